What follows belongs to an exercise in optimizing a design on an open flow for small area and a short achievable clock period; a production flow would make more cautious choices.
At most, simulation tests tie the RTL to the original design; equivalence was not proved.
Runs are listed by start time; runs that overlapped did not see each other's results, and the first one shown may already differ from the original design.
The series may have gaps, and a smaller design here may also do less where the tests do not look.
Only the layout flow was run in runs 2 to 5, 17 and 22; the RTL was not checked for function there.
Power figures rest on the tool's default switching activity, not on a simulated workload.

==> design.v <==
`timescale 1ns/1ps
module fp_add#(parameter BITS = 16)			 
(
input wire [BITS-1:0] iA,
input wire [BITS-1:0] iB,
output wire [BITS-1:0] oZ
);
localparam M_BITS = 11;
localparam E_BITS = 5;
logic sign_A;
logic sign_B;
logic [E_BITS-1:0] exp_A;
logic [E_BITS-1:0] exp_B;
logic [M_BITS-1:0] man_A;
logic [M_BITS-1:0] man_B;
assign sign_A = iA[BITS-1];
assign sign_B = iB[BITS-1];
assign exp_A = iA[BITS-2:M_BITS-1];
assign exp_B = iB[BITS-2:M_BITS-1];
assign man_A = {|exp_A,iA[M_BITS-2:0]};
assign man_B = {|exp_B,iB[M_BITS-2:0]};
logic res_nan;
logic pos_inf;
logic neg_inf;
assign res_nan = ((&exp_A && &exp_B) && (sign_A ^ sign_B)) || ((&exp_A && |man_A[M_BITS-2:0])||(&exp_B && |man_B[M_BITS-2:0]));
assign pos_inf = ((&exp_A && ~sign_A)||(&exp_B && ~sign_B)) && ~res_nan;
assign neg_inf = ((&exp_A && sign_A)||(&exp_B && sign_B)) && ~res_nan;
logic exp_equals;
logic expA_higher;
logic expB_higher;
logic [E_BITS-1:0] higher_exp;
assign exp_equals = exp_A == exp_B;
assign expA_higher = exp_A > exp_B;
assign expB_higher = !expA_higher && !exp_equals;
assign higher_exp = expA_higher ? (exp_A) : (exp_B);
logic [E_BITS-1:0] exp_diff;
assign exp_diff = expA_higher ? (exp_A - exp_B) : (expB_higher ? (exp_B - exp_A) : 5'd0);
logic [M_BITS-1:0] man_to_shift;
logic [M_BITS-1:0] man_higher;
logic [2*M_BITS-1:0] double_man;
logic [2*M_BITS-1:0] shifted_man;
logic G1;
logic R1;
logic S1;
logic subnormal_to_shift;
logic [E_BITS-1:0] right_shift_val;
assign man_to_shift =  (expA_higher && !exp_equals) ? (man_B) : (man_A);  
assign man_higher = (expA_higher && !exp_equals) ? (man_A) : (man_B);  
assign double_man = {man_to_shift, 11'b0};
assign subnormal_to_shift = (~|exp_A || ~(|exp_B)) && (exp_diff!=0) ? ~man_to_shift [M_BITS-1] : 1'b0;  
assign right_shift_val = (exp_diff - subnormal_to_shift);
always_comb begin
    shifted_man = double_man >> right_shift_val;
    G1 = shifted_man [M_BITS-1];
    R1 = shifted_man [M_BITS-2];
	S1 = |shifted_man [M_BITS-3:0];
end
logic [M_BITS+2:0] X1;  
logic [M_BITS+2:0] X2;
logic X1s;
logic X2s;
logic [M_BITS+4:0] SUM1;
logic [M_BITS+4:0] SUM2;
logic carry;
logic [M_BITS+3:0] SUM;
logic sb;
logic sb1;
assign X1s = (shifted_man[2*M_BITS-1:M_BITS-3] == 0) ? (1'b0):((expA_higher && !exp_equals) ?  sign_B : sign_A);
assign X2s = (man_higher == 0) ? (1'b0):((expA_higher && !exp_equals) ? sign_A : sign_B);
assign X1 = (X1s ? (({~shifted_man[2*M_BITS-1:M_BITS],~G1,~R1,~S1}) + 14'd1) : {shifted_man[2*M_BITS-1:M_BITS],G1,R1,S1});
assign X2 = (X2s ? ((~{man_higher,3'd0}) + 14'd1) : {man_higher,3'd0}); 
assign SUM1 = {X1s,X1} + {X2s,X2};
assign sb1 = (X1s || X2s) ? ((X1s && X2s) ? (1'b1) : (SUM1[M_BITS+3])):(1'b0);
assign SUM2 = (sb1)?((~SUM1) + 16'd1):(SUM1);
assign carry = ((X1s||X2s)?(SUM2[M_BITS+3]):(SUM1[M_BITS+3]));
assign SUM =  (right_shift_val > 12) ? {1'b0,man_higher,3'b0} : {carry,SUM2[M_BITS+2:0]};
logic [E_BITS-1:0] LZ;
logic [E_BITS-1:0] left_shift_val;
always_comb begin
	casex(SUM[M_BITS+3:3])
		12'b1xxx_xxxx_xxxx: begin
            LZ = 0;
		end
		12'b01xx_xxxx_xxxx: begin
			LZ = 1;
		end
		12'b001x_xxxx_xxxx: begin
			LZ = 2;
		end
		12'b0001_xxxx_xxxx: begin
			LZ = 3;
		end
		12'b0000_1xxx_xxxx: begin
			LZ = 4;
		end
		12'b0000_01xx_xxxx: begin
			LZ = 5;
		end
		12'b0000_001x_xxxx: begin
			LZ = 6;
		end
		12'b0000_0001_xxxx: begin
			LZ = 7;
		end
		12'b0000_0000_1xxx: begin
			LZ = 8;
		end
		12'b0000_0000_01xx: begin
			LZ = 9;
		end
		12'b0000_0000_001x: begin
			LZ = 10;
		end
		12'b0000_0000_0001: begin
			LZ = 11;
		end
		default: begin
			LZ = 12;
		end
	endcase
end
logic infinite;
assign infinite = (&exp_A || &exp_B);
logic [E_BITS-1:0] exp1;
logic [E_BITS-1:0] exp;
always_comb begin
	if (higher_exp==0) begin  
		exp1 = 5'd0;
		left_shift_val = 5'd1;
	end else if (LZ > higher_exp)begin  
		exp1 = 5'd0;
		left_shift_val = higher_exp;
	end else begin  
		exp1 = higher_exp - LZ + 5'd1;
		left_shift_val = LZ;
	end
end
logic [M_BITS+3:0] norm_man;
logic G;
logic R;
logic S;
always_comb begin
	norm_man = SUM << left_shift_val;
	G = norm_man[4];
	R = norm_man[3];
	S = |norm_man[2:0];
end
assign round = R && (G||S);
logic [M_BITS-1:0]mantissa;
logic [M_BITS-1:0]mantissa1;
assign mantissa1 = (norm_man[M_BITS+3:4] + round); 
always_comb begin
	if (infinite || res_nan) begin
		exp = 5'h1f;
	end else if ((!mantissa1[M_BITS-1] && norm_man[M_BITS+3]) || (mantissa1[M_BITS-1] && (exp1==0))) begin 
		exp = exp1 + 5'd1;
	end else if(!(|mantissa1)) begin  
		exp = 5'd0;
	end else begin
		exp = exp1;
	end
end
assign mantissa = res_nan ? 11'h600 :(&exp ? 11'd0 : mantissa1);
assign sb = pos_inf ? 1'b0 : (neg_inf || res_nan ? 1'b1 : sb1);
assign oZ = {sb, exp, mantissa[M_BITS-2:0]};
endmodule
`timescale 1ns/1ps
module fp_mult#(parameter BITS = 16)			 
(
input wire [BITS-1:0] iA,
input wire [BITS-1:0] iB,
output wire [BITS-1:0] oZ
);
localparam M_BITS = 11;
localparam E_BITS = 5;
logic [E_BITS-1:0] exp;
logic [M_BITS-1:0] man;
logic sign;
logic sign_A;
logic sign_B;
logic signed [E_BITS:0] exp_A;
logic signed [E_BITS:0] exp_B;
logic signed [E_BITS+1:0] sum1;
logic signed [E_BITS+1:0] sum2;
logic signed [E_BITS+1:0] exp1;
logic signed [E_BITS+1:0] exp2;
logic signed [E_BITS+1:0] exp3;
logic infinite;
logic normal_num;
logic subnormal_num;
logic signed [E_BITS+1:0] right_shift;
logic [M_BITS-1:0] man_A;
logic [M_BITS-1:0] man_B;
logic [M_BITS-1:0] man1;
logic [2*M_BITS-1:0] mult;
logic signed [E_BITS+1:0] left_shift;
logic [2*M_BITS-1:0] mult1;
logic [4*M_BITS-1:0] shifted_mult;
logic zero;
logic G;
logic R;
logic S;
logic round;
logic res_nan;
assign sign_A = iA[BITS-1];
assign sign_B = iB[BITS-1];
assign exp_A = {1'b0,iA[BITS-2:M_BITS-1]};  
assign exp_B = {1'b0,iB[BITS-2:M_BITS-1]};  
assign man_A = {|exp_A,iA[M_BITS-2:0]};
assign man_B = {|exp_B,iB[M_BITS-2:0]};
assign zero = ~(|iA[BITS-2:0]) || ~(|iB[BITS-2:0]);
assign res_nan =((~(|iA[BITS-2:0]) && &exp_B[E_BITS-1:0]) || (~(|iB[BITS-2:0]) && &exp_A[E_BITS-1:0])) || ((&exp_A[E_BITS-1:0] && |man_A[M_BITS-2:0])||(&exp_B[E_BITS-1:0] && |man_B[M_BITS-2:0]));
assign sign = res_nan ? 1'b1 : sign_A^sign_B;
logic [1:0] extra_add;
logic exp_A_zero;
logic exp_B_zero;
logic mult_MSB;
assign exp_A_zero = ~(|exp_A);
assign exp_B_zero = ~(|exp_B);
assign mult_MSB = mult[2*M_BITS-1];
always_comb begin  
	case ({exp_A_zero, exp_B_zero})
		2'b00 : extra_add = 2'b00;
		2'b01 : extra_add = 2'b01;
		2'b10 : extra_add = 2'b01;
		2'b11 : extra_add = 2'b10;
	endcase
end
assign sum1 = {1'b0,exp_A} + {1'b0,exp_B};
assign sum2 = {5'd0,extra_add} - 7'd14;
assign exp1 = sum1 + sum2;
assign exp2 = exp1 - left_shift;
assign infinite = (exp2[E_BITS] || (&(exp2[E_BITS-1:0]))) && ~exp2[E_BITS+1] || (&exp_A[E_BITS-1:0] || &exp_B[E_BITS-1:0]);  
assign normal_num = |exp2[E_BITS:0] && ~exp2[E_BITS+1];
assign subnormal_num = ~(|exp2[E_BITS:0]) || exp2[E_BITS+1];  
assign right_shift = subnormal_num ? ~exp2 + 7'd2 : 7'd0;  
logic man_full;
logic man_semifull;
assign man_full = &man1;
assign man_semifull = &man1[M_BITS-2:0];
assign exp3 = exp2 + (round && man_full);
assign exp = (infinite || res_nan || ((exp3[E_BITS] ^ exp3[E_BITS+1]) && ~(zero || subnormal_num))) ? 5'b1_1111 : (zero || (subnormal_num && ~(round && man_semifull))) ? 5'd0 : (subnormal_num && (round && man_semifull)) ? 5'd1 :exp3[E_BITS-1:0]; 
logic l_shift;
logic [E_BITS+1:0] shift_val;
assign mult = man_A * man_B;
LZ48 LZ_48_i(.bus(mult),.LZ(left_shift));
assign l_shift = left_shift > right_shift;
assign shift_val = l_shift ? (left_shift - right_shift) : (right_shift - left_shift);
assign shifted_mult = l_shift ? {mult,22'd0} << shift_val : {mult,22'd0} >> shift_val;
assign G = shifted_mult [3*M_BITS];
assign R = shifted_mult [3*M_BITS-1];
assign S = |shifted_mult [3*M_BITS-2:0];
assign round = R && (G||S);
assign man1 = shifted_mult[4*M_BITS-1:3*M_BITS];
assign man = res_nan ? 11'h600 :((infinite || zero) ? 11'd0: man1 + round);
assign oZ = {sign,exp,man[M_BITS-2:0]};
endmodule
module LZ48 (input logic[21:0] bus, output logic [6:0] LZ);
always_comb begin
	casex(bus)
		22'b1xxx_xxxx_xxxx_xxxx_xxxx_xx: begin
            LZ = 0;
		end
		22'b01xx_xxxx_xxxx_xxxx_xxxx_xx: begin
            LZ = 1;
		end
		22'b001x_xxxx_xxxx_xxxx_xxxx_xx: begin
            LZ = 2;
		end
		22'b0001_xxxx_xxxx_xxxx_xxxx_xx: begin
            LZ = 3;
		end
		22'b0000_1xxx_xxxx_xxxx_xxxx_xx: begin
            LZ = 4;
		end
		22'b0000_01xx_xxxx_xxxx_xxxx_xx: begin
            LZ = 5;
		end
		22'b0000_001x_xxxx_xxxx_xxxx_xx: begin
            LZ = 6;
		end
		22'b0000_0001_xxxx_xxxx_xxxx_xx: begin
            LZ = 7;
		end
		22'b0000_0000_1xxx_xxxx_xxxx_xx: begin
            LZ = 8;
		end
		22'b0000_0000_01xx_xxxx_xxxx_xx: begin
            LZ = 9;
		end
		22'b0000_0000_001x_xxxx_xxxx_xx: begin
            LZ = 10;
		end
		22'b0000_0000_0001_xxxx_xxxx_xx: begin
            LZ = 11;
		end
		22'b0000_0000_0000_1xxx_xxxx_xx: begin
            LZ = 12;
		end
		22'b0000_0000_0000_01xx_xxxx_xx: begin
            LZ = 13;
		end
		22'b0000_0000_0000_001x_xxxx_xx: begin
            LZ = 14;
		end
		22'b0000_0000_0000_0001_xxxx_xx: begin
            LZ = 15;
		end
		22'b0000_0000_0000_0000_1xxx_xx: begin
            LZ = 16;
		end
		22'b0000_0000_0000_0000_01xx_xx: begin
            LZ = 17;
		end
		22'b0000_0000_0000_0000_001x_xx: begin
            LZ = 18;
		end
		22'b0000_0000_0000_0000_0001_xx: begin
            LZ = 19;
		end
		22'b0000_0000_0000_0000_0000_1x: begin
            LZ = 20;
		end
		22'b0000_0000_0000_0000_0000_01: begin
            LZ = 21;
		end
		default: begin
			LZ = 22;
		end
	endcase
end
endmodule
`timescale 1ns/1ps
module flpcomp#(parameter Bits = 16)(
	input logic [Bits-1:0] iA,
	input logic [Bits-1:0] iB,
	output logic [Bits-1:0] oZ
);
	logic a_mag_higher;
	logic b_mag_higher;
	logic dif_sign;
	always_comb begin
		if(iA[Bits-2:0] < iB[Bits-2:0]) begin
			a_mag_higher = 0;
			b_mag_higher = 1;
		end else begin
			a_mag_higher = 1;
			b_mag_higher = 0;
		end
	end
	always_comb begin
		case({iA[Bits-1],iB[Bits-1],a_mag_higher,b_mag_higher})
			4'b0001: oZ = iB;
			4'b0010: oZ = iA;
			4'b0101: oZ = iA;
			4'b0110: oZ = iA;
			4'b1001: oZ = iB;
			4'b1010: oZ = iB;
			4'b1101: oZ = iA;
			4'b1110: oZ = iB;
			default: oZ = iA;
		endcase
	end
endmodule
`timescale 1ns/1ps
module fp16_alu (
  input  wire        clk,
  input  wire [1:0]  op,
  input  wire [15:0] a,
  input  wire [15:0] b,
  output wire [15:0] z
);
  reg [1:0]  op_q;
  reg [15:0] a_q, b_q, z_q;
  wire [15:0] add_b = (op_q == 2'd3) ? {~b_q[15], b_q[14:0]} : b_q;
  wire [15:0] add_z, mul_z, max_z;
  fp_add  #(.BITS(16)) u_add (.iA(a_q), .iB(add_b), .oZ(add_z));
  fp_mult #(.BITS(16)) u_mul (.iA(a_q), .iB(b_q), .oZ(mul_z));
  flpcomp #(.Bits(16)) u_max (.iA(a_q), .iB(b_q), .oZ(max_z));
  always @(posedge clk) begin
    op_q <= op;
    a_q  <= a;
    b_q  <= b;
    case (op_q)
      2'd1:    z_q <= mul_z;
      2'd2:    z_q <= max_z;
      default: z_q <= add_z;
    endcase
  end
  assign z = z_q;
endmodule
==> run.sh <==
#!/bin/bash
# synth_recipe.tcl (not shown) runs the flow's synth.tcl, then flattens the netlist and writes it again
# the make line also repeats each setting of config.mk as NAME=value (left out here)
make -C /OpenROAD-flow-scripts/flow DESIGN_CONFIG=/design/flow/config.mk WORK_HOME=/design/flow/orfs CLKGATE_MAP_FILE= SYNTH_SCRIPT=/design/flow/synth_recipe.tcl finish
==> config.mk <==
export PLATFORM = sky130hd
export DESIGN_NAME = fp16_alu
export DESIGN_NICKNAME = fp16_alu
export VERILOG_FILES = /design/flow/design.v
export SDC_FILE = /design/flow/constraint.sdc
export NUM_CORES = 4
export LEC_CHECK = 0
export CAP_MARGIN = 20
export CORE_MARGIN = 2
export CORE_UTILIZATION = 40
export PLACE_DENSITY = 0.6
export SLEW_MARGIN = 20
==> constraint.sdc <==
create_clock -name core_clock -period 23.0 [get_ports {clk}]
set_input_delay 4.6000 -clock core_clock [delete_from_list [all_inputs] [get_ports {clk}]]
set_output_delay 4.6000 -clock core_clock [all_outputs]
set_load 0.01 [all_outputs]
==> results of run 1 <==
==> state kept, by name, summed over array words and instances, names as in the netlist <==
signal,cells
a_q,16
b_q,16
op_q,2
z_q,16
==> cell type report <==
type,count,share of cell area [%]
Timing Repair Buffer,79,4.20
Sequential cell,50,5.70
Multi-Input combinational cell,1852,81.0
Clock inverter,3,0.164
Clock buffer,5,0.712
Tap cell,532,3.79
Inverter,209,4.46
==> layer usage <==
metal  vias up  wire length (um)  share of wire [%]
li1       7942                 -                  -
met1      8196             25800                 46
met2       790             24500                 43
met3       102              4620                8.2
met4         0              1420                2.5
met5         -                 0                  0
==> synth_stat cells, types with 61 or more instances <==
cell type,n
nand2_1,219
nor3_1,72
mux2i_1,70
fa_1,91
o21ai_0,89
inv_1,204
a21oi_1,148
ha_1,154
and2_1,61
clkbuf_1,85
nor2_1,173
xnor2_1,79
nand3_1,68
==> path summary, 6_finish.rpt <==
check	slack (ns)	start	cells after the start	to
worst max-delay path	5.91	b_q[11]	64	z_q[12]
worst min-delay path	0.85	a_q[15]	2	z_q[15]
worst max register to register	5.91	b_q[11]	64	z_q[12]
worst min register to register	0.85	a_q[15]	2	z_q[15]
==> per-stage QoR <==
| step | hold WS [ns] | std cells | setup slack (ns) | cell area [um^2] |
|---|---|---|---|---|
| floorplan | 0.634 | 2235 | 8.02 | 16600 |
| finish | 0.854 | 2730 | 5.91 | 17600 |
| global placement | 0.805 | 2721 | 6.49 | 17400 |
| detailed placement | 0.801 | 2721 | 5.98 | 17400 |
| CTS | 0.818 | 2729 | 5.87 | 17500 |
| global route | 0.852 | 2730 | 4.30 | 17600 |
==> logic make-up after synthesis <==
group	share of synthesized area, %
xor+xnor	5.81
compound gates	26.4
simple gates	23.1
mux	7.74
flops	6.04
buf+inv	8.27
fa+ha+maj	22.6
==> critical path: cells and delay by family (launching register included) <==
| kind | cells | cell delay (ns) |
|---|---|---|
| AO/OA/AOI/OAI | 25 | 5.62 |
| XOR/XNOR | 2 | 0.54 |
| adder cells (fa/ha/maj) | 11 | 4.32 |
| buffers and inverters | 7 | 0.96 |
| flip-flops | 1 | 0.45 |
| multiplexers | 2 | 1.39 |
| AND/OR/NAND/NOR | 17 | 3.62 |
==> placed cells by master (no fill, tap or decap), types with 29 or more instances in the layout <==
master and n:
a21oi_1 148, a31oi_1 47, and2_1 61, clkdlybuf4s50_1 50, dfxtp_1 50, fa_1 91, ha_1 154, inv_1 204
mux2i_1 68, nand2_1 219, nand3_1 68, nor2_1 173, nor3_1 72, o21ai_0 89, xnor2_1 77, xor2_1 29
==> impl_metrics.yaml, run 1 <==
yosys:
  postSynthCellCount: 2235
  async_flop_share_pct: 0
  synthTopCellsByArea: "ha_1 (12%), fa_1 (11%), dfxtp_1 (6.0%)"
  yosysTopAreaCell: "ha_1"
  synth_area_mm2: 0.0166
  synthDistinctLibCells: 122
  synth-main-ff-cell: "dfxtp_1"
  synth-edff-count: 0
  yosysTopAreaCellShare_pct: 11.6
  syn_nets: 2515
  seq_area_frac_synth_pct: 6.04
  ys_warn_count: 6
  synth_area_per_cell_um2: 7.41
  synth_seq_cells: 50
clock_tree:
  htree_levels: 2
  clk_path_buf_depth: 2
  clock_sinks: 50
  cts_buffers: 5
  cts_setup_buffers: 0
  path_clk_slew_ns: 0.09
  cts_tree: "built"
  cts_resized: 0
  cts_hold_buf: 0
  clockRootBuffer: "clkbuf_16"
  insertion_delay_ns: 0.32
timing:
  rsz0062_at_grt: "no"
  finClkSkew_ns: 0.00962
  setup_violations: 0
  max_freq_mhz: 58.5
  slew_headroom_pct: 27.3
  final_hold_viol_count: 0
  tightest_slew_ns: 1.09
  min_period_ns: 17.09
  post-route-period-util_pct: 74.3
  maxSlewViolCount: 0
  tns_ns: 0
setup_path:
  cp_max_fo: 45
  critPathRequiredTime_ns: 23.16
  critPathLaunchType: "flip-flop"
  path_class: "flip-flop to flip-flop"
  critPathCaptureType: "flip-flop"
  slowest_delay_ns: 0.86
  critPathArrivalTime_ns: 17.25
  cpMaxStageDelayCell: "mux2_2"
global_routing:
  grt_pass1_vias: 16100
  grt_max_degree: 46
  grt_overflow_total: 0
  track_usage_pct: 25.6
  use_met3_pct: 3.16
  grtUsageMet1_pct: 37.5
  use_met2_pct: 39.3
  grt_antenna_before_repair: 1
  busiest_layer: "met2"
  grt_pass1_wl_um: 90000
finish:
  area_growth_pct: 6.11
  drive_gt1_share_pct: 6.96
  regArea_mm2: 0.00100
  multi_input_area_mm2: 0.0142
  final_nets: 2477
  post-route-util_pct: 43.0
  diodes: 0
  fill_cells: 4135
run:
  maxCapViolCount: 0
min_path:
  hp-class: "flip-flop to flip-flop"
die:
  fp.coreArea_mm2: 0.0408
  dieArea_mm2: 0.0431
  die_h_um: 207
  row_count: 74
  ios: 51
  initial_utilization_pct: 40.6
  fp.dieW_um: 207
drt:
  ant_nets: 0
  wl_um: 56400
  drc: 0
  drt_iter0_drc: 1931
  dr.pass1.iters: 6
  vias_per_cell: 6.24
  vias: 17000
  wl_per_cell_um: 20.7
placed_design:
  port_buffers: 50
  dp_hpwl_um: 42800
  globalplace.congestion: 0.951
run_status:
  status: "complete, no violations"
Power of run 1 is left out: the tool's default activity adds up to more than one toggle a clock period on the data nets, which glitch-free logic cannot reach.
==> run 2, diff against run 1 <==
==> design.v (replaced) <==
`timescale 1ns/1ps
module fp_add (
  input  logic [15:0] iA,
  input  logic [15:0] iB,
  input  logic        lt,      
  input  logic        eq,      
  output logic        oS,
  output logic [4:0]  oE,
  output logic [9:0]  oM,
  output logic        oR
);
  logic [4:0] eA, eB, eL, eS;
  logic [10:0] mL, mS;
  logic sL, sS;
  assign eA = iA[14:10];
  assign eB = iB[14:10];
  logic res_nan, pos_inf, infinite;
  logic infA, infB;
  assign infA = &eA;
  assign infB = &eB;
  assign res_nan = (infA & infB & (iA[15] ^ iB[15])) | (infA & |iA[9:0]) | (infB & |iB[9:0]);
  assign pos_inf = (infA & ~iA[15]) | (infB & ~iB[15]);
  assign infinite = infA | infB;
  assign eL = lt ? eB : eA;
  assign eS = lt ? eA : eB;
  assign sL = lt ? iB[15] : iA[15];
  assign sS = lt ? iA[15] : iB[15];
  assign mL = lt ? {|eB, iB[9:0]} : {|eA, iA[9:0]};
  assign mS = lt ? {|eA, iA[9:0]} : {|eB, iB[9:0]};
  logic [4:0] rsv;
  assign rsv = {eL[4:1], eL[0] | ~|eL} - {eS[4:1], eS[0] | ~|eS};
  logic far;
  assign far = rsv > 5'd12;
  logic [21:0] sh;
  assign sh = {mS, 11'b0} >> rsv[3:0];
  logic [13:0] x1;
  assign x1 = {sh[21:9], |sh[8:0]};
  logic X1s, X2s, eff_sub;
  assign X1s = sS & |sh[21:8];
  assign X2s = sL & |mL;
  assign eff_sub = X1s ^ X2s;
  logic [14:0] mag;
  assign mag = {1'b0, mL, 3'b0} + ({1'b0, x1} ^ {15{eff_sub}}) + {14'd0, eff_sub};
  logic sb1;
  assign sb1 = far ? sL : (X2s & ~(eff_sub & eq));
  logic [14:0] SUM;
  assign SUM = far ? {1'b0, mL, 3'b0} : mag;
  logic [3:0] LZ;
  always_comb begin
    LZ = 4'd12;
    for (int i = 3; i < 15; i++)
      if (SUM[i]) LZ = 4'(14 - i);
  end
  logic [4:0] exp1;
  logic [3:0] lsv;
  always_comb begin
    if (eL == 5'd0) begin
      exp1 = 5'd0;
      lsv = 4'd1;
    end else if ({1'b0, LZ} > eL) begin
      exp1 = 5'd0;
      lsv = eL[3:0];
    end else begin
      exp1 = eL - {1'b0, LZ} + 5'd1;
      lsv = LZ;
    end
  end
  logic [14:0] norm_man;
  assign norm_man = SUM << lsv;
  logic round;
  assign round = norm_man[3] & (norm_man[4] | |norm_man[2:0]);
  logic [4:0] E;
  assign E = norm_man[14] ? (exp1 | {4'd0, exp1 == 5'd0}) : 5'd0;
  always_comb begin
    if (res_nan) begin
      oS = 1'b1; oE = 5'h1f; oM = 10'h200; oR = 1'b0;
    end else if (infinite) begin
      oS = ~pos_inf; oE = 5'h1f; oM = 10'd0; oR = 1'b0;
    end else if (E == 5'h1f) begin
      oS = sb1; oE = (round & &norm_man[13:4]) ? 5'd0 : 5'h1f; oM = 10'd0; oR = 1'b0;
    end else begin
      oS = sb1; oE = E; oM = norm_man[13:4]; oR = round;
    end
  end
endmodule
`timescale 1ns/1ps
module fp_mult (
  input  logic [15:0] iA,
  input  logic [15:0] iB,
  output logic        oS,
  output logic [4:0]  oE,
  output logic [9:0]  oM,
  output logic        oR
);
  logic [4:0] eA, eB;
  assign eA = iA[14:10];
  assign eB = iB[14:10];
  logic [10:0] mA, mB;
  assign mA = {|eA, iA[9:0]};
  assign mB = {|eB, iB[9:0]};
  logic zero, res_nan, infA, infB;
  assign infA = &eA;
  assign infB = &eB;
  assign zero = ~|iA[14:0] | ~|iB[14:0];
  assign res_nan = (~|iA[14:0] & infB) | (~|iB[14:0] & infA) | (infA & |iA[9:0]) | (infB & |iB[9:0]);
  logic [21:0] P;
  mul11 u_m (.a(mA), .b(mB), .p(P));
  logic [9:0] fs;
  assign fs = (eA == 5'd0) ? iA[9:0] : ((eB == 5'd0) ? iB[9:0] : 10'h3ff);
  logic [3:0] lzs;
  always_comb begin
    lzs = 4'd11;
    for (int i = 0; i < 10; i++)
      if (fs[i]) lzs = 4'(10 - i);
    if (eA != 5'd0 && eB != 5'd0) lzs = 4'd0;
  end
  logic [3:0] tzA, tzB;
  always_comb begin
    tzA = 4'd11;
    for (int i = 10; i >= 0; i--)
      if (mA[i]) tzA = 4'(i);
    tzB = 4'd11;
    for (int i = 10; i >= 0; i--)
      if (mB[i]) tzB = 4'(i);
  end
  logic signed [7:0] exp1, ea, u;
  assign exp1 = $signed({3'b0, eA[4:1], eA[0] | ~|eA}) + $signed({3'b0, eB[4:1], eB[0] | ~|eB}) - 8'sd14;
  assign ea = exp1 - $signed({4'b0, lzs});
  logic lim;      
  assign lim = ea < 8'sd1;
  assign u = lim ? 8'sd11 - exp1 : 8'sd10 - $signed({4'b0, lzs});
  logic [31:0] pext, q;
  assign pext = {P, 10'd0};
  assign q = (u > 8'sd23) ? 32'd0 : (pext >> u[4:0]);
  logic n;
  assign n = ~q[21] & (ea > 8'sd1);
  logic [11:0] w;
  assign w = n ? q[20:9] : q[21:10];
  logic signed [7:0] t;
  assign t = $signed({4'b0, tzA}) + $signed({4'b0, tzB}) + 8'sd10 - u;
  logic S;
  assign S = n ? (t < 8'sd9) : (t < 8'sd10);
  logic rnd;
  assign rnd = w[0] & (w[1] | S);
  logic subn, infinite;
  logic signed [7:0] ea1;
  assign ea1 = ea - 8'sd1;
  assign subn = lim | (~q[21] & (ea == 8'sd1));
  assign infinite = (q[21] ? (ea > 8'sd30) : (ea > 8'sd31)) | infA | infB;
  logic [4:0] E;
  assign E = subn ? 5'd0 : (q[21] ? ea[4:0] : ea1[4:0]);
  always_comb begin
    if (res_nan) begin
      oS = 1'b1; oE = 5'h1f; oM = 10'h200; oR = 1'b0;
    end else if (infinite) begin
      oS = iA[15] ^ iB[15]; oE = 5'h1f; oM = 10'd0; oR = 1'b0;
    end else if (zero) begin
      oS = iA[15] ^ iB[15]; oE = 5'd0; oM = 10'd0; oR = 1'b0;
    end else begin
      oS = iA[15] ^ iB[15]; oE = E; oM = w[10:1]; oR = rnd;
    end
  end
endmodule
module mul11 (input [10:0] a, input [10:0] b, output [21:0] p);
  localparam W=22;
  wire pp0_0 = a[0] & b[0];
  wire pp0_1 = a[0] & b[1];
  wire pp0_2 = a[0] & b[2];
  wire pp0_3 = a[0] & b[3];
  wire pp0_4 = a[0] & b[4];
  wire pp0_5 = a[0] & b[5];
  wire pp0_6 = a[0] & b[6];
  wire pp0_7 = a[0] & b[7];
  wire pp0_8 = a[0] & b[8];
  wire pp0_9 = a[0] & b[9];
  wire pp0_10 = a[0] & b[10];
  wire pp1_0 = a[1] & b[0];
  wire pp1_1 = a[1] & b[1];
  wire pp1_2 = a[1] & b[2];
  wire pp1_3 = a[1] & b[3];
  wire pp1_4 = a[1] & b[4];
  wire pp1_5 = a[1] & b[5];
  wire pp1_6 = a[1] & b[6];
  wire pp1_7 = a[1] & b[7];
  wire pp1_8 = a[1] & b[8];
  wire pp1_9 = a[1] & b[9];
  wire pp1_10 = a[1] & b[10];
  wire pp2_0 = a[2] & b[0];
  wire pp2_1 = a[2] & b[1];
  wire pp2_2 = a[2] & b[2];
  wire pp2_3 = a[2] & b[3];
  wire pp2_4 = a[2] & b[4];
  wire pp2_5 = a[2] & b[5];
  wire pp2_6 = a[2] & b[6];
  wire pp2_7 = a[2] & b[7];
  wire pp2_8 = a[2] & b[8];
  wire pp2_9 = a[2] & b[9];
  wire pp2_10 = a[2] & b[10];
  wire pp3_0 = a[3] & b[0];
  wire pp3_1 = a[3] & b[1];
  wire pp3_2 = a[3] & b[2];
  wire pp3_3 = a[3] & b[3];
  wire pp3_4 = a[3] & b[4];
  wire pp3_5 = a[3] & b[5];
  wire pp3_6 = a[3] & b[6];
  wire pp3_7 = a[3] & b[7];
  wire pp3_8 = a[3] & b[8];
  wire pp3_9 = a[3] & b[9];
  wire pp3_10 = a[3] & b[10];
  wire pp4_0 = a[4] & b[0];
  wire pp4_1 = a[4] & b[1];
  wire pp4_2 = a[4] & b[2];
  wire pp4_3 = a[4] & b[3];
  wire pp4_4 = a[4] & b[4];
  wire pp4_5 = a[4] & b[5];
  wire pp4_6 = a[4] & b[6];
  wire pp4_7 = a[4] & b[7];
  wire pp4_8 = a[4] & b[8];
  wire pp4_9 = a[4] & b[9];
  wire pp4_10 = a[4] & b[10];
  wire pp5_0 = a[5] & b[0];
  wire pp5_1 = a[5] & b[1];
  wire pp5_2 = a[5] & b[2];
  wire pp5_3 = a[5] & b[3];
  wire pp5_4 = a[5] & b[4];
  wire pp5_5 = a[5] & b[5];
  wire pp5_6 = a[5] & b[6];
  wire pp5_7 = a[5] & b[7];
  wire pp5_8 = a[5] & b[8];
  wire pp5_9 = a[5] & b[9];
  wire pp5_10 = a[5] & b[10];
  wire pp6_0 = a[6] & b[0];
  wire pp6_1 = a[6] & b[1];
  wire pp6_2 = a[6] & b[2];
  wire pp6_3 = a[6] & b[3];
  wire pp6_4 = a[6] & b[4];
  wire pp6_5 = a[6] & b[5];
  wire pp6_6 = a[6] & b[6];
  wire pp6_7 = a[6] & b[7];
  wire pp6_8 = a[6] & b[8];
  wire pp6_9 = a[6] & b[9];
  wire pp6_10 = a[6] & b[10];
  wire pp7_0 = a[7] & b[0];
  wire pp7_1 = a[7] & b[1];
  wire pp7_2 = a[7] & b[2];
  wire pp7_3 = a[7] & b[3];
  wire pp7_4 = a[7] & b[4];
  wire pp7_5 = a[7] & b[5];
  wire pp7_6 = a[7] & b[6];
  wire pp7_7 = a[7] & b[7];
  wire pp7_8 = a[7] & b[8];
  wire pp7_9 = a[7] & b[9];
  wire pp7_10 = a[7] & b[10];
  wire pp8_0 = a[8] & b[0];
  wire pp8_1 = a[8] & b[1];
  wire pp8_2 = a[8] & b[2];
  wire pp8_3 = a[8] & b[3];
  wire pp8_4 = a[8] & b[4];
  wire pp8_5 = a[8] & b[5];
  wire pp8_6 = a[8] & b[6];
  wire pp8_7 = a[8] & b[7];
  wire pp8_8 = a[8] & b[8];
  wire pp8_9 = a[8] & b[9];
  wire pp8_10 = a[8] & b[10];
  wire pp9_0 = a[9] & b[0];
  wire pp9_1 = a[9] & b[1];
  wire pp9_2 = a[9] & b[2];
  wire pp9_3 = a[9] & b[3];
  wire pp9_4 = a[9] & b[4];
  wire pp9_5 = a[9] & b[5];
  wire pp9_6 = a[9] & b[6];
  wire pp9_7 = a[9] & b[7];
  wire pp9_8 = a[9] & b[8];
  wire pp9_9 = a[9] & b[9];
  wire pp9_10 = a[9] & b[10];
  wire pp10_0 = a[10] & b[0];
  wire pp10_1 = a[10] & b[1];
  wire pp10_2 = a[10] & b[2];
  wire pp10_3 = a[10] & b[3];
  wire pp10_4 = a[10] & b[4];
  wire pp10_5 = a[10] & b[5];
  wire pp10_6 = a[10] & b[6];
  wire pp10_7 = a[10] & b[7];
  wire pp10_8 = a[10] & b[8];
  wire pp10_9 = a[10] & b[9];
  wire pp10_10 = a[10] & b[10];
  wire t1 = pp0_9 ^ pp1_8;
  wire t2 = pp0_9 & pp1_8;
  wire t3 = pp0_10 ^ pp1_9 ^ pp2_8;
  wire t4 = (pp0_10 & pp1_9) | (pp0_10 & pp2_8) | (pp1_9 & pp2_8);
  wire t5 = pp3_7 ^ pp4_6;
  wire t6 = pp3_7 & pp4_6;
  wire t7 = pp1_10 ^ pp2_9 ^ pp3_8;
  wire t8 = (pp1_10 & pp2_9) | (pp1_10 & pp3_8) | (pp2_9 & pp3_8);
  wire t9 = pp4_7 ^ pp5_6;
  wire t10 = pp4_7 & pp5_6;
  wire t11 = pp2_10 ^ pp3_9 ^ pp4_8;
  wire t12 = (pp2_10 & pp3_9) | (pp2_10 & pp4_8) | (pp3_9 & pp4_8);
  wire t13 = pp0_6 ^ pp1_5;
  wire t14 = pp0_6 & pp1_5;
  wire t15 = pp0_7 ^ pp1_6 ^ pp2_5;
  wire t16 = (pp0_7 & pp1_6) | (pp0_7 & pp2_5) | (pp1_6 & pp2_5);
  wire t17 = pp3_4 ^ pp4_3;
  wire t18 = pp3_4 & pp4_3;
  wire t19 = pp0_8 ^ pp1_7 ^ pp2_6;
  wire t20 = (pp0_8 & pp1_7) | (pp0_8 & pp2_6) | (pp1_7 & pp2_6);
  wire t21 = pp3_5 ^ pp4_4 ^ pp5_3;
  wire t22 = (pp3_5 & pp4_4) | (pp3_5 & pp5_3) | (pp4_4 & pp5_3);
  wire t23 = pp6_2 ^ pp7_1;
  wire t24 = pp6_2 & pp7_1;
  wire t25 = t1 ^ pp2_7 ^ pp3_6;
  wire t26 = (t1 & pp2_7) | (t1 & pp3_6) | (pp2_7 & pp3_6);
  wire t27 = pp4_5 ^ pp5_4 ^ pp6_3;
  wire t28 = (pp4_5 & pp5_4) | (pp4_5 & pp6_3) | (pp5_4 & pp6_3);
  wire t29 = pp7_2 ^ pp8_1 ^ pp9_0;
  wire t30 = (pp7_2 & pp8_1) | (pp7_2 & pp9_0) | (pp8_1 & pp9_0);
  wire t31 = t3 ^ t5 ^ pp5_5;
  wire t32 = (t3 & t5) | (t3 & pp5_5) | (t5 & pp5_5);
  wire t33 = pp6_4 ^ pp7_3 ^ pp8_2;
  wire t34 = (pp6_4 & pp7_3) | (pp6_4 & pp8_2) | (pp7_3 & pp8_2);
  wire t35 = pp9_1 ^ pp10_0 ^ t2;
  wire t36 = (pp9_1 & pp10_0) | (pp9_1 & t2) | (pp10_0 & t2);
  wire t37 = t7 ^ t9 ^ pp6_5;
  wire t38 = (t7 & t9) | (t7 & pp6_5) | (t9 & pp6_5);
  wire t39 = pp7_4 ^ pp8_3 ^ pp9_2;
  wire t40 = (pp7_4 & pp8_3) | (pp7_4 & pp9_2) | (pp8_3 & pp9_2);
  wire t41 = pp10_1 ^ t4 ^ t6;
  wire t42 = (pp10_1 & t4) | (pp10_1 & t6) | (t4 & t6);
  wire t43 = t11 ^ pp5_7 ^ pp6_6;
  wire t44 = (t11 & pp5_7) | (t11 & pp6_6) | (pp5_7 & pp6_6);
  wire t45 = pp7_5 ^ pp8_4 ^ pp9_3;
  wire t46 = (pp7_5 & pp8_4) | (pp7_5 & pp9_3) | (pp8_4 & pp9_3);
  wire t47 = pp10_2 ^ t8 ^ t10;
  wire t48 = (pp10_2 & t8) | (pp10_2 & t10) | (t8 & t10);
  wire t49 = pp3_10 ^ pp4_9 ^ pp5_8;
  wire t50 = (pp3_10 & pp4_9) | (pp3_10 & pp5_8) | (pp4_9 & pp5_8);
  wire t51 = pp6_7 ^ pp7_6 ^ pp8_5;
  wire t52 = (pp6_7 & pp7_6) | (pp6_7 & pp8_5) | (pp7_6 & pp8_5);
  wire t53 = pp9_4 ^ pp10_3 ^ t12;
  wire t54 = (pp9_4 & pp10_3) | (pp9_4 & t12) | (pp10_3 & t12);
  wire t55 = pp4_10 ^ pp5_9 ^ pp6_8;
  wire t56 = (pp4_10 & pp5_9) | (pp4_10 & pp6_8) | (pp5_9 & pp6_8);
  wire t57 = pp7_7 ^ pp8_6 ^ pp9_5;
  wire t58 = (pp7_7 & pp8_6) | (pp7_7 & pp9_5) | (pp8_6 & pp9_5);
  wire t59 = pp5_10 ^ pp6_9 ^ pp7_8;
  wire t60 = (pp5_10 & pp6_9) | (pp5_10 & pp7_8) | (pp6_9 & pp7_8);
  wire t61 = pp0_4 ^ pp1_3;
  wire t62 = pp0_4 & pp1_3;
  wire t63 = pp0_5 ^ pp1_4 ^ pp2_3;
  wire t64 = (pp0_5 & pp1_4) | (pp0_5 & pp2_3) | (pp1_4 & pp2_3);
  wire t65 = pp3_2 ^ pp4_1;
  wire t66 = pp3_2 & pp4_1;
  wire t67 = t13 ^ pp2_4 ^ pp3_3;
  wire t68 = (t13 & pp2_4) | (t13 & pp3_3) | (pp2_4 & pp3_3);
  wire t69 = pp4_2 ^ pp5_1 ^ pp6_0;
  wire t70 = (pp4_2 & pp5_1) | (pp4_2 & pp6_0) | (pp5_1 & pp6_0);
  wire t71 = t15 ^ t17 ^ pp5_2;
  wire t72 = (t15 & t17) | (t15 & pp5_2) | (t17 & pp5_2);
  wire t73 = pp6_1 ^ pp7_0 ^ t14;
  wire t74 = (pp6_1 & pp7_0) | (pp6_1 & t14) | (pp7_0 & t14);
  wire t75 = t19 ^ t21 ^ t23;
  wire t76 = (t19 & t21) | (t19 & t23) | (t21 & t23);
  wire t77 = pp8_0 ^ t16 ^ t18;
  wire t78 = (pp8_0 & t16) | (pp8_0 & t18) | (t16 & t18);
  wire t79 = t25 ^ t27 ^ t29;
  wire t80 = (t25 & t27) | (t25 & t29) | (t27 & t29);
  wire t81 = t20 ^ t22 ^ t24;
  wire t82 = (t20 & t22) | (t20 & t24) | (t22 & t24);
  wire t83 = t31 ^ t33 ^ t35;
  wire t84 = (t31 & t33) | (t31 & t35) | (t33 & t35);
  wire t85 = t26 ^ t28 ^ t30;
  wire t86 = (t26 & t28) | (t26 & t30) | (t28 & t30);
  wire t87 = t37 ^ t39 ^ t41;
  wire t88 = (t37 & t39) | (t37 & t41) | (t39 & t41);
  wire t89 = t32 ^ t34 ^ t36;
  wire t90 = (t32 & t34) | (t32 & t36) | (t34 & t36);
  wire t91 = t43 ^ t45 ^ t47;
  wire t92 = (t43 & t45) | (t43 & t47) | (t45 & t47);
  wire t93 = t38 ^ t40 ^ t42;
  wire t94 = (t38 & t40) | (t38 & t42) | (t40 & t42);
  wire t95 = t49 ^ t51 ^ t53;
  wire t96 = (t49 & t51) | (t49 & t53) | (t51 & t53);
  wire t97 = t44 ^ t46 ^ t48;
  wire t98 = (t44 & t46) | (t44 & t48) | (t46 & t48);
  wire t99 = t55 ^ t57 ^ pp10_4;
  wire t100 = (t55 & t57) | (t55 & pp10_4) | (t57 & pp10_4);
  wire t101 = t50 ^ t52 ^ t54;
  wire t102 = (t50 & t52) | (t50 & t54) | (t52 & t54);
  wire t103 = t59 ^ pp8_7 ^ pp9_6;
  wire t104 = (t59 & pp8_7) | (t59 & pp9_6) | (pp8_7 & pp9_6);
  wire t105 = pp10_5 ^ t56 ^ t58;
  wire t106 = (pp10_5 & t56) | (pp10_5 & t58) | (t56 & t58);
  wire t107 = pp6_10 ^ pp7_9 ^ pp8_8;
  wire t108 = (pp6_10 & pp7_9) | (pp6_10 & pp8_8) | (pp7_9 & pp8_8);
  wire t109 = pp9_7 ^ pp10_6 ^ t60;
  wire t110 = (pp9_7 & pp10_6) | (pp9_7 & t60) | (pp10_6 & t60);
  wire t111 = pp7_10 ^ pp8_9 ^ pp9_8;
  wire t112 = (pp7_10 & pp8_9) | (pp7_10 & pp9_8) | (pp8_9 & pp9_8);
  wire t113 = pp0_3 ^ pp1_2;
  wire t114 = pp0_3 & pp1_2;
  wire t115 = t61 ^ pp2_2 ^ pp3_1;
  wire t116 = (t61 & pp2_2) | (t61 & pp3_1) | (pp2_2 & pp3_1);
  wire t117 = t63 ^ t65 ^ pp5_0;
  wire t118 = (t63 & t65) | (t63 & pp5_0) | (t65 & pp5_0);
  wire t119 = t67 ^ t69 ^ t64;
  wire t120 = (t67 & t69) | (t67 & t64) | (t69 & t64);
  wire t121 = t71 ^ t73 ^ t68;
  wire t122 = (t71 & t73) | (t71 & t68) | (t73 & t68);
  wire t123 = t75 ^ t77 ^ t72;
  wire t124 = (t75 & t77) | (t75 & t72) | (t77 & t72);
  wire t125 = t79 ^ t81 ^ t76;
  wire t126 = (t79 & t81) | (t79 & t76) | (t81 & t76);
  wire t127 = t83 ^ t85 ^ t80;
  wire t128 = (t83 & t85) | (t83 & t80) | (t85 & t80);
  wire t129 = t87 ^ t89 ^ t84;
  wire t130 = (t87 & t89) | (t87 & t84) | (t89 & t84);
  wire t131 = t91 ^ t93 ^ t88;
  wire t132 = (t91 & t93) | (t91 & t88) | (t93 & t88);
  wire t133 = t95 ^ t97 ^ t92;
  wire t134 = (t95 & t97) | (t95 & t92) | (t97 & t92);
  wire t135 = t99 ^ t101 ^ t96;
  wire t136 = (t99 & t101) | (t99 & t96) | (t101 & t96);
  wire t137 = t103 ^ t105 ^ t100;
  wire t138 = (t103 & t105) | (t103 & t100) | (t105 & t100);
  wire t139 = t107 ^ t109 ^ t104;
  wire t140 = (t107 & t109) | (t107 & t104) | (t109 & t104);
  wire t141 = t111 ^ pp10_7 ^ t108;
  wire t142 = (t111 & pp10_7) | (t111 & t108) | (pp10_7 & t108);
  wire t143 = pp8_10 ^ pp9_9 ^ pp10_8;
  wire t144 = (pp8_10 & pp9_9) | (pp8_10 & pp10_8) | (pp9_9 & pp10_8);
  wire t145 = pp0_2 ^ pp1_1;
  wire t146 = pp0_2 & pp1_1;
  wire t147 = t113 ^ pp2_1 ^ pp3_0;
  wire t148 = (t113 & pp2_1) | (t113 & pp3_0) | (pp2_1 & pp3_0);
  wire t149 = t115 ^ pp4_0 ^ t114;
  wire t150 = (t115 & pp4_0) | (t115 & t114) | (pp4_0 & t114);
  wire t151 = t117 ^ t62 ^ t116;
  wire t152 = (t117 & t62) | (t117 & t116) | (t62 & t116);
  wire t153 = t119 ^ t66 ^ t118;
  wire t154 = (t119 & t66) | (t119 & t118) | (t66 & t118);
  wire t155 = t121 ^ t70 ^ t120;
  wire t156 = (t121 & t70) | (t121 & t120) | (t70 & t120);
  wire t157 = t123 ^ t74 ^ t122;
  wire t158 = (t123 & t74) | (t123 & t122) | (t74 & t122);
  wire t159 = t125 ^ t78 ^ t124;
  wire t160 = (t125 & t78) | (t125 & t124) | (t78 & t124);
  wire t161 = t127 ^ t82 ^ t126;
  wire t162 = (t127 & t82) | (t127 & t126) | (t82 & t126);
  wire t163 = t129 ^ t86 ^ t128;
  wire t164 = (t129 & t86) | (t129 & t128) | (t86 & t128);
  wire t165 = t131 ^ t90 ^ t130;
  wire t166 = (t131 & t90) | (t131 & t130) | (t90 & t130);
  wire t167 = t133 ^ t94 ^ t132;
  wire t168 = (t133 & t94) | (t133 & t132) | (t94 & t132);
  wire t169 = t135 ^ t98 ^ t134;
  wire t170 = (t135 & t98) | (t135 & t134) | (t98 & t134);
  wire t171 = t137 ^ t102 ^ t136;
  wire t172 = (t137 & t102) | (t137 & t136) | (t102 & t136);
  wire t173 = t139 ^ t106 ^ t138;
  wire t174 = (t139 & t106) | (t139 & t138) | (t106 & t138);
  wire t175 = t141 ^ t110 ^ t140;
  wire t176 = (t141 & t110) | (t141 & t140) | (t110 & t140);
  wire t177 = t143 ^ t112 ^ t142;
  wire t178 = (t143 & t112) | (t143 & t142) | (t112 & t142);
  wire t179 = pp9_10 ^ pp10_9 ^ t144;
  wire t180 = (pp9_10 & pp10_9) | (pp9_10 & t144) | (pp10_9 & t144);
  wire [21:0] ra = {1'b0, pp10_10, t179, t177, t175, t173, t171, t169, t167, t165, t163, t161, t159, t157, t155, t153, t151, t149, t147, t145, pp0_1, pp0_0};
  wire [21:0] rb = {1'b0, t180, t178, t176, t174, t172, t170, t168, t166, t164, t162, t160, t158, t156, t154, t152, t150, t148, t146, pp2_0, pp1_0, 1'b0};
  assign p = ra + rb;
endmodule
`timescale 1ns/1ps
module flpcomp (
  input  logic [15:0] iA,
  input  logic [15:0] iB,
  input  logic        lt,      
  output logic [15:0] oZ
);
  logic pick_b;
  always_comb begin
    case ({iA[15], iB[15]})
      2'b00:   pick_b = lt;
      2'b01:   pick_b = 1'b0;
      2'b10:   pick_b = 1'b1;
      default: pick_b = ~lt;
    endcase
  end
  assign oZ = pick_b ? iB : iA;
endmodule
`timescale 1ns/1ps
module fp16_alu (
  input  wire        clk,
  input  wire [1:0]  op,
  input  wire [15:0] a,
  input  wire [15:0] b,
  output wire [15:0] z
);
  reg [1:0]  op_q;
  reg [15:0] a_q, b_q;
  reg        s_q, r_q;
  reg [14:0] em_q;
  wire [15:0] add_b = (op_q == 2'd3) ? {~b_q[15], b_q[14:0]} : b_q;
  wire lt = a_q[14:0] < b_q[14:0];
  wire eq = a_q[14:0] == b_q[14:0];
  wire [15:0] max_z;
  wire as, ar, ms, mr;
  wire [4:0] ae, me;
  wire [9:0] am, mm;
  fp_add  u_add (.iA(a_q), .iB(add_b), .lt(lt), .eq(eq), .oS(as), .oE(ae), .oM(am), .oR(ar));
  fp_mult u_mul (.iA(a_q), .iB(b_q), .oS(ms), .oE(me), .oM(mm), .oR(mr));
  flpcomp u_max (.iA(a_q), .iB(b_q), .lt(lt), .oZ(max_z));
  always @(posedge clk) begin
    op_q <= op;
    a_q  <= a;
    b_q  <= b;
    case (op_q)
      2'd1: begin
        s_q <= ms; em_q <= {me, mm}; r_q <= mr;
      end
      2'd2: begin
        s_q <= max_z[15]; em_q <= max_z[14:0]; r_q <= 1'b0;
      end
      default: begin
        s_q <= as; em_q <= {ae, am}; r_q <= ar;
      end
    endcase
  end
  assign z = {s_q, em_q + {14'd0, r_q}};
endmodule
==> run 2 against run 1 <==
Net effect: first-iteration DRC count decreased by 9.9%; utilization increased by 0.52 points; via count fell by 22%; register-to-register slack better by 2.1 ns; maximum frequency increased by 14%; die area is 17% lower; critical path type unchanged; critical endpoint is now em_q[13].
==> impl_metrics.yaml, run 2 <==
timing:
  finClkSkew_ns: 0.0135
  min_period_ns: 15.00
  tightest_slew_ns: 1.10
  tns_ns: 0
  final_hold_viol_count: 0
  slew_headroom_pct: 26.8
  maxSlewViolCount: 0
  max_freq_mhz: 66.7
  setup_violations: 0
  rsz0062_at_grt: "no"
  post-route-period-util_pct: 65.2
yosys:
  seq_area_frac_synth_pct: 7.49
  syn_nets: 2028
  synth_area_mm2: 0.0136
  synthTopCellsByArea: "fa_1 (13%), ha_1 (11%), dfxtp_1 (7.5%)"
  synthDistinctLibCells: 118
  synth-edff-count: 0
  ys_warn_count: 4
  yosys-top-cells-count: "nor2_1 (183), inv_1 (172), nand2_1 (147), a21oi_1 (115), ha_1 (115)"
  synth_seq_cells: 51
  synth-main-ff-cell: "dfxtp_1"
  synth_area_per_cell_um2: 7.61
  synth.most_common_cell: "nor2_1"
  async_flop_share_pct: 0
  yosysTopAreaCell: "fa_1"
  postSynthCellCount: 1791
  yosysTopAreaCellShare_pct: 12.8
drt:
  vias: 13300
  vias_per_cell: 5.98
  drt_iter0_drc: 1739
  wl_per_cell_um: 19.9
  dr.pass1.iters: 5
  ant_nets: 0
  wl_um: 44300
  drc: 0
placed_design:
  dp.cells: 2221
  placed_area_mm2: 0.0144
  port_buffers: 50
  globalplace.congestion: 0.967
  dp_hpwl_um: 34900
finish:
  area_growth_pct: 7.17
  fill_cells: 3469
  final_nets: 2017
  reg_top3: "a_q: 16 flops, b_q: 16 flops, em_q: 15 flops"
  multi_input_area_mm2: 0.0116
  final_cell_mix: "nor2_1 (183), inv_1 (172), nand2_1 (147)"
  final_area_mm2: 0.0146
  regArea_mm2: 0.00102
  drive_gt1_share_pct: 7.08
  diodes: 0
  fin_cells: 2228
  layout_commonest_cell: "nor2_1"
global_routing:
  grt_max_degree: 33
  grt_pass1_vias: 12600
  grt_overflow_total: 0
  track_usage_pct: 24.5
  grt_pass1_wl_um: 70000
  grt_antenna_before_repair: 0
die:
  ios: 51
  dieArea_mm2: 0.0356
  fp.coreArea_mm2: 0.0335
  row_count: 67
  die_h_um: 189
  initial_utilization_pct: 40.6
  fp.dieW_um: 189
clock_tree:
  cts_buffers: 5
  cts_hold_buf: 0
  clk_path_buf_depth: 2
  clockRootBuffer: "clkbuf_16"
  htree_levels: 2
  insertion_delay_ns: 0.32
  cts_resized: 0
  cts_tree: "built"
  path_clk_slew_ns: 0.07
  cts_setup_buffers: 0
  clock_sinks: 51
setup_path:
  critPathLaunchType: "flip-flop"
  cp_common_cell: "inv_1"
  cpMaxStageDelayCell: "dfxtp_1"
  cp_max_fo: 24
  critPathRequiredTime_ns: 23.16
  critPathCaptureType: "flip-flop"
  path_class: "flip-flop to flip-flop"
  slowest_delay_ns: 0.81
  critPathArrivalTime_ns: 15.17
run_status:
  status: "complete, no violations"
min_path:
  hp-class: "flip-flop to flip-flop"
run:
  maxCapViolCount: 0
==> run 2: critical path, delay by kind of cell, from the launching register on <==
family	cells	cell delay [ns]
compound gates	20	5.27
xor+xnor	2	0.78
fa+ha+maj	5	1.87
buf+inv	7	1.49
flops	1	0.81
mux	3	0.84
simple gates	16	3.75
==> run 2: final cells by class <==
cell class / count / area share [%]
Clock buffer: 5 / 0.857
Sequential cell: 51 / 6.99
Clock inverter: 2 / 0.257
Tap cell: 448 / 3.84
Inverter: 179 / 4.60
Timing Repair Buffer: 68 / 4.35
Multi-Input combinational cell: 1475 / 79.1
==> run 2: worst paths after layout <==
path         slack, ns  endpoint    start  depth (start not counted)
max               8.00  em_q[13]   b_q[7]                         53
min               0.86  em_q[14]  b_q[14]                          4
max reg2reg       8.00  em_q[13]   b_q[7]                         53
min reg2reg       0.86  em_q[14]  b_q[14]                          4
==> run 2: kinds of logic (layout without fill, tap and decap cells) <==
kind of cell | Yosys count | in the layout | share of synthesized area [%]
fa+ha+maj | 204 | 204 | 23.5
flops | 51 | 51 | 7.49
buf+inv | 265 | 254 | 7.81
compound gates | 475 | 475 | 25.2
xor+xnor | 73 | 73 | 4.83
simple gates | 609 | 609 | 22.1
mux | 114 | 114 | 9.11
==> run 2: layer usage <==
metal  up-vias  wire [um]  GRT usage, %
li1       6305          -             -
met1      6360      20800          36.2
met2       584      18800          37.4
met3        79       3340          3.46
met4         0       1320          6.22
met5         -          0             0
==> run 2: stage by stage <==
step / hold WS (ns) / util, % / setup slack (ns)
3_3_place_gp: 0.846 / 43.1 / 8.67
4_1_cts: 0.857 / 43.6 / 8.27
2_1_floorplan: 0.584 / - / 10.86
6_report: 0.862 / 43.6 / 8.00
3_5_place_dp: 0.851 / 43.1 / 8.36
5_1_grt: 0.894 / 43.6 / 6.81
Power of run 2 is not shown: the default activity estimate is doubtful for this run.
==> run 3, diff against run 2 <==
--- a/config.mk
+++ b/config.mk
@@ -7,2 +7,3 @@
 export LEC_CHECK = 0
+export ABC_AREA = 1
 export CAP_MARGIN = 20
==> run 3 against run 2 <==
Net effect: sequential share of layout area is 0.60 points higher; first-iteration DRC count is 35% lower; highest routed layer unchanged; still clean; synthesized cell count is 13% higher; clock skew is 0.0080 ns lower; register-to-register slack better by 3.5 ns; non-clock buffer count is 6 higher; utilization is 0.40 points higher; final cell count is 9.6% higher; worst setup slack better by 3.5 ns; final area is 7.9% lower; area after synthesis is 8.7% lower.
==> impl_metrics.yaml, run 3 <==
drt:
  wl_met3_um: 2460
  wl_per_cell_um: 15.9
  vias: 12700
  wl_um: 38800
  vias_per_cell: 5.21
  routed-wl-met2_um: 16800
  drc: 0
  met1_length_um: 19100
  ant_nets: 0
  drt_iter0_drc: 1135
  top_layer_used: "met4"
  dr.pass1.iters: 6
die:
  fp.dieW_um: 180
  initial_utilization_pct: 40.7
  ios: 51
  row_count: 64
  fp.coreArea_mm2: 0.0306
  dieArea_mm2: 0.0325
  die_h_um: 180
power_and_ir_drop:
  combPwrFrac_pct: 88.4
  pwr-share-seq_pct: 6.8
  intPower_uw: 690
  total_power_mw: 1.77
  vdd_drop_max_v: 0.0000640
  power_frac_clock_pct: 4.8
  p_sw_mw: 1.08
  switching_share_pct: 61.0
  leakage_nw: 7.51
  power_density_mw_per_mm2: 131
yosys:
  synth_seq_cells: 51
  yosys-top-cells-count: "nand2_1 (583), inv_1 (381), nand3_1 (191), ha_1 (115), o21ai_0 (107)"
  async_flop_share_pct: 0
  synth.most_common_cell: "nand2_1"
  synth-main-ff-cell: "dfxtp_1"
  ys_warn_count: 4
  seq_area_frac_synth_pct: 8.20
  yosysTopAreaCellShare_pct: 17.6
  synth_area_mm2: 0.0124
  synthTopCellsByArea: "nand2_1 (18%), fa_1 (14%), ha_1 (12%)"
  synth_area_per_cell_um2: 6.14
  yosysTopAreaCell: "nand2_1"
  synth-edff-count: 0
  postSynthCellCount: 2028
  syn_nets: 2265
  synthDistinctLibCells: 56
timing:
  min_period_ns: 11.51
  slew_headroom_pct: 36.7
  finalWorstSetupSlack_ns: 11.49
  holdWs_ns: 0.760
  finClkSkew_ns: 0.00554
  rsz0062_at_grt: "no"
  setup_violations: 0
  tightest_slew_ns: 0.946
  max_freq_mhz: 86.9
  tns_ns: 0
  maxSlewViolCount: 0
  final_hold_viol_count: 0
  post-route-period-util_pct: 50.0
clock_tree:
  cts_tree: "built"
  cts_buffers: 5
  clk_path_buf_depth: 2
  cts_hold_buf: 0
  htree_levels: 2
  clock_sinks: 51
  path_clk_slew_ns: 0.08
  clockRootBuffer: "clkbuf_16"
  cts_resized: 0
  cts_setup_buffers: 0
  insertion_delay_ns: 0.32
global_routing:
  track_usage_pct: 23.5
  grt_overflow_total: 0
  grt_antenna_before_repair: 0
  grt_pass1_vias: 11900
  grt_pass1_wl_um: 62600
  grt_max_degree: 51
setup_path:
  slowest_delay_ns: 0.81
  path_class: "flip-flop to flip-flop"
  cp_common_cell: "nand2_1"
  r2r-start: "b_q[8]"
  critPathLaunchType: "flip-flop"
  critPathCaptureType: "flip-flop"
  critPathArrivalTime_ns: 11.72
  reg2reg_depth: 61
  cp_max_fo: 50
  critPathRequiredTime_ns: 23.22
  worst-r2r-setup-slack_ns: 11.49
  cpMaxStageDelayCell: "dfxtp_1"
  reg2reg_to: "em_q[14]"
  crit_start: "b_q[8]"
finish:
  fill_cells: 3273
  fin_cells: 2441
  reg_top3: "a_q: 16 flops, b_q: 16 flops, em_q: 15 flops"
  layout_commonest_cell: "nand2_1"
  final_nets: 2281
  drive_gt1_share_pct: 5.04
  area_growth_pct: 8.04
  diodes: 0
  final_cell_mix: "nand2_1 (583), inv_1 (381), nand3_1 (191)"
placed_design:
  globalplace.congestion: 0.912
  port_buffers: 50
  dp_hpwl_um: 30600
  dp.cells: 2433
  dp_slack_ns: 11.66
min_path:
  hold_end: "s_q"
  worstHoldPathCells: 3
  hp-class: "flip-flop to flip-flop"
  hp-start: "b_q[15]"
run_status:
  status: "complete, no violations"
run:
  maxCapViolCount: 0
[run 3: cell count changes after synthesis, sizes merged, moves of 28 or more]
cell and delta:
nor2 -86, mux2i -81, a21oi -51, inv +215
clkbuf -29, o21ai +28, nand2 +461, and2 -57
nand3 +159
[run 3: cell families after synthesis]
kind of cell | share of synthesized area, %
flops | 8.20
compound gates | 11.8
simple gates | 34.8
xor+xnor | 4.85
fa+ha+maj | 25.6
buf+inv | 14.5
mux | 0.322
[run 3: per-layer routing]
metal	vias to the layer above	track usage, %
met3	34	2.87
met2	446	37.0
met4	0	2.97
li1	6418	-
met1	5831	35.0
met5	-	0
[run 3: final cells by class]
class	count	area [um^2]	area share, %
well taps	396	495	3.68
inverters	392	1470	11.0
repair buffers	74	681	5.06
flip-flops and latches	51	1020	7.59
clock inverters	3	28.8	0.214
multi-input cells	1520	9620	71.6
clock buffers	5	125	0.930
[run 3: stage by stage]
stage	area, um^2	utilization [%]
global route	13400	44.0
global placement	13300	43.5
detailed placement	13300	43.5
floorplan	12400	-
finish	13400	44.0
CTS	13400	44.0
[run 3: worst max-delay path by stage]
| stage | endpoint | slack, ns | depth (start not counted) |
|---|---|---|---|
| floorplan | em_q[10] | 13.79 | 69 |
| global route | em_q[13] | 10.36 | 66 |
| CTS | em_q[13] | 11.62 | 59 |
| global placement | em_q[10] | 11.95 | 65 |
| finish | em_q[14] | 11.49 | 61 |
| detailed placement | em_q[10] | 11.66 | 59 |
[run 3: power by group through the flow]
stage	sequential (mW)	combinational, mW	clock, mW
floorplan	0.118	1.18	0
global placement	0.122	1.53	0
detailed placement	0.122	1.54	0
CTS	0.120	1.54	0.0889
global route	0.122	1.78	0.0905
finish	0.120	1.56	0.0850
[run 3: worst max-delay path: cells and delay by family, from the launching register on]
family | cells | cell delay (ns)
adder cells (fa/ha/maj) | 5 | 1.73
AND/OR/NAND/NOR | 37 | 4.57
flip-flops | 1 | 0.81
XOR/XNOR | 2 | 0.38
AO/OA/AOI/OAI | 9 | 2.62
buffers and inverters | 8 | 1.26
==> run 4, diff against run 3 <==
==> flow/run.sh (new file) <==
#!/bin/bash
# Standard layout, with timing repair aiming for setup slack 13 ns
# so that the achieved clock period is short.
set -euo pipefail
export SETUP_SLACK_MARGIN=13
bash standard.sh > standard_flow.log 2>&1
==> standard.sh (new file) <==
#!/bin/bash
# synth_recipe.tcl (not shown) runs the flow's synth.tcl, then flattens the netlist and writes it again
# the make line also repeats each setting of config.mk as NAME=value (left out here)
make -C /OpenROAD-flow-scripts/flow DESIGN_CONFIG=/design/flow/config.mk WORK_HOME=/design/flow/orfs CLKGATE_MAP_FILE= SYNTH_SCRIPT=/design/flow/synth_recipe.tcl "${@:-finish}"
removed: run.sh
==> run 4 against run 3 <==
Net effect: final cell count increased by 0.61%; combinational power increased by 3%; global-route usage about the same; sequential share of layout area decreased by 0.068 points; critical path depth decreased by 1; clock skew increased by 0.0011 ns; sequential power about the same; wire length increased by 1.5%; register-to-register slack improved by 2.3 ns; critical endpoint is now em_q[13]; largest power group unchanged; highest routed layer unchanged.
==> impl_metrics.yaml, run 4 <==
timing:
  tightest_slew_ns: 0.944
  final_hold_viol_count: 0
  post-route-period-util_pct: 40.1
  min_period_ns: 9.22
  maxSlewViolCount: 0
  holdWs_ns: 0.768
  setup_violations: 0
  slew_headroom_pct: 36.8
  finClkSkew_ns: 0.00667
  rsz0062_at_grt: "no"
  max_freq_mhz: 109
  tns_ns: 0
setup_path:
  reg2reg_depth: 60
  r2r-start: "b_q[12]"
  cp_max_fo: 17
  critPathLaunchType: "flip-flop"
  reg2reg_to: "em_q[13]"
  slowest_delay_ns: 0.51
  cp_common_cell: "nand2_1"
  critPathCaptureType: "flip-flop"
  path_class: "flip-flop to flip-flop"
  critPathArrivalTime_ns: 9.43
  cpMaxStageDelayCell: "ha_2"
  critPathRequiredTime_ns: 23.21
  worst-r2r-setup-slack_ns: 13.78
min_path:
  hp-start: "a_q[15]"
  worstHoldPathCells: 3
  hp-class: "flip-flop to flip-flop"
  hold_end: "s_q"
power_and_ir_drop:
  power_density_mw_per_mm2: 131
  vdd_drop_max_v: 0.0000641
  total_power_mw: 1.80
  leakage_nw: 7.61
finish:
  fill_cells: 3253
  drive_gt1_share_pct: 7.04
  reg_top3: "a_q: 16 flops, b_q: 16 flops, em_q: 15 flops"
  layout_commonest_cell: "nand2_1"
  final_cell_mix: "nand2_1 (582), inv_1 (377), nand3_1 (191)"
  final_nets: 2296
  area_growth_pct: 10.5
  diodes: 0
global_routing:
  grt_pass1_wl_um: 62700
  grt_antenna_before_repair: 0
  grt_max_degree: 51
  grt_pass1_vias: 11900
  track_usage_pct: 23.5
  grt_overflow_total: 0
yosys:
  synthTopCellsByArea: "nand2_1 (18%), fa_1 (14%), ha_1 (12%)"
  yosysTopAreaCell: "nand2_1"
  yosys.area_share.xor_xnor_pct: 4.85
  synth_seq_cells: 51
  postSynthCellCount: 2028
  yosysTopAreaCellShare_pct: 17.6
  syn_nets: 2265
  synth.most_common_cell: "nand2_1"
  synth_area_per_cell_um2: 6.14
  synthDistinctLibCells: 56
  synth-edff-count: 0
  synth-main-ff-cell: "dfxtp_1"
  synth-simple-area-share_pct: 34.8
  synth-compound-area-share_pct: 11.8
  async_flop_share_pct: 0
  synth-adder-area-share_pct: 25.6
  synth_top_family_by_area: "simple AND/OR/NAND/NOR gates"
  seq_area_frac_synth_pct: 8.20
  synth_area_mm2: 0.0124
  yosys-top-cells-count: "nand2_1 (583), inv_1 (381), nand3_1 (191), ha_1 (115), o21ai_0 (107)"
  ys_warn_count: 4
  synthMuxAreaShare_pct: 0.322
drt:
  ant_nets: 0
  wl_um: 39400
  vias: 12800
  wl_per_cell_um: 16.0
  vias_per_cell: 5.22
  drt_iter0_drc: 1265
  drc: 0
  dr.pass1.iters: 5
die:
  initial_utilization_pct: 40.7
  fp.coreArea_mm2: 0.0306
  dieArea_mm2: 0.0325
  die_h_um: 180
  fp.dieW_um: 180
  ios: 51
  row_count: 64
clock_tree:
  cts_buffers: 5
  clock_sinks: 51
  insertion_delay_ns: 0.32
  cts_hold_buf: 0
  htree_levels: 2
  clockRootBuffer: "clkbuf_16"
  cts_tree: "built"
  clk_path_buf_depth: 2
  path_clk_slew_ns: 0.08
run:
  maxCapViolCount: 0
placed_design:
  globalplace.congestion: 0.912
  dp_hpwl_um: 30600
  port_buffers: 50
run_status:
  status: "complete, no violations"
[run 4: cell counts after synthesis]
Identical to the previous run, type by type.
[run 4: layer usage]
metal	routed length (um)	global-route usage, %	vias up
met4	502	2.97	0
met2	17100	37.0	453
li1	-	-	6453
met5	0	0	-
met1	19500	35.1	5876
met3	2320	2.87	46
[run 4: how the worst max path moves through the flow]
stage,start,to,slack (ns)
6_report,b_q[12],em_q[13],13.78
2_1_floorplan,b_q[12],em_q[10],13.79
3_3_place_gp,b_q[8],em_q[10],11.95
3_5_place_dp,b_q[8],em_q[10],11.66
4_1_cts,b_q[6],em_q[13],13.07
5_1_grt,b_q[12],em_q[13],13.00
[run 4: kinds of logic (layout without fill, tap and decap cells)]
kind of cell	Yosys count	count (layout)
simple gates	989	991
buf+inv	457	487
compound gates	256	256
fa+ha+maj	202	202
xor+xnor	69	69
flops	51	51
mux	4	4
[run 4: worst max-delay path, delay by kind of cell (launching register included)]
kind	cells	cell delay (ns)
xor gates and xnor gates	2	0.35
adders and majority gates	6	1.94
and+or+nand+nor	36	3.89
AOI/OAI and AO/OA	8	1.40
buffers and inverters	8	1.06
DFF	1	0.44
[run 4: power breakdown]
part           switching, mW  leakage, nW  internal [mW]
Sequential            0.0149        0.430          0.105
Combinational           1.04         7.10          0.561
Clock                 0.0441       0.0759         0.0418
[run 4: timing repair]
item                       in CTS  in global routing
cloned                          0                  3
setup endpoints to repair      16                 16
hold endpoints to repair        0                  0
gates resized for setup        13                 34
pin swaps                       2                  5
buffers inserted                3                  9
[run 4: through the flow]
stage / cell area (um^2) / worst slack [ns] / util, % / cells
floorplan: 12400 / 13.79 / - / 2028
global placement: 13300 / 11.95 / 43.5 / 2433
detailed placement: 13300 / 11.66 / 43.5 / 2433
CTS: 13500 / 13.07 / 44.2 / 2444
global route: 13800 / 13.00 / 45.0 / 2456
finish: 13800 / 13.78 / 45.0 / 2456
[run 4: area by class of cell]
class	instances	area, um^2	share of cell area, %
Multi-Input combinational cell	1522	9780	71.1
Inverter	392	1480	10.8
Sequential cell	51	1030	7.52
Timing Repair Buffer	86	798	5.80
Tap cell	396	495	3.60
Clock buffer	5	125	0.910
Clock inverter	3	28.8	0.209
Timing Repair inverter	1	7.51	0.0546
==> run 5, diff against run 4 <==
==> flow/run.sh (replaced) <==
#!/bin/bash
# Standard layout, with timing repair aiming for setup slack 16 ns
# so that the achieved clock period is short.
set -euo pipefail
export SETUP_SLACK_MARGIN=16
bash standard.sh > standard_flow.log 2>&1
==> run 5 against run 4 <==
Net effect: die area unchanged; non-clock buffer count up 119; maximum frequency grew 9.8%; worst hold slack worse by 0.075 ns; worst setup slack better by 0.82 ns; critical path depth up 3; utilization grew 7.4 points; critical path type unchanged; largest cell class unchanged.
==> impl_metrics.yaml, run 5 <==
yosys:
  syn_nets: 2265
  synth-edff-count: 0
  async_flop_share_pct: 0
  yosysTopAreaCellShare_pct: 17.6
  yosys-top-cells-count: "nand2_1 (583), inv_1 (381), nand3_1 (191), ha_1 (115), o21ai_0 (107)"
  synthTopCellsByArea: "nand2_1 (18%), fa_1 (14%), ha_1 (12%)"
  ys_warn_count: 4
  postSynthCellCount: 2028
  yosysTopAreaCell: "nand2_1"
  synth_area_per_cell_um2: 6.14
  synth_area_mm2: 0.0124
  synth.most_common_cell: "nand2_1"
  synth_seq_cells: 51
  synth-main-ff-cell: "dfxtp_1"
  seq_area_frac_synth_pct: 8.20
  synthDistinctLibCells: 56
timing:
  min_period_ns: 8.40
  post-route-period-util_pct: 36.5
  final_hold_viol_count: 0
  slew_headroom_pct: 21.1
  tns_ns: 0
  tightest_slew_ns: 1.17
  maxSlewViolCount: 0
  finClkSkew_ns: 0.0152
  setup_violations: 0
  max_freq_mhz: 119
  rsz0062_at_grt: "yes"
die:
  fp.coreArea_mm2: 0.0306
  row_count: 64
  dieArea_mm2: 0.0325
  ios: 51
  initial_utilization_pct: 40.7
  fp.dieW_um: 180
  die_h_um: 180
run:
  maxCapViolCount: 0
clock_tree:
  path_clk_slew_ns: 0.08
  clock_sinks: 51
  insertion_delay_ns: 0.32
  clk_path_buf_depth: 2
  cts_buffers: 5
  cts_hold_buf: 0
  cts_tree: "built"
  htree_levels: 2
  clockRootBuffer: "clkbuf_16"
finish:
  reg_top3: "a_q: 16 flops, b_q: 16 flops, em_q: 15 flops"
  layout_commonest_cell: "nand2_1"
  area_growth_pct: 28.8
  final_cell_mix: "nand2_1 (522), inv_1 (352), nand3_1 (130)"
  diodes: 0
  post-route-util_pct: 52.4
  final_nets: 2420
  drive_gt1_share_pct: 22.5
run_status:
  status: "complete, no violations"
placed_design:
  dp_hpwl_um: 31300
  globalplace.congestion: 0.908
  port_buffers: 50
setup_path:
  slowest_delay_ns: 0.40
  critPathArrivalTime_ns: 8.60
  critPathRequiredTime_ns: 23.21
  cpMaxStageDelayCell: "dfxtp_4"
  critPathLaunchType: "flip-flop"
  critPathCaptureType: "flip-flop"
  reg2reg_depth: 63
  path_class: "flip-flop to flip-flop"
  cp_max_fo: 8
  cp_common_cell: "nand2_2"
global_routing:
  grt_pass1_wl_um: 69200
  grt_pass1_vias: 13100
  grt_overflow_total: 0
  grt_antenna_before_repair: 1
  track_usage_pct: 26.4
  grt_max_degree: 29
min_path:
  hp-class: "flip-flop to flip-flop"
  worstHoldPathCells: 4
drt:
  drc: 0
  vias: 13700
  wl_um: 44400
  wl_per_cell_um: 17.2
  dr.pass1.iters: 6
  vias_per_cell: 5.32
  ant_nets: 0
  drt_iter0_drc: 1164
==> run 5: cell counts after synthesis <==
Identical to the previous run, type by type.
==> run 5: timing repair <==
| action | CTS | global route |
|---|---|---|
| gates resized for setup | 219 | 87 |
| buffers inserted | 109 | 32 |
| hold endpoints to repair | 0 | 0 |
| pin swaps | 99 | 102 |
| cloned | 7 | 1 |
| setup endpoints to repair | 20 | 19 |
==> run 5: layer usage <==
metal	GRT usage, %	up-vias	part of all wire, %
met5	0	-	0.018
met2	41.3	543	44
li1	-	6705	-
met4	5.52	2	2.3
met1	36.9	6389	44
met3	6.41	94	8.9
==> run 5: worst max-delay path, delay by kind of cell, from the launching register on <==
family,cells,cell delay [ns]
xor+xnor,1,0.15
buf+inv,10,1.23
flops,1,0.40
compound gates,7,1.44
simple gates,40,3.62
fa+ha+maj,5,1.41
==> run 5: through the flow <==
stage	worst slack [ns]	instance area (um^2)	std cells	hold slack, ns
after global routing	14.10	16000	2580	0.705
after global placement	12.73	13500	2423	0.721
after floorplan	14.90	12800	2028	0.597
final	14.60	16000	2580	0.693
after CTS	15.00	15400	2547	0.667
after detailed placement	12.52	13500	2423	0.705
==> run 5: logic make-up after synthesis <==
kind of cell    count (synthesis)  share of synthesized area (%)
simple gates                  989                           34.8
buf+inv                       457                           14.5
compound gates                256                           11.8
fa+ha+maj                     202                           25.6
xor+xnor                       69                           4.85
flops                          51                           8.20
mux                             4                          0.322
==> run 5: layout make-up <==
cell class / count / area, um^2
clock buffers: 5 / 125
clock inverters: 3 / 27.5
fillers: 3026 / 14600
inverters: 392 / 1540
multi-input cells: 1526 / 10900
flip-flops and latches: 51 / 1110
well taps: 396 / 495
repair buffers: 205 / 1860
repair inverters: 2 / 18.8
==> run 5: path summary, 6_finish.rpt <==
kind	startpoint	end	slack, ns
worst max-delay path	b_q[8]	em_q[6]	14.60
worst min-delay path	b_q[13]	em_q[13]	0.69
worst max register to register	b_q[8]	em_q[6]	14.60
worst min register to register	b_q[13]	em_q[13]	0.69
Power of run 5 is not shown: the default activity estimate is doubtful for this run.
==> run 6, diff against run 5 <==
--- a/design.v
+++ b/design.v
@@ -125,19 +125,21 @@
   end
-  logic signed [7:0] exp1, ea, u;
-  assign exp1 = $signed({3'b0, eA[4:1], eA[0] | ~|eA}) + $signed({3'b0, eB[4:1], eB[0] | ~|eB}) - 8'sd14;
-  assign ea = exp1 - $signed({4'b0, lzs});
+  logic [5:0] X;
+  assign X = {1'b0, eA[4:1], eA[0] | ~|eA} + {1'b0, eB[4:1], eB[0] | ~|eB};
+  logic [6:0] D;
+  assign D = {1'b0, X} - {3'b0, lzs};
   logic lim;      
-  assign lim = ea < 8'sd1;
-  assign u = lim ? 8'sd11 - exp1 : 8'sd10 - $signed({4'b0, lzs});
+  assign lim = D[6] | (D < 7'd15);
+  logic [4:0] u;
+  assign u = lim ? 5'(6'd25 - X) : 5'(4'd10 - lzs);
   logic [31:0] pext, q;
   assign pext = {P, 10'd0};
-  assign q = (u > 8'sd23) ? 32'd0 : (pext >> u[4:0]);
+  assign q = pext >> u;
   logic n;
-  assign n = ~q[21] & (ea > 8'sd1);
+  assign n = ~q[21] & ~D[6] & (D > 7'd15);
   logic [11:0] w;
   assign w = n ? q[20:9] : q[21:10];
-  logic signed [7:0] t;
-  assign t = $signed({4'b0, tzA}) + $signed({4'b0, tzB}) + 8'sd10 - u;
+  logic [4:0] tz;
+  assign tz = tzA + tzB;
   logic S;
-  assign S = n ? (t < 8'sd9) : (t < 8'sd10);
+  assign S = n ? (tz + 5'd1 < u) : (tz < u);
   logic rnd;
@@ -145,8 +147,6 @@
   logic subn, infinite;
-  logic signed [7:0] ea1;
-  assign ea1 = ea - 8'sd1;
-  assign subn = lim | (~q[21] & (ea == 8'sd1));
-  assign infinite = (q[21] ? (ea > 8'sd30) : (ea > 8'sd31)) | infA | infB;
+  assign subn = lim | (~q[21] & (D == 7'd15));
+  assign infinite = (~D[6] & (q[21] ? (D > 7'd44) : (D > 7'd45))) | infA | infB;
   logic [4:0] E;
-  assign E = subn ? 5'd0 : (q[21] ? ea[4:0] : ea1[4:0]);
+  assign E = subn ? 5'd0 : (q[21] ? 5'(D - 7'd14) : 5'(D - 7'd15));
   always_comb begin
@@ -468,3 +468,97 @@
   wire [21:0] rb = {1'b0, t180, t178, t176, t174, t172, t170, t168, t166, t164, t162, t160, t158, t156, t154, t152, t150, t148, t146, pp2_0, pp1_0, 1'b0};
-  assign p = ra + rb;
+  wire [21:0] g0 = ra & rb, p0 = ra ^ rb;
+  wire bg1 = g0[1] | (p0[1] & g0[0]);
+  wire bp1 = p0[1] & p0[0];
+  wire bg2 = g0[3] | (p0[3] & g0[2]);
+  wire bp2 = p0[3] & p0[2];
+  wire bg3 = g0[5] | (p0[5] & g0[4]);
+  wire bp3 = p0[5] & p0[4];
+  wire bg4 = g0[7] | (p0[7] & g0[6]);
+  wire bp4 = p0[7] & p0[6];
+  wire bg5 = g0[9] | (p0[9] & g0[8]);
+  wire bp5 = p0[9] & p0[8];
+  wire bg6 = g0[11] | (p0[11] & g0[10]);
+  wire bp6 = p0[11] & p0[10];
+  wire bg7 = g0[13] | (p0[13] & g0[12]);
+  wire bp7 = p0[13] & p0[12];
+  wire bg8 = g0[15] | (p0[15] & g0[14]);
+  wire bp8 = p0[15] & p0[14];
+  wire bg9 = g0[17] | (p0[17] & g0[16]);
+  wire bp9 = p0[17] & p0[16];
+  wire bg10 = g0[19] | (p0[19] & g0[18]);
+  wire bp10 = p0[19] & p0[18];
+  wire bg11 = g0[21] | (p0[21] & g0[20]);
+  wire bp11 = p0[21] & p0[20];
+  wire bg12 = bg2 | (bp2 & bg1);
+  wire bp12 = bp2 & bp1;
+  wire bg13 = bg4 | (bp4 & bg3);
+  wire bp13 = bp4 & bp3;
+  wire bg14 = bg6 | (bp6 & bg5);
+  wire bp14 = bp6 & bp5;
+  wire bg15 = bg8 | (bp8 & bg7);
+  wire bp15 = bp8 & bp7;
+  wire bg16 = bg10 | (bp10 & bg9);
+  wire bp16 = bp10 & bp9;
+  wire bg17 = bg13 | (bp13 & bg12);
+  wire bp17 = bp13 & bp12;
+  wire bg18 = bg15 | (bp15 & bg14);
+  wire bp18 = bp15 & bp14;
+  wire bg19 = bg18 | (bp18 & bg17);
+  wire bp19 = bp18 & bp17;
+  wire bg20 = bg14 | (bp14 & bg17);
+  wire bp20 = bp14 & bp17;
+  wire bg21 = bg16 | (bp16 & bg19);
+  wire bp21 = bp16 & bp19;
+  wire bg22 = bg3 | (bp3 & bg12);
+  wire bp22 = bp3 & bp12;
+  wire bg23 = bg5 | (bp5 & bg17);
+  wire bp23 = bp5 & bp17;
+  wire bg24 = bg7 | (bp7 & bg20);
+  wire bp24 = bp7 & bp20;
+  wire bg25 = bg9 | (bp9 & bg19);
+  wire bp25 = bp9 & bp19;
+  wire bg26 = bg11 | (bp11 & bg21);
+  wire bp26 = bp11 & bp21;
+  wire bg27 = g0[2] | (p0[2] & bg1);
+  wire bp27 = p0[2] & bp1;
+  wire bg28 = g0[4] | (p0[4] & bg12);
+  wire bp28 = p0[4] & bp12;
+  wire bg29 = g0[6] | (p0[6] & bg22);
+  wire bp29 = p0[6] & bp22;
+  wire bg30 = g0[8] | (p0[8] & bg17);
+  wire bp30 = p0[8] & bp17;
+  wire bg31 = g0[10] | (p0[10] & bg23);
+  wire bp31 = p0[10] & bp23;
+  wire bg32 = g0[12] | (p0[12] & bg20);
+  wire bp32 = p0[12] & bp20;
+  wire bg33 = g0[14] | (p0[14] & bg24);
+  wire bp33 = p0[14] & bp24;
+  wire bg34 = g0[16] | (p0[16] & bg19);
+  wire bp34 = p0[16] & bp19;
+  wire bg35 = g0[18] | (p0[18] & bg25);
+  wire bp35 = p0[18] & bp25;
+  wire bg36 = g0[20] | (p0[20] & bg21);
+  wire bp36 = p0[20] & bp21;
+  assign p[0] = p0[0];
+  assign p[1] = p0[1] ^ g0[0];
+  assign p[2] = p0[2] ^ bg1;
+  assign p[3] = p0[3] ^ bg27;
+  assign p[4] = p0[4] ^ bg12;
+  assign p[5] = p0[5] ^ bg28;
+  assign p[6] = p0[6] ^ bg22;
+  assign p[7] = p0[7] ^ bg29;
+  assign p[8] = p0[8] ^ bg17;
+  assign p[9] = p0[9] ^ bg30;
+  assign p[10] = p0[10] ^ bg23;
+  assign p[11] = p0[11] ^ bg31;
+  assign p[12] = p0[12] ^ bg20;
+  assign p[13] = p0[13] ^ bg32;
+  assign p[14] = p0[14] ^ bg24;
+  assign p[15] = p0[15] ^ bg33;
+  assign p[16] = p0[16] ^ bg19;
+  assign p[17] = p0[17] ^ bg34;
+  assign p[18] = p0[18] ^ bg25;
+  assign p[19] = p0[19] ^ bg35;
+  assign p[20] = p0[20] ^ bg21;
+  assign p[21] = p0[21] ^ bg36;
 endmodule
==> flow/run.sh (replaced) <==
#!/bin/bash
# Standard layout, with timing repair aiming for setup slack 13 ns
# so that the achieved clock period is short.
set -euo pipefail
export SETUP_SLACK_MARGIN=13
bash standard.sh > standard_flow.log 2>&1
==> run 6 against run 5 <==
Net effect: via count is 9.1% lower; still clean; die area decreased by 1.7%; critical endpoint is now r_q; largest cell class unchanged; count of clock-buffer cells in the layout unchanged; final area down 15%; highest routed layer is now met4.
==> impl_metrics.yaml, run 6 <==
timing:
  min_period_ns: 9.24
  tightest_slew_ns: 0.960
  post-route-period-util_pct: 40.2
  max_freq_mhz: 108
  rsz0062_at_grt: "no"
  slew_headroom_pct: 35.6
  setup_violations: 0
  finalWorstSetupSlack_ns: 13.76
  maxSlewViolCount: 0
  finClkSkew_ns: 0.0245
  tns_ns: 0
  final_hold_viol_count: 0
yosys:
  synth-main-ff-cell: "dfxtp_1"
  synth_area_mm2: 0.0122
  synth_seq_cells: 51
  postSynthCellCount: 1959
  seq_area_frac_synth_pct: 8.35
  async_flop_share_pct: 0
  yosys-top-cells-count: "nand2_1 (527), inv_1 (368), nand3_1 (188), o21ai_0 (119), ha_1 (114)"
  synth_area_per_cell_um2: 6.24
  synthDistinctLibCells: 59
  yosysTopAreaCell: "nand2_1"
  syn_nets: 2203
  ys_warn_count: 4
  synth.most_common_cell: "nand2_1"
  synthTopCellsByArea: "nand2_1 (16%), fa_1 (16%), ha_1 (12%)"
  synth-edff-count: 0
  yosysTopAreaCellShare_pct: 16.2
setup_path:
  critPathArrivalTime_ns: 9.49
  crit_start: "b_q[12]"
  slowest_delay_ns: 0.55
  path_class: "flip-flop to flip-flop"
  critPathRequiredTime_ns: 23.25
  r2r-start: "b_q[12]"
  critPathLaunchType: "flip-flop"
  critPathCaptureType: "flip-flop"
  cp_top_family: "adder cells"
  cp_common_cell: "nand2_1"
  cpMaxStageDelayCell: "fa_1"
  cp_max_fo: 15
  worst-path-buf-inv: 6
global_routing:
  grt_antenna_before_repair: 0
  grt_overflow_total: 0
  track_usage_pct: 23.6
  grt_pass1_wl_um: 59900
  grt_pass1_vias: 11500
  grt_max_degree: 52
finish:
  final_cell_mix: "nand2_1 (526), inv_1 (364), nand3_1 (187)"
  area_growth_pct: 11.3
  diodes: 0
  reg_top3: "a_q: 16 flops, b_q: 16 flops, em_q: 15 flops"
  final_nets: 2242
  post-route-util_pct: 44.9
  layout_commonest_cell: "nand2_1"
  fin_cells: 2395
  drive_gt1_share_pct: 7.50
die:
  ios: 51
  row_count: 64
  dieArea_mm2: 0.0320
  initial_utilization_pct: 40.3
  fp.coreArea_mm2: 0.0303
  fp.dieW_um: 179
  die_h_um: 179
clock_tree:
  insertion_delay_ns: 0.33
  cts_buffers: 5
  clockRootBuffer: "clkbuf_16"
  clk_path_buf_depth: 2
  htree_levels: 2
  clock_sinks: 51
  cts_tree: "built"
  path_clk_slew_ns: 0.10
  cts_hold_buf: 0
drt:
  vias_per_cell: 5.21
  drc: 0
  wl_um: 37500
  dr.pass1.iters: 6
  wl_per_cell_um: 15.7
  vias: 12500
  drt_iter0_drc: 1071
  ant_nets: 0
power_and_ir_drop:
  vdd_drop_max_v: 0.0000790
  leakage_nw: 7.42
  power_density_mw_per_mm2: 127
placed_design:
  dp_slack_ns: 11.54
  globalplace.congestion: 0.894
  dp.cells: 2362
  dp_hpwl_um: 29200
  port_buffers: 50
run:
  maxCapViolCount: 0
min_path:
  hp-start: "b_q[14]"
  hp-class: "flip-flop to flip-flop"
run_status:
  status: "complete, no violations"
-- run 6: cell types whose count changed after synthesis, moves of 7 or more --
cell / delta
nand2_1: -56
nor2_1: +14
nand4_1: -12
o21ai_0: +12
fa_1: +8
inv_1: -13
xnor2_1: -7
nand3_2: -8
a31oi_1: -8
-- run 6: layout make-up --
class | instances | area [um^2]
sequential | 51 | 1030
clock buffer | 5 | 125
timing repair buffer | 93 | 858
timing repair inverter | 1 | 7.51
clock inverter | 3 | 27.5
inverter | 382 | 1450
tap | 396 | 495
multi-input combinational | 1464 | 9620
fill | 3202 | 16700
-- run 6: final timing paths --
path | cells after the start | to | slack (ns)
worst min-delay path | 3 | em_q[14] | 0.72
worst max register to register | 39 | r_q | 13.76
worst max-delay path | 39 | r_q | 13.76
worst min register to register | 3 | em_q[14] | 0.72
-- run 6: kinds of logic (layout without fill, tap and decap cells) --
family	Yosys count	after routing	synth area share (%)
adder cells (fa/ha/maj)	209	209	27.2
buffers and inverters	448	484	14.5
multiplexers	4	4	0.327
XOR/XNOR	57	57	4.08
AND/OR/NAND/NOR	919	922	32.4
flip-flops	51	51	8.35
AO/OA/AOI/OAI	271	272	13.1
-- run 6: per-stage QoR --
| stage | total power, mW | hold WS [ns] | instance area [um^2] |
|---|---|---|---|
| after global routing | 1.94 | 0.730 | 13600 |
| after floorplan | 1.23 | 0.611 | 12200 |
| after detailed placement | 1.58 | 0.699 | 13100 |
| after CTS | 1.70 | 0.711 | 13300 |
| final | 1.73 | 0.723 | 13600 |
| after global placement | 1.57 | 0.704 | 13100 |
-- run 6: per-layer routing --
layer | global-route usage (%) | vias up | wire length, um
met2 | 37.0 | 449 | 16300
met5 | 0.641 | - | 0
met4 | 3.35 | 0 | 579
li1 | - | 6246 | -
met3 | 3.88 | 49 | 2820
met1 | 34.4 | 5736 | 17900
-- run 6: tightest hold or removal path, stage by stage, from the launching register on --
cell     delay, ns
dfxtp_1       0.37
nor2_1        0.12
o21a_1        0.15
nand2_1       0.05
-- run 6: repair_timing --
| item | 4_1_cts | 5_1_grt |
|---|---|---|
| endpoints found under the hold margin | 0 | 0 |
| cloned | 1 | 4 |
| setup endpoints to repair | 16 | 16 |
| setup buffers | 5 | 15 |
| pin swaps | 3 | 7 |
| resized for setup | 15 | 35 |
-- run 6: report_power, final --
| part | switching [mW] | internal (mW) |
|---|---|---|
| registers | 0.0120 | 0.106 |
| clock network | 0.0410 | 0.0415 |
| logic | 0.985 | 0.546 |
==> run 7, diff against run 6 <==
--- a/design.v
+++ b/design.v
@@ -2,6 +2,6 @@
 module fp_add (
-  input  logic [15:0] iA,
-  input  logic [15:0] iB,
-  input  logic        lt,      
+  input  logic [15:0] iL,
+  input  logic [15:0] iS,
   input  logic        eq,      
+  input  logic [4:0]  rsv,     
   output logic        oS,
@@ -11,22 +11,18 @@
 );
-  logic [4:0] eA, eB, eL, eS;
+  logic [4:0] eL, eS;
   logic [10:0] mL, mS;
   logic sL, sS;
-  assign eA = iA[14:10];
-  assign eB = iB[14:10];
+  assign eL = iL[14:10];
+  assign eS = iS[14:10];
+  assign sL = iL[15];
+  assign sS = iS[15];
+  assign mL = {|eL, iL[9:0]};
+  assign mS = {|eS, iS[9:0]};
   logic res_nan, pos_inf, infinite;
-  logic infA, infB;
-  assign infA = &eA;
-  assign infB = &eB;
-  assign res_nan = (infA & infB & (iA[15] ^ iB[15])) | (infA & |iA[9:0]) | (infB & |iB[9:0]);
-  assign pos_inf = (infA & ~iA[15]) | (infB & ~iB[15]);
-  assign infinite = infA | infB;
-  assign eL = lt ? eB : eA;
-  assign eS = lt ? eA : eB;
-  assign sL = lt ? iB[15] : iA[15];
-  assign sS = lt ? iA[15] : iB[15];
-  assign mL = lt ? {|eB, iB[9:0]} : {|eA, iA[9:0]};
-  assign mS = lt ? {|eA, iA[9:0]} : {|eB, iB[9:0]};
-  logic [4:0] rsv;
-  assign rsv = {eL[4:1], eL[0] | ~|eL} - {eS[4:1], eS[0] | ~|eS};
+  logic infL, infS;
+  assign infL = &eL;
+  assign infS = &eS;
+  assign res_nan = (infL & infS & (sL ^ sS)) | (infL & |iL[9:0]) | (infS & |iS[9:0]);
+  assign pos_inf = (infL & ~sL) | (infS & ~sS);
+  assign infinite = infL | infS;
   logic far;
@@ -107,4 +103,2 @@
   mul11 u_m (.a(mA), .b(mB), .p(P));
-  logic [9:0] fs;
-  assign fs = (eA == 5'd0) ? iA[9:0] : ((eB == 5'd0) ? iB[9:0] : 10'h3ff);
   logic [3:0] lzs;
@@ -113,4 +107,4 @@
     for (int i = 0; i < 10; i++)
-      if (fs[i]) lzs = 4'(10 - i);
-    if (eA != 5'd0 && eB != 5'd0) lzs = 4'd0;
+      if (iB[i]) lzs = 4'(10 - i);
+    if (eB != 5'd0) lzs = 4'd0;
   end
@@ -568,5 +562,19 @@
   input  logic [15:0] iB,
-  input  logic        lt,      
-  output logic [15:0] oZ
+  output logic [15:0] oL,      
+  output logic [15:0] oS,      
+  output logic        oEq,     
+  output logic [4:0]  oRsv,    
+  output logic        oMaxL    
 );
+  logic lt;
+  assign lt = iA[14:0] < iB[14:0];
+  assign oEq = iA[14:0] == iB[14:0];
+  assign oL = lt ? iB : iA;
+  assign oS = lt ? iA : iB;
+  logic [4:0] ea, eb, dab, dba;
+  assign ea = {iA[14:11], iA[10] | ~|iA[14:10]};
+  assign eb = {iB[14:11], iB[10] | ~|iB[14:10]};
+  assign dab = ea - eb;
+  assign dba = eb - ea;
+  assign oRsv = lt ? dba : dab;
   logic pick_b;
@@ -580,3 +588,3 @@
   end
-  assign oZ = pick_b ? iB : iA;
+  assign oMaxL = pick_b == lt;
 endmodule
@@ -590,10 +598,13 @@
 );
+  wire [15:0] b_in = (op == 2'd3) ? {~b[15], b[14:0]} : b;
+  wire [15:0] l_in, s_in;
+  wire eq_in, maxl_in;
+  wire [4:0] rsv_in;
+  flpcomp u_ord (.iA(a), .iB(b_in), .oL(l_in), .oS(s_in), .oEq(eq_in), .oRsv(rsv_in), .oMaxL(maxl_in));
   reg [1:0]  op_q;
-  reg [15:0] a_q, b_q;
-  reg        s_q, r_q;
+  reg [15:0] l_q, s_q;
+  reg        eq_q, maxl_q;
+  reg [4:0]  rsv_q;
+  reg        zs_q, r_q;
   reg [14:0] em_q;
-  wire [15:0] add_b = (op_q == 2'd3) ? {~b_q[15], b_q[14:0]} : b_q;
-  wire lt = a_q[14:0] < b_q[14:0];
-  wire eq = a_q[14:0] == b_q[14:0];
-  wire [15:0] max_z;
   wire as, ar, ms, mr;
@@ -601,18 +612,21 @@
   wire [9:0] am, mm;
-  fp_add  u_add (.iA(a_q), .iB(add_b), .lt(lt), .eq(eq), .oS(as), .oE(ae), .oM(am), .oR(ar));
-  fp_mult u_mul (.iA(a_q), .iB(b_q), .oS(ms), .oE(me), .oM(mm), .oR(mr));
-  flpcomp u_max (.iA(a_q), .iB(b_q), .lt(lt), .oZ(max_z));
+  wire [15:0] max_z = maxl_q ? l_q : s_q;
+  fp_add  u_add (.iL(l_q), .iS(s_q), .eq(eq_q), .rsv(rsv_q), .oS(as), .oE(ae), .oM(am), .oR(ar));
+  fp_mult u_mul (.iA(l_q), .iB(s_q), .oS(ms), .oE(me), .oM(mm), .oR(mr));
   always @(posedge clk) begin
-    op_q <= op;
-    a_q  <= a;
-    b_q  <= b;
+    op_q   <= op;
+    l_q    <= l_in;
+    s_q    <= s_in;
+    eq_q   <= eq_in;
+    maxl_q <= maxl_in;
+    rsv_q  <= rsv_in;
     case (op_q)
       2'd1: begin
-        s_q <= ms; em_q <= {me, mm}; r_q <= mr;
+        zs_q <= ms; em_q <= {me, mm}; r_q <= mr;
       end
       2'd2: begin
-        s_q <= max_z[15]; em_q <= max_z[14:0]; r_q <= 1'b0;
+        zs_q <= max_z[15]; em_q <= max_z[14:0]; r_q <= 1'b0;
       end
       default: begin
-        s_q <= as; em_q <= {ae, am}; r_q <= ar;
+        zs_q <= as; em_q <= {ae, am}; r_q <= ar;
       end
@@ -620,3 +634,3 @@
   end
-  assign z = {s_q, em_q + {14'd0, r_q}};
+  assign z = {zs_q, em_q + {14'd0, r_q}};
 endmodule
==> flow/run.sh (replaced) <==
#!/bin/bash
# Standard layout, with timing repair aiming for setup slack 15 ns
# so that the achieved clock period is short.
set -euo pipefail
export SETUP_SLACK_MARGIN=15
bash standard.sh > standard_flow.log 2>&1
==> run 7 against run 6 <==
Net effect: area after synthesis increased by 0.78%; register-to-register slack improved by 1.7 ns; utilization about the same; clock skew decreased by 0.017 ns; count of clock-buffer cells in the layout increased by 5; worst hold slack got worse by 0.049 ns; worst setup slack improved by 1.7 ns; die area increased by 0.76%; synthesized cell count increased by 0.87%; final area increased by 0.30%; critical path type is now flip-flop to output port; critical endpoint is now z[14].
==> impl_metrics.yaml, run 7 <==
timing:
  post-route-period-util_pct: 32.9
  slew_headroom_pct: 37.3
  min_period_ns: 7.56
  rsz0062_at_grt: "yes"
  tns_ns: 0
  final_hold_viol_count: 0
  maxSlewViolCount: 0
  finClkSkew_ns: 0.00783
  max_freq_mhz: 132
  tightest_slew_ns: 0.935
  setup_violations: 0
drt:
  drt_iter0_drc: 1131
  vias: 12600
  ant_nets: 0
  vias_per_cell: 5.27
  wl_per_cell_um: 15.8
  drc: 0
  dr.pass1.iters: 6
  wl_um: 37800
global_routing:
  grt_pass1_vias: 12300
  grt_max_degree: 71
  grt_overflow_total: 0
  grt_pass1_wl_um: 61900
  grt_antenna_before_repair: 0
  track_usage_pct: 23.5
clock_tree:
  clock_sinks: 58
  insertion_delay_ns: 0.34
  cts_hold_buf: 0
  clk_path_buf_depth: 2
  cts_buffers: 9
  clockRootBuffer: "clkbuf_16"
  path_clk_slew_ns: 0.05
  htree_levels: 3
  cts_tree: "built"
placed_design:
  dp_hpwl_um: 29800
  globalplace.congestion: 0.940
  port_buffers: 50
  dp.cells: 2368
finish:
  regArea_mm2: 0.00118
  drive_gt1_share_pct: 6.20
  final_cell_mix: "nand2_1 (527), inv_1 (381), nand3_1 (151)"
  fin_cells: 2395
  fill_cells: 3251
  area_growth_pct: 10.8
  final_nets: 2230
  layout_commonest_cell: "nand2_1"
  multi_input_area_mm2: 0.00945
  reg_top3: "l_q: 16 flops, s_q: 16 flops, em_q: 15 flops"
  diodes: 0
setup_path:
  critPathRequiredTime_ns: 18.40
  cp_max_fo: 2
  worst-path-buf-inv: 1
  critPathLaunchType: "flip-flop"
  path_class: "flip-flop to output port"
  critPathCaptureType: "output port"
  critPathArrivalTime_ns: 2.96
  cpMaxStageDelayCell: "clkdlybuf4s50_1"
  slowest_delay_ns: 0.57
  cp_top_family: "simple AND/OR/NAND/NOR gates"
  cp_common_cell: "nand3_1"
  path_cells: "ha_1 -> ha_1 -> nand3_1 -> nor3b_2 -> nand3_1 -> nor3b_1 -> nand3_1 -> nor2_1 -> nand2_1 -> xnor2_1 -> clkdlybuf4s50_1"
yosys:
  synth_area_mm2: 0.0123
  synth.most_common_cell: "nand2_1"
  yosysTopAreaCellShare_pct: 16.2
  synthTopCellsByArea: "nand2_1 (16%), fa_1 (16%), inv_1 (12%)"
  ys_warn_count: 4
  synth_area_per_cell_um2: 6.24
  synthDistinctLibCells: 59
  synth-main-ff-cell: "dfxtp_1"
  async_flop_share_pct: 0
  synth-edff-count: 0
  synth_seq_cells: 58
  postSynthCellCount: 1976
  yosysTopAreaCell: "nand2_1"
  yosys-top-cells-count: "nand2_1 (532), inv_1 (384), nand3_1 (153), o21ai_0 (124), nor2_1 (111)"
  syn_nets: 2212
  seq_area_frac_synth_pct: 9.42
die:
  row_count: 64
  dieArea_mm2: 0.0322
  die_h_um: 180
  ios: 51
  fp.dieW_um: 180
  initial_utilization_pct: 40.5
  fp.coreArea_mm2: 0.0304
run_status:
  status: "complete, no violations"
run:
  maxCapViolCount: 0
min_path:
  hp-class: "flip-flop to flip-flop"
==> run 7: cell count changes in the layout (fill, tap and decap cells not counted), moves of 6 or more <==
cell,delta
a21oi_1,+25
nand3_1,-36
nand4_1,+26
o21ai_1,-13
buf_4,-7
xnor2_1,+6
inv_1,+17
nor3_1,-6
nand2_2,-9
==> run 7: metrics by stage <==
step	util, %	setup WS, ns	hold slack, ns	instance area [um^2]
2_1_floorplan	-	15.55	0.573	12300
3_5_place_dp	43.2	14.91	0.663	13200
4_1_cts	44.2	14.99	0.676	13400
5_1_grt	44.9	14.97	0.713	13700
3_3_place_gp	43.2	15.13	0.676	13200
6_report	44.9	15.44	0.674	13700
==> run 7: worst register-to-register path, delay by kind of cell, from the launching register on <==
| family | cells | cell delay [ns] |
|---|---|---|
| multiplexers | 1 | 0.11 |
| AND/OR/NAND/NOR | 11 | 1.16 |
| flip-flops | 1 | 0.34 |
| adder cells (fa/ha/maj) | 7 | 3.37 |
| AO/OA/AOI/OAI | 9 | 1.45 |
| buffers and inverters | 8 | 0.91 |
==> run 7: layout make-up <==
cell class / instances / share of cell area (%)
Clock buffer: 10 / 1.75
Timing Repair Buffer: 83 / 5.52
Sequential cell: 58 / 8.63
Inverter: 396 / 11.0
Clock inverter: 6 / 0.302
Multi-Input combinational cell: 1446 / 69.2
Tap cell: 396 / 3.63
==> run 7: final timing paths <==
kind / startpoint / endpoint / slack, ns / cells after the start
setup / recovery: em_q[0] / z[14] / 15.44 / 11
hold / removal: op_q[1] / em_q[14] / 0.67 / 3
setup reg to reg: s_q[14] / em_q[2] / 15.51 / 36
hold reg to reg: op_q[1] / em_q[14] / 0.67 / 3
==> run 7: logic make-up (layout without fill, tap and decap cells) <==
kind of cell               Yosys count  after routing  synth area share, %
adders and majority gates          201            201                 26.3
buffers and inverters              472            495                 14.9
muxes                                7              7                0.568
AOI/OAI and AO/OA                  283            283                 13.2
and+or+nand+nor                    897            897                 31.4
xor gates and xnor gates            58             58                 4.12
DFF                                 58             58                 9.42
==> run 7: layer usage <==
metal | GRT usage (%) | routed length (um) | up-vias
li1 | - | - | 6288
met1 | 31.0 | 16900 | 5809
met2 | 39.0 | 17400 | 465
met3 | 4.01 | 2660 | 61
met4 | 7.58 | 965 | 0
met5 | 0 | 0 | -
==> run 7: what timing repair did <==
action,4_1_cts,5_1_grt
endpoints found under the setup margin,9,17
cloned,0,0
setup buffers,0,11
pin swaps,0,12
resized for setup,2,45
Power of run 7 is not shown: default switching activity piles up to over one toggle a cycle in this logic, so the estimate is an artifact.
==> run 8, diff against run 7 <==
==> flow/run.sh (replaced) <==
#!/bin/bash
# Standard layout, with timing repair aiming for setup slack 16.5 ns
# so that the achieved clock period is short.
set -euo pipefail
export SETUP_SLACK_MARGIN=16.5
bash standard.sh > standard_flow.log 2>&1
==> run 8 against run 7 <==
Net effect: final area grew 13%; sequential share of layout area shrank 0.68 points; critical path depth grew 28; highest routed layer unchanged; utilization grew 5.8 points; maximum frequency grew 6.9%; wire length grew 8.9%.
==> impl_metrics.yaml, run 8 <==
run_status:
  status: "complete, no violations"
yosys:
  synth.most_common_cell: "nand2_1"
  synth_area_mm2: 0.0123
  synth_seq_cells: 58
  async_flop_share_pct: 0
  yosys-top-cells-count: "nand2_1 (532), inv_1 (384), nand3_1 (153), o21ai_0 (124), nor2_1 (111)"
  postSynthCellCount: 1976
  yosysTopAreaCellShare_pct: 16.2
  synthTopCellsByArea: "nand2_1 (16%), fa_1 (16%), inv_1 (12%)"
  synth-main-ff-cell: "dfxtp_1"
  syn_nets: 2212
  seq_area_frac_synth_pct: 9.42
  synth_area_per_cell_um2: 6.24
  synth-edff-count: 0
  synthDistinctLibCells: 59
  yosysTopAreaCell: "nand2_1"
  ys_warn_count: 4
die:
  row_count: 64
  fp.dieW_um: 180
  initial_utilization_pct: 40.5
  die_h_um: 180
  fp.coreArea_mm2: 0.0304
  ios: 51
  dieArea_mm2: 0.0322
clock_tree:
  clk_path_buf_depth: 2
  path_clk_slew_ns: 0.06
  cts_tree: "built"
  cts_buffers: 9
  insertion_delay_ns: 0.34
  clock_sinks: 58
  htree_levels: 3
  clockRootBuffer: "clkbuf_16"
timing:
  tns_ns: 0
  maxSlewViolCount: 0
  tightest_slew_ns: 1.04
  post-route-period-util_pct: 30.7
  min_period_ns: 7.07
  finClkSkew_ns: 0.00980
  max_freq_mhz: 141
  final_hold_viol_count: 0
  setup_violations: 0
  rsz0062_at_grt: "yes"
  slew_headroom_pct: 30.2
  finalWorstSetupSlack_ns: 15.93
setup_path:
  critPathLaunchType: "flip-flop"
  worst-path-buf-inv: 11
  critPathRequiredTime_ns: 23.22
  slowest_delay_ns: 0.58
  cp_common_cell: "buf_4"
  critPathArrivalTime_ns: 7.29
  cp_top_family: "adder cells"
  cp_max_fo: 5
  critPathCaptureType: "flip-flop"
  path_class: "flip-flop to flip-flop"
  cpMaxStageDelayCell: "fa_1"
global_routing:
  track_usage_pct: 24.6
  grt_pass1_wl_um: 65300
  grt_antenna_before_repair: 0
  grt_max_degree: 36
  busiest_layer: "met2"
  use_met2_pct: 42.5
  grtUsageMet1_pct: 32.7
  grt_pass1_vias: 12700
  grt_overflow_total: 0
  use_met3_pct: 2.65
min_path:
  hp-class: "flip-flop to flip-flop"
drt:
  wl_um: 41200
  vias: 13200
  ant_nets: 0
  drt_iter0_drc: 1215
  vias_per_cell: 5.31
  dr.pass1.iters: 5
  drc: 0
  wl_per_cell_um: 16.5
placed_design:
  placed_area_mm2: 0.0132
  dp_slack_ns: 15.10
  globalplace.congestion: 0.955
  dp_hpwl_um: 29700
  port_buffers: 50
finish:
  diodes: 0
  final_cell_mix: "nand2_1 (518), inv_1 (366), nand3_1 (140)"
  drive_gt1_share_pct: 17.1
  reg_top3: "l_q: 16 flops, s_q: 16 flops, em_q: 15 flops"
  area_growth_pct: 25.1
  final_area_mm2: 0.0154
  layout_commonest_cell: "nand2_1"
  final_nets: 2327
run:
  maxCapViolCount: 0
==> run 8: layout make-up <==
type | count | area (um^2)
Clock buffer | 9 | 225
Clock inverter | 7 | 125
Fill cell | 3045 | 15000
Inverter | 396 | 1520
Multi-Input combinational cell | 1452 | 10200
Sequential cell | 58 | 1230
Tap cell | 396 | 495
Timing Repair Buffer | 173 | 1590
Timing Repair inverter | 1 | 7.51
==> run 8: metal layers <==
layer  vias to the layer above  routed length (um)
met2                       483               19500
met5                         -                   0
met3                        76                2580
li1                       6498                   -
met4                         0                1120
met1                      6174               18000
==> run 8: metrics by stage <==
step	cells	hold WS (ns)	util, %
global route	2492	0.773	50.7
finish	2492	0.740	50.7
global placement	2362	0.695	43.3
CTS	2441	0.712	47.9
floorplan	1976	0.596	-
detailed placement	2362	0.701	43.3
==> run 8: worst paths after layout <==
kind	from	end	cells past startpoint	slack, ns
max	s_q[11]	em_q[2]	39	15.93
min	op_q[1]	em_q[14]	3	0.74
max reg2reg	s_q[11]	em_q[2]	39	15.93
min reg2reg	op_q[1]	em_q[14]	3	0.74
==> run 8: timing repair <==
item / in CTS / in global routing
hold buffers: 0 / 0
pin swaps: 77 / 62
endpoints found under the setup margin: 62 / 57
setup buffers: 57 / 47
resized for setup: 174 / 125
gates cloned: 6 / 4
endpoints found under the hold margin: 0 / 0
==> run 8: worst min-delay path: stages (launching register included) <==
cell and delay, ns:
dfxtp_1 0.33, ha_1 0.21, a31oi_2 0.12, nand2_1 0.06
==> run 8: logic make-up after synthesis <==
group	count (synthesis)	synth area share (%)
AND/OR/NAND/NOR	897	31.4
buffers and inverters	472	14.9
AO/OA/AOI/OAI	283	13.2
adder cells (fa/ha/maj)	201	26.3
XOR/XNOR	58	4.12
flip-flops	58	9.42
multiplexers	7	0.568
Power of run 8 is left out for the same reason.
==> run 9, diff against run 8 <==
==> flow/run.sh (replaced) <==
#!/bin/bash
# Standard layout with two changes:
#  - synthesis maps with an area-oriented ABC script (flow/abc_area.script,
#    used through ABC_AREA 1 from a copy of the ORFS scripts folder);
#  - timing repair aims for a setup slack of MARGIN ns, so that the
#    achieved clock period is short.
set -euo pipefail
MARGIN=15
here=$(pwd)
rm -rf "$here/scripts"
cp -r "$FLOW_HOME/scripts" "$here/scripts"
cp "$here/flow/abc_area.script" "$here/scripts/abc_area.script"
export SCRIPTS_DIR="$here/scripts"
export SETUP_SLACK_MARGIN=$MARGIN
bash standard.sh > standard_flow.log 2>&1
==> flow/abc_area.script (new file) <==
strash
&get -n
&fraig -x
&put
scorr
dc2
strash
dch -f
map -a
topo
stime -c
buffer -c
upsize -c
dnsize -c
==> run 9 against run 8 <==
Net effect: worst hold slack got worse by 0.058 ns; non-clock buffer count fell by 43; still clean on timing, DRC and antenna; largest cell class unchanged; utilization fell by 1.9 points; critical endpoint is now em_q[5]; final cell count fell by 12%; area after synthesis fell by 8.0%.
==> impl_metrics.yaml, run 9 <==
run_status:
  status: "complete, no violations"
die:
  initial_utilization_pct: 40.7
  die_h_um: 172
  dieArea_mm2: 0.0297
  row_count: 61
  fp.coreArea_mm2: 0.0279
  ios: 51
  fp.dieW_um: 172
setup_path:
  slowest_delay_ns: 0.56
  worst-r2r-setup-slack_ns: 15.40
  path_class: "flip-flop to flip-flop"
  reg2reg_depth: 36
  reg2reg_to: "em_q[5]"
  crit_end: "em_q[5]"
  critPathLaunchType: "flip-flop"
  cpMaxStageDelayCell: "fa_1"
  critPathArrivalTime_ns: 7.84
  cp_max_fo: 7
  cp_common_cell: "fa_1"
  critPathRequiredTime_ns: 23.24
  r2r-start: "s_q[14]"
  critPathCaptureType: "flip-flop"
  crit_start: "s_q[14]"
yosys:
  seq_area_frac_synth_pct: 10.2
  synthDistinctLibCells: 66
  synth_area_per_cell_um2: 6.53
  syn_nets: 1972
  synth_area_mm2: 0.0113
  synth-edff-count: 0
  yosysTopAreaCellShare_pct: 17.1
  synth_seq_cells: 58
  yosysTopAreaCell: "fa_1"
  ys_warn_count: 4
  yosys-top-cells-count: "nand2_1 (292), inv_1 (282), nor2_1 (240), o21ai_0 (140), a21oi_1 (125)"
  synth-main-ff-cell: "dfxtp_1"
  postSynthCellCount: 1736
  synth.most_common_cell: "nand2_1"
  async_flop_share_pct: 0
  synthTopCellsByArea: "fa_1 (17%), ha_1 (11%), dfxtp_1 (10%)"
drt:
  drt_iter0_drc: 938
  dr.pass1.iters: 5
  wl_per_cell_um: 16.8
  vias_per_cell: 5.32
  ant_nets: 0
  drc: 0
  wl_um: 36800
  vias: 11700
min_path:
  worstHoldPathCells: 2
  hp-class: "flip-flop to flip-flop"
clock_tree:
  cts_hold_buf: 0
  clk_path_buf_depth: 2
  cts_buffers: 9
  clock_sinks: 58
  path_clk_slew_ns: 0.06
  insertion_delay_ns: 0.35
  htree_levels: 3
  clockRootBuffer: "clkbuf_16"
  cts_tree: "built"
global_routing:
  grt_overflow_total: 0
  grt_pass1_wl_um: 57200
  grt_antenna_before_repair: 0
  track_usage_pct: 24.8
  grt_max_degree: 71
  grt_pass1_vias: 11000
placed_design:
  dp.cells: 2099
  port_buffers: 50
  dp_hpwl_um: 28500
  globalplace.congestion: 0.910
finish:
  diodes: 0
  layout_commonest_cell: "nand2_1"
  reg_top3: "l_q: 16 flops, s_q: 16 flops, em_q: 15 flops"
  final_cell_mix: "nand2_1 (281), inv_1 (268), nor2_1 (224)"
  fin_cells: 2193
  post-route-util_pct: 48.8
  area_growth_pct: 19.9
  final_nets: 2046
  fill_cells: 2835
  drive_gt1_share_pct: 15.4
timing:
  final_hold_viol_count: 0
  setup_violations: 0
  rsz0062_at_grt: "yes"
  tns_ns: 0
  min_period_ns: 7.60
  slew_headroom_pct: 27.0
  finClkSkew_ns: 0.00866
  maxSlewViolCount: 0
  tightest_slew_ns: 1.09
  post-route-period-util_pct: 33.1
  max_freq_mhz: 132
run:
  maxCapViolCount: 0
==> run 9: critical path, delay by kind of cell (launching register included) <==
kind	cells	cell delay [ns]
compound gates	12	1.84
simple gates	11	1.25
buf+inv	6	0.59
flops	1	0.35
fa+ha+maj	7	3.44
==> run 9: kinds of logic (layout without fill, tap and decap cells) <==
logic type / Yosys count / count (layout) / share of synthesized area, %
and+or+nand+nor: 641 / 644 / 23.6
AOI/OAI and AO/OA: 400 / 400 / 20.0
buffers and inverters: 379 / 455 / 13.0
adders and majority gates: 201 / 201 / 28.6
DFF: 58 / 58 / 10.2
xor gates and xnor gates: 52 / 52 / 4.08
muxes: 5 / 5 / 0.441
==> run 9: cell type report <==
type / count / area, um^2 / share of cell area, %
Timing Repair Buffer: 130 / 1140 / 8.37
Sequential cell: 58 / 1210 / 8.90
Clock buffer: 9 / 225 / 1.66
Clock inverter: 7 / 125 / 0.920
Multi-Input combinational cell: 1302 / 9180 / 67.5
Tap cell: 378 / 473 / 3.48
Inverter: 309 / 1250 / 9.17
==> run 9: worst min path at each step <==
| stage | start | to | slack, ns |
|---|---|---|---|
| floorplan | l_q[15] | zs_q | 0.49 |
| global placement | l_q[15] | zs_q | 0.64 |
| detailed placement | l_q[15] | zs_q | 0.65 |
| CTS | l_q[15] | zs_q | 0.65 |
| global route | l_q[15] | zs_q | 0.68 |
| finish | s_q[11] | em_q[11] | 0.68 |
==> run 9: metal layers <==
| layer | GRT usage [%] | share of wire (%) |
|---|---|---|
| met5 | 0 | 0 |
| met4 | 7.75 | 2.7 |
| met3 | 4.12 | 6.3 |
| met2 | 41.2 | 46 |
| met1 | 32.8 | 45 |
==> run 9: what timing repair did <==
action                     CTS  global route
buffers inserted            18            57
pin swaps                    6            49
gates resized for setup     33           152
cloned                       1             2
setup endpoints to repair   16            16
==> run 9: per-stage QoR <==
| step | setup slack (ns) | area, um^2 | hold WS [ns] |
|---|---|---|---|
| after floorplan | 15.67 | 11300 | 0.487 |
| after global placement | 13.81 | 12000 | 0.642 |
| after detailed placement | 13.79 | 12000 | 0.645 |
| after CTS | 15.01 | 12600 | 0.655 |
| after global routing | 14.88 | 13600 | 0.682 |
| final | 15.40 | 13600 | 0.683 |
Power of run 9 is left out for the same reason.
==> run 10, diff against run 9 <==
==> flow/run.sh (replaced) <==
#!/bin/bash
# Standard layout, with timing repair aiming for setup slack 14 ns
# so that the achieved clock period is short.
set -euo pipefail
export SETUP_SLACK_MARGIN=14
bash standard.sh > standard_flow.log 2>&1
removed: flow/abc_area.script
==> run 10 against run 9 <==
Net effect: worst setup slack worse by 0.52 ns; die area is 8.5% higher; largest cell class unchanged; final area is 1.2% lower; global-route usage is 1.3 points lower; area after synthesis is 8.7% higher; sequential share of layout area is 0.25 points lower; highest routed layer unchanged; synthesized cell count is 14% higher; register-to-register slack worse by 0.52 ns; via count is 7.6% higher; worst hold slack worse by 0.0088 ns; first-iteration DRC count is 23% higher; flip-flop and latch count stayed put.
==> impl_metrics.yaml, run 10 <==
run_status:
  status: "complete, no violations"
yosys:
  yosysTopAreaCellShare_pct: 16.2
  synth_area_per_cell_um2: 6.24
  synth-main-ff-cell: "dfxtp_1"
  yosys-top-cells-count: "nand2_1 (532), inv_1 (384), nand3_1 (153), o21ai_0 (124), nor2_1 (111)"
  synthDistinctLibCells: 59
  async_flop_share_pct: 0
  synthTopCellsByArea: "nand2_1 (16%), fa_1 (16%), inv_1 (12%)"
  synth.most_common_cell: "nand2_1"
  ys_warn_count: 4
  synth_seq_cells: 58
  postSynthCellCount: 1976
  synth_area_mm2: 0.0123
  seq_area_frac_synth_pct: 9.42
  syn_nets: 2212
  synth-edff-count: 0
  yosysTopAreaCell: "nand2_1"
finish:
  drive_gt1_share_pct: 4.02
  final_cell_mix: "nand2_1 (532), inv_1 (384), nand3_1 (153)"
  layout_commonest_cell: "nand2_1"
  post-route-util_pct: 44.1
  area_growth_pct: 8.98
  final_nets: 2219
  reg_top3: "l_q: 16 flops, s_q: 16 flops, em_q: 15 flops"
  diodes: 0
setup_path:
  critPathLaunchType: "flip-flop"
  reg2reg_depth: 40
  path_class: "flip-flop to flip-flop"
  critPathCaptureType: "flip-flop"
  r2r-start: "l_q[2]"
  slowest_delay_ns: 0.56
  cp_max_fo: 15
  critPathRequiredTime_ns: 23.21
  cp_top_family: "simple AND/OR/NAND/NOR gates"
  reg2reg_to: "em_q[6]"
  worst-path-buf-inv: 9
  critPathArrivalTime_ns: 8.33
  worst-r2r-setup-slack_ns: 14.87
  cpMaxStageDelayCell: "dfxtp_1"
global_routing:
  grt_overflow_total: 0
  track_usage_pct: 23.5
  grt_max_degree: 71
  grt_pass1_wl_um: 61900
  grt_pass1_vias: 12300
  grt_antenna_before_repair: 0
min_path:
  worstHoldPathCells: 3
  hp-start: "op_q[1]"
  hp-class: "flip-flop to flip-flop"
  hold_end: "em_q[14]"
clock_tree:
  clockRootBuffer: "clkbuf_16"
  insertion_delay_ns: 0.34
  cts_setup_buffers: 0
  cts_hold_buf: 0
  cts_tree: "built"
  path_clk_slew_ns: 0.06
  clk_path_buf_depth: 2
  cts_buffers: 9
  cts_resized: 0
  clock_sinks: 58
  htree_levels: 3
placed_design:
  port_buffers: 50
  globalplace.congestion: 0.940
  dp_hpwl_um: 29800
timing:
  finClkSkew_ns: 0.00864
  post-route-period-util_pct: 35.3
  tightest_slew_ns: 1.01
  tns_ns: 0
  maxSlewViolCount: 0
  setup_violations: 0
  slew_headroom_pct: 32.8
  rsz0062_at_grt: "no"
  min_period_ns: 8.13
  max_freq_mhz: 123
  final_hold_viol_count: 0
die:
  dieArea_mm2: 0.0322
  fp.dieW_um: 180
  fp.coreArea_mm2: 0.0304
  row_count: 64
  initial_utilization_pct: 40.5
  die_h_um: 180
  ios: 51
drt:
  vias: 12500
  vias_per_cell: 5.26
  drt_iter0_drc: 1156
  dr.pass1.iters: 6
  drc: 0
  wl_per_cell_um: 15.8
  ant_nets: 0
  wl_um: 37700
run:
  maxCapViolCount: 0
-- run 10: cell types whose count changed after synthesis, sizes merged, moves of 26 or more --
cell and change:
nand2 +248, nor2 -134, nand3 +123, inv +88, o21ai -56, a21oi -41
nand4 +26
-- run 10: cell type report --
class,instances,area [um^2]
fill,3251,17000
multi-input combinational,1446,9340
inverter,396,1490
sequential,58,1160
timing repair buffer,72,666
tap,396,495
clock buffer,10,239
clock inverter,6,41.3
-- run 10: worst min-delay path, stage by stage (launching register included) --
cell     delay [ns]
dfxtp_1        0.34
ha_1           0.18
a31oi_1        0.08
nand2_1        0.05
-- run 10: layer usage --
metal,GRT usage [%],vias up,routed length (um)
met4,7.58,0,967
met5,0,-,0
met3,4.01,61,2500
met1,31.0,5772,17000
li1,-,6263,-
met2,39.0,451,17200
-- run 10: per-stage QoR --
step                      cell area [um^2]  std cells  hold WS, ns  worst slack, ns
after global routing                 13400       2384        0.713            14.04
final                                13400       2384        0.674            14.87
after global placement               13200       2368        0.676            15.13
after detailed placement             13200       2368        0.663            14.91
after CTS                            13400       2384        0.676            14.89
after floorplan                      12300       1976        0.573            15.55
-- run 10: cells by family (layout without fill, tap and decap cells) --
| group | count (synthesis) | in the layout | share of synthesized area [%] |
|---|---|---|---|
| AOI/OAI and AO/OA | 283 | 283 | 13.2 |
| xor gates and xnor gates | 58 | 58 | 4.12 |
| adders and majority gates | 201 | 201 | 26.3 |
| buffers and inverters | 472 | 484 | 14.9 |
| DFF | 58 | 58 | 9.42 |
| muxes | 7 | 7 | 0.568 |
| and+or+nand+nor | 897 | 897 | 31.4 |
-- run 10: worst max path at each step --
stage	startpoint	endpoint	slack, ns	depth (start not counted)
after floorplan	s_q[11]	em_q[6]	15.55	39
after global placement	l_q[1]	em_q[6]	15.13	38
after detailed placement	s_q[11]	em_q[6]	14.91	37
after CTS	s_q[11]	em_q[6]	14.89	37
after global routing	s_q[3]	em_q[10]	14.04	46
final	l_q[2]	em_q[6]	14.87	40
Power of run 10 is left out for the same reason.
==> run 11, diff against run 10 <==
==> flow/run.sh (replaced) <==
#!/bin/bash
# Standard layout with two changes:
#  - synthesis maps with an area-oriented ABC script (flow/abc_area.script,
#    used through ABC_AREA 1 from a copy of the ORFS scripts folder);
#  - timing repair aims for a setup slack of MARGIN ns, so that the
#    achieved clock period is short.
set -euo pipefail
MARGIN=14
here=$(pwd)
rm -rf "$here/scripts"
cp -r "$FLOW_HOME/scripts" "$here/scripts"
cp "$here/flow/abc_area.script" "$here/scripts/abc_area.script"
export SCRIPTS_DIR="$here/scripts"
export SETUP_SLACK_MARGIN=$MARGIN
bash standard.sh > standard_flow.log 2>&1
==> flow/abc_area.script (new file) <==
strash
&get -n
&fraig -x
&put
scorr
dc2
strash
dch -f
map -a
topo
stime -c
buffer -c
upsize -c
dnsize -c
==> run 11 against run 10 <==
Net effect: critical path type unchanged; flip-flop and latch count is the same; critical path depth shrank 5; utilization grew 1.3 points; final cell count shrank 10%; register-to-register slack lost 0.35 ns; first-iteration DRC count shrank 29%; final area shrank 5.7%; non-clock buffer count grew 6; sequential share of layout area grew 0.59 points; worst hold slack lost 0.0040 ns; count of clock-buffer cells in the layout shrank 1.
==> impl_metrics.yaml, run 11 <==
die:
  row_count: 61
  ios: 51
  fp.dieW_um: 172
  initial_utilization_pct: 40.7
  fp.coreArea_mm2: 0.0279
  die_h_um: 172
  dieArea_mm2: 0.0297
yosys:
  syn_nets: 1972
  synth_area_per_cell_um2: 6.53
  yosysTopAreaCell: "fa_1"
  ys_warn_count: 4
  postSynthCellCount: 1736
  synthTopCellsByArea: "fa_1 (17%), ha_1 (11%), dfxtp_1 (10%)"
  synth_seq_cells: 58
  synth_area_mm2: 0.0113
  yosys-top-cells-count: "nand2_1 (292), inv_1 (282), nor2_1 (240), o21ai_0 (140), a21oi_1 (125)"
  synth-main-ff-cell: "dfxtp_1"
  synthDistinctLibCells: 66
  async_flop_share_pct: 0
  synth-edff-count: 0
  synth.most_common_cell: "nand2_1"
  seq_area_frac_synth_pct: 10.2
  yosysTopAreaCellShare_pct: 17.1
drt:
  ant_nets: 0
  met1_length_um: 16100
  dr.pass1.iters: 5
  top_layer_used: "met4"
  drt_iter0_drc: 816
  wl_met3_um: 2350
  wl_um: 35300
  routed-wl-met2_um: 16000
  vias_per_cell: 5.28
  vias: 11300
  wl_per_cell_um: 16.5
  drc: 0
setup_path:
  r2r-start: "l_q[2]"
  critPathRequiredTime_ns: 23.26
  path_class: "flip-flop to flip-flop"
  worst-r2r-setup-slack_ns: 14.52
  reg2reg_to: "em_q[9]"
  worstSetupPathDepth: 35
  critPathLaunchType: "flip-flop"
  crit_end: "em_q[9]"
  worst-path-buf-inv: 7
  slowest_delay_ns: 0.70
  crit_start: "l_q[2]"
  cpMaxStageDelayCell: "dfxtp_1"
  cp_max_fo: 13
  cp_common_cell: "fa_1"
  critPathArrivalTime_ns: 8.74
  critPathCaptureType: "flip-flop"
  reg2reg_depth: 35
  cp_top_family: "adder cells"
global_routing:
  grt_antenna_before_repair: 0
  grt_pass1_wl_um: 56500
  track_usage_pct: 24.4
  grt_overflow_total: 0
  grt_pass1_vias: 10900
  grt_max_degree: 71
min_path:
  hp-class: "flip-flop to flip-flop"
  worstHoldPathCells: 2
placed_design:
  dp_hpwl_um: 28500
  port_buffers: 50
  globalplace.congestion: 0.910
finish:
  final_nets: 1992
  reg_top3: "l_q: 16 flops, s_q: 16 flops, em_q: 15 flops"
  area_growth_pct: 11.7
  fill_cells: 2927
  drive_gt1_share_pct: 7.10
  diodes: 0
  final_cell_mix: "nand2_1 (290), inv_1 (279), nor2_1 (238)"
  layout_commonest_cell: "nand2_1"
clock_tree:
  clockRootBuffer: "clkbuf_16"
  insertion_delay_ns: 0.35
  cts_tree: "built"
  clk_path_buf_depth: 2
  htree_levels: 3
  cts_hold_buf: 0
  cts_buffers: 9
  clock_sinks: 58
  path_clk_slew_ns: 0.06
timing:
  tightest_slew_ns: 1.07
  setup_violations: 0
  max_freq_mhz: 118
  maxSlewViolCount: 0
  tns_ns: 0
  slew_headroom_pct: 28.3
  min_period_ns: 8.48
  post-route-period-util_pct: 36.9
  rsz0062_at_grt: "no"
  finClkSkew_ns: 0.00848
  final_hold_viol_count: 0
run_status:
  status: "complete, no violations"
run:
  maxCapViolCount: 0
[run 11: layout make-up]
class | instances | area, um^2 | share of cell area, %
Clock buffer | 9 | 225 | 1.78
Clock inverter | 7 | 125 | 0.988
Inverter | 309 | 1190 | 9.43
Multi-Input combinational cell | 1300 | 8760 | 69.2
Sequential cell | 58 | 1170 | 9.23
Tap cell | 378 | 473 | 3.74
Timing Repair Buffer | 78 | 711 | 5.61
[run 11: cell families (layout without fill, tap and decap cells)]
logic type                 after synthesis  after routing  share of synthesized area [%]
and+or+nand+nor                        641            642                           23.6
xor gates and xnor gates                52             52                           4.08
adders and majority gates              201            201                           28.6
DFF                                     58             58                           10.2
buffers and inverters                  379            403                           13.0
AOI/OAI and AO/OA                      400            400                           20.0
muxes                                    5              5                          0.441
[run 11: worst register-to-register path: cells and delay by family (launching register included)]
family	cells	cell delay, ns
AO/OA/AOI/OAI	11	2.18
AND/OR/NAND/NOR	10	1.20
adder cells (fa/ha/maj)	7	3.28
buffers and inverters	7	1.01
flip-flops	1	0.70
[run 11: routing by layer]
layer	vias up	global-route usage, %
met4	0	6.87
met5	-	0
met3	59	3.85
met1	5241	32.6
li1	5611	-
met2	377	40.9
[run 11: worst min path at each step]
stage / from / endpoint / slack [ns]
finish: l_q[15] / zs_q / 0.67
detailed placement: l_q[15] / zs_q / 0.65
floorplan: l_q[15] / zs_q / 0.49
global route: l_q[15] / zs_q / 0.68
CTS: l_q[15] / zs_q / 0.65
global placement: l_q[15] / zs_q / 0.64
[run 11: what timing repair did]
action	4_1_cts	5_1_grt
resized for setup	1	28
setup buffers	0	23
endpoints found under the setup margin	4	16
pin swaps	0	4
cloned	0	1
[run 11: metrics by stage]
step                      utilization, %  cell area, um^2  worst slack, ns  hold WS (ns)  instances
final                               45.4            12700            14.52         0.670       2139
after global routing                45.4            12700            14.01         0.683       2139
after CTS                           44.5            12400            14.22         0.655       2115
after detailed placement            43.2            12000            13.79         0.645       2099
after global placement              43.2            12000            13.81         0.642       2099
after floorplan                        -            11300            15.67         0.487       1736
Power of run 11 is left out for the same reason.
==> run 12, diff against run 11 <==
--- a/design.v
+++ b/design.v
@@ -4,2 +4,4 @@
   input  logic [15:0] iS,
+  input  logic        hL,      
+  input  logic        hS,      
   input  logic        eq,      
@@ -18,4 +20,4 @@
   assign sS = iS[15];
-  assign mL = {|eL, iL[9:0]};
-  assign mS = {|eS, iS[9:0]};
+  assign mL = {hL, iL[9:0]};
+  assign mS = {hS, iS[9:0]};
   logic res_nan, pos_inf, infinite;
@@ -85,2 +87,4 @@
   input  logic [15:0] iB,
+  input  logic        hA,      
+  input  logic        hB,      
   output logic        oS,
@@ -94,4 +98,4 @@
   logic [10:0] mA, mB;
-  assign mA = {|eA, iA[9:0]};
-  assign mB = {|eB, iB[9:0]};
+  assign mA = {hA, iA[9:0]};
+  assign mB = {hB, iB[9:0]};
   logic zero, res_nan, infA, infB;
@@ -108,3 +112,3 @@
       if (iB[i]) lzs = 4'(10 - i);
-    if (eB != 5'd0) lzs = 4'd0;
+    if (hB) lzs = 4'd0;
   end
@@ -120,3 +124,3 @@
   logic [5:0] X;
-  assign X = {1'b0, eA[4:1], eA[0] | ~|eA} + {1'b0, eB[4:1], eB[0] | ~|eB};
+  assign X = {1'b0, eA[4:1], eA[0] | ~hA} + {1'b0, eB[4:1], eB[0] | ~hB};
   logic [6:0] D;
@@ -566,3 +570,5 @@
   output logic [4:0]  oRsv,    
-  output logic        oMaxL    
+  output logic        oMaxL,   
+  output logic        oHL,     
+  output logic        oHS      
 );
@@ -573,5 +579,10 @@
   assign oS = lt ? iA : iB;
+  logic ha, hb;
+  assign ha = |iA[14:10];
+  assign hb = |iB[14:10];
+  assign oHL = lt ? hb : ha;
+  assign oHS = lt ? ha : hb;
   logic [4:0] ea, eb, dab, dba;
-  assign ea = {iA[14:11], iA[10] | ~|iA[14:10]};
-  assign eb = {iB[14:11], iB[10] | ~|iB[14:10]};
+  assign ea = {iA[14:11], iA[10] | ~ha};
+  assign eb = {iB[14:11], iB[10] | ~hb};
   assign dab = ea - eb;
@@ -600,8 +611,9 @@
   wire [15:0] l_in, s_in;
-  wire eq_in, maxl_in;
+  wire eq_in, maxl_in, hl_in, hs_in;
   wire [4:0] rsv_in;
-  flpcomp u_ord (.iA(a), .iB(b_in), .oL(l_in), .oS(s_in), .oEq(eq_in), .oRsv(rsv_in), .oMaxL(maxl_in));
+  flpcomp u_ord (.iA(a), .iB(b_in), .oL(l_in), .oS(s_in), .oEq(eq_in), .oRsv(rsv_in), .oMaxL(maxl_in),
+                 .oHL(hl_in), .oHS(hs_in));
   reg [1:0]  op_q;
   reg [15:0] l_q, s_q;
-  reg        eq_q, maxl_q;
+  reg        eq_q, maxl_q, hl_q, hs_q;
   reg [4:0]  rsv_q;
@@ -613,4 +625,4 @@
   wire [15:0] max_z = maxl_q ? l_q : s_q;
-  fp_add  u_add (.iL(l_q), .iS(s_q), .eq(eq_q), .rsv(rsv_q), .oS(as), .oE(ae), .oM(am), .oR(ar));
-  fp_mult u_mul (.iA(l_q), .iB(s_q), .oS(ms), .oE(me), .oM(mm), .oR(mr));
+  fp_add  u_add (.iL(l_q), .iS(s_q), .hL(hl_q), .hS(hs_q), .eq(eq_q), .rsv(rsv_q), .oS(as), .oE(ae), .oM(am), .oR(ar));
+  fp_mult u_mul (.iA(l_q), .iB(s_q), .hA(hl_q), .hB(hs_q), .oS(ms), .oE(me), .oM(mm), .oR(mr));
   always @(posedge clk) begin
@@ -621,2 +633,4 @@
     maxl_q <= maxl_in;
+    hl_q   <= hl_in;
+    hs_q   <= hs_in;
     rsv_q  <= rsv_in;
==> flow/run.sh (replaced) <==
#!/bin/bash
# Standard layout, with timing repair aiming for setup slack 15 ns
# so that the achieved clock period is short.
set -euo pipefail
export SETUP_SLACK_MARGIN=15
bash standard.sh > standard_flow.log 2>&1
removed: flow/abc_area.script
==> run 12 against run 11 <==
Net effect: still clean; wire length is 5.5% higher; flip-flop and latch count up 2; global-route usage fell by 1.6 points; synthesized cell count is 14% higher; maximum frequency is 14% higher; sequential share of layout area is 0.11 points lower; critical path depth down 25; utilization down 0.74 points; die area increased by 9.2%; area after synthesis rose by 9.4%; first-iteration DRC count up 25%; register-to-register slack gained 1.1 ns; critical path type is now flip-flop to output port.
==> impl_metrics.yaml, run 12 <==
die:
  ios: 51
  die_h_um: 180
  initial_utilization_pct: 40.6
  row_count: 64
  fp.dieW_um: 180
  dieArea_mm2: 0.0324
  fp.coreArea_mm2: 0.0306
timing:
  tns_ns: 0
  post-route-period-util_pct: 32.3
  min_period_ns: 7.42
  holdWs_ns: 0.745
  rsz0062_at_grt: "no"
  maxSlewViolCount: 0
  tightest_slew_ns: 1.03
  slew_headroom_pct: 31.0
  setup_violations: 0
  final_hold_viol_count: 0
  max_freq_mhz: 135
  finClkSkew_ns: 0.0103
yosys:
  async_flop_share_pct: 0
  seq_area_frac_synth_pct: 9.68
  synth-edff-count: 0
  synth_area_per_cell_um2: 6.25
  ys_warn_count: 4
  yosysTopAreaCellShare_pct: 16.6
  synth_area_mm2: 0.0124
  postSynthCellCount: 1984
  synth.most_common_cell: "nand2_1"
  synthDistinctLibCells: 61
  synthTopCellsByArea: "nand2_1 (17%), fa_1 (16%), inv_1 (12%)"
  synth_seq_cells: 60
  yosysTopAreaCell: "nand2_1"
  synth-main-ff-cell: "dfxtp_1"
  syn_nets: 2220
  yosys-top-cells-count: "nand2_1 (548), inv_1 (389), nand3_1 (141), o21ai_0 (132), ha_1 (104)"
min_path:
  worstHoldPathCells: 3
  hp-class: "flip-flop to flip-flop"
setup_path:
  worst-path-buf-inv: 1
  cp_max_fo: 2
  critPathCaptureType: "output port"
  critPathArrivalTime_ns: 2.82
  slowest_delay_ns: 0.55
  path_cells: "ha_1 -> ha_1 -> nand3_1 -> nor3b_1 -> nand3_1 -> nor2_1 -> nand4_1 -> nor3_1 -> xor2_1 -> clkdlybuf4s50_1"
  cpMaxStageDelayCell: "clkdlybuf4s50_1"
  critPathRequiredTime_ns: 18.40
  worstSetupPathDepth: 10
  path_class: "flip-flop to output port"
  reg2reg_depth: 35
  cp_top_family: "simple AND/OR/NAND/NOR gates"
  critPathLaunchType: "flip-flop"
drt:
  vias: 12400
  drt_iter0_drc: 1016
  drc: 0
  wl_um: 37300
  dr.pass1.iters: 5
  ant_nets: 0
  wl_per_cell_um: 15.6
  vias_per_cell: 5.17
clock_tree:
  clk_path_buf_depth: 2
  insertion_delay_ns: 0.34
  cts_buffers: 9
  htree_levels: 3
  clock_sinks: 60
  cts_tree: "built"
  clockRootBuffer: "clkbuf_16"
  cts_hold_buf: 0
  path_clk_slew_ns: 0.06
placed_design:
  dp_hpwl_um: 30000
  globalplace.congestion: 0.953
  port_buffers: 50
global_routing:
  grt_antenna_before_repair: 0
  grt_overflow_total: 0
  track_usage_pct: 22.8
  grt_pass1_wl_um: 60500
  grt_max_degree: 48
  grt_pass1_vias: 11800
finish:
  area_growth_pct: 10.2
  reg_top3: "l_q: 16 flops, s_q: 16 flops, em_q: 15 flops"
  fill_cells: 3276
  diodes: 0
  post-route-util_pct: 44.7
  drive_gt1_share_pct: 5.86
  final_cell_mix: "nand2_1 (546), inv_1 (389), nand3_1 (140)"
  layout_commonest_cell: "nand2_1"
  final_nets: 2228
run_status:
  status: "complete, no violations"
run:
  maxCapViolCount: 0
-- run 12: cells by family (layout without fill, tap and decap cells) --
logic type,after synthesis,in the layout,share of synthesized area (%)
flops,60,60,9.68
mux,11,11,0.888
buf+inv,478,491,15.0
simple gates,901,901,31.4
compound gates,278,278,13.0
xor+xnor,55,55,3.88
fa+ha+maj,201,201,26.1
-- run 12: metal layers --
layer	part of all wire, %	routed length (um)	vias up	track usage (%)
met5	0	0	-	0
met4	1.8	653	0	4.87
met3	5.5	2030	45	3.31
met2	45	16800	366	37.3
met1	48	17800	5709	32.0
li1	-	-	6257	-
-- run 12: final cells by class --
cell class,count,area (um^2),share of cell area [%]
multi-input cells,1446,9400,68.8
well taps,396,495,3.62
repair buffers,74,681,4.98
clock inverters,6,111,0.814
clock buffers,10,229,1.67
inverters,401,1510,11.0
flip-flops and latches,60,1250,9.12
-- run 12: worst min-delay path, delay by kind of cell (launching register included) --
family          cells  cell delay (ns)
compound gates      1             0.14
buf+inv             1             0.08
flops               1             0.37
simple gates        1             0.12
-- run 12: final timing paths --
| path | from | end | slack, ns |
|---|---|---|---|
| setup / recovery | r_q | z[14] | 15.58 |
| hold / removal | l_q[15] | zs_q | 0.75 |
| hold reg to reg | l_q[15] | zs_q | 0.75 |
| setup reg to reg | hs_q | em_q[3] | 15.59 |
-- run 12: metrics by stage --
stage                     std cells  area (um^2)  setup slack [ns]
after floorplan                1984        12400             15.80
after global placement         2364        13100             15.01
after detailed placement       2364        13100             14.68
after CTS                      2380        13500             15.10
after global routing           2393        13700             14.98
final                          2393        13700             15.58
-- run 12: timing repair --
| action | CTS | global route |
|---|---|---|
| buffers inserted | 0 | 13 |
| resized for setup | 11 | 32 |
| setup endpoints to repair | 13 | 16 |
| pin swaps | 0 | 2 |
Power of run 12 is left out for the same reason.
==> run 13, diff against run 12 <==
==> flow/run.sh (replaced) <==
#!/bin/bash
# Standard layout with two changes:
#  - timing repair aims for a setup slack of 15 ns, so that the achieved
#    clock period is short;
#  - the port buffers are the smallest buffer, buf_1 (repair may upsize them).
set -euo pipefail
export SETUP_SLACK_MARGIN=15
export BUFFER_PORTS_ARGS="-buffer_cell sky130_fd_sc_hd__buf_1"
bash standard.sh > standard_flow.log 2>&1
==> run 13 against run 12 <==
Net effect: still clean on timing, DRC and antenna; wire length about the same; register-to-register slack better by 0.06 ns; critical path depth rose by 25; die area is the same; worst setup slack improved by 0.076 ns; sequential share of layout area grew 0.25 points; via count is 0.48% higher; first-iteration DRC count up 8.7%; largest cell class unchanged.
==> impl_metrics.yaml, run 13 <==
yosys:
  ys_warn_count: 4
  yosysTopAreaCellShare_pct: 16.6
  syn_nets: 2220
  postSynthCellCount: 1984
  yosys-top-cells-count: "nand2_1 (548), inv_1 (389), nand3_1 (141), o21ai_0 (132), ha_1 (104)"
  synth-edff-count: 0
  synthDistinctLibCells: 61
  yosysTopAreaCell: "nand2_1"
  synth_seq_cells: 60
  synth-main-ff-cell: "dfxtp_1"
  async_flop_share_pct: 0
  synthTopCellsByArea: "nand2_1 (17%), fa_1 (16%), inv_1 (12%)"
  synth.most_common_cell: "nand2_1"
  seq_area_frac_synth_pct: 9.68
  synth_area_per_cell_um2: 6.25
  synth_area_mm2: 0.0124
finish:
  multi_input_area_mm2: 0.00939
  final_area_mm2: 0.0133
  diodes: 0
  final_nets: 2225
  regArea_mm2: 0.00124
  drive_gt1_share_pct: 5.77
  fill_cells: 3290
  area_growth_pct: 7.08
  reg_top3: "l_q: 16 flops, s_q: 16 flops, em_q: 15 flops"
  layout_commonest_cell: "nand2_1"
  final_cell_mix: "nand2_1 (546), inv_1 (389), nand3_1 (140)"
timing:
  min_period_ns: 7.35
  slew_headroom_pct: 44.6
  post-route-period-util_pct: 31.9
  final_hold_viol_count: 0
  tns_ns: 0
  finClkSkew_ns: 0.0131
  rsz0062_at_grt: "yes"
  maxSlewViolCount: 0
  setup_violations: 0
  holdWs_ns: 0.745
  max_freq_mhz: 136
  tightest_slew_ns: 0.829
die:
  dieArea_mm2: 0.0324
  initial_utilization_pct: 40.6
  row_count: 64
  fp.coreArea_mm2: 0.0306
  ios: 51
  die_h_um: 180
  fp.dieW_um: 180
clock_tree:
  clockRootBuffer: "clkbuf_16"
  cts_tree: "built"
  htree_levels: 3
  clk_path_buf_depth: 2
  insertion_delay_ns: 0.34
  clock_sinks: 60
  path_clk_slew_ns: 0.06
  cts_buffers: 9
drt:
  dr.pass1.iters: 7
  drt_iter0_drc: 1104
  vias_per_cell: 5.20
  vias: 12400
  drc: 0
  wl_um: 37200
  wl_per_cell_um: 15.6
  ant_nets: 0
global_routing:
  track_usage_pct: 22.6
  grt_max_degree: 48
  grt_overflow_total: 0
  grt_pass1_wl_um: 59900
  grt_pass1_vias: 11600
  grt_antenna_before_repair: 0
run_status:
  status: "complete, no violations"
placed_design:
  placed_area_mm2: 0.0128
  dp_hpwl_um: 30200
  globalplace.congestion: 0.957
  port_buffers: 50
setup_path:
  path_class: "flip-flop to flip-flop"
  critPathArrivalTime_ns: 7.57
  slowest_delay_ns: 0.56
  cp_max_fo: 14
  critPathRequiredTime_ns: 23.22
  cpMaxStageDelayCell: "fa_1"
  critPathCaptureType: "flip-flop"
  critPathLaunchType: "flip-flop"
  cp_common_cell: "fa_1"
run:
  maxCapViolCount: 0
min_path:
  hp-class: "flip-flop to flip-flop"
-- run 13: cell type report --
type | instances | share of cell area, %
well taps | 396 | 3.73
repair buffers | 71 | 2.60
inverters | 401 | 11.4
multi-input cells | 1446 | 70.7
flip-flops and latches | 60 | 9.37
clock buffers | 9 | 1.70
clock inverters | 7 | 0.565
-- run 13: path summary, 6_finish.rpt --
check                from       to  slack, ns  depth (start not counted)
setup reg to reg   l_q[2]  em_q[8]      15.65                         35
hold / removal    l_q[15]     zs_q       0.75                          3
setup / recovery   l_q[2]  em_q[8]      15.65                         35
hold reg to reg   l_q[15]     zs_q       0.75                          3
-- run 13: cells by family (layout without fill, tap and decap cells) --
group                      Yosys count  after routing  synth area share (%)
xor gates and xnor gates            55             55                  3.88
and+or+nand+nor                    901            901                  31.4
buffers and inverters              478            488                  15.0
adders and majority gates          201            201                  26.1
DFF                                 60             60                  9.68
muxes                               11             11                 0.888
AOI/OAI and AO/OA                  278            278                  13.0
-- run 13: routing by layer --
| metal | track usage, % | share of wire (%) |
|---|---|---|
| met1 | 32.4 | 48 |
| met2 | 35.8 | 44 |
| met3 | 2.95 | 5.7 |
| met4 | 6.16 | 2.5 |
| met5 | 0 | 0 |
-- run 13: what timing repair did --
| action | in CTS | in global routing |
|---|---|---|
| pin swaps | 0 | 2 |
| endpoints found under the setup margin | 11 | 16 |
| resized for setup | 12 | 28 |
| buffers inserted | 0 | 10 |
| hold buffers | 0 | 0 |
-- run 13: metrics by stage --
stage,worst slack (ns),cells,utilization [%]
floorplan,15.80,1984,-
global placement,15.00,2364,41.9
detailed placement,14.71,2364,41.9
CTS,15.05,2380,42.9
global route,14.98,2390,43.4
finish,15.65,2390,43.4
-- run 13: worst max-delay path: cells and delay by family, from the launching register on --
kind            cells  cell delay [ns]
compound gates     11             1.73
fa+ha+maj           7             3.28
buf+inv             6             0.63
flops               1             0.51
simple gates       11             1.07
Power of run 13 is left out for the same reason.
==> run 14, diff against run 13 <==
--- a/config.mk
+++ b/config.mk
@@ -10,4 +10,4 @@
 export CORE_MARGIN = 2
-export CORE_UTILIZATION = 40
-export PLACE_DENSITY = 0.6
+export CORE_UTILIZATION = 60
+export PLACE_DENSITY = 0.75
 export SLEW_MARGIN = 20
==> run 14 against run 13 <==
Net effect: still clean; synthesized cell count stayed put; die area is 33% lower; count of clock-buffer cells in the layout stayed put; via count is 1.9% higher; non-clock buffer count is 6 higher; final area is 0.41% lower; wire length is 4.3% lower; worst setup slack worse by 0.060 ns; area after synthesis stayed put; flip-flop and latch count stayed put.
==> impl_metrics.yaml, run 14 <==
drt:
  vias: 12700
  wl_per_cell_um: 15.7
  vias_per_cell: 5.58
  wl_um: 35700
  drc: 0
  drt_iter0_drc: 1127
  ant_nets: 0
  dr.pass1.iters: 8
run:
  maxCapViolCount: 0
finish:
  final_nets: 2231
  diodes: 0
  multi_input_area_mm2: 0.00940
  final_cell_mix: "nand2_1 (546), inv_1 (388), nand3_1 (140)"
  area_growth_pct: 6.65
  reg_top3: "l_q: 16 flops, s_q: 16 flops, em_q: 15 flops"
  regArea_mm2: 0.00125
  layout_commonest_cell: "nand2_1"
  fin_cells: 2270
  fill_cells: 1879
  drive_gt1_share_pct: 6.15
timing:
  tns_ns: 0
  final_hold_viol_count: 0
  maxSlewViolCount: 0
  post-route-period-util_pct: 32.2
  rsz0062_at_grt: "yes"
  holdWs_ns: 0.792
  tightest_slew_ns: 1.09
  slew_headroom_pct: 26.8
  min_period_ns: 7.41
  max_freq_mhz: 135
  setup_violations: 0
  finClkSkew_ns: 0.0130
yosys:
  seq_area_frac_synth_pct: 9.68
  synth_top_family_by_area: "simple AND/OR/NAND/NOR gates"
  async_flop_share_pct: 0
  synth-main-ff-cell: "dfxtp_1"
  yosysTopAreaCell: "nand2_1"
  synthMuxAreaShare_pct: 0.888
  synth-simple-area-share_pct: 31.4
  yosys-top-cells-count: "nand2_1 (548), inv_1 (389), nand3_1 (141), o21ai_0 (132), ha_1 (104)"
  syn_nets: 2220
  synth_area_per_cell_um2: 6.25
  yosys.area_share.xor_xnor_pct: 3.88
  synthTopCellsByArea: "nand2_1 (17%), fa_1 (16%), inv_1 (12%)"
  synth-compound-area-share_pct: 13.0
  yosysTopAreaCellShare_pct: 16.6
  postSynthCellCount: 1984
  synth.most_common_cell: "nand2_1"
  synth-adder-area-share_pct: 26.1
  synth-edff-count: 0
  synth_area_mm2: 0.0124
  synth_seq_cells: 60
  synthDistinctLibCells: 61
  ys_warn_count: 4
global_routing:
  track_usage_pct: 33.1
  grt_pass1_wl_um: 58100
  grt_max_degree: 43
  grt_antenna_before_repair: 0
  grt_pass1_vias: 11800
  grt_overflow_total: 0
placed_design:
  globalplace.congestion: 0.998
  dp.cells: 2236
  port_buffers: 50
  dp_hpwl_um: 28000
min_path:
  hp-class: "flip-flop to flip-flop"
clock_tree:
  path_clk_slew_ns: 0.06
  cts_buffers: 9
  clockRootBuffer: "clkbuf_16"
  cts_tree: "built"
  clk_path_buf_depth: 2
  clock_sinks: 60
  htree_levels: 3
  cts_hold_buf: 0
  insertion_delay_ns: 0.34
setup_path:
  critPathRequiredTime_ns: 23.27
  cp_common_cell: "inv_1"
  critPathArrivalTime_ns: 7.68
  cp_max_fo: 9
  cpMaxStageDelayCell: "fa_1"
  critPathCaptureType: "flip-flop"
  path_class: "flip-flop to flip-flop"
  critPathLaunchType: "flip-flop"
  slowest_delay_ns: 0.54
die:
  row_count: 52
  fp.coreArea_mm2: 0.0202
  ios: 51
  fp.dieW_um: 148
  die_h_um: 148
  initial_utilization_pct: 61.3
  dieArea_mm2: 0.0218
run_status:
  status: "complete, no violations"
==> run 14: cell count changes in the layout (fill, tap and decap cells not counted), sizes merged <==
cell,delta
buf,+6
bufinv,+1
clkinv,-2
clkinvlp,+2
inv,-1
==> run 14: per-layer routing <==
layer	wire (um)	GRT usage, %	vias to the layer above
met5	0	0	-
met2	15900	53.2	519
met1	16200	46.9	5810
met4	719	8.22	0
li1	-	-	6283
met3	2830	5.12	58
==> run 14: kinds of logic after synthesis <==
family          count (synthesis)
fa+ha+maj                     201
simple gates                  901
mux                            11
flops                          60
buf+inv                       478
compound gates                278
xor+xnor                       55
==> run 14: cell type report <==
type | count | area share (%)
clock buffers | 9 | 1.70
multi-input cells | 1446 | 71.1
well taps | 270 | 2.55
clock inverters | 7 | 0.747
flip-flops and latches | 60 | 9.44
repair buffers | 77 | 3.05
inverters | 401 | 11.4
==> run 14: stage by stage <==
stage	util, %	area (um^2)	setup WS, ns
final	65.4	13200	15.59
after global routing	65.4	13200	14.93
after global placement	62.5	12600	15.02
after floorplan	-	12400	15.80
after detailed placement	62.5	12600	14.80
after CTS	64.1	13000	15.03
==> run 14: path summary, 6_finish.rpt <==
kind / endpoint / cells past startpoint / startpoint / slack, ns
hold / removal: em_q[14] / 4 / s_q[14] / 0.79
setup / recovery: em_q[8] / 40 / hs_q / 15.59
setup reg to reg: em_q[8] / 40 / hs_q / 15.59
hold reg to reg: em_q[14] / 4 / s_q[14] / 0.79
==> run 14: worst max-delay path: cells and delay by family, from the launching register on <==
family,cells,cell delay (ns)
DFF,1,0.38
AOI/OAI and AO/OA,10,1.15
xor gates and xnor gates,1,0.21
buffers and inverters,10,0.84
and+or+nand+nor,12,1.45
adders and majority gates,7,3.29
==> run 14: timing repair <==
| item | 4_1_cts | 5_1_grt |
|---|---|---|
| pin swaps | 0 | 3 |
| endpoints found under the setup margin | 5 | 16 |
| gates resized for setup | 9 | 37 |
| endpoints found under the hold margin | 0 | 0 |
| setup buffers | 0 | 18 |
Power of run 14 is left out for the same reason.
==> run 15, diff against run 14 <==
--- a/config.mk
+++ b/config.mk
@@ -10,4 +10,5 @@
 export CORE_MARGIN = 2
-export CORE_UTILIZATION = 60
-export PLACE_DENSITY = 0.75
+export CORE_UTILIZATION = 40
+export GPL_TIMING_DRIVEN = 1
+export PLACE_DENSITY = 0.6
 export SLEW_MARGIN = 20
==> run 15 against run 14 <==
Net effect: register-to-register slack gained 0.06 ns; largest cell class unchanged; die area up 49%; still clean; flip-flop and latch count is the same.
==> impl_metrics.yaml, run 15 <==
die:
  initial_utilization_pct: 40.6
  die_h_um: 180
  fp.dieW_um: 180
  row_count: 64
  fp.coreArea_mm2: 0.0306
  ios: 51
  dieArea_mm2: 0.0324
yosys:
  yosys-top-cells-count: "nand2_1 (548), inv_1 (389), nand3_1 (141), o21ai_0 (132), ha_1 (104)"
  synth.most_common_cell: "nand2_1"
  syn_nets: 2220
  synth_seq_cells: 60
  synth_area_mm2: 0.0124
  synth_area_per_cell_um2: 6.25
  yosysTopAreaCell: "nand2_1"
  synthTopCellsByArea: "nand2_1 (17%), fa_1 (16%), inv_1 (12%)"
  synthDistinctLibCells: 61
  synth-main-ff-cell: "dfxtp_1"
  async_flop_share_pct: 0
  postSynthCellCount: 1984
  synth-edff-count: 0
  yosysTopAreaCellShare_pct: 16.6
  seq_area_frac_synth_pct: 9.68
  ys_warn_count: 4
clock_tree:
  clockRootBuffer: "clkbuf_16"
  htree_levels: 3
  clock_sinks: 60
  cts_buffers: 9
  insertion_delay_ns: 0.34
  path_clk_slew_ns: 0.06
  clk_path_buf_depth: 2
  cts_tree: "built"
setup_path:
  critPathRequiredTime_ns: 23.22
  path_class: "flip-flop to flip-flop"
  critPathLaunchType: "flip-flop"
  cpMaxStageDelayCell: "fa_1"
  reg2reg_depth: 35
  critPathCaptureType: "flip-flop"
  reg2reg_to: "em_q[8]"
  critPathArrivalTime_ns: 7.57
  slowest_delay_ns: 0.56
  cp_common_cell: "fa_1"
  cp_max_fo: 14
  worst-r2r-setup-slack_ns: 15.65
  r2r-start: "l_q[2]"
global_routing:
  grt_pass1_vias: 11600
  grt_max_degree: 48
  grt_overflow_total: 0
  track_usage_pct: 22.6
  grt_antenna_before_repair: 0
  grt_pass1_wl_um: 59900
run_status:
  status: "complete, no violations"
finish:
  reg_top3: "l_q: 16 flops, s_q: 16 flops, em_q: 15 flops"
  final_cell_mix: "nand2_1 (546), inv_1 (389), nand3_1 (140)"
  diodes: 0
  area_growth_pct: 7.08
  final_nets: 2225
  drive_gt1_share_pct: 5.77
  layout_commonest_cell: "nand2_1"
drt:
  ant_nets: 0
  wl_per_cell_um: 15.6
  vias: 12400
  drc: 0
  drt_iter0_drc: 1104
  vias_per_cell: 5.20
  dr.pass1.iters: 7
  wl_um: 37200
timing:
  setup_violations: 0
  post-route-period-util_pct: 31.9
  final_hold_viol_count: 0
  maxSlewViolCount: 0
  rsz0062_at_grt: "yes"
  finClkSkew_ns: 0.0131
  slew_headroom_pct: 44.6
  min_period_ns: 7.35
  max_freq_mhz: 136
  tns_ns: 0
  tightest_slew_ns: 0.829
placed_design:
  dp_hpwl_um: 30200
  globalplace.congestion: 0.957
  port_buffers: 50
run:
  maxCapViolCount: 0
min_path:
  hold_end: "zs_q"
  worstHoldPathCells: 3
  hp-class: "flip-flop to flip-flop"
  hp-start: "l_q[15]"
[run 15: final cells by class]
cell class / instances / area (um^2)
multi-input combinational: 1446 / 9390
timing repair buffer: 71 / 345
sequential: 60 / 1240
inverter: 401 / 1510
fill: 3290 / 17300
clock buffer: 9 / 225
clock inverter: 7 / 75.1
tap: 396 / 495
[run 15: critical path, delay by kind of cell, from the launching register on]
family / cells / cell delay (ns)
AO/OA/AOI/OAI: 11 / 1.73
flip-flops: 1 / 0.51
buffers and inverters: 6 / 0.63
adder cells (fa/ha/maj): 7 / 3.28
AND/OR/NAND/NOR: 11 / 1.07
[run 15: metrics by stage]
step	hold slack [ns]	setup slack [ns]	cell area, um^2	instances	utilization (%)
floorplan	0.562	15.80	12400	1984	-
global placement	0.720	15.00	12800	2364	41.9
detailed placement	0.714	14.71	12800	2364	41.9
CTS	0.726	15.05	13100	2380	42.9
global route	0.828	14.98	13300	2390	43.4
finish	0.745	15.65	13300	2390	43.4
[run 15: metal layers]
metal	vias up	global-route usage, %	share of wire [%]
li1	6253	-	-
met1	5709	32.4	48
met2	411	35.8	44
met3	64	2.95	5.7
met4	0	6.16	2.5
met5	-	0	0
[run 15: timing repair]
item / in CTS / in global routing
endpoints found under the setup margin: 11 / 16
resized for setup: 12 / 28
buffers inserted: 0 / 10
pin swaps: 0 / 2
hold buffers: 0 / 0
[run 15: worst max path at each step]
stage | startpoint | to | slack, ns | cells past startpoint
final | l_q[2] | em_q[8] | 15.65 | 35
after global routing | rsv_q[0] | em_q[13] | 14.98 | 52
after CTS | l_q[0] | em_q[8] | 15.05 | 38
after detailed placement | hs_q | em_q[8] | 14.71 | 35
after global placement | hs_q | em_q[8] | 15.00 | 35
after floorplan | s_q[8] | em_q[8] | 15.80 | 40
[run 15: cell families after synthesis]
| group | share of synthesized area, % |
|---|---|
| simple gates | 31.4 |
| fa+ha+maj | 26.1 |
| flops | 9.68 |
| buf+inv | 15.0 |
| xor+xnor | 3.88 |
| mux | 0.888 |
| compound gates | 13.0 |
Power of run 15 is left out for the same reason.
==> run 16, diff against run 15 <==
--- a/flow/run.sh
+++ b/flow/run.sh
@@ -1,3 +1,5 @@
 #!/bin/bash
-# Standard layout with two changes:
+# Standard layout with three changes:
+#  - synthesis maps with an area-oriented ABC script (flow/abc_area.script,
+#    used through ABC_AREA 1 from a copy of the ORFS scripts folder);
 #  - timing repair aims for a setup slack of 15 ns, so that the achieved
@@ -6,2 +8,7 @@
 set -euo pipefail
+here=$(pwd)
+rm -rf "$here/scripts"
+cp -r "$FLOW_HOME/scripts" "$here/scripts"
+cp "$here/flow/abc_area.script" "$here/scripts/abc_area.script"
+export SCRIPTS_DIR="$here/scripts"
 export SETUP_SLACK_MARGIN=15
==> flow/abc_area.script (new file) <==
strash
&get -n
&fraig -x
&put
scorr
dc2
strash
dch -f
map -a
topo
stime -c
buffer -c
upsize -c
dnsize -c
--- a/config.mk
+++ b/config.mk
@@ -11,3 +11,2 @@
 export CORE_UTILIZATION = 40
-export GPL_TIMING_DRIVEN = 1
 export PLACE_DENSITY = 0.6
==> run 16 against run 15 <==
Net effect: synthesized cell count fell by 13%; final cell count fell by 7.6%; utilization increased by 5.4 points; die area fell by 8.3%; worst hold slack worse by 0.15 ns; worst setup slack worse by 0.33 ns; still clean; maximum frequency shrank 4.3%; via count fell by 5.8%; critical path type unchanged; largest cell class unchanged; global-route usage grew 1.4 points.
==> impl_metrics.yaml, run 16 <==
die:
  ios: 51
  dieArea_mm2: 0.0297
  row_count: 61
  fp.dieW_um: 172
  initial_utilization_pct: 40.7
  fp.coreArea_mm2: 0.0279
  die_h_um: 172
global_routing:
  grt_antenna_before_repair: 0
  grt_pass1_vias: 10800
  grt_max_degree: 74
  grt_overflow_total: 0
  grt_pass1_wl_um: 55700
  track_usage_pct: 24.0
yosys:
  synthDistinctLibCells: 62
  yosys-top-cells-count: "nand2_1 (295), inv_1 (273), nor2_1 (260), o21ai_0 (137), a21oi_1 (115)"
  synthTopCellsByArea: "fa_1 (17%), ha_1 (11%), dfxtp_1 (11%)"
  synth_area_per_cell_um2: 6.57
  postSynthCellCount: 1728
  synth_seq_cells: 60
  ys_warn_count: 4
  synth_area_mm2: 0.0113
  synth.most_common_cell: "nand2_1"
  yosysTopAreaCell: "fa_1"
  async_flop_share_pct: 0
  seq_area_frac_synth_pct: 10.6
  synth-main-ff-cell: "dfxtp_1"
  syn_nets: 1964
  synth-edff-count: 0
  yosysTopAreaCellShare_pct: 17.1
timing:
  finClkSkew_ns: 0.00684
  tns_ns: 0
  final_hold_viol_count: 0
  max_freq_mhz: 130
  min_period_ns: 7.67
  setup_violations: 0
  post-route-period-util_pct: 33.4
  slew_headroom_pct: 50.7
  tightest_slew_ns: 0.737
  maxSlewViolCount: 0
  rsz0062_at_grt: "yes"
clock_tree:
  htree_levels: 3
  path_clk_slew_ns: 0.06
  insertion_delay_ns: 0.34
  clk_path_buf_depth: 2
  cts_buffers: 9
  clockRootBuffer: "clkbuf_16"
  cts_hold_buf: 0
  cts_tree: "built"
  clock_sinks: 60
run:
  maxCapViolCount: 0
placed_design:
  port_buffers: 50
  dp_hpwl_um: 27900
  globalplace.congestion: 0.952
setup_path:
  critPathLaunchType: "flip-flop"
  cpMaxStageDelayCell: "dfxtp_4"
  cp_max_fo: 8
  critPathCaptureType: "flip-flop"
  critPathArrivalTime_ns: 7.90
  cp_common_cell: "nand2_1"
  slowest_delay_ns: 0.35
  path_class: "flip-flop to flip-flop"
  critPathRequiredTime_ns: 23.22
drt:
  ant_nets: 0
  vias_per_cell: 5.31
  drc: 0
  drt_iter0_drc: 917
  wl_per_cell_um: 16.4
  dr.pass1.iters: 8
  wl_um: 36100
  vias: 11700
min_path:
  hp-class: "flip-flop to flip-flop"
finish:
  area_growth_pct: 19.9
  drive_gt1_share_pct: 17.4
  final_nets: 2061
  reg_top3: "l_q: 16 flops, s_q: 16 flops, em_q: 15 flops"
  final_cell_mix: "nand2_1 (277), inv_1 (253), nor2_1 (240)"
  diodes: 0
  layout_commonest_cell: "nand2_1"
  fill_cells: 2825
run_status:
  status: "complete, no violations"
-- run 16: changes by cell type in the layout (fill, tap and decap cells not counted), moves of 10 or more --
| cell | before | now |
|---|---|---|
| nor2_1 | 98 | 240 |
| o21ai_2 | 3 | 35 |
| nand2_1 | 546 | 277 |
| clkinvlp_4 | 0 | 12 |
| nand3_1 | 140 | 33 |
| a21oi_2 | 1 | 15 |
| inv_1 | 389 | 253 |
| o21ai_1 | 12 | 22 |
| a21oi_1 | 63 | 101 |
| buf_4 | 21 | 93 |
| nand4_1 | 31 | 13 |
-- run 16: logic make-up (layout without fill, tap and decap cells) --
kind of cell	count (synthesis)	after routing	synth area share, %
xor+xnor	53	53	4.16
buf+inv	359	459	12.3
fa+ha+maj	201	201	28.6
flops	60	60	10.6
mux	3	3	0.265
simple gates	657	659	23.8
compound gates	395	395	20.4
-- run 16: what timing repair did --
item	4_1_cts	5_1_grt
cloned	1	2
setup buffers	25	72
setup endpoints to repair	16	16
pin swaps	4	70
resized for setup	49	186
-- run 16: metrics by stage --
| stage | setup WS, ns | util [%] | std cells | cell area, um^2 | hold WS [ns] |
|---|---|---|---|---|---|
| 4_1_cts | 15.01 | 44.5 | 2134 | 12400 | 0.605 |
| 6_report | 15.33 | 48.8 | 2208 | 13600 | 0.596 |
| 2_1_floorplan | 15.55 | - | 1728 | 11300 | 0.509 |
| 3_5_place_dp | 14.19 | 42.1 | 2092 | 11700 | 0.591 |
| 5_1_grt | 14.68 | 48.8 | 2208 | 13600 | 0.634 |
| 3_3_place_gp | 14.23 | 42.1 | 2092 | 11700 | 0.584 |
-- run 16: final cells by class --
cell class	count	area [um^2]	area share, %
clock buffers	9	225	1.66
clock inverters	7	98.8	0.727
inverters	291	1180	8.66
multi-input cells	1311	9370	68.9
flip-flops and latches	60	1270	9.31
well taps	378	473	3.48
repair buffers	151	985	7.24
repair inverters	1	5.00	0.0368
-- run 16: layer usage --
layer	vias up	wire [um]	track usage [%]
met5	-	0	0
met1	5486	16300	33.1
li1	5775	-	-
met4	0	940	6.47
met3	66	2180	3.46
met2	387	16700	39.3
-- run 16: worst paths after layout --
kind / start / to / slack (ns) / cells past startpoint
setup / recovery: rsv_q[0] / em_q[8] / 15.33 / 60
hold / removal: l_q[15] / zs_q / 0.60 / 2
setup reg to reg: rsv_q[0] / em_q[8] / 15.33 / 60
hold reg to reg: l_q[15] / zs_q / 0.60 / 2
-- run 16: worst max-delay path, delay by kind of cell (launching register included) --
family	cells	cell delay (ns)
and+or+nand+nor	32	3.46
adders and majority gates	3	0.57
DFF	1	0.35
buffers and inverters	9	0.87
AOI/OAI and AO/OA	16	2.22
Power of run 16 is left out for the same reason.
==> run 17, diff against run 16 <==
--- a/design.v
+++ b/design.v
@@ -8,2 +8,4 @@
   input  logic [4:0]  rsv,     
+  input  logic [3:0]  tzS,     
+  input  logic [3:0]  lzS,     
   output logic        oS,
@@ -33,6 +35,8 @@
   assign sh = {mS, 11'b0} >> rsv[3:0];
+  logic S1;
+  assign S1 = (rsv == 5'd12) ? |mS[9:1] : ({1'b0, tzS} + 5'd3 <= rsv);
   logic [13:0] x1;
-  assign x1 = {sh[21:9], |sh[8:0]};
+  assign x1 = {sh[21:9], S1};
   logic X1s, X2s, eff_sub;
-  assign X1s = sS & |sh[21:8];
+  assign X1s = sS & (lzS != 4'd11) & ({1'b0, lzS} + rsv <= 5'd13);
   assign X2s = sL & |mL;
@@ -92,2 +96,4 @@
   output logic [9:0]  oM,
+  input  logic [3:0]  lzs,     
+  input  logic [3:0]  tzB,     
   output logic        oR
@@ -107,10 +113,3 @@
   mul11 u_m (.a(mA), .b(mB), .p(P));
-  logic [3:0] lzs;
-  always_comb begin
-    lzs = 4'd11;
-    for (int i = 0; i < 10; i++)
-      if (iB[i]) lzs = 4'(10 - i);
-    if (hB) lzs = 4'd0;
-  end
-  logic [3:0] tzA, tzB;
+  logic [3:0] tzA;
   always_comb begin
@@ -119,5 +118,2 @@
       if (mA[i]) tzA = 4'(i);
-    tzB = 4'd11;
-    for (int i = 10; i >= 0; i--)
-      if (mB[i]) tzB = 4'(i);
   end
@@ -625,4 +621,16 @@
   wire [15:0] max_z = maxl_q ? l_q : s_q;
-  fp_add  u_add (.iL(l_q), .iS(s_q), .hL(hl_q), .hS(hs_q), .eq(eq_q), .rsv(rsv_q), .oS(as), .oE(ae), .oM(am), .oR(ar));
-  fp_mult u_mul (.iA(l_q), .iB(s_q), .hA(hl_q), .hB(hs_q), .oS(ms), .oE(me), .oM(mm), .oR(mr));
+  wire [10:0] m_s = {hs_q, s_q[9:0]};
+  reg [3:0] lz_s, tz_s;
+  always @* begin
+    lz_s = 4'd11;
+    for (int i = 0; i < 11; i++)
+      if (m_s[i]) lz_s = 4'(10 - i);
+    tz_s = 4'd11;
+    for (int i = 10; i >= 0; i--)
+      if (m_s[i]) tz_s = 4'(i);
+  end
+  fp_add  u_add (.iL(l_q), .iS(s_q), .hL(hl_q), .hS(hs_q), .eq(eq_q), .rsv(rsv_q),
+                 .tzS(tz_s), .lzS(lz_s), .oS(as), .oE(ae), .oM(am), .oR(ar));
+  fp_mult u_mul (.iA(l_q), .iB(s_q), .hA(hl_q), .hB(hs_q), .lzs(lz_s), .tzB(tz_s),
+                 .oS(ms), .oE(me), .oM(mm), .oR(mr));
   always @(posedge clk) begin
==> flow/run.sh (replaced) <==
#!/bin/bash
# Standard layout with two changes:
#  - timing repair aims for a setup slack of 15.5 ns, so that the achieved
#    clock period is short;
#  - the port buffers are the smallest buffer, buf_1 (repair may upsize them).
set -euo pipefail
export SETUP_SLACK_MARGIN=15.5
export BUFFER_PORTS_ARGS="-buffer_cell sky130_fd_sc_hd__buf_1"
bash standard.sh > standard_flow.log 2>&1
removed: flow/abc_area.script
==> run 17 against run 16 <==
Net effect: critical endpoint is now em_q[11]; synthesized cell count grew 16%; area after synthesis rose by 12%; die area increased by 12%.
==> impl_metrics.yaml, run 17 <==
run_status:
  status: "complete, no violations"
yosys:
  synth-main-ff-cell: "dfxtp_1"
  postSynthCellCount: 2011
  synth-edff-count: 0
  yosysTopAreaCellShare_pct: 15.6
  synth_area_per_cell_um2: 6.31
  syn_nets: 2258
  synthTopCellsByArea: "nand2_1 (16%), fa_1 (15%), inv_1 (11%)"
  yosysTopAreaCell: "nand2_1"
  async_flop_share_pct: 0
  synth_seq_cells: 60
  synth.most_common_cell: "nand2_1"
  ys_warn_count: 4
  synth_area_mm2: 0.0127
  yosys-top-cells-count: "nand2_1 (528), inv_1 (382), o21ai_0 (147), nand3_1 (134), ha_1 (114)"
  synthDistinctLibCells: 60
  seq_area_frac_synth_pct: 9.46
setup_path:
  cp_max_fo: 5
  crit_end: "em_q[11]"
  critPathLaunchType: "flip-flop"
  worst-r2r-setup-slack_ns: 15.81
  reg2reg_depth: 34
  critPathRequiredTime_ns: 23.22
  slowest_delay_ns: 0.55
  critPathCaptureType: "flip-flop"
  cpMaxStageDelayCell: "fa_1"
  path_class: "flip-flop to flip-flop"
  reg2reg_to: "em_q[11]"
  crit_start: "s_q[8]"
  r2r-start: "s_q[8]"
  critPathArrivalTime_ns: 7.41
  cp_common_cell: "fa_1"
finish:
  drive_gt1_share_pct: 16.4
  final_nets: 2358
  area_growth_pct: 19.1
  final_cell_mix: "nand2_1 (508), inv_1 (369), o21ai_0 (131)"
  reg_top3: "l_q: 16 flops, s_q: 16 flops, em_q: 15 flops"
  layout_commonest_cell: "nand2_1"
  fin_cells: 2517
  final_area_mm2: 0.0151
  diodes: 0
placed_design:
  dp_slack_ns: 14.34
  dp_hpwl_um: 32100
  globalplace.congestion: 0.971
  dp.cells: 2408
  port_buffers: 50
  placed_area_mm2: 0.0132
timing:
  finClkSkew_ns: 0.00793
  finalWorstSetupSlack_ns: 15.81
  max_freq_mhz: 139
  setup_violations: 0
  tns_ns: 0
  rsz0062_at_grt: "yes"
  min_period_ns: 7.19
  post-route-period-util_pct: 31.3
  slew_headroom_pct: 16.7
  tightest_slew_ns: 1.24
  maxSlewViolCount: 0
  final_hold_viol_count: 0
global_routing:
  track_usage_pct: 24.7
  grt_pass1_vias: 12600
  grt_antenna_before_repair: 0
  grt_max_degree: 48
  grt_overflow_total: 0
  grt_pass1_wl_um: 65000
die:
  fp.coreArea_mm2: 0.0314
  die_h_um: 182
  initial_utilization_pct: 40.5
  fp.dieW_um: 182
  ios: 51
  row_count: 65
  dieArea_mm2: 0.0332
clock_tree:
  clk_path_buf_depth: 2
  cts_buffers: 9
  htree_levels: 3
  clockRootBuffer: "clkbuf_16"
  path_clk_slew_ns: 0.05
  insertion_delay_ns: 0.35
  cts_tree: "built"
  cts_hold_buf: 0
  clock_sinks: 60
drt:
  vias: 13300
  ant_nets: 0
  drc: 0
  drt_iter0_drc: 953
  dr.pass1.iters: 5
  wl_um: 42300
  wl_per_cell_um: 16.8
  vias_per_cell: 5.27
min_path:
  hp-class: "flip-flop to flip-flop"
run:
  maxCapViolCount: 0
## run 17: cell types whose count changed after synthesis, sizes merged, moves of 12 or more
cell    delta
buf       +12
nor2     -147
a21oi     -27
o21ai     -20
nand4     +12
o211ai    -12
nand3    +108
nand2    +255
inv      +109
## run 17: timing repair
item                                    4_1_cts  5_1_grt
endpoints found under the setup margin       16       18
setup buffers                                18       69
gates resized for setup                      55      176
pin swaps                                    10       85
cloned                                        1        4
## run 17: how the worst min path moves through the flow
| stage | startpoint | endpoint | cells past startpoint |
|---|---|---|---|
| CTS | s_q[14] | em_q[14] | 4 |
| floorplan | s_q[14] | em_q[14] | 4 |
| global placement | s_q[13] | em_q[13] | 3 |
| detailed placement | s_q[14] | em_q[14] | 4 |
| global route | s_q[0] | em_q[0] | 4 |
| finish | s_q[14] | em_q[14] | 4 |
## run 17: final cells by class
type | count | area (um^2)
clock buffer | 10 | 239
clock inverter | 5 | 52.6
fill | 3190 | 16300
inverter | 397 | 1510
multi-input combinational | 1485 | 10400
sequential | 60 | 1250
tap | 402 | 503
timing repair buffer | 158 | 1120
## run 17: kinds of logic (layout without fill, tap and decap cells)
group | Yosys count | in the layout | synth area share (%)
simple gates | 874 | 878 | 30.2
buf+inv | 470 | 570 | 14.5
compound gates | 328 | 328 | 14.5
fa+ha+maj | 212 | 212 | 26.7
flops | 60 | 60 | 9.46
xor+xnor | 57 | 57 | 3.93
mux | 9 | 9 | 0.709
other cells | 1 | 1 | 0.0295
## run 17: routing by layer
layer	wire, um	GRT usage [%]
met1	18500	32.7
met2	19300	40.9
met3	3180	3.89
met4	1330	8.52
met5	0	0
## run 17: stage by stage
step,utilization (%),hold WS [ns]
after detailed placement,42.0,0.763
after global routing,48.2,0.776
after CTS,44.0,0.727
after floorplan,-,0.558
after global placement,42.0,0.766
final,48.2,0.728
## run 17: critical path: cells and delay by family (launching register included)
family | cells | cell delay, ns
compound gates | 12 | 2.05
fa+ha+maj | 7 | 3.25
buf+inv | 5 | 0.42
flops | 1 | 0.38
simple gates | 10 | 0.97
Power of run 17 is left out for the same reason.
==> run 18, diff against run 17 <==
--- a/design.v
+++ b/design.v
@@ -8,4 +8,2 @@
   input  logic [4:0]  rsv,     
-  input  logic [3:0]  tzS,     
-  input  logic [3:0]  lzS,     
   output logic        oS,
@@ -35,8 +33,6 @@
   assign sh = {mS, 11'b0} >> rsv[3:0];
-  logic S1;
-  assign S1 = (rsv == 5'd12) ? |mS[9:1] : ({1'b0, tzS} + 5'd3 <= rsv);
   logic [13:0] x1;
-  assign x1 = {sh[21:9], S1};
+  assign x1 = {sh[21:9], |sh[8:0]};
   logic X1s, X2s, eff_sub;
-  assign X1s = sS & (lzS != 4'd11) & ({1'b0, lzS} + rsv <= 5'd13);
+  assign X1s = sS & |sh[21:8];
   assign X2s = sL & |mL;
@@ -96,4 +92,2 @@
   output logic [9:0]  oM,
-  input  logic [3:0]  lzs,     
-  input  logic [3:0]  tzB,     
   output logic        oR
@@ -113,3 +107,10 @@
   mul11 u_m (.a(mA), .b(mB), .p(P));
-  logic [3:0] tzA;
+  logic [3:0] lzs;
+  always_comb begin
+    lzs = 4'd11;
+    for (int i = 0; i < 10; i++)
+      if (iB[i]) lzs = 4'(10 - i);
+    if (hB) lzs = 4'd0;
+  end
+  logic [3:0] tzA, tzB;
   always_comb begin
@@ -118,2 +119,5 @@
       if (mA[i]) tzA = 4'(i);
+    tzB = 4'd11;
+    for (int i = 10; i >= 0; i--)
+      if (mB[i]) tzB = 4'(i);
   end
@@ -621,16 +625,4 @@
   wire [15:0] max_z = maxl_q ? l_q : s_q;
-  wire [10:0] m_s = {hs_q, s_q[9:0]};
-  reg [3:0] lz_s, tz_s;
-  always @* begin
-    lz_s = 4'd11;
-    for (int i = 0; i < 11; i++)
-      if (m_s[i]) lz_s = 4'(10 - i);
-    tz_s = 4'd11;
-    for (int i = 10; i >= 0; i--)
-      if (m_s[i]) tz_s = 4'(i);
-  end
-  fp_add  u_add (.iL(l_q), .iS(s_q), .hL(hl_q), .hS(hs_q), .eq(eq_q), .rsv(rsv_q),
-                 .tzS(tz_s), .lzS(lz_s), .oS(as), .oE(ae), .oM(am), .oR(ar));
-  fp_mult u_mul (.iA(l_q), .iB(s_q), .hA(hl_q), .hB(hs_q), .lzs(lz_s), .tzB(tz_s),
-                 .oS(ms), .oE(me), .oM(mm), .oR(mr));
+  fp_add  u_add (.iL(l_q), .iS(s_q), .hL(hl_q), .hS(hs_q), .eq(eq_q), .rsv(rsv_q), .oS(as), .oE(ae), .oM(am), .oR(ar));
+  fp_mult u_mul (.iA(l_q), .iB(s_q), .hA(hl_q), .hB(hs_q), .oS(ms), .oE(me), .oM(mm), .oR(mr));
   always @(posedge clk) begin
--- a/config.mk
+++ b/config.mk
@@ -8,3 +8,3 @@
 export ABC_AREA = 1
-export CAP_MARGIN = 20
+export CAP_MARGIN = 5
 export CORE_MARGIN = 2
@@ -12,2 +12,2 @@
 export PLACE_DENSITY = 0.6
-export SLEW_MARGIN = 20
+export SLEW_MARGIN = 5
==> run 18 against run 17 <==
Net effect: maximum frequency about the same; flip-flop and latch count is the same; count of clock-buffer cells in the layout down 1; die area is 2.3% lower; global-route usage shrank 2.0 points; highest routed layer unchanged; via count shrank 5.8%.
==> impl_metrics.yaml, run 18 <==
min_path:
  hp-class: "flip-flop to flip-flop"
  hp-start: "l_q[15]"
  hold_end: "zs_q"
  worstHoldPathCells: 3
clock_tree:
  clk_path_buf_depth: 2
  path_clk_slew_ns: 0.06
  clockRootBuffer: "clkbuf_16"
  cts_tree: "built"
  htree_levels: 3
  cts_buffers: 9
  clock_sinks: 60
  insertion_delay_ns: 0.34
yosys:
  synthTopCellsByArea: "nand2_1 (17%), fa_1 (16%), inv_1 (12%)"
  synth_seq_cells: 60
  yosys-top-cells-count: "nand2_1 (548), inv_1 (389), nand3_1 (141), o21ai_0 (132), ha_1 (104)"
  ys_warn_count: 4
  synth-main-ff-cell: "dfxtp_1"
  synth_area_per_cell_um2: 6.25
  yosysTopAreaCell: "nand2_1"
  synth-edff-count: 0
  yosysTopAreaCellShare_pct: 16.6
  synth.most_common_cell: "nand2_1"
  async_flop_share_pct: 0
  synthDistinctLibCells: 61
  syn_nets: 2220
  synth_area_mm2: 0.0124
  postSynthCellCount: 1984
  seq_area_frac_synth_pct: 9.68
placed_design:
  globalplace.congestion: 0.957
  dp_hpwl_um: 30200
  dp.cells: 2364
  port_buffers: 50
finish:
  layout_commonest_cell: "nand2_1"
  reg_top3: "l_q: 16 flops, s_q: 16 flops, em_q: 15 flops"
  area_growth_pct: 9.29
  drive_gt1_share_pct: 7.36
  fin_cells: 2407
  final_nets: 2242
  final_cell_mix: "nand2_1 (544), inv_1 (388), nand3_1 (139)"
  diodes: 0
timing:
  finClkSkew_ns: 0.0114
  rsz0062_at_grt: "yes"
  max_freq_mhz: 139
  post-route-period-util_pct: 31.3
  final_hold_viol_count: 0
  maxSlewViolCount: 0
  slew_headroom_pct: 23.8
  setup_violations: 0
  tns_ns: 0
  tightest_slew_ns: 1.14
  min_period_ns: 7.19
setup_path:
  path_class: "primary input to flip-flop"
  cp_common_cell: "nand2_1"
  critPathRequiredTime_ns: 23.22
  worst-path-buf-inv: 4
  cp_top_family: "buffers and inverters"
  slowest_delay_ns: 0.55
  critPathCaptureType: "flip-flop"
  critPathLaunchType: "primary input"
  r2r-start: "s_q[8]"
  critPathArrivalTime_ns: 7.41
  cp_max_fo: 47
  worst-r2r-setup-slack_ns: 15.91
  path_cells: "buf_1 -> inv_1 -> ha_1 -> nand2_1 -> nor3_1 -> nand3b_1 -> nand2_1 -> buf_4 -> clkinv_1 -> o21ai_0"
  reg2reg_to: "em_q[12]"
  cpMaxStageDelayCell: "clkinv_1"
  reg2reg_depth: 38
global_routing:
  grt_overflow_total: 0
  grt_pass1_vias: 11700
  grt_max_degree: 48
  grt_antenna_before_repair: 0
  grt_pass1_wl_um: 60100
  track_usage_pct: 22.7
die:
  fp.dieW_um: 180
  initial_utilization_pct: 40.6
  die_h_um: 180
  row_count: 64
  ios: 51
  fp.coreArea_mm2: 0.0306
  dieArea_mm2: 0.0324
run:
  maxCapViolCount: 0
drt:
  vias: 12500
  ant_nets: 0
  vias_per_cell: 5.19
  drc: 0
  wl_um: 37600
  drt_iter0_drc: 1147
  wl_per_cell_um: 15.6
  dr.pass1.iters: 6
run_status:
  status: "complete, no violations"
-- run 18: cell types whose count changed after synthesis, moves of 8 or more --
cell / before / now
a21oi_1: 87 / 63
nand2_1: 528 / 548
nor3_1: 12 / 27
o21ai_0: 147 / 132
ha_1: 114 / 104
a31oi_1: 14 / 6
nand2_2: 21 / 13
o21ai_1: 17 / 9
-- run 18: logic make-up after synthesis --
kind of cell / after synthesis / share of synthesized area [%]
buffers and inverters: 478 / 15.0
AO/OA/AOI/OAI: 278 / 13.0
XOR/XNOR: 55 / 3.88
AND/OR/NAND/NOR: 901 / 31.4
flip-flops: 60 / 9.68
multiplexers: 11 / 0.888
adder cells (fa/ha/maj): 201 / 26.1
-- run 18: area by class of cell --
cell class                 instances  area (um^2)
clock buffer                       9          225
clock inverter                     7         75.1
fill                            3271        17000
inverter                         401         1510
multi-input combinational       1447         9510
sequential                        60         1250
tap                              396          495
timing repair buffer              87          482
-- run 18: through the flow --
stage | util [%] | setup slack (ns) | hold WS (ns) | cell area [um^2]
3_3_place_gp | 41.9 | 15.00 | 0.720 | 12800
6_report | 44.3 | 15.81 | 0.740 | 13600
4_1_cts | 43.1 | 15.51 | 0.726 | 13200
3_5_place_dp | 41.9 | 14.71 | 0.714 | 12800
5_1_grt | 44.3 | 15.46 | 0.822 | 13600
2_1_floorplan | - | 15.80 | 0.562 | 12400
-- run 18: per-layer routing --
metal	global-route usage, %	vias up	part of all wire [%]
met1	32.4	5738	48
met4	6.23	0	2.4
met3	3.07	64	5.7
li1	-	6286	-
met2	35.9	403	44
met5	0	-	0
-- run 18: worst max path at each step --
stage	to	startpoint	slack, ns	cells after the start
6_report	s_q[10]	a[11]	15.81	10
5_1_grt	em_q[14]	s_q[8]	15.46	39
4_1_cts	em_q[8]	l_q[0]	15.51	38
3_5_place_dp	em_q[8]	hs_q	14.71	35
3_3_place_gp	em_q[8]	hs_q	15.00	35
2_1_floorplan	em_q[8]	s_q[8]	15.80	40
-- run 18: repair_timing --
item / 4_1_cts / 5_1_grt
endpoints found under the setup margin: 16 / 16
setup buffers: 2 / 24
hold buffers: 0 / 0
pin swaps: 1 / 23
gates resized for setup: 28 / 48
gates cloned: 0 / 1
-- run 18: tightest hold or removal path, delay by kind of cell (launching register included) --
| kind | cells | cell delay [ns] |
|---|---|---|
| AO/OA/AOI/OAI | 1 | 0.15 |
| buffers and inverters | 1 | 0.08 |
| flip-flops | 1 | 0.36 |
| AND/OR/NAND/NOR | 1 | 0.12 |
Power of run 18 is left out for the same reason.
==> run 19, diff against run 18 <==
--- a/config.mk
+++ b/config.mk
@@ -8,3 +8,3 @@
 export ABC_AREA = 1
-export CAP_MARGIN = 5
+export CAP_MARGIN = 20
 export CORE_MARGIN = 2
@@ -12,2 +12,2 @@
 export PLACE_DENSITY = 0.6
-export SLEW_MARGIN = 5
+export SLEW_MARGIN = 20
==> run 19 against run 18 <==
Net effect: register-to-register slack about the same; critical path depth stayed put; synthesized cell count unchanged; flip-flop and latch count unchanged; area after synthesis stayed put; die area is the same; via count hardly changed; worst hold slack better by 0.0027 ns; worst setup slack lost 0.0099 ns; first-iteration DRC count grew 3.9%; final cell count about the same; count of clock-buffer cells in the layout did not move.
==> impl_metrics.yaml, run 19 <==
yosys:
  synth.most_common_cell: "nand2_1"
  async_flop_share_pct: 0
  synth-main-ff-cell: "dfxtp_1"
  seq_area_frac_synth_pct: 9.68
  yosysTopAreaCell: "nand2_1"
  yosys-top-cells-count: "nand2_1 (548), inv_1 (389), nand3_1 (141), o21ai_0 (132), ha_1 (104)"
  yosysTopAreaCellShare_pct: 16.6
  synth_area_per_cell_um2: 6.25
  synth_area_mm2: 0.0124
  syn_nets: 2220
  synth_seq_cells: 60
  synthTopCellsByArea: "nand2_1 (17%), fa_1 (16%), inv_1 (12%)"
  synthDistinctLibCells: 61
  ys_warn_count: 4
  synth-edff-count: 0
  postSynthCellCount: 1984
finish:
  layout_commonest_cell: "nand2_1"
  area_growth_pct: 9.30
  final_nets: 2243
  drive_gt1_share_pct: 7.41
  reg_top3: "l_q: 16 flops, s_q: 16 flops, em_q: 15 flops"
  final_cell_mix: "nand2_1 (544), inv_1 (387), nand3_1 (140)"
  post-route-util_pct: 44.3
  fill_cells: 3273
  diodes: 0
die:
  row_count: 64
  dieArea_mm2: 0.0324
  die_h_um: 180
  initial_utilization_pct: 40.6
  fp.dieW_um: 180
  ios: 51
  fp.coreArea_mm2: 0.0306
clock_tree:
  clk_path_buf_depth: 2
  cts_buffers: 9
  clock_sinks: 60
  insertion_delay_ns: 0.34
  cts_hold_buf: 0
  path_clk_slew_ns: 0.06
  cts_tree: "built"
  htree_levels: 3
  clockRootBuffer: "clkbuf_16"
drt:
  dr.pass1.iters: 5
  vias: 12500
  met1_length_um: 18300
  drt_iter0_drc: 1192
  drc: 0
  wl_met3_um: 2030
  wl_per_cell_um: 15.6
  wl_um: 37700
  top_layer_used: "met4"
  vias_per_cell: 5.19
  ant_nets: 0
  routed-wl-met2_um: 16500
global_routing:
  grt_pass1_vias: 11700
  grt_overflow_total: 0
  grt_max_degree: 48
  track_usage_pct: 22.7
  grt_pass1_wl_um: 60100
  grt_antenna_before_repair: 0
min_path:
  hp-class: "flip-flop to flip-flop"
timing:
  min_period_ns: 7.20
  finClkSkew_ns: 0.0114
  tns_ns: 0
  rsz0062_at_grt: "yes"
  tightest_slew_ns: 0.972
  maxSlewViolCount: 0
  final_hold_viol_count: 0
  slew_headroom_pct: 35.0
  post-route-period-util_pct: 31.3
  max_freq_mhz: 139
  setup_violations: 0
placed_design:
  port_buffers: 50
  dp_hpwl_um: 30200
  globalplace.congestion: 0.957
run:
  maxCapViolCount: 0
setup_path:
  critPathRequiredTime_ns: 23.22
  critPathCaptureType: "flip-flop"
  critPathArrivalTime_ns: 7.42
  cp_max_fo: 47
  critPathLaunchType: "primary input"
  path_class: "primary input to flip-flop"
run_status:
  status: "complete, no violations"
run 19: cell type report:
class / instances / area [um^2] / share of cell area [%]
multi-input combinational: 1447 / 9500 / 70.1
tap: 396 / 495 / 3.65
timing repair buffer: 88 / 489 / 3.61
inverter: 401 / 1510 / 11.2
clock inverter: 7 / 75.1 / 0.554
clock buffer: 9 / 225 / 1.66
sequential: 60 / 1250 / 9.26
run 19: repair_timing:
action | CTS | global route
setup buffers | 2 | 25
pin swaps | 1 | 22
gates resized for setup | 28 | 47
gates cloned | 0 | 1
endpoints found under the setup margin | 16 | 16
run 19: final timing paths:
kind                               from  endpoint  slack, ns  cells past startpoint
worst min-delay path            l_q[15]      zs_q       0.74                      3
worst max register to register   l_q[3]  em_q[12]      15.92                     35
worst max-delay path              a[11]   s_q[10]      15.80                     10
worst min register to register  l_q[15]      zs_q       0.74                      3
run 19: stage by stage:
stage               hold WS (ns)  instance area (um^2)  worst slack, ns  instances
floorplan                  0.562                 12400            15.80       1984
detailed placement         0.714                 12800            14.71       2364
global placement           0.720                 12800            15.00       2364
CTS                        0.726                 13200            15.51       2382
global route               0.822                 13600            15.46       2408
finish                     0.743                 13600            15.80       2408
run 19: cells by family after synthesis:
kind of cell             share of synthesized area (%)
AO/OA/AOI/OAI                                     13.0
XOR/XNOR                                          3.88
adder cells (fa/ha/maj)                           26.1
buffers and inverters                             15.0
flip-flops                                        9.68
multiplexers                                     0.888
AND/OR/NAND/NOR                                   31.4
run 19: routing by layer:
layer	GRT usage [%]	vias to the layer above
met5	0	-
met4	6.23	0
met3	3.07	64
met2	35.9	395
met1	32.4	5752
li1	-	6292
run 19: critical path: stages:
cell      delay [ns]
buf_1           0.24
inv_1           0.15
ha_1            0.30
nand2_1         0.08
nor3_1          0.42
nand3b_1        0.16
nand2_1         0.09
buf_4           0.36
clkinv_1        0.54
o21ai_0         0.47
Power of run 19 is left out for the same reason.
==> run 20, diff against run 19 <==
==> flow/run.sh (replaced) <==
#!/bin/bash
# Standard layout with two changes:
#  - timing repair aims for a setup slack of 16 ns, so that the achieved
#    clock period is short;
#  - the port buffers are the smallest buffer, buf_1 (repair may upsize them).
set -euo pipefail
export SETUP_SLACK_MARGIN=16
export BUFFER_PORTS_ARGS="-buffer_cell sky130_fd_sc_hd__buf_1"
bash standard.sh > standard_flow.log 2>&1
==> run 20 against run 19 <==
Net effect: still clean on timing, DRC and antenna; via count grew 4.7%; critical path depth increased by 26; largest cell class unchanged; maximum frequency is 3.8% higher.
==> impl_metrics.yaml, run 20 <==
finish:
  layout_commonest_cell: "nand2_1"
  area_growth_pct: 19.0
  diodes: 0
  drive_gt1_share_pct: 16.1
  fill_cells: 3133
  fin_cells: 2482
  final_cell_mix: "nand2_1 (526), inv_1 (362), nand3_1 (130)"
  regArea_mm2: 0.00128
  final_nets: 2317
  multi_input_area_mm2: 0.0100
  reg_top3: "l_q: 16 flops, s_q: 16 flops, em_q: 15 flops"
timing:
  setup_violations: 0
  finClkSkew_ns: 0.00740
  tightest_slew_ns: 1.08
  maxSlewViolCount: 0
  rsz0062_at_grt: "yes"
  slew_headroom_pct: 27.6
  min_period_ns: 6.94
  tns_ns: 0
  final_hold_viol_count: 0
  post-route-period-util_pct: 30.2
  max_freq_mhz: 144
yosys:
  synthDistinctLibCells: 61
  synth_seq_cells: 60
  synth.most_common_cell: "nand2_1"
  syn_nets: 2220
  postSynthCellCount: 1984
  synth_area_mm2: 0.0124
  synth_area_per_cell_um2: 6.25
  synthTopCellsByArea: "nand2_1 (17%), fa_1 (16%), inv_1 (12%)"
  async_flop_share_pct: 0
  synth-edff-count: 0
  ys_warn_count: 4
  seq_area_frac_synth_pct: 9.68
  yosys-top-cells-count: "nand2_1 (548), inv_1 (389), nand3_1 (141), o21ai_0 (132), ha_1 (104)"
  synth-main-ff-cell: "dfxtp_1"
  yosysTopAreaCell: "nand2_1"
  yosysTopAreaCellShare_pct: 16.6
min_path:
  hp-class: "flip-flop to flip-flop"
  hold_end: "em_q[14]"
  hp-start: "s_q[14]"
  worstHoldPathCells: 4
die:
  die_h_um: 180
  fp.coreArea_mm2: 0.0306
  fp.dieW_um: 180
  ios: 51
  initial_utilization_pct: 40.6
  dieArea_mm2: 0.0324
  row_count: 64
global_routing:
  grt_pass1_vias: 12200
  grt_pass1_wl_um: 62400
  track_usage_pct: 23.5
  grt_antenna_before_repair: 0
  grt_overflow_total: 0
  grt_max_degree: 48
setup_path:
  cpMaxStageDelayCell: "fa_1"
  critPathLaunchType: "flip-flop"
  cp_max_fo: 8
  slowest_delay_ns: 0.55
  cp_common_cell: "fa_1"
  r2r-start: "l_q[3]"
  critPathRequiredTime_ns: 23.24
  reg2reg_to: "em_q[7]"
  reg2reg_depth: 36
  worst-r2r-setup-slack_ns: 16.06
  critPathArrivalTime_ns: 7.18
  path_class: "flip-flop to flip-flop"
  critPathCaptureType: "flip-flop"
clock_tree:
  clk_path_buf_depth: 2
  htree_levels: 3
  cts_tree: "built"
  cts_buffers: 9
  clock_sinks: 60
  path_clk_slew_ns: 0.06
  clockRootBuffer: "clkbuf_16"
  cts_hold_buf: 0
  insertion_delay_ns: 0.34
drt:
  drc: 0
  vias_per_cell: 5.27
  wl_um: 40400
  drt_iter0_drc: 1146
  ant_nets: 0
  wl_per_cell_um: 16.3
  dr.pass1.iters: 6
  vias: 13100
run_status:
  status: "complete, no violations"
placed_design:
  port_buffers: 50
  dp_hpwl_um: 30400
  dp.cells: 2365
  globalplace.congestion: 0.920
run:
  maxCapViolCount: 0
run 20: final cells by class:
class / instances / area share (%)
Inverter: 401 / 10.4
Tap cell: 396 / 3.36
Timing Repair Buffer: 159 / 7.61
Sequential cell: 60 / 8.65
Clock inverter: 7 / 0.348
Clock buffer: 9 / 1.53
Multi-Input combinational cell: 1450 / 68.1
run 20: how the worst max path moves through the flow:
| stage | slack, ns | cells after the start | startpoint | endpoint |
|---|---|---|---|---|
| after floorplan | 16.02 | 39 | s_q[8] | r_q |
| after global placement | 15.18 | 35 | hs_q | em_q[8] |
| after detailed placement | 15.03 | 35 | hs_q | em_q[8] |
| after CTS | 16.00 | 37 | s_q[9] | em_q[0] |
| after global routing | 15.68 | 39 | l_q[3] | em_q[14] |
| final | 16.06 | 36 | l_q[3] | em_q[7] |
run 20: repair_timing:
item,CTS,global route
buffers inserted,28,66
cloned,1,6
endpoints found under the setup margin,24,22
gates resized for setup,70,178
pin swaps,14,98
run 20: kinds of logic after synthesis:
family / Yosys count / share of synthesized area [%]
adders and majority gates: 201 / 26.1
muxes: 11 / 0.888
AOI/OAI and AO/OA: 278 / 13.0
and+or+nand+nor: 901 / 31.4
xor gates and xnor gates: 55 / 3.88
buffers and inverters: 478 / 15.0
DFF: 60 / 9.68
run 20: worst max-delay path: cells and delay by family, from the launching register on:
kind / cells / cell delay, ns
adders and majority gates: 7 / 3.29
and+or+nand+nor: 11 / 1.39
AOI/OAI and AO/OA: 10 / 1.18
buffers and inverters: 8 / 0.63
DFF: 1 / 0.35
run 20: metal layers:
metal,up-vias,GRT usage (%),routed length (um)
li1,6452,-,-
met1,6072,33.5,18500
met2,491,37.8,18300
met3,73,2.89,2730
met4,0,5.65,873
met5,-,0,0
run 20: metrics by stage:
| stage | hold WS (ns) | utilization [%] | instance area (um^2) | worst slack (ns) |
|---|---|---|---|---|
| floorplan | 0.562 | - | 12400 | 16.02 |
| global placement | 0.703 | 42.0 | 12800 | 15.18 |
| detailed placement | 0.696 | 42.0 | 12800 | 15.03 |
| CTS | 0.739 | 44.2 | 13500 | 16.00 |
| global route | 0.776 | 48.2 | 14800 | 15.68 |
| finish | 0.765 | 48.2 | 14800 | 16.06 |
Power of run 20 is left out for the same reason.
==> run 21, diff against run 20 <==
--- a/design.v
+++ b/design.v
@@ -103,6 +103,6 @@
   assign infB = &eB;
-  assign zero = ~|iA[14:0] | ~|iB[14:0];
-  assign res_nan = (~|iA[14:0] & infB) | (~|iB[14:0] & infA) | (infA & |iA[9:0]) | (infB & |iB[9:0]);
+  assign zero = ~|iB[14:0] | ~hA;
+  assign res_nan = (~|iB[14:0] & infA) | (infA & |iA[9:0]) | (infB & |iB[9:0]);
   logic [21:0] P;
-  mul11 u_m (.a(mA), .b(mB), .p(P));
+  mul11 u_m (.a({1'b1, iA[9:0]}), .b(mB), .p(P));
   logic [3:0] lzs;
==> flow/run.sh (replaced) <==
#!/bin/bash
# Standard layout with two changes:
#  - timing repair aims for a setup slack of 15.5 ns, so that the achieved
#    clock period is short;
#  - the port buffers are the smallest buffer, buf_1 (repair may upsize them).
set -euo pipefail
export SETUP_SLACK_MARGIN=15.5
export BUFFER_PORTS_ARGS="-buffer_cell sky130_fd_sc_hd__buf_1"
bash standard.sh > standard_flow.log 2>&1
==> run 21 against run 20 <==
Net effect: via count fell by 4.4%; worst hold slack got worse by 0.056 ns; final cell count decreased by 3.9%; global-route usage is 1.0 points lower; critical path type unchanged; register-to-register slack worse by 0.15 ns; clock skew increased by 0.0063 ns; area after synthesis fell by 0.66%; still clean.
==> impl_metrics.yaml, run 21 <==
run_status:
  status: "complete, no violations"
yosys:
  postSynthCellCount: 1957
  ys_warn_count: 4
  synth-main-ff-cell: "dfxtp_1"
  syn_nets: 2193
  yosysTopAreaCell: "nand2_1"
  synth-edff-count: 0
  synth_area_per_cell_um2: 6.30
  async_flop_share_pct: 0
  synthTopCellsByArea: "nand2_1 (16%), fa_1 (16%), inv_1 (11%)"
  seq_area_frac_synth_pct: 9.75
  yosysTopAreaCellShare_pct: 16.2
  yosys-top-cells-count: "nand2_1 (533), inv_1 (369), nand3_1 (141), o21ai_0 (134), ha_1 (104)"
  synth_area_mm2: 0.0123
  synth_seq_cells: 60
  synthDistinctLibCells: 60
  synth.most_common_cell: "nand2_1"
placed_design:
  dp_hpwl_um: 29200
  port_buffers: 50
  globalplace.congestion: 0.935
  placed_area_mm2: 0.0127
  dp_slack_ns: 14.51
setup_path:
  path_class: "flip-flop to flip-flop"
  slowest_delay_ns: 0.57
  critPathLaunchType: "flip-flop"
  critPathCaptureType: "flip-flop"
  cp_max_fo: 8
  cpMaxStageDelayCell: "fa_2"
  critPathArrivalTime_ns: 7.35
  critPathRequiredTime_ns: 23.26
  cp_common_cell: "inv_1"
die:
  dieArea_mm2: 0.0322
  initial_utilization_pct: 40.5
  die_h_um: 180
  ios: 51
  fp.coreArea_mm2: 0.0304
  fp.dieW_um: 180
  row_count: 64
timing:
  setup_violations: 0
  post-route-period-util_pct: 30.8
  final_hold_viol_count: 0
  rsz0062_at_grt: "yes"
  tns_ns: 0
  finalWorstSetupSlack_ns: 15.91
  tightest_slew_ns: 0.911
  min_period_ns: 7.09
  slew_headroom_pct: 39.1
  maxSlewViolCount: 0
  finClkSkew_ns: 0.0137
  max_freq_mhz: 141
drt:
  met1_length_um: 17300
  wl_per_cell_um: 15.6
  ant_nets: 0
  vias_per_cell: 5.25
  drt_iter0_drc: 1224
  wl_um: 37100
  wl_met3_um: 2290
  routed-wl-met2_um: 16700
  drc: 0
  vias: 12500
  top_layer_used: "met4"
  dr.pass1.iters: 6
global_routing:
  grt_pass1_vias: 11800
  grt_max_degree: 49
  grt_overflow_total: 0
  grt_pass1_wl_um: 59800
  grt_antenna_before_repair: 0
  track_usage_pct: 22.5
clock_tree:
  insertion_delay_ns: 0.34
  cts_buffers: 9
  cts_tree: "built"
  path_clk_slew_ns: 0.06
  cts_hold_buf: 0
  htree_levels: 3
  clock_sinks: 60
  clk_path_buf_depth: 2
  clockRootBuffer: "clkbuf_16"
finish:
  area_growth_pct: 9.24
  final_nets: 2219
  drive_gt1_share_pct: 8.00
  final_cell_mix: "nand2_1 (527), inv_1 (366), nand3_1 (141)"
  layout_commonest_cell: "nand2_1"
  final_area_mm2: 0.0135
  diodes: 0
  reg_top3: "l_q: 16 flops, s_q: 16 flops, em_q: 15 flops"
run:
  maxCapViolCount: 0
min_path:
  hp-class: "flip-flop to flip-flop"
-- run 21: cell types whose count changed in the layout (fill, tap and decap cells not counted), moves of 6 or more --
cell,before,now
o21ai_2,10,3
dfxtp_4,19,12
nor2_1,89,97
nand3_1,130,141
a21oi_2,16,7
inv_2,31,12
ha_4,12,1
buf_4,93,34
nand2_2,28,18
ha_1,88,103
nand3_4,9,3
nor2_2,13,6
a21oi_1,47,67
o21ai_0,112,127
-- run 21: layer usage --
| layer | vias up | GRT usage [%] |
|---|---|---|
| met1 | 5762 | 31.7 |
| met5 | - | 0 |
| li1 | 6248 | - |
| met2 | 445 | 36.7 |
| met3 | 60 | 2.41 |
| met4 | 0 | 5.76 |
-- run 21: layout make-up --
cell class                      count  area (um^2)
Timing Repair Buffer               88          499
Tap cell                          396          495
Clock buffer                        9          225
Clock inverter                      7         75.1
Fill cell                        3187        17000
Multi-Input combinational cell   1440         9460
Inverter                          384         1450
Sequential cell                    60         1250
-- run 21: per-stage QoR --
step	utilization (%)	std cells	hold slack (ns)
after floorplan	-	1957	0.561
after global placement	41.9	2341	0.686
after detailed placement	41.9	2341	0.699
after CTS	43.2	2358	0.693
after global routing	44.2	2384	0.744
final	44.2	2384	0.709
-- run 21: cell families (layout without fill, tap and decap cells) --
| kind of cell | after synthesis | count (layout) | synth area share [%] |
|---|---|---|---|
| mux | 8 | 8 | 0.650 |
| flops | 60 | 60 | 9.75 |
| simple gates | 881 | 881 | 31.0 |
| xor+xnor | 54 | 54 | 3.84 |
| buf+inv | 457 | 488 | 14.5 |
| fa+ha+maj | 201 | 201 | 26.3 |
| compound gates | 296 | 296 | 14.0 |
-- run 21: path summary, 6_finish.rpt --
path	to	from	slack, ns	cells past startpoint
setup / recovery	em_q[2]	l_q[1]	15.91	36
hold / removal	zs_q	l_q[15]	0.71	2
hold reg to reg	zs_q	l_q[15]	0.71	2
setup reg to reg	em_q[2]	l_q[1]	15.91	36
-- run 21: timing repair --
| action | in CTS | in global routing |
|---|---|---|
| buffers inserted | 1 | 26 |
| pin swaps | 2 | 10 |
| setup endpoints to repair | 16 | 16 |
| resized for setup | 32 | 43 |
-- run 21: critical path, delay by kind of cell (launching register included) --
| kind | cells | cell delay [ns] |
|---|---|---|
| buffers and inverters | 7 | 0.53 |
| AND/OR/NAND/NOR | 12 | 1.19 |
| adder cells (fa/ha/maj) | 7 | 3.42 |
| flip-flops | 1 | 0.39 |
| AO/OA/AOI/OAI | 10 | 1.48 |
Power of run 21 is left out for the same reason.
==> run 22, diff against run 21 <==
--- a/design.v
+++ b/design.v
@@ -26,5 +26,5 @@
   assign infS = &eS;
-  assign res_nan = (infL & infS & (sL ^ sS)) | (infL & |iL[9:0]) | (infS & |iS[9:0]);
+  assign res_nan = (infS & (sL ^ sS)) | (infL & |iL[9:0]);
   assign pos_inf = (infL & ~sL) | (infS & ~sS);
-  assign infinite = infL | infS;
+  assign infinite = infL;
   logic far;
@@ -104,3 +104,3 @@
   assign zero = ~|iB[14:0] | ~hA;
-  assign res_nan = (~|iB[14:0] & infA) | (infA & |iA[9:0]) | (infB & |iB[9:0]);
+  assign res_nan = infA & (~|iB[14:0] | |iA[9:0]);
   logic [21:0] P;
@@ -146,3 +146,3 @@
   assign subn = lim | (~q[21] & (D == 7'd15));
-  assign infinite = (~D[6] & (q[21] ? (D > 7'd44) : (D > 7'd45))) | infA | infB;
+  assign infinite = (~D[6] & (q[21] ? (D > 7'd44) : (D > 7'd45))) | infA;
   logic [4:0] E;
==> run 22 against run 21 <==
Net effect: still clean on timing, DRC and antenna; clock skew decreased by 0.0058 ns; synthesized cell count increased by 0.51%; worst hold slack improved by 0.050 ns; area after synthesis decreased by 0.12%; critical path depth decreased by 26; final area increased by 0.34%; utilization increased by 0.15 points; flip-flop and latch count unchanged; sequential share of layout area about the same; critical path type is now primary input to flip-flop.
==> impl_metrics.yaml, run 22 <==
placed_design:
  port_buffers: 50
  placed_area_mm2: 0.0127
  dp_slack_ns: 14.75
  dp_hpwl_um: 30100
  globalplace.congestion: 0.980
run:
  maxCapViolCount: 0
setup_path:
  reg2reg_to: "r_q"
  path_class: "primary input to flip-flop"
  reg2reg_depth: 37
  critPathLaunchType: "primary input"
  worst-r2r-setup-slack_ns: 15.93
  critPathRequiredTime_ns: 23.21
  cpMaxStageDelayCell: "clkinv_1"
  r2r-start: "hs_q"
  slowest_delay_ns: 0.58
  path_cells: "buf_1 -> inv_1 -> ha_1 -> nand2_1 -> nor4_1 -> o21ai_0 -> nand2_1 -> buf_4 -> clkinv_1 -> o21ai_0"
  critPathArrivalTime_ns: 7.40
  cp_max_fo: 47
  critPathCaptureType: "flip-flop"
global_routing:
  grt_pass1_vias: 11800
  grt_antenna_before_repair: 0
  grt_pass1_wl_um: 60000
  grt_overflow_total: 0
  grt_max_degree: 48
  track_usage_pct: 22.7
drt:
  vias: 12600
  wl_per_cell_um: 15.8
  vias_per_cell: 5.24
  drc: 0
  drt_iter0_drc: 1146
  wl_um: 37700
  ant_nets: 0
  dr.pass1.iters: 6
die:
  die_h_um: 179
  row_count: 64
  ios: 51
  dieArea_mm2: 0.0322
  fp.dieW_um: 179
  fp.coreArea_mm2: 0.0304
  initial_utilization_pct: 40.4
timing:
  rsz0062_at_grt: "yes"
  setup_violations: 0
  max_freq_mhz: 139
  maxSlewViolCount: 0
  slew_headroom_pct: 31.4
  tns_ns: 0
  min_period_ns: 7.18
  post-route-period-util_pct: 31.2
  finClkSkew_ns: 0.00787
  tightest_slew_ns: 1.03
  finalWorstSetupSlack_ns: 15.82
  final_hold_viol_count: 0
finish:
  reg_top3: "l_q: 16 flops, s_q: 16 flops, em_q: 15 flops"
  area_growth_pct: 9.75
  diodes: 0
  final_nets: 2231
  layout_commonest_cell: "nand2_1"
  drive_gt1_share_pct: 7.65
  fill_cells: 3275
  final_area_mm2: 0.0135
  final_cell_mix: "nand2_1 (517), inv_1 (361), nand3_1 (160)"
yosys:
  yosysTopAreaCell: "nand2_1"
  syn_nets: 2203
  yosysTopAreaCellShare_pct: 15.9
  synthDistinctLibCells: 56
  yosys-top-cells-count: "nand2_1 (520), inv_1 (367), nand3_1 (161), o21ai_0 (146), ha_1 (104)"
  synth-main-ff-cell: "dfxtp_1"
  synth-edff-count: 0
  synth_area_per_cell_um2: 6.26
  postSynthCellCount: 1967
  ys_warn_count: 4
  async_flop_share_pct: 0
  seq_area_frac_synth_pct: 9.76
  synth_seq_cells: 60
  synthTopCellsByArea: "nand2_1 (16%), fa_1 (16%), inv_1 (11%)"
  synth.most_common_cell: "nand2_1"
  synth_area_mm2: 0.0123
clock_tree:
  clk_path_buf_depth: 2
  path_clk_slew_ns: 0.06
  htree_levels: 3
  insertion_delay_ns: 0.34
  clock_sinks: 60
  cts_hold_buf: 0
  cts_tree: "built"
  clockRootBuffer: "clkbuf_16"
  cts_buffers: 9
min_path:
  hp-class: "flip-flop to flip-flop"
  hold_end: "zs_q"
  hp-start: "l_q[15]"
  worstHoldPathCells: 4
run_status:
  status: "complete, no violations"
run 22: timing repair:
| action | 4_1_cts | 5_1_grt |
|---|---|---|
| pin swaps | 0 | 7 |
| cloned | 0 | 3 |
| resized for setup | 26 | 41 |
| setup endpoints to repair | 16 | 16 |
| buffers inserted | 2 | 26 |
run 22: stage by stage:
stage                     instances  util [%]  hold WS, ns
final                          2396      44.4        0.758
after global routing           2396      44.4        0.796
after CTS                      2367      43.1        0.721
after detailed placement       2349      41.8        0.713
after global placement         2349      41.8        0.708
after floorplan                1967         -        0.571
run 22: metal layers:
metal	track usage, %	part of all wire, %	vias up
li1	-	-	6289
met1	32.0	47	5849
met2	37.9	46	369
met3	2.05	5.1	58
met4	4.94	2.0	0
met5	0	0	-
run 22: worst max-delay path by stage:
stage | cells after the start | slack [ns] | end | start
global route | 36 | 15.47 | em_q[14] | s_q[9]
detailed placement | 38 | 14.75 | em_q[9] | l_q[0]
global placement | 38 | 15.02 | em_q[9] | l_q[0]
floorplan | 41 | 15.92 | r_q | l_q[0]
finish | 10 | 15.82 | l_q[0] | a[11]
CTS | 45 | 15.51 | em_q[7] | rsv_q[1]
run 22: cell type report:
cell class	instances	area, um^2	share of cell area (%)
multi-input cells	1450	9450	70.0
well taps	396	495	3.67
repair inverters	1	5.00	0.0371
inverters	385	1480	10.9
flip-flops and latches	60	1250	9.29
repair buffers	88	498	3.69
clock buffers	9	225	1.67
clock inverters	7	98.8	0.732
run 22: logic make-up after synthesis:
logic type | share of synthesized area (%)
buffers and inverters | 14.5
AO/OA/AOI/OAI | 13.6
multiplexers | 0.732
flip-flops | 9.76
AND/OR/NAND/NOR | 31.1
XOR/XNOR | 3.91
adder cells (fa/ha/maj) | 26.3
run 22: worst max-delay path: cells and delay by family:
family / cells / cell delay, ns
AOI/OAI and AO/OA: 2 / 0.61
adders and majority gates: 1 / 0.31
buffers and inverters: 4 / 1.35
and+or+nand+nor: 3 / 0.52
Power of run 22 is left out for the same reason.
==> run 23, diff against run 22 <==
--- a/design.v
+++ b/design.v
@@ -26,5 +26,5 @@
   assign infS = &eS;
-  assign res_nan = (infS & (sL ^ sS)) | (infL & |iL[9:0]);
+  assign res_nan = (infL & infS & (sL ^ sS)) | (infL & |iL[9:0]) | (infS & |iS[9:0]);
   assign pos_inf = (infL & ~sL) | (infS & ~sS);
-  assign infinite = infL;
+  assign infinite = infL | infS;
   logic far;
@@ -104,3 +104,3 @@
   assign zero = ~|iB[14:0] | ~hA;
-  assign res_nan = infA & (~|iB[14:0] | |iA[9:0]);
+  assign res_nan = (~|iB[14:0] & infA) | (infA & |iA[9:0]) | (infB & |iB[9:0]);
   logic [21:0] P;
@@ -146,3 +146,3 @@
   assign subn = lim | (~q[21] & (D == 7'd15));
-  assign infinite = (~D[6] & (q[21] ? (D > 7'd44) : (D > 7'd45))) | infA;
+  assign infinite = (~D[6] & (q[21] ? (D > 7'd44) : (D > 7'd45))) | infA | infB;
   logic [4:0] E;
==> flow/run.sh (replaced) <==
#!/bin/bash
# Standard layout with two changes:
#  - timing repair aims for a setup slack of 15.25 ns, so that the achieved
#    clock period is short;
#  - the port buffers are the smallest buffer, buf_1 (repair may upsize them).
set -euo pipefail
export SETUP_SLACK_MARGIN=15.25
export BUFFER_PORTS_ARGS="-buffer_cell sky130_fd_sc_hd__buf_1"
bash standard.sh > standard_flow.log 2>&1
==> run 23 against run 22 <==
Net effect: still clean on timing, DRC and antenna; critical path depth rose by 27; worst setup slack got worse by 0.15 ns; utilization fell by 0.54 points; sequential share of layout area rose by 0.067 points; flip-flop and latch count did not move; final cell count fell by 0.75%; largest cell class unchanged.
==> impl_metrics.yaml, run 23 <==
die:
  ios: 51
  initial_utilization_pct: 40.5
  fp.dieW_um: 180
  row_count: 64
  dieArea_mm2: 0.0322
  die_h_um: 180
  fp.coreArea_mm2: 0.0304
placed_design:
  globalplace.congestion: 0.935
  dp_hpwl_um: 29200
  port_buffers: 50
clock_tree:
  clock_sinks: 60
  clockRootBuffer: "clkbuf_16"
  cts_buffers: 9
  cts_tree: "built"
  cts_hold_buf: 0
  clk_path_buf_depth: 2
  path_clk_slew_ns: 0.06
  htree_levels: 3
  insertion_delay_ns: 0.34
yosys:
  synthDistinctLibCells: 60
  synth_seq_cells: 60
  seq_area_frac_synth_pct: 9.75
  synth-edff-count: 0
  async_flop_share_pct: 0
  yosys-top-cells-count: "nand2_1 (533), inv_1 (369), nand3_1 (141), o21ai_0 (134), ha_1 (104)"
  syn_nets: 2193
  synth_area_per_cell_um2: 6.30
  synth-main-ff-cell: "dfxtp_1"
  yosysTopAreaCellShare_pct: 16.2
  synth.most_common_cell: "nand2_1"
  yosysTopAreaCell: "nand2_1"
  synthTopCellsByArea: "nand2_1 (16%), fa_1 (16%), inv_1 (11%)"
  synth_area_mm2: 0.0123
  postSynthCellCount: 1957
  ys_warn_count: 4
timing:
  tns_ns: 0
  maxSlewViolCount: 0
  slew_headroom_pct: 39.4
  setup_violations: 0
  tightest_slew_ns: 0.907
  rsz0062_at_grt: "no"
  post-route-period-util_pct: 31.9
  min_period_ns: 7.33
  finClkSkew_ns: 0.0126
  max_freq_mhz: 136
  final_hold_viol_count: 0
finish:
  drive_gt1_share_pct: 7.11
  layout_commonest_cell: "nand2_1"
  final_nets: 2213
  regArea_mm2: 0.00125
  reg_top3: "l_q: 16 flops, s_q: 16 flops, em_q: 15 flops"
  fill_cells: 3191
  multi_input_area_mm2: 0.00940
  diodes: 0
  area_growth_pct: 8.28
  final_cell_mix: "nand2_1 (529), inv_1 (367), nand3_1 (141)"
setup_path:
  cp_common_cell: "inv_1"
  critPathRequiredTime_ns: 23.26
  cp_max_fo: 10
  slowest_delay_ns: 0.57
  cpMaxStageDelayCell: "fa_2"
  path_class: "flip-flop to flip-flop"
  critPathCaptureType: "flip-flop"
  critPathArrivalTime_ns: 7.59
  critPathLaunchType: "flip-flop"
global_routing:
  grt_max_degree: 49
  grt_overflow_total: 0
  grt_antenna_before_repair: 0
  grt_pass1_vias: 11800
  track_usage_pct: 22.4
  grt_pass1_wl_um: 59700
run_status:
  status: "complete, no violations"
drt:
  drc: 0
  vias_per_cell: 5.26
  wl_um: 36900
  drt_iter0_drc: 1247
  wl_per_cell_um: 15.5
  dr.pass1.iters: 6
  ant_nets: 0
  vias: 12500
min_path:
  hp-class: "flip-flop to flip-flop"
run:
  maxCapViolCount: 0
[run 23: cell count changes after synthesis, moves of 4 or more]
cell      change
a31oi_1       +7
nand2_1      +13
o21ai_0      -12
xnor2_1      -11
o21ai_1       +5
nand4_1       -4
clkinv_1      -4
nand3_1      -20
clkbuf_1      -6
a21oi_1      -10
xor2_1       +10
[run 23: kinds of logic after synthesis]
family	synth area share (%)
and+or+nand+nor	31.0
buffers and inverters	14.5
AOI/OAI and AO/OA	14.0
adders and majority gates	26.3
DFF	9.75
xor gates and xnor gates	3.84
muxes	0.650
[run 23: metal layers]
| layer | global-route usage [%] | routed length (um) |
|---|---|---|
| met1 | 31.6 | 17300 |
| met2 | 36.6 | 16700 |
| met3 | 2.41 | 2260 |
| met4 | 5.76 | 637 |
| met5 | 0 | 0 |
[run 23: cell type report]
cell class | count | share of cell area (%)
clock buffer | 9 | 1.69
clock inverter | 7 | 0.563
inverter | 384 | 10.8
multi-input combinational | 1440 | 70.5
sequential | 60 | 9.36
tap | 396 | 3.71
timing repair buffer | 82 | 3.36
[run 23: stage by stage]
step / hold slack (ns) / instance area (um^2) / instances / setup slack (ns) / utilization [%]
finish: 0.719 / 13300 / 2378 / 15.67 / 43.9
global route: 0.745 / 13300 / 2378 / 15.24 / 43.9
CTS: 0.693 / 13100 / 2357 / 15.27 / 43.0
detailed placement: 0.699 / 12700 / 2341 / 14.51 / 41.9
global placement: 0.686 / 12700 / 2341 / 14.58 / 41.9
floorplan: 0.561 / 12300 / 1957 / 15.92 / -
[run 23: worst paths after layout]
kind	end	start	slack, ns	cells after the start
worst max register to register	em_q[0]	s_q[9]	15.67	37
worst min register to register	zs_q	l_q[15]	0.72	2
worst max-delay path	em_q[0]	s_q[9]	15.67	37
worst min-delay path	zs_q	l_q[15]	0.72	2
[run 23: repair_timing]
action                     CTS  global route
pin swaps                    0             8
resized for setup           22            35
setup buffers                0            21
setup endpoints to repair   16            16
[run 23: worst max-delay path, delay by kind of cell, from the launching register on]
kind                       cells  cell delay [ns]
adders and majority gates      7             3.24
AOI/OAI and AO/OA              9             1.29
DFF                            1             0.41
xor gates and xnor gates       1             0.18
and+or+nand+nor               11             1.27
buffers and inverters          9             0.84
Power of run 23 is left out for the same reason.
==> run 24, diff against run 23 <==
==> flow/run.sh (replaced) <==
#!/bin/bash
# Standard layout with two changes:
#  - timing repair aims for a setup slack of 15.75 ns, so that the achieved
#    clock period is short;
#  - the port buffers are the smallest buffer, buf_1 (repair may upsize them).
set -euo pipefail
export SETUP_SLACK_MARGIN=15.75
export BUFFER_PORTS_ARGS="-buffer_cell sky130_fd_sc_hd__buf_1"
bash standard.sh > standard_flow.log 2>&1
==> run 24 against run 23 <==
Net effect: worst hold slack better by 0.0044 ns; worst setup slack better by 0.29 ns; wire length rose by 3.0%; die area unchanged; count of clock-buffer cells in the layout is the same; critical path type is now flip-flop to output port; largest cell class unchanged.
==> impl_metrics.yaml, run 24 <==
global_routing:
  grt_max_degree: 49
  grt_antenna_before_repair: 0
  track_usage_pct: 22.8
  grt_pass1_vias: 11900
  grt_pass1_wl_um: 60400
  grt_overflow_total: 0
yosys:
  seq_area_frac_synth_pct: 9.75
  synth-simple-area-share_pct: 31.0
  synthTopCellsByArea: "nand2_1 (16%), fa_1 (16%), inv_1 (11%)"
  syn_nets: 2193
  synthMuxAreaShare_pct: 0.650
  synth_seq_cells: 60
  yosys-top-cells-count: "nand2_1 (533), inv_1 (369), nand3_1 (141), o21ai_0 (134), ha_1 (104)"
  synth-edff-count: 0
  synth-compound-area-share_pct: 14.0
  yosysTopAreaCell: "nand2_1"
  synth-main-ff-cell: "dfxtp_1"
  async_flop_share_pct: 0
  synth-adder-area-share_pct: 26.3
  synthDistinctLibCells: 60
  synth.most_common_cell: "nand2_1"
  postSynthCellCount: 1957
  yosysTopAreaCellShare_pct: 16.2
  synth_top_family_by_area: "simple AND/OR/NAND/NOR gates"
  synth_area_per_cell_um2: 6.30
  synth_area_mm2: 0.0123
  yosys.area_share.xor_xnor_pct: 3.84
  ys_warn_count: 4
setup_path:
  crit_start: "r_q"
  cp_max_fo: 3
  critPathCaptureType: "output port"
  cpMaxStageDelayCell: "nor4_1"
  critPathLaunchType: "flip-flop"
  slowest_delay_ns: 0.36
  worstSetupPathDepth: 9
  critPathArrivalTime_ns: 2.44
  cp_common_cell: "nand3_1"
  crit_end: "z[14]"
  reg2reg_to: "em_q[2]"
  reg2reg_depth: 36
  cp_top_family: "simple AND/OR/NAND/NOR gates"
  path_cells: "ha_1 -> ha_1 -> nand3_1 -> nor4_1 -> nand3_1 -> nor3_1 -> nand3_1 -> xnor2_1 -> buf_1"
  critPathRequiredTime_ns: 18.40
  worst-path-buf-inv: 1
  r2r-start: "l_q[1]"
  worst-r2r-setup-slack_ns: 16.06
  path_class: "flip-flop to output port"
clock_tree:
  clockRootBuffer: "clkbuf_16"
  htree_levels: 3
  cts_tree: "built"
  clk_path_buf_depth: 2
  clock_sinks: 60
  path_clk_slew_ns: 0.06
  insertion_delay_ns: 0.34
  cts_hold_buf: 0
  cts_buffers: 9
drt:
  wl_per_cell_um: 15.8
  ant_nets: 0
  vias_per_cell: 5.24
  vias: 12600
  dr.pass1.iters: 6
  drt_iter0_drc: 1267
  drc: 0
  wl_um: 38100
placed_design:
  port_buffers: 50
  dp_hpwl_um: 29200
  dp.cells: 2341
  globalplace.congestion: 0.935
die:
  ios: 51
  fp.dieW_um: 180
  die_h_um: 180
  dieArea_mm2: 0.0322
  row_count: 64
  fp.coreArea_mm2: 0.0304
  initial_utilization_pct: 40.5
timing:
  setup_violations: 0
  tightest_slew_ns: 1.02
  max_freq_mhz: 142
  maxSlewViolCount: 0
  slew_headroom_pct: 31.8
  post-route-period-util_pct: 30.6
  finClkSkew_ns: 0.00976
  min_period_ns: 7.04
  rsz0062_at_grt: "yes"
  final_hold_viol_count: 0
  tns_ns: 0
min_path:
  hp-class: "flip-flop to flip-flop"
finish:
  drive_gt1_share_pct: 11.1
  final_nets: 2249
  final_cell_mix: "nand2_1 (525), inv_1 (357), nand3_1 (139)"
  reg_top3: "l_q: 16 flops, s_q: 16 flops, em_q: 15 flops"
  fin_cells: 2414
  layout_commonest_cell: "nand2_1"
  area_growth_pct: 13.0
  diodes: 0
  post-route-util_pct: 45.8
run_status:
  status: "complete, no violations"
run:
  maxCapViolCount: 0
## run 24: repair_timing
action	4_1_cts	5_1_grt
gates cloned	0	1
resized for setup	42	95
endpoints found under the setup margin	16	20
buffers inserted	18	38
pin swaps	6	49
## run 24: cell families (layout without fill, tap and decap cells)
group           after synthesis  in the layout
simple gates                881            882
buf+inv                     457            517
compound gates              296            296
fa+ha+maj                   201            201
flops                        60             60
xor+xnor                     54             54
mux                           8              8
## run 24: final cells by class
cell class	instances	area, um^2
clock inverter	7	75.1
fill	3148	16500
multi-input combinational	1441	9660
tap	396	495
timing repair buffer	117	742
sequential	60	1270
inverter	384	1460
clock buffer	9	225
## run 24: how the worst min path moves through the flow
stage | from | end | slack [ns] | depth (start not counted)
3_5_place_dp | l_q[15] | zs_q | 0.70 | 2
2_1_floorplan | s_q[14] | em_q[14] | 0.56 | 4
4_1_cts | l_q[15] | zs_q | 0.69 | 2
3_3_place_gp | l_q[15] | zs_q | 0.69 | 2
6_report | s_q[14] | em_q[14] | 0.72 | 4
5_1_grt | s_q[14] | em_q[14] | 0.75 | 4
## run 24: through the flow
stage	cell area, um^2	hold slack (ns)	setup slack (ns)
finish	13900	0.724	15.96
global route	13900	0.747	15.66
CTS	13300	0.693	15.75
detailed placement	12700	0.699	14.51
global placement	12700	0.686	14.58
floorplan	12300	0.561	15.92
## run 24: per-layer routing
| layer | vias up | routed length, um | GRT usage (%) |
|---|---|---|---|
| met5 | - | 0 | 0 |
| met4 | 0 | 1120 | 6.76 |
| met3 | 72 | 2280 | 2.71 |
| met2 | 467 | 17000 | 37.2 |
| met1 | 5786 | 17600 | 31.6 |
| li1 | 6313 | - | - |
## run 24: tightest hold or removal path, stage by stage (launching register included)
cell and delay (ns):
dfxtp_1 0.36, inv_1 0.08, nand2_1 0.08, a31oi_2 0.10, nand2_1 0.06
Power of run 24 is left out for the same reason.

-- what the ideal ports hide --
The flow's constraints put no driver on any port. The routed layouts listed below were extracted and timed again, unchanged, in two steps. Step 1 (the two cells are an assumption about what drives the block):
set clk [get_ports {clk}]
set_driving_cell -lib_cell sky130_fd_sc_hd__clkbuf_16 $clk
set_driving_cell -lib_cell sky130_fd_sc_hd__buf_2 [delete_from_list [all_inputs] $clk]
Step 2 adds t to the input delays and takes it off the output delays; t is the mean of the earliest and latest rising clock arrival at the registers after step 1. Input paths then give back, and output paths get back, about the clock's delay inside the block. Three values: no drivers, after step 1, after step 2; two values: the first two.
run | t, ns | slack for setup (ns) | worst hold slack (ns) | slew at the worst register clock pin (ns)
run 1 | 0.369 | 5.909 / 5.909 / 5.909 | 0.854 / 0.854 / 0.854 | 0.09 / 0.09
run 2 | 0.351 | 7.998 / 7.998 / 7.998 | 0.862 / 0.862 / 0.862 | 0.09 / 0.09
run 3 | 0.355 | 11.492 / 11.492 / 11.492 | 0.760 / 0.760 / 0.760 | 0.08 / 0.08
run 4 | 0.357 | 13.785 / 13.785 / 13.785 | 0.768 / 0.768 / 0.768 | 0.08 / 0.08
run 5 | 0.360 | 14.604 / 14.604 / 14.604 | 0.693 / 0.693 / 0.693 | 0.09 / 0.09
run 6 | 0.357 | 13.761 / 13.761 / 13.761 | 0.723 / 0.723 / 0.723 | 0.10 / 0.10
run 7 | 0.381 | 15.443 / 15.396 / 15.512 | 0.674 / 0.674 / 0.674 | 0.06 / 0.06
run 8 | 0.386 | 15.930 / 15.930 / 15.930 | 0.740 / 0.740 / 0.740 | 0.07 / 0.07
run 9 | 0.400 | 15.397 / 15.397 / 15.222 | 0.683 / 0.683 / 0.683 | 0.06 / 0.06
run 10 | 0.383 | 14.873 / 14.873 / 14.873 | 0.674 / 0.674 / 0.674 | 0.06 / 0.06
run 11 | 0.395 | 14.520 / 14.520 / 14.520 | 0.670 / 0.670 / 0.670 | 0.06 / 0.06
run 12 | 0.383 | 15.577 / 15.530 / 15.263 | 0.745 / 0.745 / 0.745 | 0.06 / 0.06
run 13 | 0.389 | 15.653 / 15.653 / 15.448 | 0.745 / 0.745 / 0.745 | 0.06 / 0.06
run 14 | 0.378 | 15.593 / 15.593 / 15.593 | 0.792 / 0.792 / 0.792 | 0.06 / 0.06
run 15 | 0.389 | 15.653 / 15.653 / 15.448 | 0.745 / 0.745 / 0.745 | 0.06 / 0.06
run 16 | 0.379 | 15.325 / 15.325 / 15.325 | 0.596 / 0.596 / 0.596 | 0.06 / 0.06
run 17 | 0.393 | 15.810 / 15.810 / 15.564 | 0.728 / 0.728 / 0.728 | 0.06 / 0.06
run 18 | 0.387 | 15.811 / 15.838 / 15.451 | 0.740 / 0.740 / 0.740 | 0.06 / 0.06
run 19 | 0.387 | 15.801 / 15.828 / 15.441 | 0.743 / 0.743 / 0.743 | 0.06 / 0.06
run 20 | 0.381 | 16.063 / 16.063 / 16.063 | 0.765 / 0.765 / 0.765 | 0.06 / 0.06
run 21 | 0.380 | 15.913 / 15.913 / 15.607 | 0.709 / 0.709 / 0.709 | 0.06 / 0.06
run 22 | 0.382 | 15.816 / 15.836 / 15.454 | 0.758 / 0.758 / 0.758 | 0.06 / 0.06
run 23 | 0.380 | 15.668 / 15.668 / 15.610 | 0.719 / 0.719 / 0.719 | 0.06 / 0.06
run 24 | 0.382 | 15.961 / 15.915 / 15.797 | 0.724 / 0.724 / 0.724 | 0.06 / 0.06
After both steps setup and hold are still met in every run listed. For run 22, which loses most, drivers alone change the setup slack by +0.020 ns; drivers and shift together by -0.362 ns.
